Background: an optimization exercise with open tools, aiming at small area. Do not read the settings as production practice. In this exercise RTL edits were held to simulation tests only and were not proved equivalent to the original. Runs are listed by start time; runs that overlapped did not see each other's results, and the first one shown may already differ from the original design. Some runs may be left out. An edit can pass the tests and still lose a function that they never use. Power is estimated from default activity; no workload was simulated.

===== constraint.sdc =====
create_clock -name core_clock -period 5.0 [get_ports {clk_sys}]
set_input_delay 1.0000 -clock core_clock [delete_from_list [all_inputs] [get_ports {clk_sys}]]
set_output_delay 1.0000 -clock core_clock [all_outputs]
set_load 0.01 [all_outputs]

===== run.sh =====
#!/bin/bash
# synth_recipe.tcl (not shown) runs the flow's synth.tcl, then flattens the netlist and writes it again
# the make line also repeats each setting of config.mk as NAME=value (left out here)
make -C /OpenROAD-flow-scripts/flow DESIGN_CONFIG=/design/flow/config.mk WORK_HOME=/design/flow/orfs CLKGATE_MAP_FILE= SYNTH_SCRIPT=/design/flow/synth_recipe.tcl finish

===== design.v =====
`resetall
`timescale    1ns/100ps
module buft32 (q, d);
input  [31:0]   d;       
output [31:0]   q;       
assign q = d;
endmodule
`resetall
`timescale     1ns/100ps     
module count32 (
                a_clr,      
                s_clr,      
                clk,        
                en,         
                d           
                );
parameter               UDLY   = 1;
input          a_clr;
input          s_clr;
input          clk;
input          en;
output [31:0]  d;
reg    [7:0]   d_h;        
reg    [7:0]   d_l;        
reg            d_l_max;    
assign  d = {16'h0000, d_h, d_l};
always @( posedge clk or posedge a_clr )
    if (a_clr == 1'b1)
        d_l <= 8'h00;
    else if (s_clr)
        d_l <= 8'h00;
    else if (en)
        d_l <= d_l + 8'd1;
always @( posedge clk or posedge a_clr )
    if (a_clr == 1'b1)
        d_l_max <= 1'b0;
    else if (s_clr)
        d_l_max <= 1'b0;
    else if (en)
        d_l_max <= (d_l == 8'hfe);
always @( posedge clk or posedge a_clr )
    if (a_clr == 1'b1)
        d_h <= 8'h00;
    else if (s_clr)
        d_h <= 8'h00;
    else if (en & d_l_max)
        d_h <= d_h + 8'd1;
endmodule
module  cnt32_reg_inst
    (
    clks,
    reset,
    cpu_data_out,
    cpu_addr,
    its_addr,
    cnt_reg_inc,
    cnt_reg_clr
    );
localparam      UDLY         = 1;
parameter       ADDR_WIDTH   = 13;
input                       clks;
input                       reset;
output  [31:0]              cpu_data_out;
input   [(ADDR_WIDTH-1):0]  cpu_addr;
input   [(ADDR_WIDTH-1):0]  its_addr;
input                       cnt_reg_inc;
input                       cnt_reg_clr;
wire                        clks;
wire                        reset;
wire    [(ADDR_WIDTH-1):0]  cpu_addr;
wire    [(ADDR_WIDTH-1):0]  its_addr;
wire                        cnt_reg_inc;
wire                        cnt_reg_clr;
wire    [31:0]              dout;
wire    [31:0]              cpu_data_out;
count32  u_count32
    (
    .a_clr      ( reset         ),
    .s_clr      ( cnt_reg_clr   ),
    .clk        ( clks          ),
    .en         ( cnt_reg_inc   ),
    .d          ( dout          )
    );
buft32 u0_buft32
    (
    .q          ( cpu_data_out  ),
    .d          ( dout[31:0]    )
    );
endmodule
module  ro_reg_inst
    (
    cpu_data_out,
    cpu_addr,
    its_addr,
    din
    );
parameter       VLD_WIDTH   = 32;
parameter       ADDR_WIDTH  = 13;
localparam      UDLY        = 1;
output  [31:0]              cpu_data_out;
input   [(ADDR_WIDTH-1):0]  cpu_addr;
input   [(ADDR_WIDTH-1):0]  its_addr;
input   [(VLD_WIDTH-1):0]   din;
wire    [(ADDR_WIDTH-1):0]  cpu_addr;
wire    [(ADDR_WIDTH-1):0]  its_addr;
wire    [(VLD_WIDTH-1):0]   din;
wire                        addr_hit;
wire    [31:0]              cpu_data_out;
wire    [32:0]              temp_data;
assign  addr_hit    = (cpu_addr == its_addr) ? 1'b1 : 1'b0;
assign  temp_data   = { {(33-VLD_WIDTH){1'b0}},din };
buft32 u_buft32
    (
    .q      ( cpu_data_out      ),
    .d      ( temp_data[31:0]   )
    );
endmodule
module  rw_reg_inst
    (
    clks,
    reset,
    cpu_data_in,
    cpu_data_out,
    cpu_addr,
    cpu_wr,
    its_addr,
    dout
    );
parameter       VLD_WIDTH   = 32;
parameter       ADDR_WIDTH  = 13;
parameter       INIT_DATA   = 16'd0;
localparam      UDLY        = 1;
input                       clks;
input                       reset;
input   [31:0]              cpu_data_in;
output  [31:0]              cpu_data_out;
input   [(ADDR_WIDTH-1):0]  cpu_addr;
input                       cpu_wr;
input   [(ADDR_WIDTH-1):0]  its_addr;
output  [(VLD_WIDTH-1):0]   dout;
wire                        clks;
wire                        reset;
wire    [31:0]              cpu_data_in;
wire    [(ADDR_WIDTH-1):0]  cpu_addr;
wire                        cpu_wr;
wire    [(ADDR_WIDTH-1):0]  its_addr;
wire                        addr_hit;
reg     [(VLD_WIDTH-1):0]   rw_reg;
wire    [31:0]              cpu_data_out;
wire    [(VLD_WIDTH-1):0]   dout;
wire    [32:0]              temp_data;
assign  addr_hit    = (cpu_addr == its_addr) ? 1'b1 : 1'b0;
always @ ( posedge clks or posedge reset )
    if( reset == 1'b1 )
        rw_reg  <= INIT_DATA;
    else if( cpu_wr & addr_hit )
        rw_reg  <= cpu_data_in[(VLD_WIDTH-1):0];
assign  temp_data   = { {(33-VLD_WIDTH){1'b0}},rw_reg };
buft32 u_buft32
    (
    .q      ( cpu_data_out      ),
    .d      ( temp_data[31:0]   )
    );
assign  dout    = rw_reg;
endmodule
module  err_wc_reg_inst
    (
    clk,
    reset,
    cpu_data_out,
    cpu_data_in,
    cpu_addr,
    cpu_wr,
    its_addr,
    err_flag_in
    );
parameter       VLD_WIDTH   = 32;
parameter       ADDR_WIDTH  = 13;
localparam      UDLY        = 1;
input                       clk;
input                       reset;
output  [31:0]              cpu_data_out;
input   [31:0]              cpu_data_in;
input   [(ADDR_WIDTH-1):0]  cpu_addr;
input                       cpu_wr;
input   [(ADDR_WIDTH-1):0]  its_addr;
input   [(VLD_WIDTH-1):0]   err_flag_in;
wire                        clk;
wire                        reset;
wire    [31:0]              cpu_data_out;
wire    [31:0]              cpu_data_in;
wire    [(ADDR_WIDTH-1):0]  cpu_addr;
wire                        cpu_wr;
wire    [(ADDR_WIDTH-1):0]  its_addr;
wire    [(VLD_WIDTH-1):0]   err_flag_in;
wire                        addr_hit;
reg     [(VLD_WIDTH-1):0]   err_reg;
wire    [32:0]              temp_data;
assign  addr_hit    = (cpu_addr == its_addr) ? 1'b1 : 1'b0;
always @ ( posedge clk or posedge reset )
    if( reset == 1'b1 )
        err_reg     <= {VLD_WIDTH{1'b0}};
    else if((cpu_wr == 1'b1 ) & (addr_hit == 1'b1))
        err_reg     <= ((~cpu_data_in) & err_reg) | err_flag_in;
    else
        err_reg     <= err_reg | err_flag_in;
assign  temp_data   = { {(33-VLD_WIDTH){1'b0}},err_reg };
buft32 u_buft32
    (
    .q      ( cpu_data_out      ),
    .d      ( temp_data[31:0]   )
    );
endmodule
`resetall
`timescale 1ns / 100ps
module reg_smt_con #
                  (
                  parameter    A_WTH              =     24                    ,
                  parameter    D_WTH              =     32                    ,
                  parameter    MAX_DDR_NUM        =     4                     ,
                  parameter    DDR_NUM            =     4                     ,
                  parameter    REG_MMU_CONNECT_ID =     12'h001                
                  )
                 (
                 input                           clk_sys                     ,
                 input                           rst                         ,
                 input wire [31:0]               tx2ddr_cfifo_stat           ,
                 input wire [31:0]               tx2ddr_dfifo_stat           ,
                 input wire [31:0]               kernel2ddr_cfifo_stat       ,
                 input wire [31:0]               kernel2ddr_dfifo_stat       ,
                 input wire [31:0]               ddr_cfifo_stat              ,
                 input wire [31:0]               ddr_dfifo_stat              ,
                 input wire [31:0]               sel_cfifo_stat              ,
                 input wire [55:0]               fifo_state                  ,
                 input wire [32*MAX_DDR_NUM-1:0] reg_cont_rd_sta             ,
                 input wire [32*MAX_DDR_NUM-1:0] reg_cont_rd_err             ,
                 input wire [3:0]                axi4_s2m_rsp_ok_cnt_en      ,               
                 input wire [3:0]                axi4_s2m_rsp_exok_cnt_en    ,               
                 input wire [3:0]                axi4_s2m_rsp_slverr_cnt_en  ,               
                 input wire [3:0]                axi4_s2m_rsp_decerr_cnt_en  ,               
                 input wire [3:0]                tx2ddr_cfifo_cnt_en         ,               
                 input wire [3:0]                tx2ddr_dfifo_eop_cnt_en     ,               
                 input wire [3:0]                kernel2ddr_cfifo_cnt_en     ,               
                 input wire [3:0]                kernel2ddr_dfifo_eop_cnt_en ,               
                 input wire [3:0]                ddr2tx_bvalid_cnt_en        ,               
                 input wire [3:0]                ddr2kernel_bvalid_cnt_en    ,               
                 input wire [3:0]                pkt_fifo_rdata_sop_cnt_en   ,
                 input wire [MAX_DDR_NUM-1:0]    reg_cont_rcmd_en            , 
                 input wire [MAX_DDR_NUM-1:0]    reg_cont_rpkt_en            ,
                 input wire                      reg_axi4_sl_tran_cnt_en     , 
                 input wire                      reg_axi4_sl_frm_cnt_en      , 
                 input wire                      reg_axi4_sl_wr_cnt_en       , 
                 input wire [7:0]                reg_axi4_sl_fsm_state       , 
                 input                            cnt_reg_clr                 ,
                 input        [A_WTH -1:0]        cpu_addr                    ,
                 input        [D_WTH -1:0]        cpu_data_in                 ,
                 output  reg  [D_WTH -1:0]        cpu_data_out_pf             ,
                 input                            cpu_rd                      ,
                 input                            cpu_wr                       
                 );
reg        [31:0]           cpu_data_out_cfg_pf      ;
reg        [31:0]           cpu_data_out_err_pf      ;
reg        [31:0]           cpu_data_out_sts_pf      ;
reg        [31:0]           cpu_data_out_cnt_pf      ; 
wire       [31:0]           cpu_data_pf_out000       ;
wire       [31:0]           cpu_data_pf_out080       ;
wire       [31:0]           cpu_data_pf_out081       ;
wire       [31:0]           cpu_data_pf_out082       ;
wire       [31:0]           cpu_data_pf_out083       ;
wire       [31:0]           cpu_data_pf_out100       ;
wire       [31:0]           cpu_data_pf_out101       ;
wire       [31:0]           cpu_data_pf_out102       ;
wire       [31:0]           cpu_data_pf_out103       ;
wire       [31:0]           cpu_data_pf_out104       ;
wire       [31:0]           cpu_data_pf_out105       ;
wire       [31:0]           cpu_data_pf_out106       ;
wire       [31:0]           cpu_data_pf_out107       ;
wire       [31:0]           cpu_data_pf_out108       ;
wire       [31:0]           cpu_data_pf_out109       ;
wire       [31:0]           cpu_data_pf_out10a       ;
wire       [31:0]           cpu_data_pf_out10b       ;
wire       [31:0]           cpu_data_pf_out10c       ;
wire       [31:0]           cpu_data_pf_out10d       ;
wire       [31:0]           cpu_data_pf_out180       ;
wire       [31:0]           cpu_data_pf_out181       ;
wire       [31:0]           cpu_data_pf_out182       ;
wire       [31:0]           cpu_data_pf_out183       ;
wire       [31:0]           cpu_data_pf_out184       ;
wire       [31:0]           cpu_data_pf_out185       ;
wire       [31:0]           cpu_data_pf_out186       ;
wire       [31:0]           cpu_data_pf_out187       ;
wire       [31:0]           cpu_data_pf_out188       ;
wire       [31:0]           cpu_data_pf_out189       ;
wire       [31:0]           cpu_data_pf_out18a       ;
wire       [31:0]           cpu_data_pf_out18b       ;
wire       [31:0]           cpu_data_pf_out18c       ;
wire       [31:0]           cpu_data_pf_out18d       ;
wire       [31:0]           cpu_data_pf_out18e       ;
wire       [31:0]           cpu_data_pf_out18f       ;
wire       [31:0]           cpu_data_pf_out190       ;
wire       [31:0]           cpu_data_pf_out191       ;
wire       [31:0]           cpu_data_pf_out192       ;
wire       [31:0]           cpu_data_pf_out193       ;
wire       [31:0]           cpu_data_pf_out194       ;
wire       [31:0]           cpu_data_pf_out195       ;
wire       [31:0]           cpu_data_pf_out196       ;
wire       [31:0]           cpu_data_pf_out197       ;
wire       [31:0]           cpu_data_pf_out198       ;
wire       [31:0]           cpu_data_pf_out199       ;
wire       [31:0]           cpu_data_pf_out19a       ;
wire       [31:0]           cpu_data_pf_out19b       ;
wire       [31:0]           cpu_data_pf_out19c       ;
wire       [31:0]           cpu_data_pf_out19d       ;
wire       [31:0]           cpu_data_pf_out19e       ;
wire       [31:0]           cpu_data_pf_out19f       ;
wire       [31:0]           cpu_data_pf_out1a0       ;
wire       [31:0]           cpu_data_pf_out1a1       ;
wire       [31:0]           cpu_data_pf_out1a2       ;
wire       [31:0]           cpu_data_pf_out1a3       ;
wire       [31:0]           cpu_data_pf_out1a4       ;
wire       [31:0]           cpu_data_pf_out1a5       ;
wire       [31:0]           cpu_data_pf_out1a6       ;
wire       [31:0]           cpu_data_pf_out1a7       ;
wire       [31:0]           cpu_data_pf_out1a8       ;
wire       [31:0]           cpu_data_pf_out1a9       ;
wire       [31:0]           cpu_data_pf_out1aa       ;
wire       [31:0]           cpu_data_pf_out1ab       ;
wire       [31:0]           cpu_data_pf_out1ac       ;
wire       [31:0]           cpu_data_pf_out1ad       ;
wire       [31:0]           cpu_data_pf_out1ae       ;
wire       [31:0]           cpu_data_pf_out1af       ;
wire       [31:0]           cpu_data_pf_out1b0       ;
wire       [31:0]           cpu_data_pf_out1b1       ;
wire       [31:0]           cpu_data_pf_out1b2       ;
wire       [31:0]           cpu_data_pf_out1b3       ;
wire       [31:0]           cpu_data_pf_out1b4       ;
wire       [31:0]           cpu_data_pf_out1b5       ;
wire       [31:0]           cpu_data_pf_out1b6       ;
rw_reg_inst
    #(
    .ADDR_WIDTH(24),
    .VLD_WIDTH(32 ),                          
    .INIT_DATA(11'h180)                 
    )
    u_reg_bp_mux_cfg                      
    (
    .clks               ( clk_sys                   ),  
    .reset              ( rst                       ),  
    .cpu_data_in        ( cpu_data_in               ),  
    .cpu_data_out       ( cpu_data_pf_out000        ), 
    .cpu_addr           ( cpu_addr                  ),  
    .cpu_wr             ( cpu_wr                    ),  
    .its_addr           ( {REG_MMU_CONNECT_ID,3'd0,9'h000}),  
    .dout               (     )   
    );
err_wc_reg_inst
        #(
        .ADDR_WIDTH(24),
        .VLD_WIDTH(32)
         )
    inst_reg_bd0_sta_err                                      
     (
     .clk                ( clk_sys                  ),       
     .reset              ( rst                      ),       
     .cpu_data_out       ( cpu_data_pf_out080       ),       
     .cpu_data_in        ( cpu_data_in              ),       
     .cpu_addr           ( cpu_addr                 ),       
     .cpu_wr             ( cpu_wr                   ),       
     .its_addr           ( {REG_MMU_CONNECT_ID,3'd0,9'h080}),      
     .err_flag_in        ( reg_cont_rd_err[32*1-1:0])        
     );
err_wc_reg_inst
        #(
        .ADDR_WIDTH(24),
        .VLD_WIDTH(32)
         )
    inst_reg_bd1_sta_err                                      
     (
     .clk                ( clk_sys                  ),       
     .reset              ( rst                      ),       
     .cpu_data_out       ( cpu_data_pf_out081       ),       
     .cpu_data_in        ( cpu_data_in              ),       
     .cpu_addr           ( cpu_addr                 ),       
     .cpu_wr             ( cpu_wr                   ),       
     .its_addr           ( {REG_MMU_CONNECT_ID,3'd0,9'h081}),      
     .err_flag_in        ( reg_cont_rd_err[32*2-1:32*1])        
     );
err_wc_reg_inst
        #(
        .ADDR_WIDTH(24),
        .VLD_WIDTH(32)
         )
    inst_reg_bd2_sta_err                                      
     (
     .clk                ( clk_sys                  ),       
     .reset              ( rst                      ),       
     .cpu_data_out       ( cpu_data_pf_out082       ),       
     .cpu_data_in        ( cpu_data_in              ),       
     .cpu_addr           ( cpu_addr                 ),       
     .cpu_wr             ( cpu_wr                   ),       
     .its_addr           ( {REG_MMU_CONNECT_ID,3'd0,9'h082}),      
     .err_flag_in        ( reg_cont_rd_err[32*3-1:32*2])    
     );
err_wc_reg_inst
        #(
        .ADDR_WIDTH(24),
        .VLD_WIDTH(32)
         )
    inst_reg_bd3_sta_err                                      
     (
     .clk                ( clk_sys                  ),       
     .reset              ( rst                      ),       
     .cpu_data_out       ( cpu_data_pf_out083       ),       
     .cpu_data_in        ( cpu_data_in              ),       
     .cpu_addr           ( cpu_addr                 ),       
     .cpu_wr             ( cpu_wr                   ),       
     .its_addr           ( {REG_MMU_CONNECT_ID,3'd0,9'h083}),      
     .err_flag_in        ( reg_cont_rd_err[32*4-1:32*3])        
     );
ro_reg_inst
        #(
        .ADDR_WIDTH(24),
        .VLD_WIDTH(32)                                    
         )
     inst_reg_bd_sta                                     
     (
     .cpu_data_out       ( cpu_data_pf_out100       ),   
     .cpu_addr           ( cpu_addr                 ),   
     .its_addr           ( {REG_MMU_CONNECT_ID,3'd0,9'h100}),   
     .din                ( {2'd0,fifo_state[27:14],2'd0,fifo_state[13:0]}           )    
     );
ro_reg_inst
        #(
        .ADDR_WIDTH(24),
        .VLD_WIDTH(32)                                    
         )
     inst_reg_bd_sta1                                     
     (
     .cpu_data_out       ( cpu_data_pf_out101       ),   
     .cpu_addr           ( cpu_addr                 ),   
     .its_addr           ( {REG_MMU_CONNECT_ID,3'd0,9'h101}),   
     .din                ( {2'd0,fifo_state[55:42],2'd0,fifo_state[41:28]}           )    
     );
ro_reg_inst
        #(
        .ADDR_WIDTH(24),
        .VLD_WIDTH(32)                                    
         )
     inst_reg_cont_rd_sta3                                    
     (
     .cpu_data_out       ( cpu_data_pf_out102       ),   
     .cpu_addr           ( cpu_addr                 ),   
     .its_addr           ( {REG_MMU_CONNECT_ID,3'd0,9'h102}),   
     .din                ( tx2ddr_cfifo_stat           )    
     );
ro_reg_inst
        #(
        .ADDR_WIDTH(24),
        .VLD_WIDTH(32)                                    
         )
     inst_reg_cont_rd_sta4                                    
     (
     .cpu_data_out       ( cpu_data_pf_out103      ),   
     .cpu_addr           ( cpu_addr                 ),   
     .its_addr           ( {REG_MMU_CONNECT_ID,3'd0,9'h103}),   
     .din                ( tx2ddr_dfifo_stat           )    
     );
ro_reg_inst
        #(
        .ADDR_WIDTH(24),
        .VLD_WIDTH(32)                                    
         )
     inst_reg_cont_rd_sta5                                    
     (
     .cpu_data_out       ( cpu_data_pf_out104       ),   
     .cpu_addr           ( cpu_addr                 ),   
     .its_addr           ( {REG_MMU_CONNECT_ID,3'd0,9'h104}),   
     .din                ( kernel2ddr_cfifo_stat           )    
     );
ro_reg_inst
        #(
        .ADDR_WIDTH(24),
        .VLD_WIDTH(32)                                    
         )
     inst_reg_cont_rd_sta6                                    
     (
     .cpu_data_out       ( cpu_data_pf_out105      ),   
     .cpu_addr           ( cpu_addr                 ),   
     .its_addr           ( {REG_MMU_CONNECT_ID,3'd0,9'h105}),   
     .din                ( kernel2ddr_dfifo_stat           )    
     );
ro_reg_inst
        #(
        .ADDR_WIDTH(24),
        .VLD_WIDTH(32)                                    
         )
     inst_reg_cont_rd_sta7                                    
     (
     .cpu_data_out       ( cpu_data_pf_out106       ),   
     .cpu_addr           ( cpu_addr                 ),   
     .its_addr           ( {REG_MMU_CONNECT_ID,3'd0,9'h106}),   
     .din                ( ddr_cfifo_stat           )    
     );
ro_reg_inst
        #(
        .ADDR_WIDTH(24),
        .VLD_WIDTH(32)                                    
         )
     inst_reg_cont_rd_sta8                                     
     (
     .cpu_data_out       ( cpu_data_pf_out107      ),   
     .cpu_addr           ( cpu_addr                 ),   
     .its_addr           ( {REG_MMU_CONNECT_ID,3'd0,9'h107}),   
     .din                ( ddr_dfifo_stat           )    
     );
ro_reg_inst
        #(
        .ADDR_WIDTH(24),
        .VLD_WIDTH(32)                                    
         )
     inst_reg_cont_rd_sta9                                     
     (
     .cpu_data_out       ( cpu_data_pf_out108       ),   
     .cpu_addr           ( cpu_addr                 ),   
     .its_addr           ( {REG_MMU_CONNECT_ID,3'd0,9'h108}),   
     .din                ( sel_cfifo_stat           )    
     );
ro_reg_inst
        #(
        .ADDR_WIDTH(24),
        .VLD_WIDTH(8)                                    
         )
     inst_reg_axi4_sl_fsm_state                                     
     (
     .cpu_data_out       ( cpu_data_pf_out109      ),   
     .cpu_addr           ( cpu_addr                 ),   
     .its_addr           ( {REG_MMU_CONNECT_ID,3'd0,9'h109}),   
     .din                ( reg_axi4_sl_fsm_state           )    
     );
ro_reg_inst
        #(
        .ADDR_WIDTH(24),
        .VLD_WIDTH(32)                                    
         )
     inst_reg_cont0_rd_sta                                     
     (
     .cpu_data_out       ( cpu_data_pf_out10a       ),   
     .cpu_addr           ( cpu_addr                 ),   
     .its_addr           ( {REG_MMU_CONNECT_ID,3'd0,9'h10a}),   
     .din                ( reg_cont_rd_sta[32*1-1:32*0]  )    
     );
ro_reg_inst
        #(
        .ADDR_WIDTH(24),
        .VLD_WIDTH(32)                                    
         )
     inst_reg_cont1_rd_sta                                     
     (
     .cpu_data_out       ( cpu_data_pf_out10b      ),   
     .cpu_addr           ( cpu_addr                 ),   
     .its_addr           ( {REG_MMU_CONNECT_ID,3'd0,9'h10b}),   
     .din                ( reg_cont_rd_sta[32*2-1:32*1]  )    
     );
ro_reg_inst
        #(
        .ADDR_WIDTH(24),
        .VLD_WIDTH(32)                                    
         )
     inst_reg_cont2_rd_sta                                     
     (
     .cpu_data_out       ( cpu_data_pf_out10c       ),   
     .cpu_addr           ( cpu_addr                 ),   
     .its_addr           ( {REG_MMU_CONNECT_ID,3'd0,9'h10c}),   
     .din                ( reg_cont_rd_sta[32*3-1:32*2]  )    
     );
ro_reg_inst
        #(
        .ADDR_WIDTH(24),
        .VLD_WIDTH(32)                                    
         )
     inst_reg_cont3_rd_sta                                     
     (
     .cpu_data_out       ( cpu_data_pf_out10d      ),   
     .cpu_addr           ( cpu_addr                 ),   
     .its_addr           ( {REG_MMU_CONNECT_ID,3'd0,9'h10d}),   
     .din                ( reg_cont_rd_sta[32*4-1:32*3]  )    
     );
cnt32_reg_inst
         #(
         .ADDR_WIDTH(24)                                        
          )
axi4_s2m_rsp_ok_cnt_en0
     (
     .clks               ( clk_sys                  ),     
     .reset              ( rst                      ),     
     .cpu_data_out       ( cpu_data_pf_out180       ),     
     .cpu_addr           ( cpu_addr                 ),     
     .its_addr           ( {REG_MMU_CONNECT_ID,3'd0,9'h180}),     
     .cnt_reg_inc        (  axi4_s2m_rsp_ok_cnt_en[0]       ),     
     .cnt_reg_clr        ( cnt_reg_clr              )      
     );
cnt32_reg_inst
         #(
         .ADDR_WIDTH(24)                                        
          )
axi4_s2m_rsp_ok_cnt_en1
     (
     .clks               ( clk_sys                  ),     
     .reset              ( rst                      ),     
     .cpu_data_out       ( cpu_data_pf_out181       ),     
     .cpu_addr           ( cpu_addr                 ),     
     .its_addr           ( {REG_MMU_CONNECT_ID,3'd0,9'h181}),     
     .cnt_reg_inc        (  axi4_s2m_rsp_ok_cnt_en[1]       ),     
     .cnt_reg_clr        ( cnt_reg_clr              )      
     );
cnt32_reg_inst
         #(
         .ADDR_WIDTH(24)                                        
          )
axi4_s2m_rsp_ok_cnt_en2
     (
     .clks               ( clk_sys                  ),     
     .reset              ( rst                      ),     
     .cpu_data_out       ( cpu_data_pf_out182       ),     
     .cpu_addr           ( cpu_addr                 ),     
     .its_addr           ( {REG_MMU_CONNECT_ID,3'd0,9'h182}),     
     .cnt_reg_inc        (  axi4_s2m_rsp_ok_cnt_en[2]       ),     
     .cnt_reg_clr        ( cnt_reg_clr              )      
     );
cnt32_reg_inst
         #(
         .ADDR_WIDTH(24)                                        
          )
axi4_s2m_rsp_ok_cnt_en3
     (
     .clks               ( clk_sys                  ),     
     .reset              ( rst                      ),     
     .cpu_data_out       ( cpu_data_pf_out183       ),     
     .cpu_addr           ( cpu_addr                 ),     
     .its_addr           ( {REG_MMU_CONNECT_ID,3'd0,9'h183}),     
     .cnt_reg_inc        (  axi4_s2m_rsp_ok_cnt_en[3]       ),     
     .cnt_reg_clr        ( cnt_reg_clr              )      
     );
cnt32_reg_inst
         #(
         .ADDR_WIDTH(24)                                        
          )
axi4_s2m_rsp_exok_cnt_en0
     (
     .clks               ( clk_sys                  ),     
     .reset              ( rst                      ),     
     .cpu_data_out       ( cpu_data_pf_out184       ),     
     .cpu_addr           ( cpu_addr                 ),     
     .its_addr           ( {REG_MMU_CONNECT_ID,3'd0,9'h184}),     
     .cnt_reg_inc        (  axi4_s2m_rsp_exok_cnt_en[0]       ),     
     .cnt_reg_clr        ( cnt_reg_clr              )      
     );
cnt32_reg_inst
         #(
         .ADDR_WIDTH(24)                                        
          )
axi4_s2m_rsp_exok_cnt_en1
     (
     .clks               ( clk_sys                  ),     
     .reset              ( rst                      ),     
     .cpu_data_out       ( cpu_data_pf_out185       ),     
     .cpu_addr           ( cpu_addr                 ),     
     .its_addr           ( {REG_MMU_CONNECT_ID,3'd0,9'h185}),     
     .cnt_reg_inc        (  axi4_s2m_rsp_exok_cnt_en[1]       ),     
     .cnt_reg_clr        ( cnt_reg_clr              )      
     );
cnt32_reg_inst
         #(
         .ADDR_WIDTH(24)                                        
          )
axi4_s2m_rsp_exok_cnt_en2
     (
     .clks               ( clk_sys                  ),     
     .reset              ( rst                      ),     
     .cpu_data_out       ( cpu_data_pf_out186       ),     
     .cpu_addr           ( cpu_addr                 ),     
     .its_addr           ( {REG_MMU_CONNECT_ID,3'd0,9'h186}),     
     .cnt_reg_inc        (  axi4_s2m_rsp_exok_cnt_en[2]       ),     
     .cnt_reg_clr        ( cnt_reg_clr              )      
     );
cnt32_reg_inst
         #(
         .ADDR_WIDTH(24)                                        
          )
axi4_s2m_rsp_exok_cnt_en3
     (
     .clks               ( clk_sys                  ),     
     .reset              ( rst                      ),     
     .cpu_data_out       ( cpu_data_pf_out187       ),     
     .cpu_addr           ( cpu_addr                 ),     
     .its_addr           ( {REG_MMU_CONNECT_ID,3'd0,9'h187}),     
     .cnt_reg_inc        (  axi4_s2m_rsp_exok_cnt_en[3]       ),     
     .cnt_reg_clr        ( cnt_reg_clr              )      
     );
cnt32_reg_inst
         #(
         .ADDR_WIDTH(24)                                        
          )
axi4_s2m_rsp_slverr_en0
     (
     .clks               ( clk_sys                  ),     
     .reset              ( rst                      ),     
     .cpu_data_out       ( cpu_data_pf_out188       ),     
     .cpu_addr           ( cpu_addr                 ),     
     .its_addr           ( {REG_MMU_CONNECT_ID,3'd0,9'h188}),     
     .cnt_reg_inc        (  axi4_s2m_rsp_slverr_cnt_en[0]       ),     
     .cnt_reg_clr        ( cnt_reg_clr              )      
     );
cnt32_reg_inst
         #(
         .ADDR_WIDTH(24)                                        
          )
axi4_s2m_rsp_slverr_en1
     (
     .clks               ( clk_sys                  ),     
     .reset              ( rst                      ),     
     .cpu_data_out       ( cpu_data_pf_out189       ),     
     .cpu_addr           ( cpu_addr                 ),     
     .its_addr           ( {REG_MMU_CONNECT_ID,3'd0,9'h189}),     
     .cnt_reg_inc        (  axi4_s2m_rsp_slverr_cnt_en[1]       ),     
     .cnt_reg_clr        ( cnt_reg_clr              )      
     );
cnt32_reg_inst
         #(
         .ADDR_WIDTH(24)                                        
          )
axi4_s2m_rsp_slverr_en2
     (
     .clks               ( clk_sys                  ),     
     .reset              ( rst                      ),     
     .cpu_data_out       ( cpu_data_pf_out18a       ),     
     .cpu_addr           ( cpu_addr                 ),     
     .its_addr           ( {REG_MMU_CONNECT_ID,3'd0,9'h18a}),     
     .cnt_reg_inc        (  axi4_s2m_rsp_slverr_cnt_en[2]       ),     
     .cnt_reg_clr        ( cnt_reg_clr              )      
     );
cnt32_reg_inst
         #(
         .ADDR_WIDTH(24)                                        
          )
axi4_s2m_rsp_slverr_en3
     (
     .clks               ( clk_sys                  ),     
     .reset              ( rst                      ),     
     .cpu_data_out       ( cpu_data_pf_out18b       ),     
     .cpu_addr           ( cpu_addr                 ),     
     .its_addr           ( {REG_MMU_CONNECT_ID,3'd0,9'h18b}),     
     .cnt_reg_inc        (  axi4_s2m_rsp_slverr_cnt_en[3]       ),     
     .cnt_reg_clr        ( cnt_reg_clr              )      
     );
cnt32_reg_inst
         #(
         .ADDR_WIDTH(24)                                        
          )
axi4_s2m_rsp_decerr_en0
     (
     .clks               ( clk_sys                  ),     
     .reset              ( rst                      ),     
     .cpu_data_out       ( cpu_data_pf_out18c       ),     
     .cpu_addr           ( cpu_addr                 ),     
     .its_addr           ( {REG_MMU_CONNECT_ID,3'd0,9'h18c}),     
     .cnt_reg_inc        (  axi4_s2m_rsp_decerr_cnt_en[0]       ),     
     .cnt_reg_clr        ( cnt_reg_clr              )      
     );
cnt32_reg_inst
         #(
         .ADDR_WIDTH(24)                                        
          )
axi4_s2m_rsp_decerr_en1
     (
     .clks               ( clk_sys                  ),     
     .reset              ( rst                      ),     
     .cpu_data_out       ( cpu_data_pf_out18d       ),     
     .cpu_addr           ( cpu_addr                 ),     
     .its_addr           ( {REG_MMU_CONNECT_ID,3'd0,9'h18d}),     
     .cnt_reg_inc        (  axi4_s2m_rsp_decerr_cnt_en[1]       ),     
     .cnt_reg_clr        ( cnt_reg_clr              )      
     );
cnt32_reg_inst
         #(
         .ADDR_WIDTH(24)                                        
          )
axi4_s2m_rsp_decerr_en2
     (
     .clks               ( clk_sys                  ),     
     .reset              ( rst                      ),     
     .cpu_data_out       ( cpu_data_pf_out18e       ),     
     .cpu_addr           ( cpu_addr                 ),     
     .its_addr           ( {REG_MMU_CONNECT_ID,3'd0,9'h18e}),     
     .cnt_reg_inc        (  axi4_s2m_rsp_decerr_cnt_en[2]       ),     
     .cnt_reg_clr        ( cnt_reg_clr              )      
     );
cnt32_reg_inst
         #(
         .ADDR_WIDTH(24)                                        
          )
axi4_s2m_rsp_decerr_en3
     (
     .clks               ( clk_sys                  ),     
     .reset              ( rst                      ),     
     .cpu_data_out       ( cpu_data_pf_out18f       ),     
     .cpu_addr           ( cpu_addr                 ),     
     .its_addr           ( {REG_MMU_CONNECT_ID,3'd0,9'h18f}),     
     .cnt_reg_inc        (  axi4_s2m_rsp_decerr_cnt_en[3]       ),     
     .cnt_reg_clr        ( cnt_reg_clr              )      
     );
cnt32_reg_inst
         #(
         .ADDR_WIDTH(24)                                        
          )
tx2ddr_cfifo0
     (
     .clks               ( clk_sys                  ),     
     .reset              ( rst                      ),     
     .cpu_data_out       ( cpu_data_pf_out190       ),     
     .cpu_addr           ( cpu_addr                 ),     
     .its_addr           ( {REG_MMU_CONNECT_ID,3'd0,9'h190}),     
     .cnt_reg_inc        (  tx2ddr_cfifo_cnt_en[0]       ),     
     .cnt_reg_clr        ( cnt_reg_clr              )      
     );
cnt32_reg_inst
         #(
         .ADDR_WIDTH(24)                                        
          )
tx2ddr_cfifo_en1
     (
     .clks               ( clk_sys                  ),     
     .reset              ( rst                      ),     
     .cpu_data_out       ( cpu_data_pf_out191       ),     
     .cpu_addr           ( cpu_addr                 ),     
     .its_addr           ( {REG_MMU_CONNECT_ID,3'd0,9'h191}),     
     .cnt_reg_inc        (  tx2ddr_cfifo_cnt_en[1]       ),     
     .cnt_reg_clr        ( cnt_reg_clr              )      
     );
cnt32_reg_inst
         #(
         .ADDR_WIDTH(24)                                        
          )
tx2ddr_cfifo_en2
     (
     .clks               ( clk_sys                  ),     
     .reset              ( rst                      ),     
     .cpu_data_out       ( cpu_data_pf_out192       ),     
     .cpu_addr           ( cpu_addr                 ),     
     .its_addr           ( {REG_MMU_CONNECT_ID,3'd0,9'h192}),     
     .cnt_reg_inc        (  tx2ddr_cfifo_cnt_en[2]       ),     
     .cnt_reg_clr        ( cnt_reg_clr              )      
     );
cnt32_reg_inst
         #(
         .ADDR_WIDTH(24)                                        
          )
tx2ddr_cfifo_en3
     (
     .clks               ( clk_sys                  ),     
     .reset              ( rst                      ),     
     .cpu_data_out       ( cpu_data_pf_out193       ),     
     .cpu_addr           ( cpu_addr                 ),     
     .its_addr           ( {REG_MMU_CONNECT_ID,3'd0,9'h193}),     
     .cnt_reg_inc        (  tx2ddr_cfifo_cnt_en[3]       ),     
     .cnt_reg_clr        ( cnt_reg_clr              )      
     );
cnt32_reg_inst
         #(
         .ADDR_WIDTH(24)                                        
          )
tx2ddr_dfifo_eop_en0
     (
     .clks               ( clk_sys                  ),     
     .reset              ( rst                      ),     
     .cpu_data_out       ( cpu_data_pf_out194       ),     
     .cpu_addr           ( cpu_addr                 ),     
     .its_addr           ( {REG_MMU_CONNECT_ID,3'd0,9'h194}),     
     .cnt_reg_inc        (  tx2ddr_dfifo_eop_cnt_en[0]       ),     
     .cnt_reg_clr        ( cnt_reg_clr              )      
     );
cnt32_reg_inst
         #(
         .ADDR_WIDTH(24)                                        
          )
tx2ddr_dfifo_eop_en1
     (
     .clks               ( clk_sys                  ),     
     .reset              ( rst                      ),     
     .cpu_data_out       ( cpu_data_pf_out195       ),     
     .cpu_addr           ( cpu_addr                 ),     
     .its_addr           ( {REG_MMU_CONNECT_ID,3'd0,9'h195}),     
     .cnt_reg_inc        (  tx2ddr_dfifo_eop_cnt_en[1]       ),     
     .cnt_reg_clr        ( cnt_reg_clr              )      
     );
cnt32_reg_inst
         #(
         .ADDR_WIDTH(24)                                        
          )
tx2ddr_dfifo_eop_en2
     (
     .clks               ( clk_sys                  ),     
     .reset              ( rst                      ),     
     .cpu_data_out       ( cpu_data_pf_out196       ),     
     .cpu_addr           ( cpu_addr                 ),     
     .its_addr           ( {REG_MMU_CONNECT_ID,3'd0,9'h196}),     
     .cnt_reg_inc        (  tx2ddr_dfifo_eop_cnt_en[2]       ),     
     .cnt_reg_clr        ( cnt_reg_clr              )      
     );
cnt32_reg_inst
         #(
         .ADDR_WIDTH(24)                                        
          )
tx2ddr_dfifo_eop_en3
     (
     .clks               ( clk_sys                  ),     
     .reset              ( rst                      ),     
     .cpu_data_out       ( cpu_data_pf_out197       ),     
     .cpu_addr           ( cpu_addr                 ),     
     .its_addr           ( {REG_MMU_CONNECT_ID,3'd0,9'h197}),     
     .cnt_reg_inc        (  tx2ddr_dfifo_eop_cnt_en[3]       ),     
     .cnt_reg_clr        ( cnt_reg_clr              )      
     );
cnt32_reg_inst
         #(
         .ADDR_WIDTH(24)                                        
          )
kernel2ddr_cfifo_cnt_en0
     (
     .clks               ( clk_sys                  ),     
     .reset              ( rst                      ),     
     .cpu_data_out       ( cpu_data_pf_out198       ),     
     .cpu_addr           ( cpu_addr                 ),     
     .its_addr           ( {REG_MMU_CONNECT_ID,3'd0,9'h198}),     
     .cnt_reg_inc        (  kernel2ddr_cfifo_cnt_en[0]       ),     
     .cnt_reg_clr        ( cnt_reg_clr              )      
     );
cnt32_reg_inst
         #(
         .ADDR_WIDTH(24)                                        
          )
kernel2ddr_cfifo_cnt_en1
     (
     .clks               ( clk_sys                  ),     
     .reset              ( rst                      ),     
     .cpu_data_out       ( cpu_data_pf_out199       ),     
     .cpu_addr           ( cpu_addr                 ),     
     .its_addr           ( {REG_MMU_CONNECT_ID,3'd0,9'h199}),     
     .cnt_reg_inc        (  kernel2ddr_cfifo_cnt_en[1]       ),     
     .cnt_reg_clr        ( cnt_reg_clr              )      
     );
cnt32_reg_inst
         #(
         .ADDR_WIDTH(24)                                        
          )
kernel2ddr_cfifo_cnt_en2
     (
     .clks               ( clk_sys                  ),     
     .reset              ( rst                      ),     
     .cpu_data_out       ( cpu_data_pf_out19a       ),     
     .cpu_addr           ( cpu_addr                 ),     
     .its_addr           ( {REG_MMU_CONNECT_ID,3'd0,9'h19a}),     
     .cnt_reg_inc        (  kernel2ddr_cfifo_cnt_en[2]       ),     
     .cnt_reg_clr        ( cnt_reg_clr              )      
     );
cnt32_reg_inst
         #(
         .ADDR_WIDTH(24)                                        
          )
kernel2ddr_cfifo_cnt_en3
     (
     .clks               ( clk_sys                  ),     
     .reset              ( rst                      ),     
     .cpu_data_out       ( cpu_data_pf_out19b       ),     
     .cpu_addr           ( cpu_addr                 ),     
     .its_addr           ( {REG_MMU_CONNECT_ID,3'd0,9'h19b}),     
     .cnt_reg_inc        (  kernel2ddr_cfifo_cnt_en[3]       ),     
     .cnt_reg_clr        ( cnt_reg_clr              )      
     );
cnt32_reg_inst
         #(
         .ADDR_WIDTH(24)                                        
          )
kernel2ddr_dfifo_eop_en0
     (
     .clks               ( clk_sys                  ),     
     .reset              ( rst                      ),     
     .cpu_data_out       ( cpu_data_pf_out19c       ),     
     .cpu_addr           ( cpu_addr                 ),     
     .its_addr           ( {REG_MMU_CONNECT_ID,3'd0,9'h19c}),     
     .cnt_reg_inc        (  kernel2ddr_dfifo_eop_cnt_en[0]       ),     
     .cnt_reg_clr        ( cnt_reg_clr              )      
     );
cnt32_reg_inst
         #(
         .ADDR_WIDTH(24)                                        
          )
kernel2ddr_dfifo_eop_en1
     (
     .clks               ( clk_sys                  ),     
     .reset              ( rst                      ),     
     .cpu_data_out       ( cpu_data_pf_out19d       ),     
     .cpu_addr           ( cpu_addr                 ),     
     .its_addr           ( {REG_MMU_CONNECT_ID,3'd0,9'h19d}),     
     .cnt_reg_inc        (  kernel2ddr_dfifo_eop_cnt_en[1]       ),     
     .cnt_reg_clr        ( cnt_reg_clr              )      
     );
cnt32_reg_inst
         #(
         .ADDR_WIDTH(24)                                        
          )
kernel2ddr_dfifo_eop_en2
     (
     .clks               ( clk_sys                  ),     
     .reset              ( rst                      ),     
     .cpu_data_out       ( cpu_data_pf_out19e       ),     
     .cpu_addr           ( cpu_addr                 ),     
     .its_addr           ( {REG_MMU_CONNECT_ID,3'd0,9'h19e}),     
     .cnt_reg_inc        (  kernel2ddr_dfifo_eop_cnt_en[2]       ),     
     .cnt_reg_clr        ( cnt_reg_clr              )      
     );
cnt32_reg_inst
         #(
         .ADDR_WIDTH(24)                                        
          )
kernel2ddr_dfifo_eop_en3
     (
     .clks               ( clk_sys                  ),     
     .reset              ( rst                      ),     
     .cpu_data_out       ( cpu_data_pf_out19f       ),     
     .cpu_addr           ( cpu_addr                 ),     
     .its_addr           ( {REG_MMU_CONNECT_ID,3'd0,9'h19f}),     
     .cnt_reg_inc        (  kernel2ddr_dfifo_eop_cnt_en[3]       ),     
     .cnt_reg_clr        ( cnt_reg_clr              )      
     );
cnt32_reg_inst
         #(
         .ADDR_WIDTH(24)                                        
          )
ddr2tx_bvalid_en0
     (
     .clks               ( clk_sys                  ),     
     .reset              ( rst                      ),     
     .cpu_data_out       ( cpu_data_pf_out1a0       ),     
     .cpu_addr           ( cpu_addr                 ),     
     .its_addr           ( {REG_MMU_CONNECT_ID,3'd0,9'h1a0}),     
     .cnt_reg_inc        (  ddr2tx_bvalid_cnt_en[0]       ),     
     .cnt_reg_clr        ( cnt_reg_clr              )      
     );
cnt32_reg_inst
         #(
         .ADDR_WIDTH(24)                                        
          )
ddr2tx_bvalid_en1
     (
     .clks               ( clk_sys                  ),     
     .reset              ( rst                      ),     
     .cpu_data_out       ( cpu_data_pf_out1a1       ),     
     .cpu_addr           ( cpu_addr                 ),     
     .its_addr           ( {REG_MMU_CONNECT_ID,3'd0,9'h1a1}),     
     .cnt_reg_inc        (  ddr2tx_bvalid_cnt_en[1]       ),     
     .cnt_reg_clr        ( cnt_reg_clr              )      
     );
cnt32_reg_inst
         #(
         .ADDR_WIDTH(24)                                        
          )
ddr2tx_bvalid_en2
     (
     .clks               ( clk_sys                  ),     
     .reset              ( rst                      ),     
     .cpu_data_out       ( cpu_data_pf_out1a2       ),     
     .cpu_addr           ( cpu_addr                 ),     
     .its_addr           ( {REG_MMU_CONNECT_ID,3'd0,9'h1a2}),     
     .cnt_reg_inc        (  ddr2tx_bvalid_cnt_en[2]       ),     
     .cnt_reg_clr        ( cnt_reg_clr              )      
     );
cnt32_reg_inst
         #(
         .ADDR_WIDTH(24)                                        
          )
ddr2tx_bvalid_en3
     (
     .clks               ( clk_sys                  ),     
     .reset              ( rst                      ),     
     .cpu_data_out       ( cpu_data_pf_out1a3       ),     
     .cpu_addr           ( cpu_addr                 ),     
     .its_addr           ( {REG_MMU_CONNECT_ID,3'd0,9'h1a3}),     
     .cnt_reg_inc        (  ddr2tx_bvalid_cnt_en[3]       ),     
     .cnt_reg_clr        ( cnt_reg_clr              )      
     );
cnt32_reg_inst
         #(
         .ADDR_WIDTH(24)                                        
          )
ddr2kernel_bvalid_cnt_en0
     (
     .clks               ( clk_sys                  ),     
     .reset              ( rst                      ),     
     .cpu_data_out       ( cpu_data_pf_out1a4       ),     
     .cpu_addr           ( cpu_addr                 ),     
     .its_addr           ( {REG_MMU_CONNECT_ID,3'd0,9'h1a4}),     
     .cnt_reg_inc        (  ddr2kernel_bvalid_cnt_en[0]       ),     
     .cnt_reg_clr        ( cnt_reg_clr              )      
     );
cnt32_reg_inst
         #(
         .ADDR_WIDTH(24)                                        
          )
ddr2kernel_bvalid_cnt_en1
     (
     .clks               ( clk_sys                  ),     
     .reset              ( rst                      ),     
     .cpu_data_out       ( cpu_data_pf_out1a5       ),     
     .cpu_addr           ( cpu_addr                 ),     
     .its_addr           ( {REG_MMU_CONNECT_ID,3'd0,9'h1a5}),     
     .cnt_reg_inc        (  ddr2kernel_bvalid_cnt_en[1]       ),     
     .cnt_reg_clr        ( cnt_reg_clr              )      
     );
cnt32_reg_inst
         #(
         .ADDR_WIDTH(24)                                        
          )
ddr2kernel_bvalid_cnt_en2
     (
     .clks               ( clk_sys                  ),     
     .reset              ( rst                      ),     
     .cpu_data_out       ( cpu_data_pf_out1a6       ),     
     .cpu_addr           ( cpu_addr                 ),     
     .its_addr           ( {REG_MMU_CONNECT_ID,3'd0,9'h1a6}),     
     .cnt_reg_inc        (  ddr2kernel_bvalid_cnt_en[2]       ),     
     .cnt_reg_clr        ( cnt_reg_clr              )      
     );
cnt32_reg_inst
         #(
         .ADDR_WIDTH(24)                                        
          )
ddr2kernel_bvalid_cnt_en3
     (
     .clks               ( clk_sys                  ),     
     .reset              ( rst                      ),     
     .cpu_data_out       ( cpu_data_pf_out1a7       ),     
     .cpu_addr           ( cpu_addr                 ),     
     .its_addr           ( {REG_MMU_CONNECT_ID,3'd0,9'h1a7}),     
     .cnt_reg_inc        (  ddr2kernel_bvalid_cnt_en[3]       ),     
     .cnt_reg_clr        ( cnt_reg_clr              )      
     );
cnt32_reg_inst
         #(
         .ADDR_WIDTH(24)                                        
          )
pkt_fifo_rdata_sop_cnt_en0
     (
     .clks               ( clk_sys                  ),     
     .reset              ( rst                      ),     
     .cpu_data_out       ( cpu_data_pf_out1a8       ),     
     .cpu_addr           ( cpu_addr                 ),     
     .its_addr           ( {REG_MMU_CONNECT_ID,3'd0,9'h1a8}),     
     .cnt_reg_inc        (  pkt_fifo_rdata_sop_cnt_en[0]       ),     
     .cnt_reg_clr        ( cnt_reg_clr              )      
     );
cnt32_reg_inst
         #(
         .ADDR_WIDTH(24)                                        
          )
pkt_fifo_rdata_sop_cnt_en1
     (
     .clks               ( clk_sys                  ),     
     .reset              ( rst                      ),     
     .cpu_data_out       ( cpu_data_pf_out1a9       ),     
     .cpu_addr           ( cpu_addr                 ),     
     .its_addr           ( {REG_MMU_CONNECT_ID,3'd0,9'h1a9}),     
     .cnt_reg_inc        (  pkt_fifo_rdata_sop_cnt_en[1]       ),     
     .cnt_reg_clr        ( cnt_reg_clr              )      
     );
cnt32_reg_inst
         #(
         .ADDR_WIDTH(24)                                        
          )
pkt_fifo_rdata_sop_cnt_en2
     (
     .clks               ( clk_sys                  ),     
     .reset              ( rst                      ),     
     .cpu_data_out       ( cpu_data_pf_out1aa       ),     
     .cpu_addr           ( cpu_addr                 ),     
     .its_addr           ( {REG_MMU_CONNECT_ID,3'd0,9'h1aa}),     
     .cnt_reg_inc        (  pkt_fifo_rdata_sop_cnt_en[2]       ),     
     .cnt_reg_clr        ( cnt_reg_clr              )      
     );
cnt32_reg_inst
         #(
         .ADDR_WIDTH(24)                                        
          )
pkt_fifo_rdata_sop_cnt_en3
     (
     .clks               ( clk_sys                  ),     
     .reset              ( rst                      ),     
     .cpu_data_out       ( cpu_data_pf_out1ab       ),     
     .cpu_addr           ( cpu_addr                 ),     
     .its_addr           ( {REG_MMU_CONNECT_ID,3'd0,9'h1ab}),     
     .cnt_reg_inc        (  pkt_fifo_rdata_sop_cnt_en[3]       ),     
     .cnt_reg_clr        ( cnt_reg_clr              )      
     );
cnt32_reg_inst
         #(
         .ADDR_WIDTH(24)                                        
          )
inst_reg_cont0_rcmd_en
     (
     .clks               ( clk_sys                  ),     
     .reset              ( rst                      ),     
     .cpu_data_out       ( cpu_data_pf_out1ac       ),     
     .cpu_addr           ( cpu_addr                 ),     
     .its_addr           ( {REG_MMU_CONNECT_ID,3'd0,9'h1ac}),     
     .cnt_reg_inc        (  reg_cont_rcmd_en[0]       ),     
     .cnt_reg_clr        ( cnt_reg_clr              )      
     );
cnt32_reg_inst
         #(
         .ADDR_WIDTH(24)                                        
          )
inst_reg_cont1_rcmd_en
     (
     .clks               ( clk_sys                  ),     
     .reset              ( rst                      ),     
     .cpu_data_out       ( cpu_data_pf_out1ad       ),     
     .cpu_addr           ( cpu_addr                 ),     
     .its_addr           ( {REG_MMU_CONNECT_ID,3'd0,9'h1ad}),     
     .cnt_reg_inc        (  reg_cont_rcmd_en[1]     ),     
     .cnt_reg_clr        ( cnt_reg_clr              )      
     );
cnt32_reg_inst
         #(
         .ADDR_WIDTH(24)                                        
          )
inst_reg_cont2_rcmd_en
     (
     .clks               ( clk_sys                  ),     
     .reset              ( rst                      ),     
     .cpu_data_out       ( cpu_data_pf_out1ae       ),     
     .cpu_addr           ( cpu_addr                 ),     
     .its_addr           ( {REG_MMU_CONNECT_ID,3'd0,9'h1ae}),     
     .cnt_reg_inc        (  reg_cont_rcmd_en[2]       ),     
     .cnt_reg_clr        ( cnt_reg_clr              )      
     );
cnt32_reg_inst
         #(
         .ADDR_WIDTH(24)                                        
          )
inst_reg_cont3_rcmd_en
     (
     .clks               ( clk_sys                  ),     
     .reset              ( rst                      ),     
     .cpu_data_out       ( cpu_data_pf_out1af       ),     
     .cpu_addr           ( cpu_addr                 ),     
     .its_addr           ( {REG_MMU_CONNECT_ID,3'd0,9'h1af}),     
     .cnt_reg_inc        (  reg_cont_rcmd_en[3]     ),     
     .cnt_reg_clr        ( cnt_reg_clr              )      
     );
cnt32_reg_inst
         #(
         .ADDR_WIDTH(24)                                        
          )
inst_reg_cont0_rpkt_en
     (
     .clks               ( clk_sys                  ),     
     .reset              ( rst                      ),     
     .cpu_data_out       ( cpu_data_pf_out1b0       ),     
     .cpu_addr           ( cpu_addr                 ),     
     .its_addr           ( {REG_MMU_CONNECT_ID,3'd0,9'h1b0}),     
     .cnt_reg_inc        (  reg_cont_rpkt_en[0]     ),     
     .cnt_reg_clr        ( cnt_reg_clr              )      
     );
cnt32_reg_inst
         #(
         .ADDR_WIDTH(24)                                        
          )
inst_reg_cont1_rpkt_en
     (
     .clks               ( clk_sys                  ),     
     .reset              ( rst                      ),     
     .cpu_data_out       ( cpu_data_pf_out1b1       ),     
     .cpu_addr           ( cpu_addr                 ),     
     .its_addr           ( {REG_MMU_CONNECT_ID,3'd0,9'h1b1}),     
     .cnt_reg_inc        (  reg_cont_rpkt_en[1]     ),     
     .cnt_reg_clr        ( cnt_reg_clr              )      
     );
cnt32_reg_inst
         #(
         .ADDR_WIDTH(24)                                        
          )
inst_reg_cont2_rpkt_en
     (
     .clks               ( clk_sys                  ),     
     .reset              ( rst                      ),     
     .cpu_data_out       ( cpu_data_pf_out1b2       ),     
     .cpu_addr           ( cpu_addr                 ),     
     .its_addr           ( {REG_MMU_CONNECT_ID,3'd0,9'h1b2}),     
     .cnt_reg_inc        (  reg_cont_rpkt_en[2]     ),     
     .cnt_reg_clr        ( cnt_reg_clr              )      
     );
cnt32_reg_inst
         #(
         .ADDR_WIDTH(24)                                        
          )
inst_reg_cont3_rpkt_en
     (
     .clks               ( clk_sys                  ),     
     .reset              ( rst                      ),     
     .cpu_data_out       ( cpu_data_pf_out1b3       ),     
     .cpu_addr           ( cpu_addr                 ),     
     .its_addr           ( {REG_MMU_CONNECT_ID,3'd0,9'h1b3}),     
     .cnt_reg_inc        (  reg_cont_rpkt_en[3]     ),     
     .cnt_reg_clr        ( cnt_reg_clr              )      
     );
cnt32_reg_inst
         #(
         .ADDR_WIDTH(24)                                        
          )
inst_axi4_sl_tran_cnt_en
     (
     .clks               ( clk_sys                  ),     
     .reset              ( rst                      ),     
     .cpu_data_out       ( cpu_data_pf_out1b4       ),     
     .cpu_addr           ( cpu_addr                 ),     
     .its_addr           ( {REG_MMU_CONNECT_ID,3'd0,9'h1b4}),     
     .cnt_reg_inc        (  reg_axi4_sl_tran_cnt_en       ),     
     .cnt_reg_clr        ( cnt_reg_clr              )      
     );
cnt32_reg_inst
         #(
         .ADDR_WIDTH(24)                                        
          )
inst_axi4_sl_frm_cnt_en
     (
     .clks               ( clk_sys                  ),     
     .reset              ( rst                      ),     
     .cpu_data_out       ( cpu_data_pf_out1b5       ),     
     .cpu_addr           ( cpu_addr                 ),     
     .its_addr           ( {REG_MMU_CONNECT_ID,3'd0,9'h1b5}),     
     .cnt_reg_inc        (  reg_axi4_sl_frm_cnt_en       ),     
     .cnt_reg_clr        ( cnt_reg_clr              )      
     );
cnt32_reg_inst
         #(
         .ADDR_WIDTH(24)                                        
          )
inst_reg_axi4_sl_wr_cnt_en
     (
     .clks               ( clk_sys                  ),     
     .reset              ( rst                      ),     
     .cpu_data_out       ( cpu_data_pf_out1b6       ),     
     .cpu_addr           ( cpu_addr                 ),     
     .its_addr           ( {REG_MMU_CONNECT_ID,3'd0,9'h1b6}),     
     .cnt_reg_inc        (  reg_axi4_sl_wr_cnt_en       ),     
     .cnt_reg_clr        ( cnt_reg_clr              )      
     );  
always @ (posedge clk_sys or posedge rst)
begin
    if (rst == 1'b1)
        cpu_data_out_cfg_pf <=  32'd0;
    else
    begin
        casez (cpu_addr[6:0])
           7'h00: cpu_data_out_cfg_pf <= cpu_data_pf_out000;
         default: cpu_data_out_cfg_pf <= 32'd0;
        endcase
    end
end
always @ (posedge clk_sys or posedge rst)
begin
    if (rst == 1'b1) begin
        cpu_data_out_err_pf <=  32'd0;
    end
    else begin
        casez(cpu_addr[6:0])
           7'h00: cpu_data_out_err_pf <= cpu_data_pf_out080;
           7'h01: cpu_data_out_err_pf <= cpu_data_pf_out081;
           7'h02: cpu_data_out_err_pf <= cpu_data_pf_out082;
           7'h03: cpu_data_out_err_pf <= cpu_data_pf_out083;
         default: cpu_data_out_err_pf <= 32'd0;
        endcase
    end
end
always @ (posedge clk_sys or posedge rst)
begin
    if (rst == 1'b1) begin
        cpu_data_out_sts_pf <=  32'd0;
    end
    else begin
       casez(cpu_addr[6:0])
           7'h00: cpu_data_out_sts_pf <= cpu_data_pf_out100;
           7'h01: cpu_data_out_sts_pf <= cpu_data_pf_out101;
           7'h02: cpu_data_out_sts_pf <= cpu_data_pf_out102;
           7'h03: cpu_data_out_sts_pf <= cpu_data_pf_out103;
           7'h04: cpu_data_out_sts_pf <= cpu_data_pf_out104;
           7'h05: cpu_data_out_sts_pf <= cpu_data_pf_out105;
           7'h06: cpu_data_out_sts_pf <= cpu_data_pf_out106;
           7'h07: cpu_data_out_sts_pf <= cpu_data_pf_out107;
           7'h08: cpu_data_out_sts_pf <= cpu_data_pf_out108;
           7'h09: cpu_data_out_sts_pf <= cpu_data_pf_out109;
           7'h0a: cpu_data_out_sts_pf <= cpu_data_pf_out10a;
         default: cpu_data_out_sts_pf <= 32'd0;
       endcase
    end
end
always @ (posedge clk_sys or posedge rst)
begin
    if (rst == 1'b1) begin
        cpu_data_out_cnt_pf <=  32'd0;
    end
    else begin
       casez(cpu_addr[6:0])
           7'h00: cpu_data_out_cnt_pf <= cpu_data_pf_out180;
           7'h01: cpu_data_out_cnt_pf <= cpu_data_pf_out181;
           7'h02: cpu_data_out_cnt_pf <= cpu_data_pf_out182;
           7'h03: cpu_data_out_cnt_pf <= cpu_data_pf_out183;
           7'h04: cpu_data_out_cnt_pf <= cpu_data_pf_out184;
           7'h05: cpu_data_out_cnt_pf <= cpu_data_pf_out185;
           7'h06: cpu_data_out_cnt_pf <= cpu_data_pf_out186;
           7'h07: cpu_data_out_cnt_pf <= cpu_data_pf_out187;
           7'h08: cpu_data_out_cnt_pf <= cpu_data_pf_out188;
           7'h09: cpu_data_out_cnt_pf <= cpu_data_pf_out189;
           7'h0a: cpu_data_out_cnt_pf <= cpu_data_pf_out18a;
           7'h0b: cpu_data_out_cnt_pf <= cpu_data_pf_out18b;
           7'h0c: cpu_data_out_cnt_pf <= cpu_data_pf_out18c;
           7'h0d: cpu_data_out_cnt_pf <= cpu_data_pf_out18d;
           7'h0e: cpu_data_out_cnt_pf <= cpu_data_pf_out18e;
           7'h0f: cpu_data_out_cnt_pf <= cpu_data_pf_out18f;
           7'h10: cpu_data_out_cnt_pf <= cpu_data_pf_out190;
           7'h11: cpu_data_out_cnt_pf <= cpu_data_pf_out191;
           7'h12: cpu_data_out_cnt_pf <= cpu_data_pf_out192;
           7'h13: cpu_data_out_cnt_pf <= cpu_data_pf_out193;
           7'h14: cpu_data_out_cnt_pf <= cpu_data_pf_out194;
           7'h15: cpu_data_out_cnt_pf <= cpu_data_pf_out195;
           7'h16: cpu_data_out_cnt_pf <= cpu_data_pf_out196;
           7'h17: cpu_data_out_cnt_pf <= cpu_data_pf_out197;
           7'h18: cpu_data_out_cnt_pf <= cpu_data_pf_out198;
           7'h19: cpu_data_out_cnt_pf <= cpu_data_pf_out199;
           7'h1a: cpu_data_out_cnt_pf <= cpu_data_pf_out19a;
           7'h1b: cpu_data_out_cnt_pf <= cpu_data_pf_out19b;
           7'h1c: cpu_data_out_cnt_pf <= cpu_data_pf_out19c;
           7'h1d: cpu_data_out_cnt_pf <= cpu_data_pf_out19d;
           7'h1e: cpu_data_out_cnt_pf <= cpu_data_pf_out19e;
           7'h1f: cpu_data_out_cnt_pf <= cpu_data_pf_out19f;
           7'h20: cpu_data_out_cnt_pf <= cpu_data_pf_out1a0;
           7'h21: cpu_data_out_cnt_pf <= cpu_data_pf_out1a1;
           7'h22: cpu_data_out_cnt_pf <= cpu_data_pf_out1a2;
           7'h23: cpu_data_out_cnt_pf <= cpu_data_pf_out1a3;
           7'h24: cpu_data_out_cnt_pf <= cpu_data_pf_out1a4;
           7'h25: cpu_data_out_cnt_pf <= cpu_data_pf_out1a5;
           7'h26: cpu_data_out_cnt_pf <= cpu_data_pf_out1a6;
           7'h27: cpu_data_out_cnt_pf <= cpu_data_pf_out1a7;
           7'h28: cpu_data_out_cnt_pf <= cpu_data_pf_out1a8;
           7'h29: cpu_data_out_cnt_pf <= cpu_data_pf_out1a9;
           7'h2a: cpu_data_out_cnt_pf <= cpu_data_pf_out1aa;
           7'h2b: cpu_data_out_cnt_pf <= cpu_data_pf_out1ab;
           7'h2c: cpu_data_out_cnt_pf <= cpu_data_pf_out1ac;
           7'h2d: cpu_data_out_cnt_pf <= cpu_data_pf_out1ad;
           7'h2e: cpu_data_out_cnt_pf <= cpu_data_pf_out1ae;
           7'h2f: cpu_data_out_cnt_pf <= cpu_data_pf_out1af;
           7'h30: cpu_data_out_cnt_pf <= cpu_data_pf_out1b0;
           7'h31: cpu_data_out_cnt_pf <= cpu_data_pf_out1b1;
           7'h32: cpu_data_out_cnt_pf <= cpu_data_pf_out1b2;
           7'h33: cpu_data_out_cnt_pf <= cpu_data_pf_out1b3;
           7'h34: cpu_data_out_cnt_pf <= cpu_data_pf_out1b4;
           7'h35: cpu_data_out_cnt_pf <= cpu_data_pf_out1b5;
           7'h36: cpu_data_out_cnt_pf <= cpu_data_pf_out1b6;
         default: cpu_data_out_cnt_pf <= 32'd0;
       endcase
    end
end
always @ (posedge clk_sys or posedge rst)
begin
    if (rst == 1'b1) begin
        cpu_data_out_pf <=  32'd0;
    end
    else begin
        casez (cpu_addr[9:7])
            3'h0: cpu_data_out_pf <= cpu_data_out_cfg_pf;
            3'h1: cpu_data_out_pf <= cpu_data_out_err_pf;
            3'h2: cpu_data_out_pf <= cpu_data_out_sts_pf;
            3'h3: cpu_data_out_pf <= cpu_data_out_cnt_pf;
         default: cpu_data_out_pf <= 32'd0;
        endcase
    end
end
endmodule

===== config.mk =====
export PLATFORM = sky130hd
export DESIGN_NAME = reg_smt_con
export DESIGN_NICKNAME = reg_smt_con
export VERILOG_FILES = /design/flow/design.v
export SDC_FILE = /design/flow/constraint.sdc
export NUM_CORES = 4
export LEC_CHECK = 0
export CAP_MARGIN = 20
export CORE_MARGIN = 2
export CORE_UTILIZATION = 40
export PLACE_DENSITY = 0.6
export SLEW_MARGIN = 20

==> summary.md, run 1 <==
| Metric | Value |
|---|---|
| Status | complete, no violations |
| CTS root buffer | clkbuf_16 |
| Final worst-path cycle share | 79.22% |
| Top post-synthesis cells by area | dfrtp_1 (49%), xor2_1 (6.6%), a22oi_1 (5.8%), nor2_1 (5.5%), nand2_1 (3.8%) |
| Most frequent cells in the layout | dfrtp_1 (1,237), nor2_1 (915), nand2_1 (642) |
| Initial core utilization | 40.32% |
| TNS Setup | 0 ps |
| Max-Cap Viols | 0 |
| Synthesized instance count | 6,499 |
| VDD IR max | 0.3592 mV |
| First-pass DRT Iterations | 8 |
| Rel. slew slack | 14.37% |
| H-tree Lvls | 4 |
| Sequential cell area fraction in the yosys report | 49.17% |
| Power per Cell Area | 297.1 nW/µm² |
| Leakage | 33.00 nW |
| # resized after CTS | 0 |
| Largest net degree at the start of global routing | 143 |
| Clk Latency, worst-skew pair | 820 ps |
| Std-Cell Rows | 145 |
| Core area | 156,400 µm² |
| Slew @ Worst Pin | 1280 ps |
| Number of flops mapped to enable cells by yosys | 0 |
| Routed vias/inst | 6.151 |
| Max-slew violations | 0 |
| Final-report hold violation count | 0 |
| Unrepaired setup endpoints after global routing | false |
| CTS tree | built |
| Antenna violations before repair | 49 |
| WL final | 325,900 µm |
| Setup-violating endpoint count in the final report | 0 |
| Drt wl/cell | 34.83 µm |
| First-pass GRT wire length | 444,300 µm |
| CTS Hold Bufs | 0 |
| Crit. End Element | register |
| Clk sinks | 1,239 |
| Via count | 57,550 |
| Die height | 401.1 µm |
| Post-DP HPWL | 259,600 µm |
| Total track usage | 39.81% |
| Routability cong. | 1.068 |
| Mean Syn Cell Area | 9.703 µm² |
| Nets | 7,980 |
| Post-Syn Area | 63,060 µm² |
| Commonest non-fill, non-tap cell in the layout | dfrtp_1 |
| Final ANT Viol Nets | 0 |
| Max Fanout on Critical Path | 12 |
| Io pins | 692 |
| I/O Buffers | 594 |
| DRT iter0 DRCs | 7,901 |
| Worst Path Required | 5700 ps |
| Main synth FF type | dfrtp_1 |
| #FFs+latches synth | 1,239 |
| Die Wd | 401.1 µm |
| Data arrival, critical path | 4660 ps |
| Clock transition at the registers of the reported paths | 60 ps |
| FFs w/ async S/R, synth | 100.0% |
| DRC viols | 0 |
| WHS | 474.8 ps |
| Yosys cell types | 73 |
| CTS Buffer Depth | 3 |
| Die Area | 160,800 µm² |
| Area Overhead vs Synth | 23.16% |
| Layout cell share with drive strength beyond 1 | 8.565% |
| Crit start category | input port |
| Syn_nets | 7,324 |
| Fmax | 252.5 MHz |
| Vias in the first global route | 53,530 |
| Fin crit period | 3961 ps |
| Cell taking the most area after synthesis | dfrtp_1 |
| YS warnings | 4 |
| Hold Crit Class | reg2reg |
| Overflow after GRT | 0 |
| Final Skew | 44.92 ps |
| Critical setup path kind | in2reg |
| Yosys top cell area share | 49.09% |
| CTS buffer count | 145 |
| Post-CTS setup buffer count | 0 |
| Utilization after layout | 49.66% |
[critical path: stages]
cell and delay, ps:
clkdlybuf4s50_1 710, buf_4 280, or3b_2 630, nor2_1 1030
buf_4 330, a22oi_1 100, nand4_1 120, nor3_1 110
buf_4 170, nand3_1 170
[kinds of logic after synthesis]
logic type / share of synthesized area [%]
XOR/XNOR: 8.833
adder cells (fa/ha/maj): 3.274
buffers and inverters: 3.069
AO/OA/AOI/OAI: 13.64
flip-flops: 49.17
AND/OR/NAND/NOR: 19.33
multiplexers: 2.684
[report_power, final]
part	internal, mW	switching [mW]
sequential	10.1	0.254
combinational	0.686	1.02
clock	6.41	4.57
[final cells by class]
type / instances / area, µm²
repair buffers: 878 / 8476
clock buffers: 209 / 4253
fillers: 14630 / 78720
inverters: 98 / 371.6
multi-input cells: 4793 / 30310
clock inverters: 57 / 620.6
well taps: 2058 / 2575
diodes: 24 / 60.06
flip-flops and latches: 1239 / 31010
[metrics by stage]
step	power, mW	setup slack [ps]	cells	cell area (µm²)
after floorplan	11.16	-13120	6499	63070
after CTS	23.20	1248	9331	77590
after global routing	23.75	1061	9346	77640
after detailed placement	12.24	403.4	9065	72720
final	23.08	1039	9356	77670
after global placement	12.23	490.7	9065	72720
[metal layers]
layer / GRT usage, % / vias to the layer above / wire length, µm
li1: - / 24410 / -
met1: 53.95 / 29230 / 132300
met2: 58.06 / 3183 / 138100
met3: 8.556 / 691 / 31040
met4: 24.77 / 30 / 24170
met5: 0 / - / 229
[Yosys cell counts, drive strengths merged, types with 5 or more instances]
library cell,count
a211oi,58
a21o,128
a21oi,241
a221oi,35
a222oi,23
a22o,42
a22oi,489
a31oi,6
a32oi,12
and2,34
and3,127
and4,6
buf,105
clkbuf,264
dfrtp,1237
ha,165
inv,98
mux2,45
mux2i,78
mux4,18
nand2,642
nand2b,22
nand3,260
nand4,267
nor2,931
nor2b,22
nor3,74
nor4,29
nor4b,5
o2111a,14
o2111ai,11
o211ai,8
o21ai,136
o221ai,5
o22ai,9
or2,17
or3,143
or4,8
xnor2,162
xor2,474
[final timing paths]
path / from / end / slack (ps) / cells past startpoint
setup / recovery: cpu_addr[5] / cpu_data_out_cnt_pf[4]$_DFF_PP0_ / 1040 / 10
hold / removal: inst_reg_bd1_sta_err.err_reg[21]$_DFF_PP0_ / inst_reg_bd1_sta_err.err_reg[21]$_DFF_PP0_ / 470 / 1
setup reg to reg: ddr2tx_bvalid_en2.u_count32.d_l[0]$_DFFE_PP0P_ / cpu_data_out_cnt_pf[0]$_DFF_PP0_ / 2160 / 6
hold reg to reg: inst_reg_bd1_sta_err.err_reg[21]$_DFF_PP0_ / inst_reg_bd1_sta_err.err_reg[21]$_DFF_PP0_ / 470 / 1
max in group asynchronous: rst / inst_reg_cont2_rcmd_en.u_count32.d_h[4]$_DFFE_PP0P_ / 3110 / 5
min in group asynchronous: rst / u_reg_bp_mux_cfg.rw_reg[4]$_DFFE_PP0P_ / 600 / 2
==> run 2: changes to the inputs <==
==> design.v (replaced) <==
`resetall
`timescale    1ns/100ps
module buft32 (q, d);
input  [31:0]   d;       
output [31:0]   q;       
assign q = d;
endmodule
`resetall
`timescale     1ns/100ps     
module count32 (
                a_clr,      
                s_clr,      
                clk,        
                en,         
                d           
                );
parameter               UDLY   = 1;
input          a_clr;
input          s_clr;
input          clk;
input          en;
output [31:0]  d;
reg    [7:0]   d_h;        
reg    [7:0]   d_l;        
reg            d_l_max;    
assign  d = {16'h0000, d_h, d_l};
always @( posedge clk or posedge a_clr )
    if (a_clr == 1'b1)
        d_l <= 8'h00;
    else if (s_clr)
        d_l <= 8'h00;
    else if (en)
        d_l <= d_l + 8'd1;
always @( posedge clk or posedge a_clr )
    if (a_clr == 1'b1)
        d_l_max <= 1'b0;
    else if (s_clr)
        d_l_max <= 1'b0;
    else if (en)
        d_l_max <= (d_l == 8'hfe);
always @( posedge clk or posedge a_clr )
    if (a_clr == 1'b1)
        d_h <= 8'h00;
    else if (s_clr)
        d_h <= 8'h00;
    else if (en & d_l_max)
        d_h <= d_h + 8'd1;
endmodule
module  cnt32_reg_inst
    (
    clks,
    reset,
    cpu_data_out,
    cpu_addr,
    its_addr,
    cnt_reg_inc,
    cnt_reg_clr
    );
localparam      UDLY         = 1;
parameter       ADDR_WIDTH   = 13;
input                       clks;
input                       reset;
output  [31:0]              cpu_data_out;
input   [(ADDR_WIDTH-1):0]  cpu_addr;
input   [(ADDR_WIDTH-1):0]  its_addr;
input                       cnt_reg_inc;
input                       cnt_reg_clr;
wire                        clks;
wire                        reset;
wire    [(ADDR_WIDTH-1):0]  cpu_addr;
wire    [(ADDR_WIDTH-1):0]  its_addr;
wire                        cnt_reg_inc;
wire                        cnt_reg_clr;
wire    [31:0]              dout;
wire    [31:0]              cpu_data_out;
count32  u_count32
    (
    .a_clr      ( reset         ),
    .s_clr      ( cnt_reg_clr   ),
    .clk        ( clks          ),
    .en         ( cnt_reg_inc   ),
    .d          ( dout          )
    );
buft32 u0_buft32
    (
    .q          ( cpu_data_out  ),
    .d          ( dout[31:0]    )
    );
endmodule
module  ro_reg_inst
    (
    cpu_data_out,
    cpu_addr,
    its_addr,
    din
    );
parameter       VLD_WIDTH   = 32;
parameter       ADDR_WIDTH  = 13;
localparam      UDLY        = 1;
output  [31:0]              cpu_data_out;
input   [(ADDR_WIDTH-1):0]  cpu_addr;
input   [(ADDR_WIDTH-1):0]  its_addr;
input   [(VLD_WIDTH-1):0]   din;
wire    [(ADDR_WIDTH-1):0]  cpu_addr;
wire    [(ADDR_WIDTH-1):0]  its_addr;
wire    [(VLD_WIDTH-1):0]   din;
wire                        addr_hit;
wire    [31:0]              cpu_data_out;
wire    [32:0]              temp_data;
assign  addr_hit    = (cpu_addr == its_addr) ? 1'b1 : 1'b0;
assign  temp_data   = { {(33-VLD_WIDTH){1'b0}},din };
buft32 u_buft32
    (
    .q      ( cpu_data_out      ),
    .d      ( temp_data[31:0]   )
    );
endmodule
module  rw_reg_inst
    (
    clks,
    reset,
    cpu_data_in,
    cpu_data_out,
    cpu_addr,
    cpu_wr,
    its_addr,
    dout
    );
parameter       VLD_WIDTH   = 32;
parameter       ADDR_WIDTH  = 13;
parameter       INIT_DATA   = 16'd0;
localparam      UDLY        = 1;
input                       clks;
input                       reset;
input   [31:0]              cpu_data_in;
output  [31:0]              cpu_data_out;
input   [(ADDR_WIDTH-1):0]  cpu_addr;
input                       cpu_wr;
input   [(ADDR_WIDTH-1):0]  its_addr;
output  [(VLD_WIDTH-1):0]   dout;
wire                        clks;
wire                        reset;
wire    [31:0]              cpu_data_in;
wire    [(ADDR_WIDTH-1):0]  cpu_addr;
wire                        cpu_wr;
wire    [(ADDR_WIDTH-1):0]  its_addr;
wire                        addr_hit;
reg     [(VLD_WIDTH-1):0]   rw_reg;
wire    [31:0]              cpu_data_out;
wire    [(VLD_WIDTH-1):0]   dout;
wire    [32:0]              temp_data;
assign  addr_hit    = (cpu_addr == its_addr) ? 1'b1 : 1'b0;
always @ ( posedge clks or posedge reset )
    if( reset == 1'b1 )
        rw_reg  <= INIT_DATA;
    else if( cpu_wr & addr_hit )
        rw_reg  <= cpu_data_in[(VLD_WIDTH-1):0];
assign  temp_data   = { {(33-VLD_WIDTH){1'b0}},rw_reg };
buft32 u_buft32
    (
    .q      ( cpu_data_out      ),
    .d      ( temp_data[31:0]   )
    );
assign  dout    = rw_reg;
endmodule
module  err_wc_reg_inst
    (
    clk,
    reset,
    cpu_data_out,
    cpu_data_in,
    cpu_addr,
    cpu_wr,
    its_addr,
    err_flag_in
    );
parameter       VLD_WIDTH   = 32;
parameter       ADDR_WIDTH  = 13;
localparam      UDLY        = 1;
input                       clk;
input                       reset;
output  [31:0]              cpu_data_out;
input   [31:0]              cpu_data_in;
input   [(ADDR_WIDTH-1):0]  cpu_addr;
input                       cpu_wr;
input   [(ADDR_WIDTH-1):0]  its_addr;
input   [(VLD_WIDTH-1):0]   err_flag_in;
wire                        clk;
wire                        reset;
wire    [31:0]              cpu_data_out;
wire    [31:0]              cpu_data_in;
wire    [(ADDR_WIDTH-1):0]  cpu_addr;
wire                        cpu_wr;
wire    [(ADDR_WIDTH-1):0]  its_addr;
wire    [(VLD_WIDTH-1):0]   err_flag_in;
wire                        addr_hit;
reg     [(VLD_WIDTH-1):0]   err_reg;
wire    [32:0]              temp_data;
assign  addr_hit    = (cpu_addr == its_addr) ? 1'b1 : 1'b0;
always @ ( posedge clk or posedge reset )
    if( reset == 1'b1 )
        err_reg     <= {VLD_WIDTH{1'b0}};
    else if((cpu_wr == 1'b1 ) & (addr_hit == 1'b1))
        err_reg     <= ((~cpu_data_in) & err_reg) | err_flag_in;
    else
        err_reg     <= err_reg | err_flag_in;
assign  temp_data   = { {(33-VLD_WIDTH){1'b0}},err_reg };
buft32 u_buft32
    (
    .q      ( cpu_data_out      ),
    .d      ( temp_data[31:0]   )
    );
endmodule
`resetall
`timescale 1ns / 100ps
module reg_smt_con #
                  (
                  parameter    A_WTH              =     24                    ,
                  parameter    D_WTH              =     32                    ,
                  parameter    MAX_DDR_NUM        =     4                     ,
                  parameter    DDR_NUM            =     4                     ,
                  parameter    REG_MMU_CONNECT_ID =     12'h001
                  )
                 (
                 input                           clk_sys                     ,
                 input                           rst                         ,
                 input wire [31:0]               tx2ddr_cfifo_stat           ,
                 input wire [31:0]               tx2ddr_dfifo_stat           ,
                 input wire [31:0]               kernel2ddr_cfifo_stat       ,
                 input wire [31:0]               kernel2ddr_dfifo_stat       ,
                 input wire [31:0]               ddr_cfifo_stat              ,
                 input wire [31:0]               ddr_dfifo_stat              ,
                 input wire [31:0]               sel_cfifo_stat              ,
                 input wire [55:0]               fifo_state                  ,
                 input wire [32*MAX_DDR_NUM-1:0] reg_cont_rd_sta             ,
                 input wire [32*MAX_DDR_NUM-1:0] reg_cont_rd_err             ,
                 input wire [3:0]                axi4_s2m_rsp_ok_cnt_en      ,
                 input wire [3:0]                axi4_s2m_rsp_exok_cnt_en    ,
                 input wire [3:0]                axi4_s2m_rsp_slverr_cnt_en  ,
                 input wire [3:0]                axi4_s2m_rsp_decerr_cnt_en  ,
                 input wire [3:0]                tx2ddr_cfifo_cnt_en         ,
                 input wire [3:0]                tx2ddr_dfifo_eop_cnt_en     ,
                 input wire [3:0]                kernel2ddr_cfifo_cnt_en     ,
                 input wire [3:0]                kernel2ddr_dfifo_eop_cnt_en ,
                 input wire [3:0]                ddr2tx_bvalid_cnt_en        ,
                 input wire [3:0]                ddr2kernel_bvalid_cnt_en    ,
                 input wire [3:0]                pkt_fifo_rdata_sop_cnt_en   ,
                 input wire [MAX_DDR_NUM-1:0]    reg_cont_rcmd_en            ,
                 input wire [MAX_DDR_NUM-1:0]    reg_cont_rpkt_en            ,
                 input wire                      reg_axi4_sl_tran_cnt_en     ,
                 input wire                      reg_axi4_sl_frm_cnt_en      ,
                 input wire                      reg_axi4_sl_wr_cnt_en       ,
                 input wire [7:0]                reg_axi4_sl_fsm_state       ,
                 input                            cnt_reg_clr                 ,
                 input        [A_WTH -1:0]        cpu_addr                    ,
                 input        [D_WTH -1:0]        cpu_data_in                 ,
                 output  reg  [D_WTH -1:0]        cpu_data_out_pf             ,
                 input                            cpu_rd                      ,
                 input                            cpu_wr
                 );
wire [6:0] a = cpu_addr[6:0];
reg  [31:0] cfg;
always @(posedge clk_sys or posedge rst)
    if (rst)
        cfg <= 32'h0000_0180;
    else if (cpu_wr && cpu_addr == {REG_MMU_CONNECT_ID, 12'h000})
        cfg <= cpu_data_in;
wire        err_wr = cpu_wr && cpu_addr[23:2] == {REG_MMU_CONNECT_ID, 3'd0, 7'h20};
reg  [31:0] err [0:3];
genvar k;
generate
for (k = 0; k < 4; k = k + 1) begin : g_err
    wire hit = err_wr && cpu_addr[1:0] == k;
    always @(posedge clk_sys)
        if (rst)
            err[k] <= 32'd0;
        else
            err[k] <= (hit ? (~cpu_data_in & err[k]) : err[k]) | reg_cont_rd_err[32*k+31:32*k];
end
endgenerate
wire [54:0] ev = {reg_axi4_sl_wr_cnt_en, reg_axi4_sl_frm_cnt_en, reg_axi4_sl_tran_cnt_en,
                  reg_cont_rpkt_en, reg_cont_rcmd_en, pkt_fifo_rdata_sop_cnt_en,
                  ddr2kernel_bvalid_cnt_en, ddr2tx_bvalid_cnt_en,
                  kernel2ddr_dfifo_eop_cnt_en, kernel2ddr_cfifo_cnt_en,
                  tx2ddr_dfifo_eop_cnt_en, tx2ddr_cfifo_cnt_en,
                  axi4_s2m_rsp_decerr_cnt_en, axi4_s2m_rsp_slverr_cnt_en,
                  axi4_s2m_rsp_exok_cnt_en, axi4_s2m_rsp_ok_cnt_en};
wire        clr = cnt_reg_clr | rst;
wire [15:0] cnt_rd [0:54];
genvar i, b;
generate
for (i = 0; i < 55; i = i + 1) begin : g_cnt
    reg  [15:0] q;
    wire [16:0] t;
    assign t[0] = ev[i];
    for (b = 0; b < 16; b = b + 1) begin : g_t
        assign t[b+1] = t[b] & q[b];
    end
    always @(posedge clk_sys)
        if (clr)
            q <= 16'd0;
        else
            q <= q ^ t[15:0];
    assign cnt_rd[i] = (a == i) ? q : 16'd0;
end
endgenerate
wire [31:0] sts [0:10];
assign sts[0]  = {2'b0, fifo_state[27:14], 2'b0, fifo_state[13:0]};
assign sts[1]  = {2'b0, fifo_state[55:42], 2'b0, fifo_state[41:28]};
assign sts[2]  = tx2ddr_cfifo_stat;
assign sts[3]  = tx2ddr_dfifo_stat;
assign sts[4]  = kernel2ddr_cfifo_stat;
assign sts[5]  = kernel2ddr_dfifo_stat;
assign sts[6]  = ddr_cfifo_stat;
assign sts[7]  = ddr_dfifo_stat;
assign sts[8]  = sel_cfifo_stat;
assign sts[9]  = {24'b0, reg_axi4_sl_fsm_state};
assign sts[10] = reg_cont_rd_sta[31:0];
reg  [31:0] cfg_pf, err_pf, sts_pf;
reg  [15:0] cnt_pf;
reg  [15:0] cnt_mux;
reg  [31:0] sts_mux, err_mux;
integer n;
always @* begin
    cnt_mux = 16'd0;
    for (n = 0; n < 55; n = n + 1)
        cnt_mux = cnt_mux | cnt_rd[n];
    sts_mux = 32'd0;
    for (n = 0; n < 11; n = n + 1)
        if (a == n)
            sts_mux = sts_mux | sts[n];
    err_mux = 32'd0;
    for (n = 0; n < 4; n = n + 1)
        if (a == n)
            err_mux = err_mux | err[n];
end
always @(posedge clk_sys) begin
    if (rst) begin
        cfg_pf <= 32'd0;
        err_pf <= 32'd0;
        sts_pf <= 32'd0;
        cnt_pf <= 16'd0;
    end else begin
        cfg_pf <= (a == 7'd0) ? cfg : 32'd0;
        err_pf <= err_mux;
        sts_pf <= sts_mux;
        cnt_pf <= cnt_mux;
    end
end
always @(posedge clk_sys or posedge rst)
    if (rst)
        cpu_data_out_pf <= 32'd0;
    else
        case (cpu_addr[9:7])
            3'd0:    cpu_data_out_pf <= cfg_pf;
            3'd1:    cpu_data_out_pf <= err_pf;
            3'd2:    cpu_data_out_pf <= sts_pf;
            3'd3:    cpu_data_out_pf <= {16'd0, cnt_pf};
            default: cpu_data_out_pf <= 32'd0;
        endcase
endmodule
==> summary.md, run 2 <==
| Metric | Value |
|---|---|
| Hold Path End | cpu_data_out_pf[17]$_DFF_PP0_ |
| Setup-violating endpoint count in the final report | 0 (unchanged) |
| Yosys top cell area share | 42.41% (-6.7 points) |
| WHS | 471.5 ps (-3.283 ps) |
| Synthesized instance count | 4,954 (-24%) |
| Main synth FF type | dfxtp_1 |
| Power, Total | 20.81 mW (-9.8%) |
| Number of flops mapped to enable cells by yosys | 0 (unchanged) |
| Syn_nets | 6,439 (-12%) |
| Final worst-path cycle share | 89.40% (+10 points) |
| Hold Crit Class | reg2reg |
| Die Area | 135,100 µm² (-16%) |
| Clock transition at the registers of the reported paths | 60 ps (about the same) |
| Fmax | 223.7 MHz (-11%) |
| Fin crit period | 4470 ps (+509.3 ps) |
| Routed vias/inst | 5.656 (-8.0%) |
| RR Endpoint | g_cnt[32].q[14]$_SDFF_PP0_ |
| Routability cong. | 1.013 (-5.2%) |
| Hold wc startpoint | err_pf[17]$_SDFF_PP0_ |
| Filler cells | 11,910 (-19%) |
| Max-slew violations | 0 (unchanged) |
| Crit start category | input port |
| Clk sinks | 1,184 (-4.4%) |
| Nets | 7,107 (-11%) |
| Max-Cap Viols | 0 (unchanged) |
| Final ANT Viol Nets | 0 (unchanged) |
| FFs w/ async S/R, synth | 5.405% (-95 points) |
| Utilization after layout | 50.47% (+0.80 points) |
| Critical setup path kind | in2reg |
| Data arrival, critical path | 5150 ps (+490 ps) |
| Multi-input gate area in the final layout | 27,630 µm² (-8.8%) |
| CTS Hold Bufs | 0 (unchanged) |
| Die height | 367.6 µm (-8.4%) |
| First-pass DRT Iterations | 8 (unchanged) |
| Sequential cell area | 24,030 µm² (-23%) |
| Largest net degree at the start of global routing | 200 (+40%) |
| Layout cell share with drive strength beyond 1 | 10.14% (+1.6 points) |
| Max FFs per register | 880 |
| Reg2Reg Setup Slack | 870 ps (-1290 ps) |
| Finished Cell Area | 66,260 µm² (-15%) |
| Drt wl/cell | 33.67 µm (-3.3%) |
| Unrepaired setup endpoints after global routing | false |
| Overflow after GRT | 0 (unchanged) |
| Die Wd | 367.6 µm (-8.4%) |
| Final Skew | 35.45 ps (-9.474 ps) |
| Max Fanout on Critical Path | 1 (-11) |
| Area Overhead vs Synth | 25.34% |
| DRC viols | 0 (unchanged) |
| Final-report hold violation count | 0 (unchanged) |
| #FFs+latches synth | 1,184 (-4.4%) |
| Status | complete, no violations |
| I/O Buffers | 594 (unchanged) |
| Std-Cell Rows | 133 (-8.3%) |
| Mean Syn Cell Area | 10.67 µm² (+10%) |
| Top post-synthesis cells by area | dfxtp_1 (42%), ha_1 (20%), and2_1 (9.9%), a22oi_1 (6.9%), dfrtp_1 (2.9%) |
| First-pass GRT wire length | 336,400 µm (-24%) |
| H-tree Lvls | 4 (unchanged) |
| YS warnings | 2 (-2) |
| Most numerous cell in the Yosys netlist | dfxtp_1 |
| Sequential cell area fraction in the yosys report | 45.44% (-3.7 points) |
| Placement Cell Area | 61,840 µm² (-15%) |
| CTS buffer count | 133 (-8.3%) |
| Yosys cell types | 75 (+2.7%) |
| TNS Setup | 0 ps (unchanged) |
| Antenna violations before repair | 36 (-27%) |
| R2r worst-path depth | 16 (+10) |
| # resized after CTS | 0 (unchanged) |
| Vias in the first global route | 40,890 (-24%) |
| CTS root buffer | clkbuf_16 |
| VDD IR max | 0.3160 mV (-12%) |
| Io pins | 692 (unchanged) |
| Post-Syn Area | 52,870 µm² (-16%) |
| Post-CTS setup buffer count | 0 (unchanged) |
| Post-DP HPWL | 196,000 µm (-25%) |
| Rel. slew slack | 23.47% (+9.1 points) |
| Slew @ Worst Pin | 1147 ps (-133.1 ps) |
| WL final | 252,400 µm (-23%) |
| Worst Hold Depth | 2 (+1) |
| Total track usage | 36.29% (-3.5 points) |
| Clk Latency, worst-skew pair | 790 ps (-30 ps) |
| Worst Path Required | 5680 ps (-20 ps) |
| Power per Cell Area | 314.1 nW/µm² (+5.7%) |
| Initial core utilization | 40.27% (-0.057 points) |
| Via count | 42,400 (-26%) |
| Worst reg2reg path startpoint | g_cnt[32].q[0]$_SDFF_PP0_ |
| CTS tree | built |
| Most frequent cells in the layout | dfxtp_1 (1,120), and2_1 (835), ha_1 (825) |
| Core area | 131,300 µm² (-16%) |
| Leakage | 30.70 nW (-7.0%) |
| Commonest non-fill, non-tap cell in the layout | dfxtp_1 |
| Crit. End Element | register |
| Cell taking the most area after synthesis | dfxtp_1 |
| Synth top cells by count | dfxtp_1 (1,120), and2_1 (836), ha_1 (825), a22oi_1 (487), nor2_1 (274) |
| CTS Buffer Depth | 3 (unchanged) |
| DRT iter0 DRCs | 4,800 (-39%) |
run 2: cell count changes after synthesis, sizes merged, moves of 221 or more:
cell	change
dfrtp	-1175
dfxtp	+1120
and2	+804
ha	+660
nor2	-639
xor2	-474
nand2	-426
nand3	-238
nand4	-221
run 2: worst max path at each step:
stage	depth (start not counted)	end	slack, ps	from
after CTS	18	g_cnt[23].q[15]$_SDFF_PP0_	880	tx2ddr_dfifo_eop_cnt_en[3]
after floorplan	16	g_cnt[48].q[14]$_SDFF_PP0_	1110	reg_cont_rpkt_en[0]
after global routing	17	g_cnt[32].q[14]$_SDFF_PP0_	490	ddr2tx_bvalid_cnt_en[0]
after global placement	18	g_cnt[32].q[15]$_SDFF_PP0_	40	ddr2tx_bvalid_cnt_en[0]
after detailed placement	17	g_cnt[32].q[14]$_SDFF_PP0_	40	ddr2tx_bvalid_cnt_en[0]
final	17	g_cnt[32].q[14]$_SDFF_PP0_	530	ddr2tx_bvalid_cnt_en[0]
run 2: logic make-up after synthesis:
family          Yosys count  synth area share, %
compound gates          898                11.92
xor+xnor                 55               0.9111
fa+ha+maj               825                19.52
buf+inv                 299                2.523
flops                  1184                45.44
mux                     120                3.013
simple gates           1573                16.67
run 2: through the flow:
stage | instances | setup slack [ps]
after global placement | 7240 | 40.65
after floorplan | 4954 | 1107
after global routing | 7486 | 486.5
final | 7497 | 529.8
after CTS | 7476 | 882.7
after detailed placement | 7241 | 39.85
run 2: worst max-delay path, stage by stage:
cell and delay (ps):
clkdlybuf4s50_1 420, ha_1 200, ha_1 180, ha_1 210
ha_1 200, ha_1 180, ha_1 200, ha_1 210
ha_1 450, ha_1 330, ha_1 190, ha_1 220
ha_1 200, ha_1 310, ha_1 240, ha_1 260
and2_1 130
run 2: where the power goes:
group          switching [mW]  internal, mW
combinational           0.700         0.559
clock                    4.15          5.77
sequential             0.0771          9.55
total                    4.93          15.9
run 2: layout make-up:
cell class              instances  share of cell area (%)
multi-input cells            3471                   41.70
clock buffers                 200                   5.952
diodes                         20                 0.07553
inverters                       4                 0.02643
repair buffers                828                   12.05
well taps                    1755                   3.314
flip-flops and latches       1184                   36.26
clock inverters                35                  0.6288
run 2: metal layers:
layer  vias up  GRT usage (%)  routed length, µm
met5         -              0                184
met3       650          7.735              20500
met4        28          30.07              23620
li1      19150              -                  -
met1     20410          42.82              95850
met2      2166          56.62             112300
==> run 3: changes to the inputs <==
==> flow/run.sh (new file) <==
#!/bin/bash
# Own layout flow: the standard flow (standard synthesis unchanged) with
# smaller port buffers and a clock tree without dummy loads.
set -euo pipefail
cd "$(dirname "$0")/.."
CTS="-sink_clustering_enable -repair_clock_nets -dont_use_dummy_load -buf_list {sky130_fd_sc_hd__clkbuf_4 sky130_fd_sc_hd__clkbuf_8}"
bash standard.sh synth > synth.log 2>&1
bash standard.sh "BUFFER_PORTS_ARGS=-buffer_cell sky130_fd_sc_hd__buf_1" "CTS_ARGS=$CTS" finish > layout.log 2>&1
==> standard.sh (new file) <==
#!/bin/bash
# synth_recipe.tcl (not shown) runs the flow's synth.tcl, then flattens the netlist and writes it again
# the make line also repeats each setting of config.mk as NAME=value (left out here)
make -C /OpenROAD-flow-scripts/flow DESIGN_CONFIG=/design/flow/config.mk WORK_HOME=/design/flow/orfs CLKGATE_MAP_FILE= SYNTH_SCRIPT=/design/flow/synth_recipe.tcl "${@:-finish}"
--- a/config.mk
+++ b/config.mk
@@ -7,6 +7,6 @@
 export LEC_CHECK = 0
 export CAP_MARGIN = 20
 export CORE_MARGIN = 2
-export CORE_UTILIZATION = 40
-export PLACE_DENSITY = 0.6
+export CORE_UTILIZATION = 55
+export PLACE_DENSITY = 0.7
 export SLEW_MARGIN = 20
removed: run.sh
==> summary.md, run 3 <==
| Metric | Value |
|---|---|
| Vias in the first global route | 41,480 (+1.4%) |
| CTS buffer count | 191 (+44%) |
| Post-CTS setup buffer count | 0 (unchanged) |
| Pint | 13.19 mW (-17%) |
| FFs w/ async S/R, synth | 5.405% (unchanged) |
| Cell taking the most area after synthesis | dfxtp_1 |
| Fmax | 249.3 MHz (+11%) |
| Clk Latency, worst-skew pair | 890 ps (+100 ps) |
| DRT iter0 DRCs | 5,566 (+16%) |
| Post-Syn Area | 52,870 µm² (unchanged) |
| Status | complete, no violations |
| Reg2Reg Setup Slack | 990 ps (+120 ps) |
| Switch share | 24.48% (+0.80 points) |
| Sequential cell area fraction in the yosys report | 45.44% (unchanged) |
| Power per Cell Area | 289.9 nW/µm² (-7.7%) |
| DRC viols | 0 (unchanged) |
| Max-slew violations | 0 (unchanged) |
| Clk pwr share | 39.5% (-8.2 points) |
| Max FFs per register | 880 (unchanged) |
| Commonest non-fill, non-tap cell in the layout | dfxtp_1 |
| CTS Buffer Depth | 3 (unchanged) |
| Initial core utilization | 55.56% (+15 points) |
| Layout cell share with drive strength beyond 1 | 9.877% (-0.26 points) |
| Finished Cell Area | 60,230 µm² (-9.1%) |
| CTS tree | built |
| Most numerous cell in the Yosys netlist | dfxtp_1 |
| Synthesized instance count | 4,954 (unchanged) |
| Clk sinks | 1,184 (unchanged) |
| Total track usage | 44.46% (+8.2 points) |
| Routed vias/inst | 6.167 (+9.0%) |
| Max-Cap Viols | 0 (unchanged) |
| Slew @ Worst Pin | 1305 ps (+157.9 ps) |
| I/O Buffers | 594 (unchanged) |
| Drt wl/cell | 32.25 µm (-4.2%) |
| First-pass DRT Iterations | 7 (-1) |
| Max Fanout on Critical Path | 2 (+1) |
| Nets | 7,157 (+0.70%) |
| Hold wc startpoint | reg_cont_rd_err[16] |
| CTS root buffer | clkbuf_8 |
| Overflow after GRT | 0 (unchanged) |
| Area Overhead vs Synth | 13.92% |
| Die Area | 98,620 µm² (-27%) |
| Final Skew | 54.44 ps (+18.99 ps) |
| Clock transition at the registers of the reported paths | 60 ps (about the same) |
| Die height | 314.0 µm (-15%) |
| Fin crit period | 4011 ps (-459.0 ps) |
| Routability cong. | 1.093 (+8.0%) |
| Worst Hold Depth | 3 (+1) |
| Crit path to | g_cnt[32].q[15]$_SDFF_PP0_ |
| Syn_nets | 6,439 (unchanged) |
| WHS | 322.3 ps (-149.1 ps) |
| H-tree Lvls | 4 (unchanged) |
| CTS Hold Bufs | 0 (unchanged) |
| Critical setup path kind | reg2reg |
| Placement Cell Area | 57,520 µm² (-7.0%) |
| Worst Path Required | 5740 ps (+60 ps) |
| #FFs+latches synth | 1,184 (unchanged) |
| Std-Cell Rows | 113 (-15%) |
| Final ANT Viol Nets | 0 (unchanged) |
| Switch Pwr | 4.275 mW (-13%) |
| Yosys top cell area share | 42.41% (unchanged) |
| Hold Crit Class | in2reg |
| Yosys cell types | 75 (unchanged) |
| Reg power frac | 55.2% (+8.9 points) |
| RR Endpoint | g_cnt[32].q[15]$_SDFF_PP0_ |
| Data arrival, critical path | 4750 ps (-400 ps) |
| Post-DP HPWL | 172,300 µm (-12%) |
| Antenna violations before repair | 34 (-5.6%) |
| Most frequent cells in the layout | dfxtp_1 (1,120), and2_1 (835), ha_1 (825) |
| Number of flops mapped to enable cells by yosys | 0 (unchanged) |
| Via count | 42,950 (+1.3%) |
| First-pass GRT wire length | 304,400 µm (-9.5%) |
| Final worst-path cycle share | 80.22% (-9.2 points) |
| Largest net degree at the start of global routing | 179 (-11%) |
| Die Wd | 314.0 µm (-15%) |
| WL final | 224,700 µm (-11%) |
| Setup-violating endpoint count in the final report | 0 (unchanged) |
| YS warnings | 2 (unchanged) |
| Mean Syn Cell Area | 10.67 µm² (unchanged) |
| Crit. Startpoint | g_cnt[32].q[0]$_SDFF_PP0_ |
| R2r worst-path depth | 17 (+1) |
| Unrepaired setup endpoints after global routing | false |
| TNS Setup | 0 ps (unchanged) |
| Synth top cells by count | dfxtp_1 (1,120), and2_1 (836), ha_1 (825), a22oi_1 (487), nor2_1 (274) |
| # resized after CTS | 0 (unchanged) |
| Setup ws final | 988.8 ps (+459.0 ps) |
| Io pins | 692 (unchanged) |
| Rel. slew slack | 12.94% (-11 points) |
| Leakage | 28.33 nW (-7.7%) |
| Top post-synthesis cells by area | dfxtp_1 (42%), ha_1 (20%), and2_1 (9.9%), a22oi_1 (6.9%), dfrtp_1 (2.9%) |
| Main synth FF type | dfxtp_1 |
| Core area | 95,150 µm² (-28%) |
| Comb power frac | 5.3% (-0.7 points) |
| Crit start category | register |
| Crit. End Element | register |
| Setup WS pre-CTS | 390.0 ps (+350.1 ps) |
| Worst reg2reg path startpoint | g_cnt[32].q[0]$_SDFF_PP0_ |
| Final-report hold violation count | 0 (unchanged) |
| VDD IR max | 0.2725 mV (-14%) |
==> run 3: logic make-up after synthesis <==
logic type      synth area share, %
buf+inv                       2.523
simple gates                  16.67
mux                           3.013
fa+ha+maj                     19.52
flops                         45.44
xor+xnor                     0.9111
compound gates                11.92
==> run 3: layout make-up <==
class / count / area [µm²]
fill: 8012 / 34920
multi-input combinational: 3471 / 27620
sequential: 1184 / 24030
timing repair buffer: 820 / 4279
clock buffer: 191 / 2629
tap: 1265 / 1583
antenna: 30 / 75.07
inverter: 4 / 17.52
==> run 3: worst max-delay path: stages, from the launching register on <==
cell,delay (ps)
dfxtp_1,320
ha_1,180
ha_1,180
ha_1,170
ha_1,190
ha_1,180
ha_1,180
ha_1,200
ha_1,430
ha_1,330
ha_1,190
ha_1,200
ha_1,190
ha_1,320
ha_1,240
ha_1,180
xnor2_1,140
nor2_1,50
==> run 3: power by group through the flow <==
stage / Sequential [mW] / Clock, mW / Combinational (mW)
after CTS: 9.63 / 6.93 / 0.891
after global routing: 9.64 / 7.34 / 0.960
final: 9.63 / 6.90 / 0.931
after global placement: 9.83 / 0 / 0.881
after detailed placement: 9.83 / 0 / 0.884
after floorplan: 9.80 / 0 / 0.363
==> run 3: worst min path at each step <==
stage                                     to
2_1_floorplan  cpu_data_out_pf[16]$_DFF_PP0_
3_3_place_gp   cpu_data_out_pf[19]$_DFF_PP0_
3_5_place_dp   cpu_data_out_pf[22]$_DFF_PP0_
4_1_cts                err[0][16]$_SDFF_PP0_
5_1_grt                err[1][30]$_SDFF_PP0_
6_report               err[0][16]$_SDFF_PP0_
==> run 3: metal layers <==
| metal | track usage [%] | wire, µm |
|---|---|---|
| met1 | 49.90 | 80000 |
| met2 | 66.51 | 95080 |
| met3 | 11.24 | 21140 |
| met4 | 47.26 | 28360 |
| met5 | 0.4352 | 68 |
==> run 3: metrics by stage <==
stage	cells	utilization, %	power (mW)
4_1_cts	6934	63.21	17.45
5_1_grt	6949	63.26	17.94
3_3_place_gp	6743	60.45	10.71
2_1_floorplan	4954	-	10.17
6_report	6965	63.30	17.46
3_5_place_dp	6743	60.45	10.72
==> run 4: changes to the inputs <==
--- a/design.v
+++ b/design.v
@@ -290,18 +290,22 @@
 genvar i, b;
 generate
 for (i = 0; i < 55; i = i + 1) begin : g_cnt
-    reg  [15:0] q;
-    wire [16:0] t;
-    assign t[0] = ev[i];
-    for (b = 0; b < 16; b = b + 1) begin : g_t
-        assign t[b+1] = t[b] & q[b];
+    reg  [15:0] s;
+    wire [16:0] c;     
+    wire [15:0] d;
+    assign c[0] = ev[i];
+    for (b = 0; b < 16; b = b + 1) begin : g_b
+        if (b % 2 == 0) begin : g_even
+            assign c[b+1] = ~(s[b] & c[b]);
+            assign d[b]   = (s[b] | c[b]) & c[b+1] & ~clr;
+        end else begin : g_odd
+            assign c[b+1] = ~(s[b] | c[b]);
+            assign d[b]   = (s[b] & c[b]) | c[b+1] | clr;
+        end
     end
     always @(posedge clk_sys)
-        if (clr)
-            q <= 16'd0;
-        else
-            q <= q ^ t[15:0];
-    assign cnt_rd[i] = (a == i) ? q : 16'd0;
+        s <= d;
+    assign cnt_rd[i] = s ^ 16'haaaa;
 end
 endgenerate
 wire [31:0] sts [0:10];
@@ -316,6 +320,7 @@
 assign sts[8]  = sel_cfifo_stat;
 assign sts[9]  = {24'b0, reg_axi4_sl_fsm_state};
 assign sts[10] = reg_cont_rd_sta[31:0];
+wire        nr = ~rst;
 reg  [31:0] cfg_pf, err_pf, sts_pf;
 reg  [15:0] cnt_pf;
 reg  [15:0] cnt_mux;
@@ -324,28 +329,19 @@
 always @* begin
     cnt_mux = 16'd0;
     for (n = 0; n < 55; n = n + 1)
-        cnt_mux = cnt_mux | cnt_rd[n];
+        cnt_mux = cnt_mux | ({16{nr && a == n}} & cnt_rd[n]);
     sts_mux = 32'd0;
     for (n = 0; n < 11; n = n + 1)
-        if (a == n)
-            sts_mux = sts_mux | sts[n];
+        sts_mux = sts_mux | ({32{nr && a == n}} & sts[n]);
     err_mux = 32'd0;
     for (n = 0; n < 4; n = n + 1)
-        if (a == n)
-            err_mux = err_mux | err[n];
+        err_mux = err_mux | ({32{nr && a == n}} & err[n]);
 end
 always @(posedge clk_sys) begin
-    if (rst) begin
-        cfg_pf <= 32'd0;
-        err_pf <= 32'd0;
-        sts_pf <= 32'd0;
-        cnt_pf <= 16'd0;
-    end else begin
-        cfg_pf <= (a == 7'd0) ? cfg : 32'd0;
-        err_pf <= err_mux;
-        sts_pf <= sts_mux;
-        cnt_pf <= cnt_mux;
-    end
+    cfg_pf <= {32{nr && a == 7'd0}} & cfg;
+    err_pf <= err_mux;
+    sts_pf <= sts_mux;
+    cnt_pf <= cnt_mux;
 end
 always @(posedge clk_sys or posedge rst)
     if (rst)
==> flow/run.sh (replaced) <==
#!/bin/bash
# Own layout flow: the standard synthesis, then flow/remap.py re-maps the
# event counters' next-state logic (flip-flops untouched), then the standard flow's
# standard layout with buf_1 port buffers and a clock tree without dummy loads.
set -euo pipefail
cd "$(dirname "$0")/.."
R=orfs/results/sky130hd/reg_smt_con/base
CTS="-sink_clustering_enable -repair_clock_nets -dont_use_dummy_load -buf_list {sky130_fd_sc_hd__clkbuf_8} -sink_clustering_size 15 -sink_clustering_max_diameter 50"
bash standard.sh synth > synth.log 2>&1
cp $R/1_2_yosys.v $R/1_2_yosys_std.v
python3 flow/remap.py $R/1_2_yosys_std.v $R/1_2_yosys.v > remap.log 2>&1
rm -f $R/1_synth.odb $R/1_synth.sdc
bash standard.sh synth > synth_odb.log 2>&1
bash standard.sh "BUFFER_PORTS_ARGS=-buffer_cell sky130_fd_sc_hd__buf_1" "CTS_ARGS=$CTS" finish > layout.log 2>&1
==> flow/remap.py (new file) <==
#!/usr/bin/env python3
"""Re-map the event counters' next-state logic in the synthesized netlist.

Usage: remap.py NETLIST_IN NETLIST_OUT

The RTL keeps each counter g_cnt[i].s with its odd bits inverted, so the carry
chain alternates polarity. Yosys/ABC map that chain to half adders plus an AND
per bit; here the logic feeding each counter flip-flop's D pin is removed and
replaced with, per bit pair:
  even bit b (true carry c in, stored true):
      c' = nand2(s, c)                 (inverted carry out)
      d  = o211a(s, c, c', ~clr)       = ~clr & (s ^ c)
  odd bit b (inverted carry nc in, stored inverted):
      c' = nor2(s, nc)                 (true carry out)
      d  = a211o(s, nc, c', clr)       = clr | ~(s ^ nc)
which is the same function as the RTL. Flip-flops keep their names and cells.
"""
import re
import sys

OUT_PINS = {"X", "Y", "Q", "Q_N", "SUM", "COUT", "HI", "LO"}
EV = (["axi4_s2m_rsp_ok_cnt_en", "axi4_s2m_rsp_exok_cnt_en", "axi4_s2m_rsp_slverr_cnt_en",
       "axi4_s2m_rsp_decerr_cnt_en", "tx2ddr_cfifo_cnt_en", "tx2ddr_dfifo_eop_cnt_en",
       "kernel2ddr_cfifo_cnt_en", "kernel2ddr_dfifo_eop_cnt_en", "ddr2tx_bvalid_cnt_en",
       "ddr2kernel_bvalid_cnt_en", "pkt_fifo_rdata_sop_cnt_en", "reg_cont_rcmd_en",
       "reg_cont_rpkt_en"])


def ev_net(i):
    if i < 52:
        return "%s[%d]" % (EV[i // 4], i % 4)
    return ["reg_axi4_sl_tran_cnt_en", "reg_axi4_sl_frm_cnt_en", "reg_axi4_sl_wr_cnt_en"][i - 52]


def norm(n):
    return n.strip()


def fmt(n):
    return n + " " if n.startswith("\\") else n


src = open(sys.argv[1]).read()
m = re.search(r"^module\s+reg_smt_con\b.*?;\n", src, re.S | re.M)
head_end = m.end()
end = src.rindex("endmodule")
body = src[head_end:end]

# split body into statements
stmts = []
cell_re = re.compile(r"^\s*(sky130_fd_sc_hd__\w+)\s+(\\\S+|\w+)\s*\((.*?)\);\s*$", re.S)
pin_re = re.compile(r"\.(\w+)\s*\(\s*(.*?)\s*\)\s*(?:,|$)", re.S)
cells = {}
order = []
other = []
for st in re.split(r"(?<=;)\n", body):
    if not st.strip():
        continue
    cm = cell_re.match(st)
    if cm:
        typ, name, pins = cm.group(1), cm.group(2), cm.group(3)
        pd = {}
        for pm in pin_re.finditer(pins.strip()):
            pd[pm.group(1)] = norm(pm.group(2))
        cells[name] = [typ, pd]
        order.append(name)
    else:
        other.append(st)

# output port nets must be kept
ports_out = set()
for st in other:
    mm = re.match(r"\s*output\s+(\[\d+:\d+\]\s*)?(\S+)\s*;", st)
    if mm:
        ports_out.add(mm.group(2))
assigns = [st for st in other if st.strip().startswith("assign")]
assign_nets = set()
for st in assigns:
    for tok in re.findall(r"\\\S+|[A-Za-z_][\w\[\]]*", st.replace("assign", "", 1)):
        assign_nets.add(tok)

# find counter flops
flop_re = re.compile(r"^\\g_cnt\[(\d+)\]\.s\[(\d+)\]\$_DFF_P_$")
flops = {}
for name, (typ, pd) in cells.items():
    fm = flop_re.match(name)
    if fm:
        flops[(int(fm.group(1)), int(fm.group(2)))] = name
assert len(flops) == 55 * 16, len(flops)

# disconnect D pins
for (i, b), name in flops.items():
    cells[name][1]["D"] = "cntd_%d_%d" % (i, b)

# dead logic removal
def loads_map():
    lm = {}
    for name, (typ, pd) in cells.items():
        for p, n in pd.items():
            if p not in OUT_PINS:
                lm[n] = lm.get(n, 0) + 1
    return lm

removed = 0
while True:
    lm = loads_map()
    dead = []
    for name, (typ, pd) in cells.items():
        if "__df" in typ:
            continue
        outs = [n for p, n in pd.items() if p in OUT_PINS]
        if outs and all(lm.get(n, 0) == 0 and n.split("[")[0] not in ports_out
                        and n not in assign_nets for n in outs):
            dead.append(name)
    if not dead:
        break
    for d in dead:
        del cells[d]
        order.remove(d)
    removed += len(dead)

# new logic
new_cells = []
new_wires = ["cnt_clr", "cnt_nclr"]
new_cells.append(("sky130_fd_sc_hd__or2_1", "cnt_clr_or", {"A": "cnt_reg_clr", "B": "rst", "X": "cnt_clr"}))
new_cells.append(("sky130_fd_sc_hd__nor2_1", "cnt_nclr_nor", {"A": "cnt_reg_clr", "B": "rst", "Y": "cnt_nclr"}))
for i in range(55):
    c = ev_net(i)
    for b in range(16):
        q = cells[flops[(i, b)]][1]["Q"]
        co = "cntc_%d_%d" % (i, b + 1)
        d = "cntd_%d_%d" % (i, b)
        new_wires += [co, d]
        if b % 2 == 0:
            new_cells.append(("sky130_fd_sc_hd__nand2_1", "cntg_%d_%d_c" % (i, b), {"A": q, "B": c, "Y": co}))
            new_cells.append(("sky130_fd_sc_hd__o211a_1", "cntg_%d_%d_d" % (i, b),
                              {"A1": q, "A2": c, "B1": co, "C1": "cnt_nclr", "X": d}))
        else:
            new_cells.append(("sky130_fd_sc_hd__nor2_1", "cntg_%d_%d_c" % (i, b), {"A": q, "B": c, "Y": co}))
            new_cells.append(("sky130_fd_sc_hd__a211o_1", "cntg_%d_%d_d" % (i, b),
                              {"A1": q, "A2": c, "B1": co, "C1": "cnt_clr", "X": d}))
        c = co

out = [src[:head_end]]
for w in new_wires:
    out.append("  wire %s;\n" % w)
for st in other:
    out.append(st + "\n")
for name in order:
    typ, pd = cells[name]
    out.append("  %s %s (\n%s\n  );\n" % (typ, fmt(name), ",\n".join("    .%s(%s)" % (p, fmt(n)) for p, n in pd.items())))
for typ, name, pd in new_cells:
    out.append("  %s %s (\n%s\n  );\n" % (typ, name, ",\n".join("    .%s(%s)" % (p, fmt(n)) for p, n in pd.items())))
out.append(src[end:])
open(sys.argv[2], "w").write("".join(out))
print("remap: removed %d cells, added %d" % (removed, len(new_cells)), file=sys.stderr)
==> summary.md, run 4 <==
| Metric | Value |
|---|---|
| DRC viols | 0 (unchanged) |
| Initial core utilization | 55.47% (-0.094 points) |
| Antenna violations before repair | 41 (+21%) |
| Utilization after layout | 62.74% (-0.56 points) |
| Via count | 47,290 (+10%) |
| WL final | 217,300 µm (-3.3%) |
| Setup-violating endpoint count in the final report | 0 (unchanged) |
| Placed Cells | 6,752 (+0.13%) |
| Final Skew | 116.1 ps (+61.62 ps) |
| Power per Cell Area | 289.0 nW/µm² (-0.32%) |
| Overflow after GRT | 0 (unchanged) |
| Core area | 86,620 µm² (-9.0%) |
| Critical setup path kind | in2reg |
| Std-Cell Rows | 108 (-4.4%) |
| Die Area | 89,740 µm² (-9.0%) |
| I/O Buffers | 594 (unchanged) |
| Unrepaired setup endpoints after global routing | false |
| Crit path to | cnt_pf[5]$_DFF_P_ |
| Routed vias/inst | 6.859 (+11%) |
| Worst reg2reg path startpoint | g_cnt[4].s[0]$_DFF_P_ |
| Post-DP HPWL | 167,000 µm (-3.1%) |
| Layout cell share with drive strength beyond 1 | 7.268% (-2.6 points) |
| Rel. slew slack | 9.439% (-3.5 points) |
| First-pass GRT wire length | 299,900 µm (-1.5%) |
| Crit start category | input port |
| Die Wd | 299.6 µm (-4.6%) |
| Total track usage | 46.67% (+2.2 points) |
| Hold Crit Class | in2reg |
| Final-report hold violation count | 0 (unchanged) |
| Drt wl/cell | 31.52 µm (-2.3%) |
| Crit. End Element | register |
| Slew @ Worst Pin | 1353 ps (+48.89 ps) |
| Routability cong. | 1.015 (-7.1%) |
| Synthesized instance count | 4,986 (+0.65%) |
| Max-slew violations | 0 (unchanged) |
| Max FFs per register | 880 (unchanged) |
| Data arrival, critical path | 4990 ps (+240 ps) |
| Commonest non-fill, non-tap cell in the layout | dfxtp_1 |
| Post-CTS setup buffer count | 0 (unchanged) |
| Final worst-path cycle share | 84.60% (+4.4 points) |
| CTS Buffer Depth | 3 (unchanged) |
| Syn_nets | 5,646 (-12%) |
| Max-Cap Viols | 0 (unchanged) |
| First-pass DRT Iterations | 9 (+2) |
| Clk Latency, worst-skew pair | 820 ps (-70 ps) |
| Worst Hold Depth | 3 (unchanged) |
| Die height | 299.6 µm (-4.6%) |
| CTS tree | built |
| VDD IR max | 0.2443 mV (-10%) |
| Nets | 6,372 (-11%) |
| Clock transition at the registers of the reported paths | 90 ps (+30 ps) |
| Largest net degree at the start of global routing | 133 (-26%) |
| Max Fanout on Critical Path | 28 (+26) |
| Fmax | 236.4 MHz (-5.2%) |
| Fin crit period | 4230 ps (+218.7 ps) |
| CTS buffer count | 113 (-41%) |
| Non-filler instance count after layout | 6,894 (-1.0%) |
| H-tree Lvls | 3 (-1) |
| Post-Syn Area | 48,050 µm² (-9.1%) |
| Vias in the first global route | 43,000 (+3.7%) |
| Status | complete, no violations |
| TNS Setup | 0 ps (unchanged) |
| Power, Total | 15.71 mW (-10%) |
| Leakage | 22.85 nW (-19%) |
| CTS root buffer | clkbuf_8 |
| WHS | 399.6 ps (+77.30 ps) |
| # resized after CTS | 0 (unchanged) |
| R2r worst-path depth | 16 (-1) |
| Area Overhead vs Synth | 13.11% |
| Mean Syn Cell Area | 9.636 µm² (-9.7%) |
| CTS Hold Bufs | 0 (unchanged) |
| YS warnings | 2 (unchanged) |
| Worst Path Required | 5760 ps (+20 ps) |
| Crit. Startpoint | cpu_addr[0] |
| RR Endpoint | g_cnt[4].s[15]$_DFF_P_ |
| Clk sinks | 1,184 (unchanged) |
| Most frequent cells in the layout | dfxtp_1 (1,120), nand2_1 (647), buf_1 (586) |
| Io pins | 692 (unchanged) |
| DRT iter0 DRCs | 6,693 (+20%) |
| Reg2Reg Setup Slack | 1300 ps (+310 ps) |
| Final ANT Viol Nets | 0 (unchanged) |
[run 4: how the worst min path moves through the flow]
stage | to | slack (ps) | startpoint
after floorplan | err_pf[0]$_DFF_P_ | 430 | err[3][0]$_SDFF_PP0_
after global placement | err_pf[26]$_DFF_P_ | 440 | err[1][26]$_SDFF_PP0_
after detailed placement | err_pf[16]$_DFF_P_ | 450 | err[3][16]$_SDFF_PP0_
after CTS | g_cnt[28].s[0]$_DFF_P_ | 380 | kernel2ddr_dfifo_eop_cnt_en[0]
after global routing | err[0][8]$_SDFF_PP0_ | 390 | reg_cont_rd_err[8]
final | err[0][7]$_SDFF_PP0_ | 400 | reg_cont_rd_err[7]
[run 4: report_power, final]
group	total, mW	switching (mW)	internal (mW)
clock	5.14	3.14	2.00
sequential	9.61	0.0648	9.54
combinational	0.960	0.687	0.273
[run 4: layout make-up]
type | instances | area, µm²
clock buffers | 113 | 1555
fillers | 7540 | 32270
inverters | 215 | 808.3
flip-flops and latches | 1184 | 24030
multi-input cells | 3411 | 22530
well taps | 1155 | 1445
repair buffers | 787 | 3909
diodes | 29 | 72.57
[run 4: through the flow]
stage / area, µm² / setup WS (ps)
4_1_cts: 54260 / 1162
3_5_place_dp: 52710 / 341.5
6_report: 54340 / 770.2
5_1_grt: 54310 / 960.6
3_3_place_gp: 52690 / 412.5
2_1_floorplan: 48060 / -961.7
[run 4: layer usage]
metal,vias to the layer above,track usage (%),part of all wire (%)
met4,24,37.35,9.5
met2,3356,68.68,42
met3,762,13.24,13
li1,20380,-,-
met1,22770,57.29,36
met5,-,0,0.067
[run 4: worst max-delay path, cell delays in order]
cell and delay (ps):
clkbuf_4 430, buf_4 450, nor2b_2 1060, nand3_1 800, o22ai_1 420, a221o_1 150, nor3_1 70, nand4_1 350
buf_4 180
==> run 5: changes to the inputs <==
==> flow/run.sh (replaced) <==
#!/bin/bash
# Own layout flow: the standard synthesis; flow/gen_netlist.py then keeps
# its flip-flops (names, cells, clock and reset nets) and rebuilds the logic
# feeding them by hand; then the standard layout with buf_1 port buffers
# and a clock tree without dummy loads.
set -euo pipefail
cd "$(dirname "$0")/.."
R=orfs/results/sky130hd/reg_smt_con/base
CTS="-sink_clustering_enable -repair_clock_nets -dont_use_dummy_load -buf_list {sky130_fd_sc_hd__clkbuf_8} -sink_clustering_size 15 -sink_clustering_max_diameter 50"
bash standard.sh synth > synth.log 2>&1
cp $R/1_2_yosys.v $R/1_2_yosys_std.v
python3 flow/gen_netlist.py $R/1_2_yosys_std.v $R/1_2_yosys.v > gen_netlist.log 2>&1
rm -f $R/1_synth.odb $R/1_synth.sdc
bash standard.sh synth > synth_odb.log 2>&1
bash standard.sh "BUFFER_PORTS_ARGS=-buffer_cell sky130_fd_sc_hd__buf_1" "CTS_ARGS=$CTS" finish > layout.log 2>&1
==> flow/gen_netlist.py (new file) <==
#!/usr/bin/env python3
"""Rebuild the combinational logic of the synthesized reg_smt_con netlist.

Usage: gen_netlist.py NETLIST_IN NETLIST_OUT

Every flip-flop of bench's standard synthesis is kept (name, cell, clock, reset
and Q net); all other cells are dropped and the logic feeding the flip-flops is
rebuilt by hand from sky130hd cells, implementing the same next-state function
as rtl/reg_smt_con.v:
  * counters g_cnt[i].s (odd bits stored inverted): alternating-polarity carry
    chain, nand2 + o211a on even bits, nor2 + a211o on odd bits;
  * one shared read decode SEL[n] = (cpu_addr[6:0] == n) & ~rst;
  * read multiplexers as a222oi/a22oi (true data) or o22ai (inverted data)
    groups reduced with nand/nor trees;
  * err: d = ~rst & (flag | (err & ~(hit & din))) as nand2 + a21oi + nor2;
  * cfg: mux2 write enable on its asynchronously reset flip-flops.
"""
import re
import sys

src = open(sys.argv[1]).read()
m = re.search(r"^module\s+reg_smt_con\b.*?;\n", src, re.S | re.M)
head_end = m.end()
end = src.rindex("endmodule")
body = src[head_end:end]

cell_re = re.compile(r"^\s*(sky130_fd_sc_hd__\w+)\s+(\\\S+|\w+)\s*\((.*?)\);\s*$", re.S)
pin_re = re.compile(r"\.(\w+)\s*\(\s*(.*?)\s*\)\s*(?:,|$)", re.S)
decls = []
flops = {}
for st in re.split(r"(?<=;)\n", body):
    if not st.strip():
        continue
    cm = cell_re.match(st)
    if cm:
        typ, name, pins = cm.group(1), cm.group(2), cm.group(3)
        if "__df" in typ:
            pd = {}
            for pm in pin_re.finditer(pins.strip()):
                pd[pm.group(1)] = pm.group(2).strip()
            flops[name] = [typ, pd]
    elif re.match(r"\s*(input|output)\b", st):
        decls.append(st)

def fmt(n):
    return n + " " if n.startswith("\\") else n

def flop(pattern):
    """Flip-flop whose name (without the $_..._ suffix) is pattern."""
    for name in flops:
        base = name.split("$")[0]
        if base == pattern:
            return name
    raise KeyError(pattern)

cells = []
wires = set()
cnt = [0]

def new(prefix="n"):
    cnt[0] += 1
    w = "%s_%d" % (prefix, cnt[0])
    wires.add(w)
    return w

def cell(typ, pins, out=None, outpin=None):
    cnt[0] += 1
    cells.append(("sky130_fd_sc_hd__" + typ, "g_%d" % cnt[0], pins))

def g(typ, outpin="Y", **pins):
    o = new()
    pins = dict(pins)
    pins[outpin] = o
    cell(typ, pins)
    return o

def inv(a): return g("inv_1", A=a)
def nand2(a, b): return g("nand2_1", A=a, B=b)
def nor2(a, b): return g("nor2_1", A=a, B=b)
def and2(a, b): return g("and2_1", "X", A=a, B=b)
def or2(a, b): return g("or2_1", "X", A=a, B=b)

def reduce_or(terms):
    """terms: list of (net, pol) with pol True for a true-polarity OR term,
    False for an inverted one. Returns a true-polarity net = OR of terms."""
    pos = [n for n, p in terms if p]
    neg = [n for n, p in terms if not p]
    while True:
        if len(pos) + len(neg) == 1:
            if pos:
                return pos[0]
            return inv(neg[0])
        # combine whichever group is larger
        if len(neg) >= len(pos) and len(neg) >= 2 or len(pos) < 2:
            if len(neg) < 2:
                # one neg and one pos left
                return g("nand2b_1", A_N=pos[0], B=neg[0])  # ~(~pos & neg) = pos | ~neg
            grp, neg = neg[:4], neg[4:]
            pos.append(g("nand%d_1" % len(grp), **dict(zip("ABCD", grp))))
        else:
            grp, pos = pos[:4], pos[4:]
            neg.append(g("nor%d_1" % len(grp), **dict(zip("ABCD", grp))))

def and_terms_true(pairs):
    """pairs of (sel, data), true data; returns list of inverted OR terms."""
    out = []
    i = 0
    while i < len(pairs):
        grp = pairs[i:i + 3]
        i += 3
        if len(grp) == 3:
            out.append((g("a222oi_1", A1=grp[0][0], A2=grp[0][1], B1=grp[1][0], B2=grp[1][1],
                          C1=grp[2][0], C2=grp[2][1]), False))
        elif len(grp) == 2:
            out.append((g("a22oi_1", A1=grp[0][0], A2=grp[0][1], B1=grp[1][0], B2=grp[1][1]), False))
        else:
            out.append((nand2(grp[0][0], grp[0][1]), False))
    return out

def and_terms_inv(pairs):
    """pairs of (nsel, ndata) (both inverted); returns list of true OR terms of sel & data."""
    out = []
    i = 0
    while i < len(pairs):
        grp = pairs[i:i + 2]
        i += 2
        if len(grp) == 2:
            out.append((g("o22ai_1", A1=grp[0][0], A2=grp[0][1], B1=grp[1][0], B2=grp[1][1]), True))
        else:
            out.append((nor2(grp[0][0], grp[0][1]), True))
    return out

A = ["cpu_addr[%d]" % i for i in range(24)]
An = {}
def na(i):
    if i not in An:
        An[i] = inv(A[i])
    return An[i]

# ---- reset and clear
nrst = inv("rst")
clr = or2("cnt_reg_clr", "rst")
nclr = nor2("cnt_reg_clr", "rst")

# ---- read decode SEL[n] = (a == n) & ~rst, n = 0..54
lit = lambda i, v: A[i] if v else na(i)
L = []
for j in range(8):
    L.append(g("and3_1", "X", A=lit(0, j & 1), B=lit(1, (j >> 1) & 1), C=lit(2, (j >> 2) & 1)))
H = []
for mm in range(7):
    m1 = and2(lit(3, mm & 1), lit(4, (mm >> 1) & 1))
    m2 = g("and3_1", "X", A=lit(5, (mm >> 2) & 1), B=na(6), C=nrst)
    H.append(and2(m1, m2))
SEL = [and2(H[n // 8], L[n % 8]) for n in range(55)]
NSEL = {}
def nsel(n):
    if n not in NSEL:
        NSEL[n] = nand2(H[n // 8], L[n % 8])
    return NSEL[n]

def connect_d(name, net):
    flops[name][1]["D"] = net

# ---- counters
EV = ["axi4_s2m_rsp_ok_cnt_en", "axi4_s2m_rsp_exok_cnt_en", "axi4_s2m_rsp_slverr_cnt_en",
      "axi4_s2m_rsp_decerr_cnt_en", "tx2ddr_cfifo_cnt_en", "tx2ddr_dfifo_eop_cnt_en",
      "kernel2ddr_cfifo_cnt_en", "kernel2ddr_dfifo_eop_cnt_en", "ddr2tx_bvalid_cnt_en",
      "ddr2kernel_bvalid_cnt_en", "pkt_fifo_rdata_sop_cnt_en", "reg_cont_rcmd_en",
      "reg_cont_rpkt_en"]
def ev_net(i):
    if i < 52:
        return "%s[%d]" % (EV[i // 4], i % 4)
    return ["reg_axi4_sl_tran_cnt_en", "reg_axi4_sl_frm_cnt_en", "reg_axi4_sl_wr_cnt_en"][i - 52]

S = {}
for i in range(55):
    c = ev_net(i)
    for b in range(16):
        fn = flop("\\g_cnt[%d].s[%d]" % (i, b))
        q = flops[fn][1]["Q"]
        S[(i, b)] = q
        if b % 2 == 0:
            co = nand2(q, c)
            d = g("o211a_1", "X", A1=q, A2=c, B1=co, C1=nclr)
        else:
            co = nor2(q, c)
            d = g("a211o_1", "X", A1=q, A2=c, B1=co, C1=clr)
        connect_d(fn, d)
        c = co

# ---- counter read: cnt_pf[b] = OR_i SEL[i] & q_i[b]
for b in range(16):
    if b % 2 == 0:
        terms = and_terms_true([(SEL[i], S[(i, b)]) for i in range(55)])
    else:
        terms = and_terms_inv([(nsel(i), S[(i, b)]) for i in range(55)])
    connect_d(flop("\\cnt_pf[%d]" % b), reduce_or(terms))

# ---- status read
def sts_bit(s, b):
    fs = lambda k: "fifo_state[%d]" % k
    if s == 0:
        if b < 14: return fs(b)
        if 16 <= b < 30: return fs(b - 2)
        return None
    if s == 1:
        if b < 14: return fs(28 + b)
        if 16 <= b < 30: return fs(28 + b - 2)
        return None
    names = {2: "tx2ddr_cfifo_stat", 3: "tx2ddr_dfifo_stat", 4: "kernel2ddr_cfifo_stat",
             5: "kernel2ddr_dfifo_stat", 6: "ddr_cfifo_stat", 7: "ddr_dfifo_stat",
             8: "sel_cfifo_stat"}
    if s in names: return "%s[%d]" % (names[s], b)
    if s == 9: return "reg_axi4_sl_fsm_state[%d]" % b if b < 8 else None
    if s == 10: return "reg_cont_rd_sta[%d]" % b
for b in range(32):
    pairs = [(SEL[s], sts_bit(s, b)) for s in range(11) if sts_bit(s, b) is not None]
    connect_d(flop("\\sts_pf[%d]" % b), reduce_or(and_terms_true(pairs)))

# ---- err registers and read
Q = lambda n: flops[flop(n)][1]["Q"]
ERR = [[Q("\\err[%d][%d]" % (k, b)) for b in range(32)] for k in range(4)]
for b in range(32):
    pairs = [(SEL[k], ERR[k][b]) for k in range(4)]
    connect_d(flop("\\err_pf[%d]" % b), reduce_or(and_terms_true(pairs)))

# write decode: addr[23:13]==0, addr[12]==1, addr[11:8]==0, addr[6:2]==0, cpu_wr
z1 = g("nor4_1", A=A[23], B=A[22], C=A[21], D=A[20])
z2 = g("nor4_1", A=A[19], B=A[18], C=A[17], D=A[16])
z3 = g("nor4_1", A=A[15], B=A[14], C=A[13], D=A[11])
z4 = g("nor4_1", A=A[10], B=A[9], C=A[8], D=A[6])
z5 = g("nor3_1", A=A[5], B=A[4], C=A[3])
zz1 = g("and4_1", "X", A=z1, B=z2, C=z3, D=z4)
zz2 = g("and4_1", "X", A=z5, B=A[2], C=A[12], D="cpu_wr") if False else None
zz2 = g("and4b_1", "X", A_N=A[2], B=z5, C=A[12], D="cpu_wr")
WZ = and2(zz1, zz2)
for k in range(4):
    hit = g("and4_1", "X", A=WZ, B=A[7], C=lit(0, k & 1), D=lit(1, (k >> 1) & 1))
    for b in range(32):
        x = nand2(hit, "cpu_data_in[%d]" % b)
        nd = g("a21oi_1", A1=ERR[k][b], A2=x, B1="reg_cont_rd_err[%d]" % (32 * k + b))
        connect_d(flop("\\err[%d][%d]" % (k, b)), nor2(nd, "rst"))

# ---- cfg
cfg_we = g("and4_1", "X", A=WZ, B=na(7), C=na(0), D=na(1))
CFG = [Q("\\cfg[%d]" % b) for b in range(32)]
for b in range(32):
    connect_d(flop("\\cfg[%d]" % b), g("mux2_1", "X", A0=CFG[b], A1="cpu_data_in[%d]" % b, S=cfg_we))
    connect_d(flop("\\cfg_pf[%d]" % b), and2(SEL[0], CFG[b]))

# ---- output register
O = [g("and3_1", "X", A=lit(7, k & 1), B=lit(8, (k >> 1) & 1), C=na(9)) for k in range(4)]
for b in range(32):
    pairs = [(O[0], Q("\\cfg_pf[%d]" % b)), (O[1], Q("\\err_pf[%d]" % b)), (O[2], Q("\\sts_pf[%d]" % b))]
    if b < 16:
        pairs.append((O[3], Q("\\cnt_pf[%d]" % b)))
    connect_d(flop("\\cpu_data_out_pf[%d]" % b), reduce_or(and_terms_true(pairs)))

# async reset / set pins
for name, (typ, pd) in flops.items():
    for p in ("RESET_B", "SET_B"):
        if p in pd:
            pd[p] = nrst

# every flop D must be rebuilt
for name, (typ, pd) in flops.items():
    assert pd["D"] in wires, name

ports = set()
for st in decls:
    mm = re.match(r"\s*(?:input|output)\s+(?:\[\d+:\d+\]\s*)?(\S+)\s*;", st)
    ports.add(mm.group(1))
for name, (typ, pd) in flops.items():
    qn = pd["Q"]
    if qn.split("[")[0] not in ports:
        wires.add(qn)

out = [src[:head_end]]
for st in decls:
    out.append(st + "\n")
for w in sorted(wires):
    out.append("  wire %s;\n" % fmt(w))
for name, (typ, pd) in flops.items():
    out.append("  %s %s (\n%s\n  );\n" % (typ, fmt(name), ",\n".join("    .%s(%s)" % (p, fmt(n)) for p, n in pd.items())))
for typ, name, pd in cells:
    out.append("  %s %s (\n%s\n  );\n" % (typ, name, ",\n".join("    .%s(%s)" % (p, fmt(n)) for p, n in pd.items())))
out.append(src[end:])
open(sys.argv[2], "w").write("".join(out))
print("gen_netlist: %d flops, %d cells" % (len(flops), len(cells)), file=sys.stderr)
removed: flow/remap.py
==> summary.md, run 5 <==
| Metric | Value |
|---|---|
| Status | complete, no violations |
| Reg power frac | 62.6% (+1.4 points) |
| Finished Cell Area | 50,570 µm² (-7.0%) |
| H-tree Lvls | 3 (unchanged) |
| Die height | 288.9 µm (-3.5%) |
| Pint | 11.74 mW (-0.60%) |
| Io pins | 692 (unchanged) |
| Synthesized instance count | 4,405 (-12%) |
| Routability cong. | 1.052 (+3.6%) |
| Utilization after layout | 62.88% (+0.14 points) |
| Most frequent cells in the layout | dfxtp_1 (1,120), nand2_1 (747), buf_1 (593) |
| First-pass GRT wire length | 231,800 µm (-23%) |
| Max-Cap Viols | 0 (unchanged) |
| Switch Pwr | 3.602 mW (-7.5%) |
| CTS root buffer | clkbuf_8 |
| Largest net degree at the start of global routing | 232 (+74%) |
| Leakage | 20.04 nW (-12%) |
| WL final | 163,000 µm (-25%) |
| Worst Path Required | 5590 ps (-170 ps) |
| Die Wd | 288.9 µm (-3.5%) |
| Placement Cell Area | 48,880 µm² (-7.3%) |
| Crit. End Element | register |
| Area Overhead vs Synth | 13.25% |
| Final worst-path cycle share | 71.28% (-13 points) |
| Fmax | 280.6 MHz (+19%) |
| Total track usage | 37.50% (-9.2 points) |
| Initial core utilization | 55.52% (+0.056 points) |
| Drt wl/cell | 25.96 µm (-18%) |
| Clk Latency, worst-skew pair | 800 ps (-20 ps) |
| I/O Buffers | 594 (unchanged) |
| Antenna violations before repair | 43 (+4.9%) |
| Post-Syn Area | 44,650 µm² (-7.1%) |
| Unrepaired setup endpoints after global routing | false |
| Data arrival, critical path | 4160 ps (-830 ps) |
| DRT iter0 DRCs | 5,216 (-22%) |
| Vias in the first global route | 36,940 (-14%) |
| Clk sinks | 1,184 (unchanged) |
| Routed vias/inst | 6.532 (-4.8%) |
| # resized after CTS | 0 (unchanged) |
| Std-Cell Rows | 104 (-3.7%) |
| Final Skew | 125.7 ps (+9.601 ps) |
| Max FFs per register | 880 (unchanged) |
| Final-report hold violation count | 0 (unchanged) |
| Power per Cell Area | 303.4 nW/µm² (+5.0%) |
| CTS Buffer Depth | 3 (unchanged) |
| Die Area | 83,480 µm² (-7.0%) |
| Slew @ Worst Pin | 1227 ps (-126.5 ps) |
| Comb power frac | 4.6% (-1.5 points) |
| First-pass DRT Iterations | 14 (+5) |
| Core area | 80,420 µm² (-7.2%) |
| Clk pwr share | 32.7% (about the same) |
| Fin crit period | 3564 ps (-665.9 ps) |
| Max-slew violations | 0 (unchanged) |
| Rel. slew slack | 18.21% (+8.8 points) |
| Commonest non-fill, non-tap cell in the layout | dfxtp_1 |
| Hold Crit Class | reg2reg |
| CTS buffer count | 113 (unchanged) |
| DRC viols | 0 (unchanged) |
| Crit start category | input port |
| WHS | 354.1 ps (-45.55 ps) |
| Setup-violating endpoint count in the final report | 0 (unchanged) |
| VDD IR max | 0.2557 mV (+4.7%) |
| Max Fanout on Critical Path | 24 (-14%) |
| Clock transition at the registers of the reported paths | 90 ps (about the same) |
| Overflow after GRT | 0 (unchanged) |
| Post-DP HPWL | 119,300 µm (-29%) |
| Final ANT Viol Nets | 0 (unchanged) |
| Critical setup path kind | in2reg |
| Post-CTS setup buffer count | 0 (unchanged) |
| Layout cell share with drive strength beyond 1 | 3.958% (-3.3 points) |
| CTS Hold Bufs | 0 (unchanged) |
| Via count | 41,000 (-13%) |
| YS warnings | 2 (unchanged) |
| TNS Setup | 0 ps (unchanged) |
| CTS tree | built |
| Syn_nets | 5,065 (-10%) |
| Nets | 5,842 (-8.3%) |
| Switch share | 23.48% (-1.3 points) |
| Mean Syn Cell Area | 10.14 µm² (+5.2%) |
run 5: area by class of cell:
| cell class | instances | area (µm²) |
|---|---|---|
| diodes | 37 | 92.59 |
| clock buffers | 113 | 1555 |
| fillers | 6893 | 29850 |
| inverters | 35 | 133.9 |
| multi-input cells | 3186 | 20530 |
| flip-flops and latches | 1184 | 24030 |
| well taps | 1060 | 1326 |
| repair buffers | 662 | 2902 |
run 5: worst paths after layout:
check                                      start  cells past startpoint  slack (ps)                             to
setup / recovery                             rst                     10        1440              cnt_pf[4]$_DFF_P_
hold / removal             err[3][30]$_SDFF_PP0_                      2         350             err_pf[30]$_DFF_P_
setup reg to reg           g_cnt[8].s[0]$_DFF_P_                     16        1760         g_cnt[8].s[15]$_DFF_P_
hold reg to reg            err[3][30]$_SDFF_PP0_                      2         350             err_pf[30]$_DFF_P_
max in group asynchronous                    rst                      4        3470  cpu_data_out_pf[14]$_DFF_PP0_
min in group asynchronous                    rst                      3         390            cfg[15]$_DFFE_PP0P_
run 5: stage by stage:
step / worst slack (ps) / power (mW) / cells
4_1_cts: 1533 / 15.38 / 6238
3_3_place_gp: 819.8 / 10.48 / 6125
6_report: 1436 / 15.34 / 6277
3_5_place_dp: 745.7 / 10.49 / 6125
5_1_grt: 1295 / 15.82 / 6267
2_1_floorplan: -961.7 / 10.03 / 4405
run 5: power groups by stage:
stage | Combinational [mW] | Clock [mW] | Sequential (mW)
final | 0.713 | 5.02 | 9.61
after global routing | 0.742 | 5.46 | 9.62
after CTS | 0.669 | 5.10 | 9.61
after detailed placement | 0.666 | 0 | 9.82
after global placement | 0.660 | 0 | 9.82
after floorplan | 0.222 | 0 | 9.80
run 5: critical path, cell delays in order:
cell and delay [ps]:
clkbuf_4 210, inv_4 50, buf_4 230, and3_1 230, and2_1 350, and2_1 540, a222oi_1 700, nand4_1 330
nor4_1 370, nand4_1 120
run 5: layer usage:
layer / global-route usage, % / wire (µm) / vias to the layer above
li1: - / - / 18940
met1: 44.28 / 61640 / 19600
met2: 57.52 / 72090 / 1927
met3: 11.20 / 15550 / 507
met4: 28.18 / 13360 / 22
met5: 1.989 / 341 / -
==> run 6: changes to the inputs <==
==> config.mk (replaced) <==
export PLATFORM = sky130hd
export DESIGN_NAME = reg_smt_con
export DESIGN_NICKNAME = reg_smt_con
export VERILOG_FILES = /design/flow/design.v
export SDC_FILE = /design/flow/constraint.sdc
export NUM_CORES = 4
export LEC_CHECK = 0
export CAP_MARGIN = 10
export CORE_MARGIN = 2
export CORE_UTILIZATION = 65
export PLACE_DENSITY = 0.8
export SLEW_MARGIN = 10
==> summary.md, run 6 <==
| Metric | Value |
|---|---|
| Critical setup path kind | in2reg |
| Final worst-path cycle share | 82.80% (+12 points) |
| Vias in the first global route | 37,530 (+1.6%) |
| DRT iter0 DRCs | 6,815 (+31%) |
| Core area | 68,350 µm² (-15%) |
| Fmax | 241.5 MHz (-14%) |
| Die Wd | 266.1 µm (-7.9%) |
| Hold wc startpoint | err[3][8]$_SDFF_PP0_ |
| Power per Cell Area | 306.7 nW/µm² (+1.1%) |
| Via count | 42,110 (+2.7%) |
| Die Area | 70,810 µm² (-15%) |
| Worst Path Required | 5580 ps (about the same) |
| Crit start category | input port |
| Routability cong. | 1.011 (-3.9%) |
| CTS Hold Bufs | 0 (unchanged) |
| Slowest stage delay, CP | 1090 ps (+390 ps) |
| Hold Path End | err_pf[8]$_DFF_P_ |
| Commonest non-fill, non-tap cell in the layout | dfxtp_1 |
| TNS Setup | 0 ps (unchanged) |
| Setup ws final | 859.8 ps (-576.3 ps) |
| Crit-path leading delay family | simple AND/OR/NAND/NOR gates |
| CTS Buffer Depth | 3 (unchanged) |
| CTS tree | built |
| Data arrival, critical path | 4720 ps (+560 ps) |
| Placed Cells | 5,928 (-3.2%) |
| VDD IR max | 0.2861 mV (+12%) |
| Std-Cell Rows | 96 (-7.7%) |
| Reg2Reg Setup Slack | 1500 ps (-260 ps) |
| Rel. slew slack | 15.68% (-2.5 points) |
| Initial core utilization | 65.33% (+9.8 points) |
| Largest net degree at the start of global routing | 201 (-13%) |
| Most used cell, CP | nand4_1 |
| Max-Cap Viols | 0 (unchanged) |
| Synthesized instance count | 4,405 (unchanged) |
| Fin crit period | 4140 ps (+576.3 ps) |
| WL final | 167,400 µm (+2.7%) |
| Unrepaired setup endpoints after global routing | false |
| CTS buffer count | 111 (-1.8%) |
| Overflow after GRT | 0 (unchanged) |
| Clk Latency, worst-skew pair | 750 ps (-50 ps) |
| Nets | 5,819 (-0.39%) |
| Status | complete, no violations |
| YS warnings | 2 (unchanged) |
| Slew @ Worst Pin | 1265 ps (+37.94 ps) |
| Finished Cell Area | 50,050 µm² (-1.0%) |
| Drt wl/cell | 27.58 µm (+6.2%) |
| Post-DP HPWL | 121,600 µm (+1.9%) |
| Mean Syn Cell Area | 10.14 µm² (unchanged) |
| DRC viols | 0 (unchanged) |
| Max Fanout on Critical Path | 14 (-42%) |
| Layout cell share with drive strength beyond 1 | 3.490% (-0.47 points) |
| Crit. End Element | register |
| RR Endpoint | g_cnt[8].s[15]$_DFF_P_ |
| Clock transition at the registers of the reported paths | 100 ps (about the same) |
| Hold Crit Class | reg2reg |
| Filler cells | 5,324 (-23%) |
| Die height | 266.1 µm (-7.9%) |
| Total track usage | 45.62% (+8.1 points) |
| Leakage | 19.89 nW (-0.75%) |
| First-pass GRT wire length | 237,600 µm (+2.5%) |
| Worst reg2reg path startpoint | g_cnt[8].s[0]$_DFF_P_ |
| Area Overhead vs Synth | 12.08% |
| Worst-path cell chain | buf_1, inv_1, and3_1, and2_1, buf_4, a222oi_1, nand4_1, nor4_1, nand4_1 |
| Syn_nets | 5,065 (unchanged) |
| Setup WS pre-CTS | 811.5 ps (+65.86 ps) |
| Io pins | 692 (unchanged) |
| # resized after CTS | 0 (unchanged) |
| First-pass DRT Iterations | 13 (-1) |
| Routed vias/inst | 6.937 (+6.2%) |
| H-tree Lvls | 3 (unchanged) |
| Max FFs per register | 880 (unchanged) |
| I/O Buffers | 594 (unchanged) |
| Final Skew | 72.83 ps (-52.83 ps) |
| Worst path slowest cell | a222oi_1 |
| Final ANT Viol Nets | 0 (unchanged) |
| CTS root buffer | clkbuf_8 |
| Crit. Startpoint | cpu_addr[2] |
| Final-report hold violation count | 0 (unchanged) |
| WHS | 409.1 ps (+55.04 ps) |
| Non-filler instance count after layout | 6,070 (-3.3%) |
| Placement Cell Area | 48,440 µm² (-0.91%) |
| Max-slew violations | 0 (unchanged) |
| Antenna violations before repair | 49 (+14%) |
| Worst Hold Depth | 2 (unchanged) |
| Post-Syn Area | 44,650 µm² (unchanged) |
| Clk sinks | 1,184 (unchanged) |
| Most frequent cells in the layout | dfxtp_1 (1,120), nand2_1 (747), buf_1 (593) |
| R2r worst-path depth | 16 (unchanged) |
| Post-CTS setup buffer count | 0 (unchanged) |
| Setup-violating endpoint count in the final report | 0 (unchanged) |
| CP bufs+invs | 3 (unchanged) |
## run 6: worst register-to-register path: stages, from the launching register on
cell	delay, ps
dfxtp_1	410
nand2_1	110
nor2_1	220
nand2_1	130
nor2_1	200
nand2_1	130
nor2_1	270
nand2_1	150
nor2_1	310
nand2_1	160
nor2_1	190
nand2_1	120
nor2_1	190
nand2_1	150
nor2_1	190
nand2_1	170
a211o_1	330
## run 6: worst max-delay path by stage
stage / to / slack, ps / depth (start not counted)
after floorplan: g_cnt[0].s[0]$_DFF_P_ / -960 / 2
after global placement: cnt_pf[8]$_DFF_P_ / 850 / 9
after detailed placement: cnt_pf[10]$_DFF_P_ / 810 / 9
after CTS: cnt_pf[10]$_DFF_P_ / 1570 / 9
after global routing: cnt_pf[12]$_DFF_P_ / 950 / 10
final: cnt_pf[12]$_DFF_P_ / 860 / 9
## run 6: final cells by class
cell class,count,area (µm²),share of cell area (%)
Tap cell,882,1104,2.205
Timing Repair Buffer,641,2649,5.293
Multi-Input combinational cell,3186,20530,41.02
Antenna cell,31,77.57,0.1550
Inverter,35,132.6,0.2650
Clock buffer,111,1528,3.053
Sequential cell,1184,24030,48.01
## run 6: routing by layer
layer / wire length, µm / up-vias / share of wire (%) / GRT usage, %
met4: 14360 / 44 / 8.6 / 33.31
met1: 60770 / 20090 / 36 / 55.73
met3: 22860 / 589 / 14 / 17.93
met2: 68800 / 2510 / 41 / 64.96
li1: - / 18880 / - / -
met5: 593 / - / 0.35 / 3.188
## run 6: stage by stage
step,util [%],power [mW]
6_report,73.22,15.35
3_5_place_dp,70.88,10.49
2_1_floorplan,-,10.03
3_3_place_gp,70.88,10.48
5_1_grt,73.19,15.74
4_1_cts,73.11,15.28
## run 6: power breakdown
group | switching (mW) | internal (mW) | leakage, nW
Sequential | 0.0706 | 9.54 | 9.98
Clock | 3.04 | 1.97 | 0.798
Combinational | 0.538 | 0.190 | 9.12
Total | 3.65 | 11.7 | 19.9
==> run 7: changes to the inputs <==
--- a/flow/gen_netlist.py
+++ b/flow/gen_netlist.py
@@ -8,7 +8,8 @@
 rebuilt by hand from sky130hd cells, implementing the same next-state function
 as rtl/reg_smt_con.v:
   * counters g_cnt[i].s (odd bits stored inverted): alternating-polarity carry
-    chain, nand2 + o211a on even bits, nor2 + a211o on odd bits;
+    chain, a21oi + o21a on even bits (the clear forces the inverted carry
+    out low), nor2 + a211o on odd bits;
   * one shared read decode SEL[n] = (cpu_addr[6:0] == n) & ~rst;
   * read multiplexers as a222oi/a22oi (true data) or o22ai (inverted data)
     groups reduced with nand/nor trees;
@@ -140,23 +141,19 @@
 # ---- reset and clear
 nrst = inv("rst")
 clr = or2("cnt_reg_clr", "rst")
-nclr = nor2("cnt_reg_clr", "rst")
 
 # ---- read decode SEL[n] = (a == n) & ~rst, n = 0..54
 lit = lambda i, v: A[i] if v else na(i)
 L = []
 for j in range(8):
     L.append(g("and3_1", "X", A=lit(0, j & 1), B=lit(1, (j >> 1) & 1), C=lit(2, (j >> 2) & 1)))
+P = nor2(A[6], "rst")
 H = []
 for mm in range(7):
-    m1 = and2(lit(3, mm & 1), lit(4, (mm >> 1) & 1))
-    m2 = g("and3_1", "X", A=lit(5, (mm >> 2) & 1), B=na(6), C=nrst)
-    H.append(and2(m1, m2))
-SEL = [and2(H[n // 8], L[n % 8]) for n in range(55)]
-NSEL = {}
+    H.append(g("and4_1", "X", A=lit(3, mm & 1), B=lit(4, (mm >> 1) & 1), C=lit(5, (mm >> 2) & 1), D=P))
+NSEL = [nand2(H[n // 8], L[n % 8]) for n in range(55)]
+SEL = [inv(NSEL[n]) for n in range(55)]
 def nsel(n):
-    if n not in NSEL:
-        NSEL[n] = nand2(H[n // 8], L[n % 8])
     return NSEL[n]
 
 def connect_d(name, net):
@@ -181,8 +178,10 @@
         q = flops[fn][1]["Q"]
         S[(i, b)] = q
         if b % 2 == 0:
-            co = nand2(q, c)
-            d = g("o211a_1", "X", A1=q, A2=c, B1=co, C1=nclr)
+            # inverted carry out, forced low by the clear (the next stages
+            # are forced by the clear themselves)
+            co = g("a21oi_1", A1=q, A2=c, B1=clr)
+            d = g("o21a_1", "X", A1=q, A2=c, B1=co)
         else:
             co = nor2(q, c)
             d = g("a211o_1", "X", A1=q, A2=c, B1=co, C1=clr)
@@ -263,6 +262,17 @@
         if p in pd:
             pd[p] = nrst
 
+# every new net must have a load
+used = set()
+for typ, name, pd in cells:
+    for p, n in pd.items():
+        if p not in ("X", "Y"):
+            used.add(n)
+for name, (typ, pd) in flops.items():
+    used.update(v for p, v in pd.items() if p != "Q")
+outs = set(pd.get("X", pd.get("Y")) for typ, name, pd in cells)
+assert not (outs - used), sorted(outs - used)[:5]
+
 # every flop D must be rebuilt
 for name, (typ, pd) in flops.items():
     assert pd["D"] in wires, name
==> config.mk (replaced) <==
export PLATFORM = sky130hd
export DESIGN_NAME = reg_smt_con
export DESIGN_NICKNAME = reg_smt_con
export VERILOG_FILES = /design/flow/design.v
export SDC_FILE = /design/flow/constraint.sdc
export NUM_CORES = 4
export LEC_CHECK = 0
export CAP_MARGIN = 20
export CORE_MARGIN = 2
export CORE_UTILIZATION = 55
export PLACE_DENSITY = 0.7
export SLEW_MARGIN = 20
==> summary.md, run 7 <==
| Metric | Value |
|---|---|
| Status | complete, no violations |
| Slew @ Worst Pin | 1140 ps (-124.6 ps) |
| Comb power frac | 8.1% (+3.4 points) |
| Max-slew violations | 0 (unchanged) |
| Routability cong. | 1.089 (+7.7%) |
| Placed Cells | 6,164 (+4.0%) |
| Layout cell share with drive strength beyond 1 | 5.107% (+1.6 points) |
| Final Skew | 70.02 ps (-2.819 ps) |
| I/O Buffers | 594 (unchanged) |
| Post-DP HPWL | 126,200 µm (+3.8%) |
| Die height | 286.5 µm (+7.7%) |
| Data arrival, critical path | 4960 ps (+240 ps) |
| Clk pwr share | 30.7% (-1.9 points) |
| Max FFs per register | 880 (unchanged) |
| Clock transition at the registers of the reported paths | 90 ps (about the same) |
| Synthesized instance count | 4,390 (-0.34%) |
| Worst Path Required | 5610 ps (+30 ps) |
| Final ANT Viol Nets | 0 (unchanged) |
| Via count | 40,780 (-3.1%) |
| Syn_nets | 5,050 (-0.30%) |
| VDD IR max | 0.2393 mV (-16%) |
| Fin crit period | 4346 ps (+205.6 ps) |
| Post-CTS setup buffer count | 0 (unchanged) |
| Max-Cap Viols | 0 (unchanged) |
| Hold Crit Class | reg2reg |
| DRC viols | 0 (unchanged) |
| Initial core utilization | 55.56% (-9.8 points) |
| First-pass GRT wire length | 231,900 µm (-2.4%) |
| Power per Cell Area | 329.9 nW/µm² (+7.6%) |
| Unrepaired setup endpoints after global routing | false |
| # resized after CTS | 0 (unchanged) |
| Die Wd | 286.5 µm (+7.7%) |
| Non-filler instance count after layout | 6,324 (+4.2%) |
| Utilization after layout | 63.61% (-9.6 points) |
| Drt wl/cell | 25.94 µm (-6.0%) |
| Final worst-path cycle share | 86.92% (+4.1 points) |
| WL final | 164,000 µm (-2.0%) |
| Leakage | 20.34 nW (+2.3%) |
| Area Overhead vs Synth | 14.50% |
| CTS tree | built |
| Crit. End Element | register |
| Max Fanout on Critical Path | 46 (+32) |
| Antenna violations before repair | 61 (+24%) |
| CTS Hold Bufs | 0 (unchanged) |
| Overflow after GRT | 0 (unchanged) |
| CTS buffer count | 114 (+2.7%) |
| Most frequent cells in the layout | dfxtp_1 (1,120), buf_1 (593), nor2_1 (585) |
| Clk Latency, worst-skew pair | 790 ps (+40 ps) |
| Fmax | 230.1 MHz (-4.7%) |
| Commonest non-fill, non-tap cell in the layout | dfxtp_1 |
| Reg power frac | 61.2% (-1.4 points) |
| H-tree Lvls | 3 (unchanged) |
| Pint | 12.36 mW (+5.7%) |
| YS warnings | 2 (unchanged) |
| Total track usage | 38.28% (-7.3 points) |
| Critical setup path kind | in2reg |
| Setup-violating endpoint count in the final report | 0 (unchanged) |
| CTS Buffer Depth | 3 (unchanged) |
| Routed vias/inst | 6.448 (-7.0%) |
| Largest net degree at the start of global routing | 130 (-35%) |
| DRT iter0 DRCs | 5,323 (-22%) |
| Die Area | 82,070 µm² (+16%) |
| Std-Cell Rows | 103 (+7.3%) |
| CTS root buffer | clkbuf_8 |
| Rel. slew slack | 23.99% (+8.3 points) |
| Switch share | 25.41% (+1.6 points) |
| First-pass DRT Iterations | 13 (unchanged) |
| Clk sinks | 1,184 (unchanged) |
| TNS Setup | 0 ps (unchanged) |
| Mean Syn Cell Area | 9.998 µm² (-1.4%) |
| Crit start category | input port |
| Vias in the first global route | 36,580 (-2.5%) |
| Switch Pwr | 4.212 mW (+15%) |
| Io pins | 692 (unchanged) |
| Core area | 79,000 µm² (+16%) |
| Nets | 5,890 (+1.2%) |
| Final-report hold violation count | 0 (unchanged) |
| Post-Syn Area | 43,890 µm² (-1.7%) |
==> run 7: worst paths after layout <==
check,endpoint,slack [ps],from,cells after the start
max,g_cnt[16].s[15]$_DFF_P_,650,rst,20
min,cpu_data_out_pf[29]$_DFF_PP0_,420,sts_pf[29]$_DFF_P_,2
max reg2reg,g_cnt[4].s[15]$_DFF_P_,1430,g_cnt[4].s[0]$_DFF_P_,17
min reg2reg,cpu_data_out_pf[29]$_DFF_PP0_,420,sts_pf[29]$_DFF_P_,2
max in group asynchronous,cpu_data_out_pf[31]$_DFF_PP0_,3130,rst,4
min in group asynchronous,cfg[22]$_DFFE_PP0P_,940,rst,3
==> run 7: critical path, cell delays in order <==
cell and delay (ps):
clkbuf_4 170, or2_4 460, buf_12 250, a21oi_1 270, nor2_1 130, a21oi_1 240
nor2_1 130, a21oi_1 220, nor2_1 110, a21oi_1 240, nor2_1 110, a21oi_1 240
nor2_1 110, a21oi_1 230, nor2_1 110, a21oi_1 230, nor2_1 110, a21oi_1 220
nor2_1 60, a211o_1 260
==> run 7: power by group through the flow <==
stage	logic, mW	registers, mW	clock network, mW
2_1_floorplan	0.851	10.3	0
3_3_place_gp	1.25	10.3	0
3_5_place_dp	1.29	10.4	0
4_1_cts	1.29	10.1	5.17
5_1_grt	1.45	10.2	5.49
6_report	1.34	10.2	5.09
==> run 7: metal layers <==
layer	part of all wire, %	wire [µm]	global-route usage, %
met3	9.3	15200	10.00
met2	44	71890	58.94
met4	8.1	13350	27.36
met1	39	63390	46.65
met5	0.11	179	0
==> run 7: metrics by stage <==
stage | cell area, µm² | hold WS (ps) | worst slack (ps) | power (mW)
floorplan | 43890 | 409.8 | -5097 | 11.13
global placement | 48570 | 426.5 | 108.5 | 11.60
detailed placement | 48570 | 429.3 | -5.205 | 11.65
CTS | 50140 | 393.0 | 794.7 | 16.61
global route | 50220 | 414.9 | 153.7 | 17.15
finish | 50250 | 415.7 | 654.2 | 16.58
==> run 7: area by class of cell <==
cell class	instances	area, µm²
multi-input combinational	3117	19540
clock buffer	114	1569
inverter	89	339.1
sequential	1184	24030
tap	1050	1314
timing repair buffer	724	3347
antenna	46	115.1
fill	6887	28750
==> run 8: changes to the inputs <==
--- a/design.v
+++ b/design.v
@@ -260,7 +260,7 @@
                  );
 wire [6:0] a = cpu_addr[6:0];
 reg  [31:0] cfg;
-always @(posedge clk_sys or posedge rst)
+always @(posedge clk_sys)
     if (rst)
         cfg <= 32'h0000_0180;
     else if (cpu_wr && cpu_addr == {REG_MMU_CONNECT_ID, 12'h000})
--- a/flow/gen_netlist.py
+++ b/flow/gen_netlist.py
@@ -14,7 +14,7 @@
   * read multiplexers as a222oi/a22oi (true data) or o22ai (inverted data)
     groups reduced with nand/nor trees;
   * err: d = ~rst & (flag | (err & ~(hit & din))) as nand2 + a21oi + nor2;
-  * cfg: mux2 write enable on its asynchronously reset flip-flops.
+  * cfg: mux2i write enable and a synchronous reset gate.
 """
 import re
 import sys
@@ -213,15 +213,17 @@
     if s in names: return "%s[%d]" % (names[s], b)
     if s == 9: return "reg_axi4_sl_fsm_state[%d]" % b if b < 8 else None
     if s == 10: return "reg_cont_rd_sta[%d]" % b
+SELS = [inv(NSEL[n]) for n in range(11)]
 for b in range(32):
-    pairs = [(SEL[s], sts_bit(s, b)) for s in range(11) if sts_bit(s, b) is not None]
+    pairs = [(SELS[s], sts_bit(s, b)) for s in range(11) if sts_bit(s, b) is not None]
     connect_d(flop("\\sts_pf[%d]" % b), reduce_or(and_terms_true(pairs)))
 
 # ---- err registers and read
 Q = lambda n: flops[flop(n)][1]["Q"]
+SELE = [inv(NSEL[n]) for n in range(4)]
 ERR = [[Q("\\err[%d][%d]" % (k, b)) for b in range(32)] for k in range(4)]
 for b in range(32):
-    pairs = [(SEL[k], ERR[k][b]) for k in range(4)]
+    pairs = [(SELE[k], ERR[k][b]) for k in range(4)]
     connect_d(flop("\\err_pf[%d]" % b), reduce_or(and_terms_true(pairs)))
 
 # write decode: addr[23:13]==0, addr[12]==1, addr[11:8]==0, addr[6:2]==0, cpu_wr
@@ -244,9 +246,14 @@
 # ---- cfg
 cfg_we = g("and4_1", "X", A=WZ, B=na(7), C=na(0), D=na(1))
 CFG = [Q("\\cfg[%d]" % b) for b in range(32)]
+SELC = inv(NSEL[0])
 for b in range(32):
-    connect_d(flop("\\cfg[%d]" % b), g("mux2_1", "X", A0=CFG[b], A1="cpu_data_in[%d]" % b, S=cfg_we))
-    connect_d(flop("\\cfg_pf[%d]" % b), and2(SEL[0], CFG[b]))
+    mi = g("mux2i_1", A0=CFG[b], A1="cpu_data_in[%d]" % b, S=cfg_we)
+    if (0x180 >> b) & 1:
+        connect_d(flop("\\cfg[%d]" % b), nand2(mi, nrst))
+    else:
+        connect_d(flop("\\cfg[%d]" % b), nor2(mi, "rst"))
+    connect_d(flop("\\cfg_pf[%d]" % b), and2(SELC, CFG[b]))
 
 # ---- output register
 O = [g("and3_1", "X", A=lit(7, k & 1), B=lit(8, (k >> 1) & 1), C=na(9)) for k in range(4)]
==> config.mk (replaced) <==
export PLATFORM = sky130hd
export DESIGN_NAME = reg_smt_con
export DESIGN_NICKNAME = reg_smt_con
export VERILOG_FILES = /design/flow/design.v
export SDC_FILE = /design/flow/constraint.sdc
export NUM_CORES = 4
export LEC_CHECK = 0
export CAP_MARGIN = 10
export CORE_MARGIN = 2
export CORE_UTILIZATION = 65
export PLACE_DENSITY = 0.8
export SLEW_MARGIN = 10
==> summary.md, run 8 <==
| Metric | Value |
|---|---|
| CTS Hold Bufs | 0 (unchanged) |
| First-pass DRT Iterations | 13 (unchanged) |
| TNS Setup | 0 ps (unchanged) |
| Drt wl/cell | 26.04 µm (+0.42%) |
| Fin crit period | 4523 ps (+177.5 ps) |
| Hold Crit Class | reg2reg |
| Vias in the first global route | 37,990 (+3.9%) |
| CTS tree | built |
| Max FFs per register | 880 (unchanged) |
| CTS buffer count | 105 (-7.9%) |
| YS warnings | 2 (unchanged) |
| Post-DP HPWL | 124,800 µm (-1.1%) |
| Initial core utilization | 65.43% (+9.9 points) |
| Io pins | 692 (unchanged) |
| Nets | 5,965 (+1.3%) |
| Max Fanout on Critical Path | 39 (-15%) |
| R2r worst-path depth | 17 (unchanged) |
| Mean Syn Cell Area | 9.884 µm² (-1.1%) |
| Clk Latency, worst-skew pair | 740 ps (-50 ps) |
| Max-slew violations | 0 (unchanged) |
| Most frequent cells in the layout | dfxtp_1 (1,152), nor2_1 (615), buf_1 (593) |
| Area Overhead vs Synth | 14.35% |
| Leakage | 20.28 nW (-0.29%) |
| Crit path to | g_cnt[9].s[15]$_DFF_P_ |
| Post-Syn Area | 43,870 µm² (about the same) |
| Die Area | 69,580 µm² (-15%) |
| Layout cell share with drive strength beyond 1 | 5.186% (+0.079 points) |
| Routed vias/inst | 6.776 (+5.1%) |
| First-pass GRT wire length | 231,400 µm (-0.23%) |
| Overflow after GRT | 0 (unchanged) |
| Fmax | 221.1 MHz (-3.9%) |
| Clk sinks | 1,184 (unchanged) |
| Total track usage | 44.77% (+6.5 points) |
| Final ANT Viol Nets | 0 (unchanged) |
| Worst Path Required | 5630 ps (+20 ps) |
| Crit. End Element | register |
| Worst reg2reg path startpoint | g_cnt[9].s[0]$_DFF_P_ |
| I/O Buffers | 594 (unchanged) |
| CTS root buffer | clkbuf_8 |
| VDD IR max | 0.3376 mV (+41%) |
| Filler cells | 5,103 (-26%) |
| CTS Buffer Depth | 3 (unchanged) |
| Die height | 263.8 µm (-7.9%) |
| Worst Hold Depth | 2 (unchanged) |
| Setup-violating endpoint count in the final report | 0 (unchanged) |
| WL final | 162,500 µm (-0.92%) |
| # resized after CTS | 0 (unchanged) |
| Std-Cell Rows | 95 (-7.8%) |
| Core area | 67,040 µm² (-15%) |
| Unrepaired setup endpoints after global routing | false |
| Final worst-path cycle share | 90.47% (+3.5 points) |
| Antenna violations before repair | 76 (+25%) |
| RR Endpoint | g_cnt[9].s[15]$_DFF_P_ |
| Crit. Startpoint | rst |
| Rel. slew slack | 16.09% (-7.9 points) |
| Reg2Reg Setup Slack | 1300 ps (-130 ps) |
| Final-report hold violation count | 0 (unchanged) |
| Commonest non-fill, non-tap cell in the layout | dfxtp_1 |
| Final Skew | 53.55 ps (-16.47 ps) |
| WHS | 429.5 ps (+13.79 ps) |
| Via count | 42,280 (+3.7%) |
| Post-CTS setup buffer count | 0 (unchanged) |
| Synthesized instance count | 4,438 (+1.1%) |
| Critical setup path kind | in2reg |
| DRT iter0 DRCs | 6,318 (+19%) |
| H-tree Lvls | 3 (unchanged) |
| Power per Cell Area | 325.3 nW/µm² (-1.4%) |
| DRC viols | 0 (unchanged) |
| Clock transition at the registers of the reported paths | 90 ps (about the same) |
| Syn_nets | 5,098 (+0.95%) |
| Max-Cap Viols | 0 (unchanged) |
| Crit start category | input port |
| Routability cong. | 1.071 (-1.7%) |
| Data arrival, critical path | 5150 ps (+190 ps) |
| Largest net degree at the start of global routing | 66 (-49%) |
| Slew @ Worst Pin | 1259 ps (+118.4 ps) |
| Die Wd | 263.8 µm (-7.9%) |
| Status | complete, no violations |
-- run 8: area by class of cell --
type / count / area [µm²] / share of cell area, %
diodes: 64 / 160.2 / 0.3193
clock buffers: 105 / 1445 / 2.881
inverters: 105 / 394.1 / 0.7857
multi-input cells: 3149 / 19610 / 39.10
flip-flops and latches: 1184 / 23860 / 47.57
well taps: 873 / 1092 / 2.178
repair buffers: 760 / 3592 / 7.161
-- run 8: through the flow --
step	instances	utilization (%)	setup slack, ps	total power [mW]	area (µm²)
detailed placement	6071	72.43	-42.59	11.61	48560
global placement	6071	72.43	130.0	11.54	48560
global route	6214	74.73	111.2	16.82	50100
finish	6240	74.82	476.7	16.32	50160
floorplan	4438	-	-5097	11.13	43870
CTS	6176	74.58	646.0	16.26	50000
-- run 8: worst min path at each step --
stage	start	end	slack, ps
after floorplan	cnt_pf[0]$_DFF_P_	cpu_data_out_pf[0]$_DFF_PP0_	410
after global placement	cnt_pf[1]$_DFF_P_	cpu_data_out_pf[1]$_DFF_PP0_	420
after detailed placement	cnt_pf[8]$_DFF_P_	cpu_data_out_pf[8]$_DFF_PP0_	420
after CTS	cnt_pf[9]$_DFF_P_	cpu_data_out_pf[9]$_DFF_PP0_	430
after global routing	cnt_pf[9]$_DFF_P_	cpu_data_out_pf[9]$_DFF_PP0_	440
final	sts_pf[17]$_DFF_P_	cpu_data_out_pf[17]$_DFF_PP0_	430
-- run 8: power breakdown --
part	switching [mW]	internal, mW	total [mW]
sequential	0.301	9.85	10.1
combinational	0.827	0.486	1.31
clock	2.99	1.86	4.86
total	4.12	12.2	16.3
-- run 8: critical path: stages --
cell and delay (ps):
clkbuf_4 180, or2_4 410, buf_12 230, a21oi_1 250, nor2_1 130, a21oi_1 250, nor2_1 120, a21oi_1 240
nor2_1 120, a21oi_1 230, nor2_1 130, a21oi_1 260, nor2_1 130, a21oi_1 300, nor2_1 160, a21oi_1 250
nor2_1 120, a21oi_1 250, nor2_1 70, a211o_1 270
-- run 8: layer usage --
layer / routed length (µm) / global-route usage, %
met3: 24080 / 20.25
met1: 59150 / 53.74
met4: 12000 / 29.16
met5: 437 / 2.841
met2: 66840 / 64.59
==> run 9: changes to the inputs <==
--- a/flow/gen_netlist.py
+++ b/flow/gen_netlist.py
@@ -9,7 +9,7 @@
 as rtl/reg_smt_con.v:
   * counters g_cnt[i].s (odd bits stored inverted): alternating-polarity carry
     chain, a21oi + o21a on even bits (the clear forces the inverted carry
-    out low), nor2 + a211o on odd bits;
+    out low), o21ai + a21o on odd bits (the clear forces the carry out high);
   * one shared read decode SEL[n] = (cpu_addr[6:0] == n) & ~rst;
   * read multiplexers as a222oi/a22oi (true data) or o22ai (inverted data)
     groups reduced with nand/nor trees;
@@ -141,6 +141,7 @@
 # ---- reset and clear
 nrst = inv("rst")
 clr = or2("cnt_reg_clr", "rst")
+nclr = nor2("cnt_reg_clr", "rst")
 
 # ---- read decode SEL[n] = (a == n) & ~rst, n = 0..54
 lit = lambda i, v: A[i] if v else na(i)
@@ -152,7 +153,7 @@
 for mm in range(7):
     H.append(g("and4_1", "X", A=lit(3, mm & 1), B=lit(4, (mm >> 1) & 1), C=lit(5, (mm >> 2) & 1), D=P))
 NSEL = [nand2(H[n // 8], L[n % 8]) for n in range(55)]
-SEL = [inv(NSEL[n]) for n in range(55)]
+SEL = [and2(H[n // 8], L[n % 8]) for n in range(55)]
 def nsel(n):
     return NSEL[n]
 
@@ -183,8 +184,9 @@
             co = g("a21oi_1", A1=q, A2=c, B1=clr)
             d = g("o21a_1", "X", A1=q, A2=c, B1=co)
         else:
-            co = nor2(q, c)
-            d = g("a211o_1", "X", A1=q, A2=c, B1=co, C1=clr)
+            # true carry out, forced high by the clear
+            co = g("o21ai_0", A1=q, A2=c, B1=nclr)
+            d = g("a21o_1", "X", A1=q, A2=c, B1=co)
         connect_d(fn, d)
         c = co
 
@@ -213,14 +215,14 @@
     if s in names: return "%s[%d]" % (names[s], b)
     if s == 9: return "reg_axi4_sl_fsm_state[%d]" % b if b < 8 else None
     if s == 10: return "reg_cont_rd_sta[%d]" % b
-SELS = [inv(NSEL[n]) for n in range(11)]
+SELS = [and2(H[n // 8], L[n % 8]) for n in range(11)]
 for b in range(32):
     pairs = [(SELS[s], sts_bit(s, b)) for s in range(11) if sts_bit(s, b) is not None]
     connect_d(flop("\\sts_pf[%d]" % b), reduce_or(and_terms_true(pairs)))
 
 # ---- err registers and read
 Q = lambda n: flops[flop(n)][1]["Q"]
-SELE = [inv(NSEL[n]) for n in range(4)]
+SELE = [and2(H[0], L[n]) for n in range(4)]
 ERR = [[Q("\\err[%d][%d]" % (k, b)) for b in range(32)] for k in range(4)]
 for b in range(32):
     pairs = [(SELE[k], ERR[k][b]) for k in range(4)]
@@ -246,7 +248,7 @@
 # ---- cfg
 cfg_we = g("and4_1", "X", A=WZ, B=na(7), C=na(0), D=na(1))
 CFG = [Q("\\cfg[%d]" % b) for b in range(32)]
-SELC = inv(NSEL[0])
+SELC = and2(H[0], L[0])
 for b in range(32):
     mi = g("mux2i_1", A0=CFG[b], A1="cpu_data_in[%d]" % b, S=cfg_we)
     if (0x180 >> b) & 1:
==> summary.md, run 9 <==
| Metric | Value |
|---|---|
| Die Area | 69,870 µm² (+0.41%) |
| CTS Hold Bufs | 0 (unchanged) |
| Most frequent cells in the layout | dfxtp_1 (1,152), buf_1 (593), a21oi_1 (560) |
| Core area | 67,160 µm² (+0.18%) |
| Critical setup path kind | in2reg |
| Std-Cell Rows | 95 (unchanged) |
| Final worst-path cycle share | 94.27% (+3.8 points) |
| Worst Path Required | 5670 ps (+40 ps) |
| Leakage | 21.13 nW (+4.2%) |
| Crit start category | input port |
| Utilization after layout | 79.48% (+4.7 points) |
| Max-slew violations | 0 (unchanged) |
| Nets | 6,363 (+6.7%) |
| Post-DP HPWL | 136,800 µm (+9.6%) |
| Total track usage | 49.62% (+4.8 points) |
| Via count | 44,900 (+6.2%) |
| Mean Syn Cell Area | 9.923 µm² (+0.39%) |
| Power per Cell Area | 320.2 nW/µm² (-1.6%) |
| Final ANT Viol Nets | 0 (unchanged) |
| DRT iter0 DRCs | 7,044 (+11%) |
| Hold Crit Class | reg2reg |
| Die height | 264.3 µm (+0.20%) |
| Initial core utilization | 65.59% (+0.15 points) |
| Worst Hold Depth | 2 (unchanged) |
| WHS | 430.3 ps (+0.7940 ps) |
| Slowest stage delay, CP | 360 ps (-50 ps) |
| Filler cells | 4,551 (-11%) |
| Setup-violating endpoint count in the final report | 0 (unchanged) |
| Area Overhead vs Synth | 21.18% |
| CTS buffer count | 105 (unchanged) |
| Fmax | 212.2 MHz (-4.0%) |
| Io pins | 692 (unchanged) |
| Max Fanout on Critical Path | 23 (-41%) |
| Crit. End Element | register |
| Final Skew | 73.67 ps (+20.12 ps) |
| Worst-path cell chain | clkbuf_4, or2_4, buf_12, buf_12, a21oi_1, o21ai_0, a21oi_1, o21ai_0, a21oi_1, o21ai_0, a21oi_1, o21ai_0, a21oi_1, o21ai_0, a21oi_1, o21ai_0, a21oi_1, o21ai_0, a21oi_1, o21ai_0, a21o_1 |
| VDD IR max | 0.3395 mV (+0.59%) |
| Finished Cell Area | 53,380 µm² (+6.4%) |
| DRC viols | 0 (unchanged) |
| Drt wl/cell | 27.18 µm (+4.4%) |
| Clk Latency, worst-skew pair | 760 ps (+20 ps) |
| Data arrival, critical path | 5390 ps (+240 ps) |
| Fin crit period | 4714 ps (+190.3 ps) |
| R2r worst-path depth | 17 (unchanged) |
| CP bufs+invs | 3 (+1) |
| First-pass DRT Iterations | 13 (unchanged) |
| Final-report hold violation count | 0 (unchanged) |
| Crit-path leading delay family | compound AO/OA/AOI/OAI gates |
| Largest net degree at the start of global routing | 81 (+23%) |
| Clock transition at the registers of the reported paths | 90 ps (about the same) |
| CTS Buffer Depth | 3 (unchanged) |
| Worst path slowest cell | or2_4 |
| Vias in the first global route | 41,950 (+10%) |
| Antenna violations before repair | 63 (-17%) |
| Clk sinks | 1,184 (unchanged) |
| First-pass GRT wire length | 256,500 µm (+11%) |
| WL final | 180,100 µm (+11%) |
| Synthesized instance count | 4,439 (+0.023%) |
| CP Depth | 21 (+5.0%) |
| Crit path to | g_cnt[45].s[15]$_DFF_P_ |
| Commonest non-fill, non-tap cell in the layout | dfxtp_1 |
| Rel. slew slack | 14.98% (-1.1 points) |
| CTS tree | built |
| Placement Cell Area | 51,760 µm² (+6.6%) |
| Worst reg2reg path startpoint | g_cnt[27].s[0]$_DFF_P_ |
| Crit. Startpoint | rst |
| Overflow after GRT | 0 (unchanged) |
| Syn_nets | 5,099 (+0.020%) |
| RR Endpoint | g_cnt[27].s[15]$_DFF_P_ |
| Max-Cap Viols | 0 (unchanged) |
| Die Wd | 264.3 µm (+0.20%) |
| Post-Syn Area | 44,050 µm² (+0.41%) |
| CTS root buffer | clkbuf_8 |
| Reg2Reg Setup Slack | 980 ps (-320 ps) |
| Layout cell share with drive strength beyond 1 | 12.12% (+6.9 points) |
| H-tree Lvls | 3 (unchanged) |
| Routed vias/inst | 6.777 (about the same) |
| Status | complete, no violations |
| Slew @ Worst Pin | 1275 ps (+16.72 ps) |
| I/O Buffers | 594 (unchanged) |
| YS warnings | 2 (unchanged) |
| Routability cong. | 1.077 (+0.52%) |
| Max FFs per register | 880 (unchanged) |
run 9: layout make-up:
cell class / instances / area [µm²] / share of cell area [%]
antenna: 51 / 127.6 / 0.2391
timing repair buffer: 1157 / 6610 / 12.38
sequential: 1184 / 23860 / 44.71
tap: 873 / 1092 / 2.046
clock buffer: 105 / 1445 / 2.707
multi-input combinational: 3221 / 20110 / 37.68
inverter: 34 / 127.6 / 0.2391
run 9: worst min path at each step:
| stage | start | to | slack [ps] |
|---|---|---|---|
| 2_1_floorplan | cnt_pf[0]$_DFF_P_ | cpu_data_out_pf[0]$_DFF_PP0_ | 410 |
| 3_3_place_gp | cnt_pf[1]$_DFF_P_ | cpu_data_out_pf[1]$_DFF_PP0_ | 420 |
| 3_5_place_dp | cnt_pf[1]$_DFF_P_ | cpu_data_out_pf[1]$_DFF_PP0_ | 420 |
| 4_1_cts | tx2ddr_dfifo_eop_cnt_en[0] | g_cnt[20].s[0]$_DFF_P_ | 430 |
| 5_1_grt | err[3][28]$_SDFF_PP0_ | err_pf[28]$_DFF_P_ | 440 |
| 6_report | err[3][28]$_SDFF_PP0_ | err_pf[28]$_DFF_P_ | 430 |
run 9: report_power, final:
part | switching [mW] | total, mW | internal [mW] | leakage [nW]
registers | 0.398 | 10.4 | 9.97 | 9.97
logic | 1.04 | 1.84 | 0.792 | 10.4
clock network | 3.02 | 4.89 | 1.86 | 0.755
run 9: timing repair:
item / in CTS / in global routing
setup endpoints to repair: 0 / 27
setup buffers: 0 / 2
resized for setup: 0 / 29
run 9: worst reg2reg max path: stages, from the launching register on:
cell and delay, ps:
dfxtp_1 380, a21oi_1 120, o21ai_0 320, a21oi_1 140, o21ai_0 380, a21oi_1 170, o21ai_0 270, a21oi_1 150
o21ai_0 260, a21oi_1 150, o21ai_0 270, a21oi_1 150, o21ai_0 250, a21oi_1 150, o21ai_0 330, a21oi_1 170
o21ai_0 180, a21o_1 110
run 9: routing by layer:
layer | wire [µm] | GRT usage, %
met4 | 15610 | 35.84
met3 | 27940 | 22.68
met1 | 62780 | 58.53
met5 | 557 | 2.772
met2 | 73210 | 70.95
run 9: metrics by stage:
stage | instances | setup TNS, ps | total power [mW] | worst slack (ps)
2_1_floorplan | 4439 | -1825680 | 11.30 | -4212
3_3_place_gp | 6467 | -406.3 | 12.19 | -149.1
3_5_place_dp | 6467 | -11270 | 12.29 | -493.9
4_1_cts | 6572 | 0 | 16.94 | 190.1
5_1_grt | 6609 | -5.019 | 17.56 | -5.019
6_report | 6625 | 0 | 17.09 | 286.4
==> run 10: changes to the inputs <==
==> config.mk (replaced) <==
export PLATFORM = sky130hd
export DESIGN_NAME = reg_smt_con
export DESIGN_NICKNAME = reg_smt_con
export VERILOG_FILES = /design/flow/design.v
export SDC_FILE = /design/flow/constraint.sdc
export NUM_CORES = 4
export LEC_CHECK = 0
export CAP_MARGIN = 20
export CORE_MARGIN = 2
export CORE_UTILIZATION = 55
export PLACE_DENSITY = 0.7
export SLEW_MARGIN = 20
==> summary.md, run 10 <==
| Metric | Value |
|---|---|
| Most frequent cells in the layout | dfxtp_1 (1,152), buf_1 (593), a21oi_1 (567) |
| Power, Total | 17.23 mW (+0.79%) |
| Routed vias/inst | 6.396 (-5.6%) |
| Clk sinks | 1,184 (unchanged) |
| Power per Cell Area | 324.9 nW/µm² (+1.5%) |
| Worst reg2reg path startpoint | g_cnt[30].s[0]$_DFF_P_ |
| Clk Latency, worst-skew pair | 760 ps (about the same) |
| DRT iter0 DRCs | 5,248 (-25%) |
| Std-Cell Rows | 103 (+8.4%) |
| Reg2Reg Setup Slack | 930 ps (-50 ps) |
| Hold Crit Class | reg2reg |
| CTS Hold Bufs | 0 (unchanged) |
| Core area | 79,130 µm² (+18%) |
| Io pins | 692 (unchanged) |
| First-pass DRT Iterations | 14 (+1) |
| CTS tree | built |
| Final-report hold violation count | 0 (unchanged) |
| Status | complete, no violations |
| Max-slew violations | 0 (unchanged) |
| Hold wc startpoint | cnt_pf[11]$_DFF_P_ |
| VDD IR max | 0.2818 mV (-17%) |
| Switch share | 25.77% (-0.35 points) |
| Worst Path Required | 5690 ps (+20 ps) |
| Commonest non-fill, non-tap cell in the layout | dfxtp_1 |
| Via count | 42,880 (-4.5%) |
| Final Skew | 84.32 ps (+10.65 ps) |
| Max FFs per register | 880 (unchanged) |
| Nets | 6,276 (-1.4%) |
| Fmax | 222.3 MHz (+4.8%) |
| Mean Syn Cell Area | 9.923 µm² (unchanged) |
| Largest net degree at the start of global routing | 83 (+2.5%) |
| Setup-violating endpoint count in the final report | 0 (unchanged) |
| Overflow after GRT | 0 (unchanged) |
| Max Fanout on Critical Path | 24 (+4.3%) |
| Post-CTS setup buffer count | 0 (unchanged) |
| YS warnings | 2 (unchanged) |
| Post-DP HPWL | 133,800 µm (-2.2%) |
| Crit. End Element | register |
| DRC viols | 0 (unchanged) |
| CTS Buffer Depth | 3 (unchanged) |
| Die Wd | 287 µm (+8.6%) |
| Leakage | 20.79 nW (-1.6%) |
| R2r worst-path depth | 17 (unchanged) |
| Clk pwr share | 29.9% (+1.3 points) |
| Final ANT Viol Nets | 0 (unchanged) |
| Max-Cap Viols | 0 (unchanged) |
| Antenna violations before repair | 54 (-14%) |
| CTS root buffer | clkbuf_8 |
| Die height | 287 µm (+8.6%) |
| Filler cells | 6,596 (+45%) |
| Comb power frac | 10.0% (-0.7 points) |
| Total track usage | 40.89% (-8.7 points) |
| Layout cell share with drive strength beyond 1 | 10.78% (-1.3 points) |
| Vias in the first global route | 40,190 (-4.2%) |
| Reg power frac | 60.1% (-0.6 points) |
| Clock transition at the registers of the reported paths | 90 ps (about the same) |
| Area Overhead vs Synth | 20.37% |
| I/O Buffers | 594 (unchanged) |
| Die Area | 82,370 µm² (+18%) |
| Switch Pwr | 4.439 mW (-0.55%) |
| Crit start category | input port |
| Slew @ Worst Pin | 1247 ps (-28.66 ps) |
| Initial core utilization | 55.67% (-9.9 points) |
| CTS buffer count | 117 (+11%) |
| Utilization after layout | 67.00% (-12 points) |
| Worst Hold Depth | 2 (unchanged) |
| Data arrival, critical path | 5190 ps (-200 ps) |
| Rel. slew slack | 16.89% (+1.9 points) |
| Synthesized instance count | 4,439 (unchanged) |
| Drt wl/cell | 26.13 µm (-3.9%) |
| First-pass GRT wire length | 250,200 µm (-2.4%) |
| WL final | 175,200 µm (-2.7%) |
| Fin crit period | 4498 ps (-215.9 ps) |
| Routability cong. | 1.027 (-4.6%) |
| Hold Path End | cpu_data_out_pf[11]$_DFF_PP0_ |
| RR Endpoint | g_cnt[30].s[15]$_DFF_P_ |
| Pint | 12.79 mW (+1.3%) |
| Post-Syn Area | 44,050 µm² (unchanged) |
| Syn_nets | 5,099 (unchanged) |
| Critical setup path kind | in2reg |
| H-tree Lvls | 3 (unchanged) |
| Final worst-path cycle share | 89.95% (-4.3 points) |
-- run 10: metal layers --
layer  track usage, %  up-vias  wire length [µm]
met1            48.60    20500             66230
met2            63.31     2074             77770
li1                 -    19820                 -
met4            28.80       24             12960
met5           0.2907        -               171
met3            12.28      470             18090
-- run 10: power by group through the flow --
stage / Sequential [mW] / Clock, mW / Combinational, mW
finish: 10.4 / 5.16 / 1.72
global route: 10.4 / 5.57 / 1.85
CTS: 10.3 / 5.20 / 1.67
detailed placement: 10.6 / 0 / 1.66
global placement: 10.5 / 0 / 1.61
floorplan: 10.5 / 0 / 0.844
-- run 10: worst max path at each step --
stage,from,end
floorplan,rst,g_cnt[10].s[15]$_DFF_P_
global placement,cnt_reg_clr,g_cnt[32].s[15]$_DFF_P_
detailed placement,cnt_reg_clr,g_cnt[32].s[15]$_DFF_P_
CTS,cnt_reg_clr,g_cnt[32].s[15]$_DFF_P_
global route,cnt_reg_clr,g_cnt[0].s[15]$_DFF_P_
finish,cnt_reg_clr,g_cnt[30].s[15]$_DFF_P_
-- run 10: worst max-delay path, stage by stage --
cell	delay, ps
buf_1	150
or2_4	210
buf_12	180
a21oi_1	90
o21ai_0	310
a21oi_1	160
o21ai_0	230
a21oi_1	130
o21ai_0	300
a21oi_1	160
o21ai_0	310
a21oi_1	160
o21ai_0	320
a21oi_1	160
o21ai_0	320
a21oi_1	160
o21ai_0	350
a21oi_1	160
o21ai_0	190
a21o_1	110
-- run 10: final cells by class --
class	count	area [µm²]	area share (%)
diodes	40	100.1	0.1888
flip-flops and latches	1184	23860	45.01
repair buffers	1058	5904	11.14
inverters	34	127.6	0.2407
multi-input cells	3221	20100	37.91
clock buffers	117	1610	3.037
well taps	1050	1314	2.478
-- run 10: metrics by stage --
stage,hold slack [ps],worst slack [ps],instances,setup TNS (ps),cell area [µm²]
floorplan,409.8,-4212,4439,-1825680,44060
global placement,419.0,-34.95,6546,-34.95,51300
detailed placement,422.4,-418.5,6546,-2950,51300
CTS,423.6,361.8,6663,0,52910
global route,445.1,-1.579,6689,-1.579,52980
finish,409.1,502.3,6704,0,53020
-- run 10: repair_timing --
item                       in CTS  in global routing
setup endpoints to repair       0                 14
resized for setup               0                 14
hold endpoints to repair        0                  0

## static timing again, ports no longer ideal
The flow's constraints put no driver on any port. The routed layouts listed below were extracted and timed again, unchanged, in two steps.
Step 1 assumes that a clkbuf_16 drives the clock port and a buf_2 every other input.
Step 2, shift: input delay + t, output delay - t, t = (earliest + latest rising clock arrival at the registers) / 2. This alone moves slack from input paths to output paths.
Slacks: no drivers / after step 1 / after step 2; pairs: no drivers / after step 1.
run | shift t [ns] | setup slack, ns | worst data-port slew with drivers (ns)
run 1 | 0.893 | 1.039 / 1.102 / 0.210 | 0.37
run 2 | 0.857 | 0.530 / 0.588 / -0.268 | 0.29
run 3 | 0.941 | 0.989 / 0.989 / 0.175 | 0.22
run 4 | 0.842 | 0.770 / 0.815 / -0.027 | 0.26
run 5 | 0.805 | 1.436 / 1.478 / 0.673 | 0.29
run 6 | 0.778 | 0.860 / 0.897 / 0.118 | 0.25
run 7 | 0.811 | 0.654 / 0.648 / -0.163 | 0.36
run 8 | 0.784 | 0.477 / 0.525 / -0.259 | 0.32
run 9 | 0.784 | 0.286 / 0.314 / -0.471 | 0.41
run 10 | 0.789 | 0.502 / 0.429 / -0.360 | 0.29
Met with ideal ports but missed after step 2: setup timing in 6 of these runs. For run 10, which loses most, drivers alone change the setup slack by -0.073 ns; drivers and shift together by -0.862 ns.
